Context: an optimization exercise on an open-source flow, tuned for small area. The choices shown serve that exercise and are no tape-out recipe.
Function was checked by simulation only, so behaviour that the tests miss may differ from the original.
Order is by start time. A run may have started before the one above it ended, and the first run may already hold edits.
Some runs may be left out. An edit can pass the tests and still lose a function that they never use.
The flow treats the clock pin as an ideal source, which a real chip does not have.
Power figures rest on the tool's default switching activity, not on a simulated workload.

`run.sh`:
```
#!/bin/bash
# synth_recipe.tcl (not shown) runs the flow's synth.tcl, then flattens the netlist and writes it again
# the make line also repeats each setting of config.mk as NAME=value (left out here)
make -C /OpenROAD-flow-scripts/flow DESIGN_CONFIG=/design/flow/config.mk WORK_HOME=/design/flow/orfs CLKGATE_MAP_FILE= SYNTH_SCRIPT=/design/flow/synth_recipe.tcl finish
```
`config.mk`:
```
export PLATFORM = sky130hd
export DESIGN_NAME = vga_demo
export DESIGN_NICKNAME = vga_demo
export VERILOG_FILES = /design/flow/design.v
export SDC_FILE = /design/flow/constraint.sdc
export NUM_CORES = 4
export LEC_CHECK = 0
export CAP_MARGIN = 20
export CORE_MARGIN = 2
export CORE_UTILIZATION = 40
export PLACE_DENSITY = 0.6
export SLEW_MARGIN = 20
```
`constraint.sdc`:
```
create_clock -name core_clock -period 10.0 [get_ports {ClkPort}]
set_input_delay 2.0000 -clock core_clock [delete_from_list [all_inputs] [get_ports {ClkPort}]]
set_output_delay 2.0000 -clock core_clock [all_outputs]
set_load 0.01 [all_outputs]
```
`design.v`:
```
module hvsync_generator(clk, ce, reset,vga_h_sync, vga_v_sync, inDisplayArea, CounterX, CounterY);
input clk;
input ce;
input reset;
output vga_h_sync, vga_v_sync;
output inDisplayArea;
output [9:0] CounterX;
output [9:0] CounterY;
reg [9:0] CounterX;
reg [9:0] CounterY;
reg vga_HS, vga_VS;
reg inDisplayArea;
always @(posedge clk)
begin
   if(reset)
      CounterX <= 0;
   else if(!ce)
      CounterX <= CounterX;
   else if(CounterX==10'h320)
	   CounterX <= 0;
   else
	   CounterX <= CounterX +1;
end
always @(posedge clk)
begin
   if(reset)
      CounterY<=0; 
   else if(!ce)
      CounterY <= CounterY;
   else if(CounterY==10'h209)     
      CounterY<=0;
   else if(CounterX==10'h320)     
      CounterY <= CounterY + 1;
end
always @(posedge clk)
if(reset || ce)
begin
	vga_HS <= (CounterX>655 && CounterX<752); 	 
	vga_VS <= (CounterY==490 ||CounterY==491); 	 
end 
always @(posedge clk)
   if(reset)
      inDisplayArea<=0;
   else if(ce)
	   inDisplayArea <= (CounterX<640) && (CounterY<480);
assign vga_h_sync = ~vga_HS;
assign vga_v_sync = ~vga_VS;
endmodule
`timescale 1ns / 1ps
module ee354_spinvaders_sm(Clk, ce, reset, L, R, shoot, topY, midY, botY, position, projectileX, projectileY, returnX, returnY,
	alien1X, alien2X,alien3X,alien4X,alien5X,alien6X,alien7X,alien8X,alien9X,alien10X,alien11X,alien12X,alien13X,alien14X,alien15X, score  
		);
    input Clk, ce, reset;
	 input L, R;
	 input shoot;
	 output[9:0] topY, midY, botY;
	 output[3:0] score;
	 output reg[9:0] position;
	 output reg[9:0] alien1X, alien2X,alien3X,alien4X,alien5X;
	 output reg[9:0] alien6X, alien7X,alien8X,alien9X,alien10X;
	 output reg[9:0] alien11X, alien12X,alien13X,alien14X,alien15X;
	 reg[9:0] topY, midY, botY, base;
	 reg[3:0] score;
	 reg[3:0] direction;
	 wire gameOver;
	 output reg[9:0] returnX, returnY;
	 reg[3:0] alienSel;
	 output reg[9:0] projectileX, projectileY;
	assign gameOver = (score == 15) || (botY > 410) || ( returnY > 415 && returnY < 435 && returnX > position-10 && returnX < position+10);
    always @(posedge Clk)  
		if(reset || ce)
		begin
			if(reset || gameOver)
			begin
				position <= 300;
			end
			else if(R && ~L)
				position <= position+5;
			else if(L && ~R)
				position <= position-5;
		end
	always @(posedge Clk)  
	if(reset || ce)
	begin
		if(reset)
		begin
			alienSel <= 1;
			returnX <= 0;
			returnY <= 0;
		end
		else if( returnY >= 480 )
		begin
			case(alienSel)
			4'd0: alienSel <= alienSel + 6;
			4'd1: 
			if(alien1X == 950) alienSel <=alienSel + 6;
			else
			begin
				returnX <= alien1X;
				returnY <= topY;
			end
			4'd2: 
			if(alien2X == 950)alienSel <= alienSel + 6;
			else
			begin
				returnX <= alien2X;
				returnY <= topY;
			end
			4'd3: 
			if(alien3X == 950)alienSel <= alienSel + 6;
			else
			begin
				returnX <= alien3X;
				returnY <= topY;
			end
			4'd4: 
			if(alien4X == 950)alienSel <= alienSel + 6;
			else
			begin
				returnX <= alien4X;
				returnY <= topY;
			end
			4'd5: 
			if(alien5X == 950)alienSel <= alienSel + 6;
			else
			begin
				returnX <= alien5X;
				returnY <= topY;
			end
			4'd6: 
			if(alien6X == 950)alienSel <= alienSel + 6;
			else
			begin
				returnX <= alien6X;
				returnY <= midY;
			end
			4'd7: 
			if(alien7X == 950)alienSel <= alienSel + 6;
			else
			begin
				returnX <= alien7X;
				returnY <= midY;
			end
			4'd8: 
			if(alien8X == 950)alienSel <= alienSel + 6;
			else
			begin
				returnX <= alien8X;
				returnY <= midY;
			end
			4'd9: 
			if(alien9X == 950)alienSel <= alienSel + 6;
			else
			begin
				returnX <= alien9X;
				returnY <= midY;
			end
			4'd10: 
			if(alien10X == 950)alienSel <= alienSel + 6;
			else
			begin
				returnX <= alien10X;
				returnY <= midY;
			end
			4'd11: 
			if(alien11X == 950)alienSel <= alienSel + 6;
			else
			begin
				returnX <= alien11X;
				returnY <= botY;
			end
			4'd12: 
			if(alien12X == 950)alienSel <= alienSel + 6;
			else
			begin
				returnX <= alien12X;
				returnY <= botY;
			end
			4'd13: 
			if(alien13X == 950)alienSel <= alienSel + 6;
			else
			begin
				returnX <= alien13X;
				returnY <= botY;
			end
			4'd14: 
			if(alien14X == 950)alienSel <= alienSel + 6;
			else
			begin
				returnX <= alien14X;
				returnY <= botY;
			end
			4'd15: 
			if(alien15X == 950)alienSel <= alienSel + 6;
			else
			begin
				returnX <= alien15X;
				returnY <= botY;
			end
			endcase
		end
		else
		begin
			returnY <= returnY + 10;
		end
	end
	 always @ (posedge Clk)  
	 if(reset || ce)
	 begin
		if(direction)
		begin
			if(base > 25)
			begin
				direction <= 0;
				topY <= topY + 7;
				midY <= midY + 7;
				botY <= botY + 7;
			end
			else
			begin
				alien1X <= alien1X + 2; 		
				alien2X <= alien2X + 2;
				alien3X <= alien3X + 2;
				alien4X <= alien4X + 2;
				alien5X <= alien5X + 2;
				alien6X <= alien6X + 2;
				alien7X <= alien7X + 2;
				alien8X <= alien8X + 2;
				alien9X <= alien9X + 2;
				alien10X <= alien10X + 2;
				alien11X <= alien11X + 2;
				alien12X <= alien12X + 2;
				alien13X <= alien13X + 2;
				alien14X <= alien14X + 2;
				alien15X <= alien15X + 2;
				base <= base + 1;
			end
		end
		else
		begin
		if(base == 0)
		begin
				direction <=1;
				topY <= topY + 7;
				midY <= midY + 7;
				botY <= botY + 7;
		end
			else
			begin
				base <= base-1;
				alien1X <= alien1X - 2; 		
				alien2X <= alien2X - 2;
				alien3X <= alien3X - 2;
				alien4X <= alien4X - 2;
				alien5X <= alien5X - 2;
				alien6X <= alien6X - 2;
				alien7X <= alien7X - 2;
				alien8X <= alien8X - 2;
				alien9X <= alien9X - 2;
				alien10X <= alien10X - 2;
				alien11X <= alien11X - 2;
				alien12X <= alien12X - 2;
				alien13X <= alien13X - 2;
				alien14X <= alien14X - 2;
				alien15X <= alien15X - 2;
			end
		end
		if(reset || gameOver)
		begin
			direction <= 1;
			base <= 0;
			projectileX <= 10'd900;
			projectileY <= 0;
			alien1X <= 10'd75; 		
			alien2X <= 10'd175;
			alien3X <= 10'd275;
			alien4X <= 10'd375;
			alien5X <= 10'd475;
			alien6X <= 10'd150;
			alien7X <= 10'd250;
			alien8X <= 10'd350;
			alien9X <= 10'd450;
			alien10X <= 10'd550;
			alien11X <= 10'd75;
			alien12X <= 10'd175;
			alien13X <= 10'd275;
			alien14X <= 10'd375;
			alien15X <= 10'd475;
			topY <= 10'd50;
			midY <= 10'd100;
			botY <= 10'd150;
			score <= 0;
		end
		 else if(projectileX == 10'd900 )  
		 begin
			if(shoot)  
			begin
				projectileX <= position;
				projectileY <= 400;
			end
		 end
		 else if(projectileY == 0)  
		 begin
			projectileX <= 10'd900;  
			projectileY <= 10;
		 end
		 else if( projectileY <= topY +10 && projectileY >= topY-10)  
		 begin 
			if(projectileX <= alien1X+20 && projectileX >=alien1X-20)
			begin
				projectileX <= 10'd900;
				projectileY <=10;
				alien1X <= 10'd950;
				score <= score + 1;
			end
			else if(projectileX <= alien2X+20 && projectileX >=alien2X-20)
			begin
				projectileX <= 10'd900;
				projectileY <= 10;
				alien2X <= 10'd950;
				score <= score + 1;
			end
			else if(projectileX <= alien3X+20 && projectileX >=alien3X-20)
			begin
				projectileX <= 10'd900;
				projectileY <= 10;
				alien3X <= 10'd950;
				score <= score + 1;
			end
			else if(projectileX <= alien4X+20 && projectileX >=alien4X-20)
			begin
				projectileX <= 10'd900;
				projectileY <= 10;
				alien4X <= 10'd950;
				score <= score + 1;
			end
			else if(projectileX <= alien5X+20 && projectileX >=alien5X-20)
			begin
				projectileX <= 10'd900;
				projectileY <=0;
				alien5X <= 10'd950;
				score <= score + 1;
			end
			else
				projectileY <= projectileY - 10;
		 end
		 else if( projectileY <= midY +10 && projectileY >= midY-10)  
		 begin
			if(projectileX <= alien6X+20 && projectileX >=alien6X-20)
			begin
				projectileX <= 10'd900;
				projectileY <=0;
				alien6X <= 10'd950;
				score <= score + 1;
			end
			else if(projectileX <= alien7X+20 && projectileX >=alien7X-20) 
			begin
				projectileX <= 10'd900;
				projectileY <=0;
				alien7X <= 10'd950;
				score <= score + 1;
			end
			else if(projectileX <= alien8X+20 && projectileX >=alien8X-20)
			begin
				projectileX <= 10'd900;
				projectileY <=0;
				alien8X <= 10'd950;
				score <= score + 1;
			end
			else if(projectileX <= alien9X+20 && projectileX >=alien9X-20)
			begin
				projectileX <= 10'd900;
				projectileY <=0;
				alien9X <= 10'd950;
				score <= score + 1;
			end
			else if(projectileX <= alien10X+20 && projectileX >=alien10X-20)
			begin
				projectileX <= 10'd900;
				projectileY <=0;
				alien10X <= 10'd950;
				score <= score + 1;
			end
			else
				projectileY <= projectileY - 10;
		 end
		 else if( projectileY <= botY +10 && projectileY >= botY-10)  
		 begin
			if(projectileX <= alien11X+20 && projectileX >=alien11X-20)
			begin
				projectileX <= 10'd900;
				projectileY <=0;
				alien11X <= 10'd950;
				score <= score + 1;
			end
			else if(projectileX <= alien12X+20 && projectileX >=alien12X-20)
			begin
				projectileX <= 10'd900;
				projectileY <=0;
				alien12X <= 10'd950;
				score <= score + 1;
			end
			else if(projectileX <= alien13X+20 && projectileX >=alien13X-20)
			begin
				projectileX <= 10'd900;
				projectileY <=0;
				alien13X <= 10'd950;
				score <= score + 1;
			end
			else if(projectileX <= alien14X+20 && projectileX >=alien14X-20)
			begin
				projectileX <= 10'd900;
				projectileY <=0;
				alien14X <= 10'd950;
				score <= score + 1;
			end
			else if(projectileX <= alien15X+20 && projectileX >=alien15X-20)
			begin
				projectileX <= 10'd900;
				projectileY <=0;
				alien15X <= 10'd950;
				score <= score + 1;
			end
			else
				projectileY <= projectileY - 10;
		 end
		 else  
		 begin
			projectileY <= projectileY - 10; 
		 end
	 end
endmodule 
`timescale 1ns / 1ps
module vga_demo(ClkPort, vga_h_sync, vga_v_sync, vga_r, vga_g, vga_b, Sw0, Sw1, btnU, btnR, btnL,
	St_ce_bar, St_rp_bar, Mt_ce_bar, Mt_St_oe_bar, Mt_St_we_bar,
	An0, An1, An2, An3, Ca, Cb, Cc, Cd, Ce, Cf, Cg, Dp,
	LD0, LD1, LD2, LD3, LD4, LD5, LD6, LD7);
	input ClkPort, btnU, btnR, btnL, Sw0, Sw1;
	output St_ce_bar, St_rp_bar, Mt_ce_bar, Mt_St_oe_bar, Mt_St_we_bar;
	output vga_h_sync, vga_v_sync, vga_r, vga_g, vga_b;
	output An0, An1, An2, An3, Ca, Cb, Cc, Cd, Ce, Cf, Cg, Dp;
	output LD0, LD1, LD2, LD3, LD4, LD5, LD6, LD7;
	reg vga_r, vga_g, vga_b;
	wire	reset, start, board_clk, pixel_ce, game_ce;
	assign board_clk = ClkPort;
	assign reset = Sw0;
	assign start = Sw1;
	reg [12:0]	DIV_CLK;
	always @ (posedge board_clk)
	begin : CLOCK_DIVIDER
      if (reset)
			DIV_CLK <= 0;
      else
			DIV_CLK <= DIV_CLK + 1'b1;
	end	
	assign	pixel_ce = (DIV_CLK[1:0] == 2'b01);        
	assign	game_ce = (DIV_CLK[12:0] == 13'h0FFF);     
	assign 	{St_ce_bar, St_rp_bar, Mt_ce_bar, Mt_St_oe_bar, Mt_St_we_bar} = {5'b11111};
	wire inDisplayArea;
	wire [9:0] CounterX;
	wire [9:0] CounterY;
	wire[9:0] alien1X, alien2X,alien3X,alien4X,alien5X;
	wire[9:0] alien6X, alien7X,alien8X,alien9X,alien10X;
	wire[9:0] alien11X, alien12X,alien13X,alien14X,alien15X;
	wire[9:0] topY, midY, botY;
	wire[3:0] score;
	wire[9:0] projectileX, projectileY;
	hvsync_generator syncgen(.clk(board_clk), .ce(pixel_ce), .reset(reset),.vga_h_sync(vga_h_sync), .vga_v_sync(vga_v_sync), .inDisplayArea(inDisplayArea), .CounterX(CounterX), .CounterY(CounterY));
	wire [9:0] playerX;
	reg [9:0] playerY;
	wire[9:0] returnX, returnY;
	ee354_spinvaders_sm Invaders(.Clk(board_clk), .ce(game_ce), .reset(reset), .L(btnL), .R(btnR), .shoot(btnU), .topY(topY), .midY(midY), .botY(botY), .position(playerX), .projectileX(projectileX), .projectileY(projectileY), .returnX(returnX), .returnY(returnY),
	.alien1X(alien1X), .alien2X(alien2X), .alien3X(alien3X),.alien4X(alien4X), .alien5X(alien5X), 
	.alien6X(alien6X), .alien7X(alien7X), .alien8X(alien8X), .alien9X(alien9X), .alien10X(alien10X), 
	.alien11X(alien11X), .alien12X(alien12X), .alien13X(alien13X), .alien14X(alien14X),.alien15X(alien15X), .score(score));
	wire R = (CounterX>=(alien1X-20) && CounterX<=(alien1X+20) && CounterY<=(topY+10) && CounterY>=(topY-10)) || 
		(CounterX>=(alien2X-20) && CounterX<=(alien2X+20) && CounterY<=(topY+10) && CounterY>=(topY-10)) || 
		(CounterX>=(alien3X-20) && CounterX<=(alien3X+20) && CounterY<=(topY+10) && CounterY>=(topY-10)) || 
		(CounterX>=(alien4X-20) && CounterX<=(alien4X+20) && CounterY<=(topY+10) && CounterY>=(topY-10)) || 
		(CounterX>=(alien5X-20) && CounterX<=(alien5X+20) && CounterY<=(topY+10) && CounterY>=(topY-10)) || 
		(CounterX>=(alien6X-20) && CounterX<=(alien6X+20) && CounterY<=(midY+10) && CounterY>=(midY-10)) || 
		(CounterX>=(alien7X-20) && CounterX<=(alien7X+20) && CounterY<=(midY+10) && CounterY>=(midY-10)) || 
		(CounterX>=(alien8X-20) && CounterX<=(alien8X+20) && CounterY<=(midY+10) && CounterY>=(midY-10)) || 
		(CounterX>=(alien9X-20) && CounterX<=(alien9X+20) && CounterY<=(midY+10) && CounterY>=(midY-10)) || 
		(CounterX>=(alien10X-20) && CounterX<=(alien10X+20) && CounterY<=(midY+10) && CounterY>=(midY-10)) || 
		(CounterX>=(alien11X-20) && CounterX<=(alien11X+20) && CounterY<=(botY+10) && CounterY>=(botY-10)) || 
		(CounterX>=(alien12X-20) && CounterX<=(alien12X+20) && CounterY<=(botY+10) && CounterY>=(botY-10)) ||
		(CounterX>=(alien13X-20) && CounterX<=(alien13X+20) && CounterY<=(botY+10) && CounterY>=(botY-10)) || 
		(CounterX>=(alien14X-20) && CounterX<=(alien14X+20) && CounterY<=(botY+10) && CounterY>=(botY-10)) || 
		(CounterX>=(alien15X-20) && CounterX<=(alien15X+20) && CounterY<=(botY+10) && CounterY>=(botY-10)); 
	wire G = CounterX>=(playerX-20) && CounterX<=(playerX+20) && CounterY<=(425+10) && CounterY>=(425-10);
	wire B = (CounterX>=(projectileX-2) && CounterX<=(projectileX+2) && CounterY<=(projectileY+5) && CounterY>=(projectileY-5)) ||
				(CounterX>=(returnX-2) && CounterX<=(returnX+2) && CounterY<=(returnY+5) && CounterY>=(returnY-5));
	always @(posedge board_clk)
	if (reset || pixel_ce)
	begin
		vga_r <= R & inDisplayArea;
		vga_g <= G & inDisplayArea;
		vga_b <= B & inDisplayArea;
	end
	wire [3:0] p2_score = 4'b0000;
	wire [3:0] p1_score = 4'b0000;
	wire [1:0] state = 2'b00;
	wire LD0, LD1, LD2, LD3, LD4, LD5, LD6, LD7;
	assign LD0 = (p1_score == 4'b1010);
	assign LD1 = (p2_score == 4'b1010);
	assign LD2 = start;
	assign LD4 = reset;
	assign LD3 = (state == 2'b00);
	assign LD5 = (state == 2'b01);	
	assign LD6 = (state == 2'b10);
	assign LD7 = (state == 2'b11);
	reg 	[3:0]	SSD;
	wire 	[3:0]	SSD0, SSD1, SSD2, SSD3;
	wire 	[1:0] ssdscan_clk;
	assign SSD3 = 4'b1111;
	assign SSD2 = 4'b1111;
	assign SSD1 = 4'B1111;
	assign SSD0 = score[3:0];
	assign ssdscan_clk = DIV_CLK[10:9];	
	assign An0	= !(~(ssdscan_clk[1]) && ~(ssdscan_clk[0]));   
	assign An1	= !(~(ssdscan_clk[1]) &&  (ssdscan_clk[0]));   
	assign An2	= !( (ssdscan_clk[1]) && ~(ssdscan_clk[0]));   
	assign An3	= !( (ssdscan_clk[1]) &&  (ssdscan_clk[0]));   
	always @ (ssdscan_clk, SSD0, SSD1, SSD2, SSD3)
	begin : SSD_SCAN_OUT
		case (ssdscan_clk) 
			2'b00:
					SSD = SSD0;
			2'b01:
					SSD = SSD1;
			2'b10:
					SSD = SSD2;
			2'b11:
					SSD = SSD3;
		endcase 
	end	
	reg [6:0]  SSD_CATHODES;
	assign {Ca, Cb, Cc, Cd, Ce, Cf, Cg, Dp} = {SSD_CATHODES, 1'b1};
	always @ (SSD) 
	begin : HEX_TO_SSD
		case (SSD)		
			4'b1111: SSD_CATHODES = 7'b1111111 ;  
			4'b0000: SSD_CATHODES = 7'b0000001 ;  
			4'b0001: SSD_CATHODES = 7'b1001111 ;  
			4'b0010: SSD_CATHODES = 7'b0010010 ;  
			4'b0011: SSD_CATHODES = 7'b0000110 ;  
			4'b0100: SSD_CATHODES = 7'b1001100 ;  
			4'b0101: SSD_CATHODES = 7'b0100100 ;  
			4'b0110: SSD_CATHODES = 7'b0100000 ;  
			4'b0111: SSD_CATHODES = 7'b0001111 ;  
			4'b1000: SSD_CATHODES = 7'b0000000 ;  
			4'b1001: SSD_CATHODES = 7'b0000100 ;  
			4'b1010: SSD_CATHODES = 7'b0001000 ;  
			4'b1011: SSD_CATHODES = 7'b1100000 ;  
			4'b1100: SSD_CATHODES = 7'b0110001 ;  
			4'b1101: SSD_CATHODES = 7'b1000010 ;  
			4'b1110: SSD_CATHODES = 7'b0110000 ;  
			4'b1111: SSD_CATHODES = 7'b0111000 ;  
			default: SSD_CATHODES = 7'b1111111 ;  
		endcase
	end
endmodule
```
==> results of run 1 <==
==> final timing paths <==
kind | slack [ns] | cells past startpoint | end
min reg2reg | 0.46 | 1 | DIV_CLK[0]
max | 4.72 | 3 | LD4
max reg2reg | 4.84 | 13 | Invaders.projectileX[9]
min | 0.46 | 1 | DIV_CLK[0]
==> cells by family after synthesis <==
| logic type | after synthesis | share of synthesized area [%] |
|---|---|---|
| flops | 287 | 20.2 |
| mux | 27 | 0.856 |
| buf+inv | 392 | 3.97 |
| xor+xnor | 499 | 10.7 |
| compound gates | 1205 | 19.1 |
| simple gates | 1540 | 18.7 |
| other cells | 2 | 0.0183 |
| fa+ha+maj | 865 | 26.5 |
==> cells in the final DEF, fill, tap and decap left out, types with 27 or more instances in the layout <==
cell type	n
o21ai_0	292
xor2_1	258
a211oi_1	48
nor2b_1	78
nor3_1	125
a21oi_1	287
clkbuf_16	38
or3_1	33
a2111oi_0	32
nand2b_1	85
o211ai_1	65
a21o_1	105
o21a_1	71
nand2_1	366
and3_1	53
buf_4	67
o21bai_1	27
edfxtp_1	253
ha_1	862
a31oi_1	54
nor4_1	50
xnor2_1	241
nand4_1	110
nor2_1	362
inv_1	156
a221oi_1	31
nand3_1	154
==> metrics by stage <==
step,cell area [um2],hold WS (ns),setup WS [ns]
floorplan,41000,0.430,3.63
global placement,42400,0.444,4.45
detailed placement,42400,0.461,4.39
CTS,43600,0.475,4.71
global route,43600,0.502,4.57
finish,43600,0.465,4.72
==> report_power, final <==
group / internal [mW] / switching, mW
combinational: 1.06 / 1.59
sequential: 1.46 / 0.275
clock: 0.744 / 0.593
total: 3.26 / 2.46
==> metal layers <==
metal | up-vias | share of wire, % | track usage, %
li1 | 17700 | - | -
met1 | 17700 | 45 | 33.5
met2 | 1178 | 45 | 41.1
met3 | 232 | 6.5 | 3.26
met4 | 2 | 3.8 | 8.59
met5 | - | 0.0083 | 0
==> synth_stat cells, drive strengths merged (19+ instances only) <==
cell	count	area share [%]
ha	862	26
nand2	366	3.4
nor2	365	3.4
o21ai	299	3.7
a21oi	288	3.5
xor2	258	5.5
edfxtp	253	19
xnor2	241	5.2
inv	158	1.4
nand3	155	1.9
clkbuf	136	1.3
nor3	126	1.6
nand4	110	1.7
a21o	105	1.9
buf	96	1.3
nand2b	86	1.3
nor2b	79	1.2
o21a	71	1.3
o211ai	65	1.2
a31oi	54	0.83
and3	53	0.81
a211oi	50	0.94
nor4	50	0.76
a2111oi	34	0.74
dfxtp	34	1.7
or3	33	0.50
a221oi	31	0.66
or4	28	0.53
o21bai	27	0.50
and2	25	0.39
o2111ai	25	0.53
a211o	19	0.41
a22oi	19	0.35
==> worst reg2reg max path, cell delays in order (launching register included) <==
cell and delay, ns:
edfxtp_1 0.64, or3_1 0.50, or2_2 0.31, nor2b_1 0.14, xnor2_1 0.19, ha_1 0.30, and4_1 0.22, a221o_1 0.29
a31oi_1 0.34, o22ai_1 0.15, o41ai_1 0.91, and2_1 0.28, a32oi_4 0.12, o31a_1 0.46
==> layout make-up <==
| type | instances | area [um2] | share of cell area [%] |
|---|---|---|---|
| flip-flops and latches | 287 | 8290 | 19.0 |
| clock buffers | 45 | 997 | 2.29 |
| repair buffers | 89 | 736 | 1.69 |
| inverters | 160 | 606 | 1.39 |
| multi-input cells | 4149 | 31100 | 71.3 |
| well taps | 1368 | 1710 | 3.92 |
| clock inverters | 23 | 171 | 0.393 |
==> results_dict.tcl, run 1 <==
set metrics [dict create \
    status "timing/DRC/antenna clean" \
    io_buffers 21 \
    layout_min_cycle_time_ns 5.28 \
    grt_usage_pct 25.0 \
    clk_pin_slew_ns 0.06 \
    ys_seq_area_share_pct 20.2 \
    synth-edff-count 253 \
    syn_avg_cell_area_um2 8.50 \
    power.total_mw 5.73 \
    path_buf_inv 3 \
    hold_viol_final 0 \
    nNetsFinal 5594 \
    powerDensity_nw_per_um2 131 \
    ir_drop_v 0.000105 \
    setup_viol 0 \
    insertion_delay_ns 0.58 \
    regMostFlops "DIV_CLK" \
    arrival_ns 3.28 \
    crit_required_ns 8.00 \
    vias 36800 \
    cp_max_fo 17 \
    rsz0062_at_grt "no" \
    fin_util_pct 43.0 \
    clockBufferDepth 3 \
    routedWlPerCell_um 21.8 \
    slew_headroom_pct 20.9 \
    end_kind "output port" \
    route.antenna.remaining_nets 0 \
    rows 117 \
    crit_start "Sw0" \
    synthesis.area_um2 40900 \
    max_freq_mhz 189 \
    cts_resized 0 \
    yosysUniqueCellTypes 93 \
    place_hpwl_um 94700 \
    tritoncts "built" \
    antenna_found_initial 3 \
    post-place-cells 6052 \
    yosys_warnings 3 \
    grt_pass1_vias 35200 \
    die_h_um 324 \
    yosys_register_bits 287 \
    dieArea_um2 105000 \
    io_pins 36 \
    first_pass_iters 6 \
    async_reset_ff_share_pct 0 \
    worstHoldStart "DIV_CLK[0]" \
    cts_root_buf "clkbuf_16" \
    diodes 0 \
    timing.rr.start "Invaders.alien7X[5]" \
    drc 0 \
    wl_um 133000 \
    post-cts-setup-buffers 0 \
    fin_skew_ns 0.0293 \
    final_cells 6121 \
    period_share_pct 52.8 \
    largest_reg_flops 13 \
    numCtsBuffers 37 \
    core_um2 102000 \
    postCtsHoldBufs 0 \
    ys.flop_type "edfxtp_1" \
    via_per_inst 6.02 \
    die_w_um 324 \
    start_kind "input pin" \
    crit_chain "buf_2 > buf_4 > clkdlybuf4s50_1" \
    drv_slew 0 \
    cap_violations 0 \
    nFillCells 10200 \
    crit_path_top_delay_cell "clkdlybuf4s50_1" \
    area_growth_pct 6.61 \
    worstHoldPathType "flip-flop to flip-flop" \
    crit_family "buffers and inverters" \
    grt_pass1_wl_um 206000 \
    tns_ns 0 \
    power.leakage_nw 18.2 \
    grt_max_degree 68 \
    tightestPinTransition_ns 1.18 \
    globalplace.congestion 0.945 \
    syn-instance-count 4817 \
    grt-ovfl-total 0 \
    cp_slowest_stage_delay_ns 0.60 \
    critPathKind "input pin to output port" \
    cts-htree-levels 2 \
    initial_core_util_pct 40.3 \
    first_iter_violations 2989 \
    clock_sinks 287 \
    drive_gt1_share_pct 4.02 \
]
==> run 2: changes to the inputs <==
==> design.v (replaced) <==
module hvsync_generator(clk, ce, reset,vga_h_sync, vga_v_sync, inDisplayArea, CounterX, CounterY);
input clk;
input ce;
input reset;
output vga_h_sync, vga_v_sync;
output inDisplayArea;
output [9:0] CounterX;
output [9:0] CounterY;
reg [9:0] CounterX;
reg [9:0] CounterY;
reg vga_HS, vga_VS;
reg inDisplayArea;
always @(posedge clk)
begin
   if(reset)
      CounterX <= 0;
   else if(!ce)
      CounterX <= CounterX;
   else if(CounterX==10'h320)
	   CounterX <= 0;
   else
	   CounterX <= CounterX +1;
end
always @(posedge clk)
begin
   if(reset)
      CounterY<=0; 
   else if(!ce)
      CounterY <= CounterY;
   else if(CounterY==10'h209)     
      CounterY<=0;
   else if(CounterX==10'h320)     
      CounterY <= CounterY + 1;
end
always @(posedge clk)
if(reset || ce)
begin
	vga_HS <= (CounterX>655 && CounterX<752); 	 
	vga_VS <= (CounterY==490 ||CounterY==491); 	 
end 
always @(posedge clk)
   if(reset)
      inDisplayArea<=0;
   else if(ce)
	   inDisplayArea <= (CounterX<640) && (CounterY<480);
assign vga_h_sync = ~vga_HS;
assign vga_v_sync = ~vga_VS;
endmodule
`timescale 1ns / 1ps
module ee354_spinvaders_sm(Clk, ce, win, p, reset, L, R, shoot,
	position, projX, py, returnX, returnY, topY, base, alive, score);
	input Clk, ce, win, reset;
	input [3:0] p;
	input L, R, shoot;
	output reg [9:0] position;
	output reg [9:0] projX;
	output reg [7:0] py;           
	output reg [9:0] returnX;
	output reg [8:0] returnY;
	output reg [8:0] topY;         
	output reg [4:0] base;         
	output reg [14:0] alive;       
	output reg [3:0] score;
	reg dir;
	reg [2:0] selh;                
	reg [79:0] ring;
	reg found;
	reg [4:0] sel_bk;
	reg sel_dead;
	wire [4:0] head = ring[4:0];
	wire go = (score == 4'd15) || (topY > 9'd310) ||
		(returnY > 9'd415 && returnY < 9'd435 && position >= 10'd10 &&
		 {1'b0, returnX} + 11'd10 > {1'b0, position} && {1'b0, returnX} < {1'b0, position} + 11'd10);
	wire turn = dir ? (base > 5'd25) : (base == 5'd0);
	wire [4:0] base_next = turn ? base : (dir ? base + 5'd1 : base - 5'd1);
	wire [9:0] projY = {1'b0, py, 1'b0};
	wire [11:0] f = {2'b0, projY} + 12'd16 - {3'b0, topY};
	wire prow0 = (f >= 12'd6) && (f <= 12'd26);
	wire prow1 = (f >= 12'd56) && (f <= 12'd76);
	wire prow2 = (f >= 12'd106) && (f <= 12'd126);
	wire active = !go && (projX != 10'd900) && (py != 8'd0);
	wire [11:0] g = {2'b0, projX} + 12'd64 - {6'b0, base, 1'b0};
	wire [4:0] gA, gB;
	genvar m;
	generate for (m = 0; m < 5; m = m + 1) begin : cols
		assign gA[m] = (g >= 119 + 100*m) && (g <= 159 + 100*m);
		assign gB[m] = (g >= 194 + 100*m) && (g <= 234 + 100*m);
	end endgenerate
	wire [14:0] ahit = alive & {{5{prow2}} & gA, {5{prow1}} & gB, {5{prow0}} & gA};
	wire head_alive = (p == 4'd15) ? 1'b1 : alive[p];
	wire head_row = (p < 4'd5) ? prow0 : (p < 4'd10) ? prow1 : (p < 4'd15) ? prow2 : 1'b0;
	wire [11:0] s = g + {6'b0, head, 1'b0};
	wire cand = win && active && head_row && !head_alive && (s >= 12'd994) && (s <= 12'd1034);
	wire found_eff = found && (p != 4'd0);
	wire first = cand && !found_eff;
	always @(posedge Clk) begin
		found <= found_eff | cand;
		ring <= {(head_alive | first) ? base_next : head, ring[79:5]};
		if (p == {selh, 1'b0}) begin
			sel_bk <= head;
			sel_dead <= !head_alive;
		end
	end
	wire sel_is950 = sel_dead && (sel_bk == base);
	reg [9:0] sel_init;
	reg [1:0] sel_row;
	always @(*) begin
		case (selh)
			3'd0: begin sel_init = 10'd75;  sel_row = 2'd0; end
			3'd1: begin sel_init = 10'd275; sel_row = 2'd0; end
			3'd2: begin sel_init = 10'd475; sel_row = 2'd0; end
			3'd3: begin sel_init = 10'd250; sel_row = 2'd1; end
			3'd4: begin sel_init = 10'd450; sel_row = 2'd1; end
			3'd5: begin sel_init = 10'd75;  sel_row = 2'd2; end
			3'd6: begin sel_init = 10'd275; sel_row = 2'd2; end
			default: begin sel_init = 10'd475; sel_row = 2'd2; end
		endcase
	end
	wire [9:0] selX = {base, 1'b0} + (sel_dead ? 10'd950 - {4'b0, sel_bk, 1'b0} : sel_init);
	wire [8:0] selY = topY + ((sel_row == 2'd0) ? 9'd0 : (sel_row == 2'd1) ? 9'd50 : 9'd100);
	always @(posedge Clk)
	if (reset || ce) begin
		if (reset || go)
			position <= 10'd300;
		else if (R && !L)
			position <= position + 10'd5;
		else if (L && !R)
			position <= position - 10'd5;
		if (reset) begin
			selh <= 3'd0;
			returnX <= 10'd0;
			returnY <= 9'd0;
		end else if (returnY >= 9'd480) begin
			if (sel_is950)
				selh <= selh + 3'd3;
			else begin
				returnX <= selX;
				returnY <= selY;
			end
		end else
			returnY <= returnY + 9'd10;
		if (reset || go) begin
			dir <= 1'b1;
			base <= 5'd0;
			projX <= 10'd900;
			py <= 8'd0;
			alive <= 15'h7fff;
			topY <= 9'd50;
			score <= 4'd0;
		end else begin
			base <= base_next;
			if (turn) begin
				dir <= !dir;
				topY <= topY + 9'd7;
			end
			if (projX == 10'd900) begin
				if (shoot) begin
					projX <= position;
					py <= 8'd200;
				end
			end else if (py == 8'd0)
				projX <= 10'd900;
			else if ((|ahit) || found) begin
				projX <= 10'd900;
				score <= score + 4'd1;
				alive <= alive & ~ahit;
			end else
				py <= py - 8'd5;
		end
	end
endmodule
`timescale 1ns / 1ps
module vga_demo(ClkPort, vga_h_sync, vga_v_sync, vga_r, vga_g, vga_b, Sw0, Sw1, btnU, btnR, btnL,
	St_ce_bar, St_rp_bar, Mt_ce_bar, Mt_St_oe_bar, Mt_St_we_bar,
	An0, An1, An2, An3, Ca, Cb, Cc, Cd, Ce, Cf, Cg, Dp,
	LD0, LD1, LD2, LD3, LD4, LD5, LD6, LD7);
	input ClkPort, btnU, btnR, btnL, Sw0, Sw1;
	output St_ce_bar, St_rp_bar, Mt_ce_bar, Mt_St_oe_bar, Mt_St_we_bar;
	output vga_h_sync, vga_v_sync, vga_r, vga_g, vga_b;
	output An0, An1, An2, An3, Ca, Cb, Cc, Cd, Ce, Cf, Cg, Dp;
	output LD0, LD1, LD2, LD3, LD4, LD5, LD6, LD7;
	reg vga_r, vga_g, vga_b;
	wire board_clk = ClkPort;
	wire reset = Sw0;
	reg [12:0] DIV_CLK;
	always @(posedge board_clk)
		if (reset)
			DIV_CLK <= 13'd0;
		else
			DIV_CLK <= DIV_CLK + 1'b1;
	wire pixel_ce = (DIV_CLK[1:0] == 2'b01);
	wire game_ce = (DIV_CLK == 13'h0FFF);
	wire scan_win = (DIV_CLK[12:4] == 9'h0FF);    
	assign {St_ce_bar, St_rp_bar, Mt_ce_bar, Mt_St_oe_bar, Mt_St_we_bar} = 5'b11111;
	wire inDisplayArea;
	wire [9:0] CounterX, CounterY;
	hvsync_generator syncgen(.clk(board_clk), .ce(pixel_ce), .reset(reset), .vga_h_sync(vga_h_sync),
		.vga_v_sync(vga_v_sync), .inDisplayArea(inDisplayArea), .CounterX(CounterX), .CounterY(CounterY));
	wire [9:0] position, projX, returnX;
	wire [7:0] py;
	wire [8:0] returnY, topY;
	wire [4:0] base;
	wire [14:0] alive;
	wire [3:0] score;
	ee354_spinvaders_sm Invaders(.Clk(board_clk), .ce(game_ce), .win(scan_win), .p(DIV_CLK[3:0]), .reset(reset),
		.L(btnL), .R(btnR), .shoot(btnU), .position(position), .projX(projX), .py(py),
		.returnX(returnX), .returnY(returnY), .topY(topY), .base(base), .alive(alive), .score(score));
	wire [11:0] d = {2'b0, CounterX} + 12'd64 - {6'b0, base, 1'b0};
	wire [11:0] e = {2'b0, CounterY} + 12'd16 - {3'b0, topY};
	wire row0 = (e >= 12'd6) && (e <= 12'd26);
	wire row1 = (e >= 12'd56) && (e <= 12'd76);
	wire row2 = (e >= 12'd106) && (e <= 12'd126);
	wire [4:0] dA, dB;
	genvar m;
	generate for (m = 0; m < 5; m = m + 1) begin : cols
		assign dA[m] = (d >= 119 + 100*m) && (d <= 159 + 100*m);
		assign dB[m] = (d >= 194 + 100*m) && (d <= 234 + 100*m);
	end endgenerate
	wire R = (row0 && |(alive[4:0] & dA)) || (row1 && |(alive[9:5] & dB)) || (row2 && |(alive[14:10] & dA));
	wire [10:0] cx = {1'b0, CounterX};
	wire [10:0] cy = {1'b0, CounterY};
	wire G = (CounterY >= 10'd415) && (CounterY <= 10'd435) && (position >= 10'd20) &&
		(cx + 11'd20 >= {1'b0, position}) && (cx <= {1'b0, position} + 11'd20);
	wire [9:0] projY = {1'b0, py, 1'b0};
	wire B = ((projX >= 10'd2) && (cx + 11'd2 >= {1'b0, projX}) && (cx <= {1'b0, projX} + 11'd2) &&
		  (projY >= 10'd5) && (cy + 11'd5 >= {1'b0, projY}) && (cy <= {1'b0, projY} + 11'd5)) ||
		 ((returnX >= 10'd2) && (cx + 11'd2 >= {1'b0, returnX}) && (cx <= {1'b0, returnX} + 11'd2) &&
		  (returnY >= 9'd5) && (cy + 11'd5 >= {2'b0, returnY}) && (cy <= {2'b0, returnY} + 11'd5));
	always @(posedge board_clk)
	if (reset || pixel_ce) begin
		vga_r <= R & inDisplayArea;
		vga_g <= G & inDisplayArea;
		vga_b <= B & inDisplayArea;
	end
	assign {LD0, LD1, LD2, LD3, LD4, LD5, LD6, LD7} = {1'b0, 1'b0, Sw1, 1'b1, reset, 1'b0, 1'b0, 1'b0};
	wire [1:0] ssdscan_clk = DIV_CLK[10:9];
	assign An0 = !(ssdscan_clk == 2'b00);
	assign An1 = !(ssdscan_clk == 2'b01);
	assign An2 = !(ssdscan_clk == 2'b10);
	assign An3 = !(ssdscan_clk == 2'b11);
	reg [6:0] seg;
	always @(*)
		case (score)
			4'b0000: seg = 7'b0000001;
			4'b0001: seg = 7'b1001111;
			4'b0010: seg = 7'b0010010;
			4'b0011: seg = 7'b0000110;
			4'b0100: seg = 7'b1001100;
			4'b0101: seg = 7'b0100100;
			4'b0110: seg = 7'b0100000;
			4'b0111: seg = 7'b0001111;
			4'b1000: seg = 7'b0000000;
			4'b1001: seg = 7'b0000100;
			4'b1010: seg = 7'b0001000;
			4'b1011: seg = 7'b1100000;
			4'b1100: seg = 7'b0110001;
			4'b1101: seg = 7'b1000010;
			4'b1110: seg = 7'b0110000;
			default: seg = 7'b1111111;
		endcase
	assign {Ca, Cb, Cc, Cd, Ce, Cf, Cg, Dp} = {(ssdscan_clk == 2'b00) ? seg : 7'b1111111, 1'b1};
endmodule
==> run 2 against run 1 <==
  * First-iteration DRC count is 65% lower
  * Combinational power is 67% lower
  * Design area is 56% lower
  * Flip-flop and latch count is 70 lower
  * Worst setup slack worse by 0.44 ns
  * Critical path type is now flip-flop to flip-flop
  * Highest routed layer unchanged
==> results_dict.tcl, run 2 <==
set metrics [dict create \
    status "timing/DRC/antenna clean" \
    grt_max_degree 46 \
    tightestPinTransition_ns 1.05 \
    cts_root_buf "clkbuf_16" \
    cts_resized 0 \
    dieArea_um2 45200 \
    setup_viol 0 \
    ys.flop_type "dfxtp_1" \
    fin_skew_ns 0.0212 \
    crit_chain "inv_1 > ha_1 > ha_1 > a21o_1 > a221oi_1 > a21oi_1 > o211a_1 > o2111a_1 > o21bai_1 > a221oi_1 > a221o_1 > or3_1 > nand2_1 > a21oi_4 > o22ai_1 > inv_1 > ha_1 > o21ai_0 > o32ai_1" \
    area_growth_pct 9.09 \
    synthesis.area_um2 17400 \
    diodes 0 \
    initial_core_util_pct 40.5 \
    power.leakage_nw 7.80 \
    ir_drop_v 0.000203 \
    clockBufferDepth 3 \
    grt-ovfl-total 0 \
    routedWlPerCell_um 18.6 \
    worstHoldPathType "flip-flop to flip-flop" \
    fin_area_um2 19000 \
    via_per_inst 5.56 \
    end_kind "flip-flop" \
    layout_min_cycle_time_ns 5.72 \
    post-cts-setup-buffers 0 \
    async_reset_ff_share_pct 0 \
    powerDensity_nw_per_um2 157 \
    hold_viol_final 0 \
    largest_reg_flops 80 \
    drc 0 \
    insertion_delay_ns 0.55 \
    io_buffers 21 \
    p_clk_share_pct 31.7 \
    die_w_um 213 \
    syn-instance-count 1985 \
    first_iter_violations 1055 \
    ys_seq_area_share_pct 30.4 \
    slew_headroom_pct 29.4 \
    tritoncts "built" \
    crit_path_top_delay_cell "edfxtp_1" \
    synth_most_common_cell "ha_1" \
    drive_gt1_share_pct 4.65 \
    comb_power_share_pct 29.2 \
    yosys_register_bits 217 \
    power.total_mw 2.99 \
    cts-htree-levels 1 \
    start_kind "flip-flop" \
    p_int_mw 1.98 \
    final_common_cell "ha_1" \
    max_freq_mhz 175 \
    cap_violations 0 \
    p_seq_share_pct 39.1 \
    clk_pin_slew_ns 0.06 \
    p_switching_mw 1.01 \
    grt_usage_pct 21.4 \
    final_cells 2584 \
    rsz0062_at_grt "no" \
    reg2reg_setup_slack_ns 4.28 \
    regMostFlops "Invaders.ring" \
    dpl_cell_area_um2 18100 \
    rr_endpoint "seg[2]" \
    fin_util_pct 44.2 \
    r2r.worst_path.cells 19 \
    nNetsFinal 2239 \
    yosys_warnings 3 \
    synth_top_area_share_pct 17.5 \
    grt_pass1_vias 13800 \
    synth-edff-count 95 \
    timing.rr.start "Invaders.py[3]" \
    endpoint "seg[2]" \
    place_ws_ns 4.14 \
    synth_area_leader_cell "ha_1" \
    core_um2 43000 \
    rows 76 \
    first_pass_iters 5 \
    postCtsHoldBufs 0 \
    cp_max_fo 20 \
    crit_start "Invaders.py[3]" \
    worst_path_most_repeated_cell "ha_1" \
    period_share_pct 57.2 \
    arrival_ns 6.12 \
    route.antenna.remaining_nets 0 \
    globalplace.congestion 0.911 \
    antenna_found_initial 1 \
    cp_slowest_stage_delay_ns 0.58 \
    p_sw_share_pct 33.8 \
    whs_path_depth 0 \
    mostFrequentLayoutCells "ha_1 (243), nor2_1 (164), inv_1 (149)" \
    syn_avg_cell_area_um2 8.77 \
    reg_top3 "Invaders.ring x80, Invaders.alive x15, DIV_CLK x13" \
    io_pins 36 \
    drv_slew 0 \
    yosysUniqueCellTypes 90 \
    crit_required_ns 10.40 \
    clock_sinks 217 \
    die_h_um 213 \
    tns_ns 0 \
    yosys-top-cells-area "ha_1 (17%), edfxtp_1 (16%), dfxtp_1 (14%)" \
    hold_ws_ns 0.324 \
    setup_slack_ns 4.28 \
    synth_common_cells "ha_1 (243), nor2_1 (166), inv_1 (149)" \
    wl_um 48100 \
    numCtsBuffers 25 \
    critPathKind "flip-flop to flip-flop" \
    vias 14400 \
    grt_pass1_wl_um 76100 \
    place_hpwl_um 36900 \
    post-place-cells 2538 \
]
-- run 2: final cells by class --
class / count / area [um2]
fill: 4262 / 24000
clock inverter: 18 / 195
timing repair buffer: 35 / 310
sequential: 217 / 5300
inverter: 151 / 567
tap: 585 / 732
multi-input combinational: 1550 / 11200
clock buffer: 28 / 647
-- run 2: cell families (layout without fill, tap and decap cells) --
logic type | after synthesis | in the layout | synth area share, %
AOI/OAI and AO/OA | 433 | 433 | 16.1
other | 2 | 12 | 0.0431
muxes | 26 | 26 | 1.83
DFF | 217 | 217 | 30.4
adders and majority gates | 253 | 253 | 18.6
xor gates and xnor gates | 176 | 176 | 8.86
buffers and inverters | 228 | 232 | 5.41
and+or+nand+nor | 650 | 650 | 18.7
-- run 2: worst min-delay path by stage --
stage,from,end
5_1_grt,Invaders.ring[22],Invaders.ring[17]
4_1_cts,Invaders.ring[33],Invaders.ring[28]
3_5_place_dp,Invaders.ring[33],Invaders.ring[28]
3_3_place_gp,Invaders.ring[8],Invaders.ring[3]
6_report,Invaders.ring[5],Invaders.ring[0]
2_1_floorplan,Invaders.ring[5],Invaders.ring[0]
-- run 2: worst max-delay path: cells and delay by family (launching register included) --
kind | cells | cell delay, ns
AOI/OAI and AO/OA | 12 | 3.08
adders and majority gates | 3 | 0.97
buffers and inverters | 2 | 0.34
DFF | 1 | 0.58
and+or+nand+nor | 2 | 0.62
-- run 2: routing by layer --
metal  routed length (um)  vias up  part of all wire (%)  GRT usage [%]
met1                22000     6742                    46           29.2
met5                   12        -                 0.025              0
met3                 3110       82                   6.5           2.98
li1                     -     7069                     -              -
met2                21400      471                    44           34.2
met4                 1590        2                   3.3           8.01
-- run 2: power groups by stage --
stage               clock, mW  sequential, mW  combinational (mW)
global route             1.00            1.19               0.971
CTS                     0.966            1.17               0.861
floorplan                   0            1.14               0.674
detailed placement          0            1.19               0.853
finish                  0.945            1.17               0.872
global placement            0            1.19               0.849
==> run 3: changes to the inputs <==
--- a/design.v
+++ b/design.v
@@ -68,9 +68,9 @@
 	reg [4:0] sel_bk;
 	reg sel_dead;
 	wire [4:0] head = ring[4:0];
+	wire [10:0] rpd = {1'b0, returnX} + 11'd9 - {1'b0, position};
 	wire go = (score == 4'd15) || (topY > 9'd310) ||
-		(returnY > 9'd415 && returnY < 9'd435 && position >= 10'd10 &&
-		 {1'b0, returnX} + 11'd10 > {1'b0, position} && {1'b0, returnX} < {1'b0, position} + 11'd10);
+		(returnY > 9'd415 && returnY < 9'd435 && position >= 10'd10 && rpd <= 11'd18);
 	wire turn = dir ? (base > 5'd25) : (base == 5'd0);
 	wire [4:0] base_next = turn ? base : (dir ? base + 5'd1 : base - 5'd1);
 	wire [9:0] projY = {1'b0, py, 1'b0};
@@ -205,27 +205,26 @@
 	ee354_spinvaders_sm Invaders(.Clk(board_clk), .ce(game_ce), .win(scan_win), .p(DIV_CLK[3:0]), .reset(reset),
 		.L(btnL), .R(btnR), .shoot(btnU), .position(position), .projX(projX), .py(py),
 		.returnX(returnX), .returnY(returnY), .topY(topY), .base(base), .alive(alive), .score(score));
-	wire [11:0] d = {2'b0, CounterX} + 12'd64 - {6'b0, base, 1'b0};
 	wire [11:0] e = {2'b0, CounterY} + 12'd16 - {3'b0, topY};
 	wire row0 = (e >= 12'd6) && (e <= 12'd26);
 	wire row1 = (e >= 12'd56) && (e <= 12'd76);
 	wire row2 = (e >= 12'd106) && (e <= 12'd126);
-	wire [4:0] dA, dB;
+	wire [11:0] q = {2'b0, CounterX} - {6'b0, base, 1'b0} + (row1 ? 12'd126 : 12'd201);
+	wire [4:0] rowalive = ({5{row0}} & alive[4:0]) | ({5{row1}} & alive[9:5]) | ({5{row2}} & alive[14:10]);
+	wire [4:0] col;
 	genvar m;
 	generate for (m = 0; m < 5; m = m + 1) begin : cols
-		assign dA[m] = (d >= 119 + 100*m) && (d <= 159 + 100*m);
-		assign dB[m] = (d >= 194 + 100*m) && (d <= 234 + 100*m);
+		assign col[m] = (q >= 256 + 100*m) && (q <= 296 + 100*m);
 	end endgenerate
-	wire R = (row0 && |(alive[4:0] & dA)) || (row1 && |(alive[9:5] & dB)) || (row2 && |(alive[14:10] & dA));
-	wire [10:0] cx = {1'b0, CounterX};
-	wire [10:0] cy = {1'b0, CounterY};
-	wire G = (CounterY >= 10'd415) && (CounterY <= 10'd435) && (position >= 10'd20) &&
-		(cx + 11'd20 >= {1'b0, position}) && (cx <= {1'b0, position} + 11'd20);
-	wire [9:0] projY = {1'b0, py, 1'b0};
-	wire B = ((projX >= 10'd2) && (cx + 11'd2 >= {1'b0, projX}) && (cx <= {1'b0, projX} + 11'd2) &&
-		  (projY >= 10'd5) && (cy + 11'd5 >= {1'b0, projY}) && (cy <= {1'b0, projY} + 11'd5)) ||
-		 ((returnX >= 10'd2) && (cx + 11'd2 >= {1'b0, returnX}) && (cx <= {1'b0, returnX} + 11'd2) &&
-		  (returnY >= 9'd5) && (cy + 11'd5 >= {2'b0, returnY}) && (cy <= {2'b0, returnY} + 11'd5));
+	wire R = |(rowalive & col);
+	wire [10:0] gx = {1'b0, CounterX} + 11'd20 - {1'b0, position};
+	wire G = (CounterY >= 10'd415) && (CounterY <= 10'd435) && (position >= 10'd20) && (gx <= 11'd40);
+	wire [10:0] pxd = {1'b0, CounterX} + 11'd2 - {1'b0, projX};
+	wire [10:0] pyd = {1'b0, CounterY} + 11'd5 - {2'b0, py, 1'b0};
+	wire [10:0] rxd = {1'b0, CounterX} + 11'd2 - {1'b0, returnX};
+	wire [10:0] ryd = {1'b0, CounterY} + 11'd5 - {2'b0, returnY};
+	wire B = (|projX[9:1] && pxd <= 11'd4 && py >= 8'd3 && pyd <= 11'd10) ||
+		 (|returnX[9:1] && rxd <= 11'd4 && returnY >= 9'd5 && ryd <= 11'd10);
 	always @(posedge board_clk)
 	if (reset || pixel_ce) begin
 		vga_r <= R & inDisplayArea;
==> run 3 against run 2 <==
  * Global-route usage fell by 0.53 points
  * Maximum frequency fell by 6.1%
  * Clock skew fell by 0.0040 ns
  * Critical path type unchanged
  * Worst hold slack improved by 0.0019 ns
==> results_dict.tcl, run 3 <==
set metrics [dict create \
    drive_gt1_share_pct 5.81 \
    max_freq_mhz 164 \
    cp_max_fo 7 \
    wl_um 43400 \
    cts_root_buf "clkbuf_16" \
    postCtsHoldBufs 0 \
    ys_seq_area_share_pct 32.9 \
    worstHoldPathType "flip-flop to flip-flop" \
    area_growth_pct 9.05 \
    slew_headroom_pct 30.2 \
    insertion_delay_ns 0.55 \
    vias 13000 \
    clk_pin_slew_ns 0.06 \
    grt-ovfl-total 0 \
    regMostFlops "Invaders.ring" \
    critPathKind "flip-flop to flip-flop" \
    syn_avg_cell_area_um2 9.01 \
    clockBufferDepth 3 \
    grt_max_degree 38 \
    via_per_inst 5.58 \
    fin_skew_ns 0.0172 \
    ir_drop_v 0.000172 \
    tns_ns 0 \
    async_reset_ff_share_pct 0 \
    final_common_cell "ha_1" \
    power.leakage_nw 7.27 \
    io_pins 36 \
    initial_core_util_pct 40.5 \
    start_kind "flip-flop" \
    period_share_pct 60.8 \
    power.total_mw 2.87 \
    first_pass_iters 8 \
    globalplace.congestion 0.934 \
    grt_usage_pct 20.8 \
    largest_reg_flops 80 \
    synth_top_area_share_pct 17.7 \
    place_hpwl_um 33800 \
    crit_required_ns 10.36 \
    numCtsBuffers 24 \
    synth_common_cells "ha_1 (182), inv_1 (158), nor2_1 (151)" \
    yosys_register_bits 217 \
    diodes 0 \
    die_w_um 205 \
    tritoncts "built" \
    setup_viol 0 \
    yosys_warnings 3 \
    grt_pass1_vias 12500 \
    tightestPinTransition_ns 1.04 \
    synth_area_leader_cell "edfxtp_1" \
    reg_top3 "Invaders.ring x80, Invaders.alive x15, DIV_CLK x13" \
    die_h_um 205 \
    drc 0 \
    cap_violations 0 \
    layout_min_cycle_time_ns 6.08 \
    status "timing/DRC/antenna clean" \
    mostFrequentLayoutCells "ha_1 (182), inv_1 (159), nor2_1 (151)" \
    rows 73 \
    synthesis.area_um2 16100 \
    synth-edff-count 95 \
    hold_ws_ns 0.326 \
    grt_pass1_wl_um 68500 \
    clock_sinks 217 \
    drv_slew 0 \
    cts_resized 0 \
    antenna_found_initial 0 \
    post-cts-setup-buffers 0 \
    core_um2 39700 \
    powerDensity_nw_per_um2 164 \
    rsz0062_at_grt "no" \
    ys.flop_type "dfxtp_1" \
    first_iter_violations 1032 \
    route.antenna.remaining_nets 0 \
    yosys-top-cells-area "edfxtp_1 (18%), dfxtp_1 (15%), ha_1 (14%)" \
    nNetsFinal 1990 \
    arrival_ns 6.44 \
    io_buffers 21 \
    yosysUniqueCellTypes 102 \
    hold_viol_final 0 \
    nFillCells 3854 \
    cts-htree-levels 1 \
    dieArea_um2 41800 \
    syn-instance-count 1785 \
    end_kind "flip-flop" \
    routedWlPerCell_um 18.6 \
    synth_most_common_cell "ha_1" \
]
==> run 3: cell types whose count changed after synthesis, sizes merged, moves of 10 or more <==
| cell | delta |
|---|---|
| xnor2 | -40 |
| nor2b | -11 |
| nand2 | -13 |
| a21oi | -35 |
| nand2b | -12 |
| nand3 | -20 |
| inv | +10 |
| clkbuf | -15 |
| xor2 | +11 |
| nor2 | -14 |
| ha | -61 |
==> run 3: cell families after synthesis <==
kind of cell / after synthesis / synth area share (%)
AND/OR/NAND/NOR: 564 / 17.4
AO/OA/AOI/OAI: 399 / 17.3
buffers and inverters: 224 / 5.76
flip-flops: 217 / 32.9
adder cells (fa/ha/maj): 196 / 15.9
XOR/XNOR: 147 / 8.05
multiplexers: 36 / 2.54
other: 2 / 0.0467
==> run 3: report_power, final <==
group	switching, mW	internal [mW]	total, mW
combinational	0.498	0.332	0.830
sequential	0.0763	1.08	1.16
clock	0.378	0.503	0.881
==> run 3: layout make-up <==
type / instances / area [um2] / share of cell area (%)
Clock buffer: 31 / 668 / 3.81
Clock inverter: 13 / 115 / 0.656
Inverter: 161 / 604 / 3.45
Multi-Input combinational cell: 1354 / 9930 / 56.6
Sequential cell: 217 / 5300 / 30.2
Tap cell: 525 / 657 / 3.74
Timing Repair Buffer: 30 / 273 / 1.55
==> run 3: path summary, 6_finish.rpt <==
path,cells past startpoint,from,slack [ns],to
setup / recovery,22,Invaders.topY[2],3.92,vga_r
hold / removal,0,Invaders.ring[9],0.33,Invaders.ring[4]
setup reg to reg,22,Invaders.topY[2],3.92,vga_r
hold reg to reg,0,Invaders.ring[9],0.33,Invaders.ring[4]
==> run 3: metal layers <==
metal	track usage, %	vias up	share of wire [%]
met3	2.97	83	5.4
li1	-	6366	-
met5	0	-	0
met1	28.4	6206	46
met4	7.79	0	3.8
met2	33.4	343	44
==> run 3: critical path, stage by stage, from the launching register on <==
cell,delay (ns)
edfxtp_1,0.44
inv_1,0.26
ha_1,0.33
ha_1,0.30
a21o_1,0.16
a21oi_1,0.30
o21bai_1,0.11
a21oi_1,0.23
xnor2_1,0.23
mux2i_1,0.64
nor2b_1,0.41
ha_1,0.33
nor2b_1,0.14
nor3_1,0.26
nor2b_1,0.08
o21ai_0,0.21
nand2_1,0.10
xor2_1,0.42
mux2i_1,0.14
nor3_1,0.22
a21oi_1,0.08
a211o_1,0.30
a211oi_1,0.22
==> run 3: through the flow <==
step                area, um2  std cells  setup WS [ns]  utilization (%)
floorplan               16100       1795           4.85                -
global placement        16700       2287           4.27             42.1
detailed placement      16700       2287           4.09             42.1
CTS                     17500       2331           4.04             44.1
global route            17500       2331           3.47             44.2
finish                  17500       2331           3.92             44.2
==> run 4: changes to the inputs <==
--- a/config.mk
+++ b/config.mk
@@ -7,6 +7,9 @@
 export LEC_CHECK = 0
 export CAP_MARGIN = 20
 export CORE_MARGIN = 2
-export CORE_UTILIZATION = 40
-export PLACE_DENSITY = 0.6
+export CORE_UTILIZATION = 60
+export CTS_BUF_LIST = sky130_fd_sc_hd__clkbuf_8
+export CTS_CLUSTER_DIAMETER = 50
+export CTS_CLUSTER_SIZE = 12
+export PLACE_DENSITY = 0.75
 export SLEW_MARGIN = 20
==> run 4 against run 3 <==
  * Clock-buffer cell count shrank 1
  * Core utilization grew 21 points
  * Flip-flop and latch count is the same
  * Largest power group unchanged
  * First-iteration DRC count grew 6.5%
  * Worst setup slack gained 0.042 ns
  * Maximum frequency grew 0.69%
  * Synthesized cell count is the same
  * Cell count shrank 7.8%
  * Sequential share of layout area grew 0.76 points
  * Power shrank 6.7%
  * Still clean
  * Wire length shrank 5.0%
==> results_dict.tcl, run 4 <==
set metrics [dict create \
    status "timing/DRC/antenna clean" \
    route.antenna.remaining_nets 0 \
    vias 13200 \
    largest_reg_flops 80 \
    cp_slowest_stage_delay_ns 0.71 \
    crit_start "Invaders.topY[2]" \
    via_per_inst 6.13 \
    endpoint "vga_r" \
    die_w_um 168 \
    arrival_ns 6.45 \
    clock_sinks 217 \
    ys_seq_area_share_pct 32.9 \
    yosys-top-cells-area "edfxtp_1 (18%), dfxtp_1 (15%), ha_1 (14%)" \
    syn-instance-count 1785 \
    p_sw_share_pct 35.2 \
    ir_drop_v 0.000196 \
    drc 0 \
    p_int_mw 1.73 \
    start_kind "flip-flop" \
    post-cts-setup-buffers 0 \
    crit_required_ns 10.41 \
    clk_pin_slew_ns 0.08 \
    io_buffers 21 \
    r2r.worst_path.cells 22 \
    diodes 0 \
    reg_top3 "Invaders.ring x80, Invaders.alive x15, DIV_CLK x13" \
    nFillCells 2160 \
    grt-ovfl-total 0 \
    setup_slack_ns 3.96 \
    io_pins 36 \
    period_share_pct 60.4 \
    p_switching_uw 942 \
    max_freq_mhz 165 \
    clockBufferDepth 3 \
    powerDensity_nw_per_um2 156 \
    yosys_warnings 3 \
    die_h_um 168 \
    async_reset_ff_share_pct 0 \
    critPathKind "flip-flop to flip-flop" \
    area_growth_pct 6.37 \
    globalplace.congestion 0.991 \
    grt_max_degree 46 \
    nNetsFinal 1996 \
    p_clk_share_pct 25.6 \
    fin_skew_ns 0.0379 \
    postCtsHoldBufs 0 \
    final_common_cell "ha_1" \
    crit_family "compound AO/OA/AOI/OAI gates" \
    antenna_found_initial 1 \
    grt_usage_pct 29.2 \
    layout_min_cycle_time_ns 6.04 \
    timing.rr.start "Invaders.topY[2]" \
    worstHoldPathType "flip-flop to flip-flop" \
    setup_viol 0 \
    cp.depth 22 \
    wl_um 41200 \
    synthesis.area_um2 16100 \
    comb_power_share_pct 31.0 \
    whs_path_depth 0 \
    path_buf_inv 1 \
    place_hpwl_um 32200 \
    first_pass_iters 7 \
    cp_max_fo 7 \
    numCtsBuffers 28 \
    insertion_delay_ns 0.61 \
    grt_pass1_wl_um 66400 \
    ys.flop_type "dfxtp_1" \
    syn_avg_cell_area_um2 9.01 \
    rr_endpoint "vga_r" \
    synth_most_common_cell "ha_1" \
    grt_pass1_vias 12800 \
    cts-htree-levels 1 \
    synth_common_cells "ha_1 (182), inv_1 (158), nor2_1 (151)" \
    mostFrequentLayoutCells "ha_1 (182), inv_1 (165), nor2_1 (151)" \
    hold_viol_final 0 \
    synth_area_leader_cell "edfxtp_1" \
    synth-edff-count 95 \
    regMostFlops "Invaders.ring" \
    p_seq_share_pct 43.4 \
    end_kind "flip-flop" \
    drive_gt1_share_pct 6.17 \
    tightestPinTransition_ns 1.15 \
    yosys_register_bits 217 \
    core_um2 26200 \
    power.leakage_nw 7.22 \
    tns_ns 0 \
    crit_path_top_delay_cell "mux2i_1" \
    reg2reg_setup_slack_ns 3.96 \
    dieArea_um2 28100 \
    synth_top_area_share_pct 17.7 \
    routedWlPerCell_um 19.2 \
    cts_root_buf "clkbuf_8" \
    initial_core_util_pct 61.4 \
    crit_chain "inv_1 > ha_1 > ha_1 > a21o_1 > a21oi_1 > o21bai_1 > a21oi_1 > xnor2_1 > mux2i_1 > nor2b_1 > ha_1 > nor2b_1 > nor3_1 > nor2b_1 > o21ai_0 > nand2_1 > xor2_1 > mux2i_1 > nor3_1 > a21oi_1 > a211o_1 > a211oi_1" \
    first_iter_violations 1099 \
    rsz0062_at_grt "no" \
    place_ws_ns 4.07 \
    cts_resized 0 \
    drv_slew 0 \
    rows 59 \
    yosysUniqueCellTypes 102 \
    slew_headroom_pct 23.0 \
    cap_violations 0 \
    tritoncts "built" \
]
[run 4: worst register-to-register path, delay by kind of cell, from the launching register on]
kind / cells / cell delay, ns
compound gates: 8 / 1.60
xor+xnor: 2 / 0.64
fa+ha+maj: 3 / 0.94
buf+inv: 1 / 0.23
flops: 1 / 0.45
mux: 2 / 0.85
simple gates: 6 / 1.17
[run 4: worst min-delay path by stage]
| stage | end | startpoint | slack, ns |
|---|---|---|---|
| 3_3_place_gp | Invaders.ring[3] | Invaders.ring[8] | 0.31 |
| 6_report | Invaders.ring[70] | Invaders.ring[75] | 0.32 |
| 4_1_cts | Invaders.ring[70] | Invaders.ring[75] | 0.32 |
| 3_5_place_dp | Invaders.ring[50] | Invaders.ring[55] | 0.31 |
| 5_1_grt | Invaders.ring[70] | Invaders.ring[75] | 0.33 |
| 2_1_floorplan | Invaders.ring[0] | Invaders.ring[5] | 0.31 |
[run 4: final cells by class]
class	count	area (um2)	area share, %
clock inverter	20	165	0.965
sequential	217	5300	30.9
tap	335	419	2.45
clock buffer	30	413	2.41
multi-input combinational	1354	9930	58.0
inverter	161	604	3.53
timing repair buffer	32	288	1.68
[run 4: layer usage]
| layer | vias to the layer above | GRT usage, % | share of wire (%) |
|---|---|---|---|
| li1 | 6384 | - | - |
| met1 | 6253 | 39.6 | 45 |
| met2 | 447 | 48.5 | 46 |
| met3 | 94 | 3.33 | 5.7 |
| met4 | 0 | 10.9 | 3.5 |
| met5 | - | 0 | 0 |
[run 4: cells by family (layout without fill, tap and decap cells)]
logic type / count (synthesis) / count (layout) / synth area share [%]
other: 2 / 12 / 0.0467
multiplexers: 36 / 36 / 2.54
AND/OR/NAND/NOR: 564 / 564 / 17.4
AO/OA/AOI/OAI: 399 / 399 / 17.3
adder cells (fa/ha/maj): 196 / 196 / 15.9
flip-flops: 217 / 217 / 32.9
buffers and inverters: 224 / 243 / 5.76
XOR/XNOR: 147 / 147 / 8.05
[run 4: metrics by stage]
| stage | power [mW] | cells | hold slack [ns] | utilization (%) | area (um2) |
|---|---|---|---|---|---|
| finish | 2.68 | 2149 | 0.319 | 65.3 | 17100 |
| global route | 2.83 | 2149 | 0.329 | 65.3 | 17100 |
| CTS | 2.67 | 2149 | 0.321 | 65.2 | 17100 |
| detailed placement | 1.99 | 2099 | 0.312 | 63.0 | 16500 |
| global placement | 1.96 | 2099 | 0.310 | 63.0 | 16500 |
| floorplan | 1.77 | 1795 | 0.310 | - | 16100 |
[run 4: power by group through the flow]
stage | Clock [mW] | Sequential [mW] | Combinational, mW
2_1_floorplan | 0 | 1.14 | 0.633
3_3_place_gp | 0 | 1.18 | 0.787
3_5_place_dp | 0 | 1.18 | 0.809
4_1_cts | 0.695 | 1.16 | 0.815
5_1_grt | 0.729 | 1.18 | 0.922
6_report | 0.687 | 1.16 | 0.829
==> run 5: changes to the inputs <==
--- a/config.mk
+++ b/config.mk
@@ -8,8 +8,8 @@
 export CAP_MARGIN = 20
 export CORE_MARGIN = 2
 export CORE_UTILIZATION = 60
-export CTS_BUF_LIST = sky130_fd_sc_hd__clkbuf_8
-export CTS_CLUSTER_DIAMETER = 50
-export CTS_CLUSTER_SIZE = 12
+export CTS_BUF_LIST = sky130_fd_sc_hd__clkbuf_4
+export CTS_CLUSTER_DIAMETER = 30
+export CTS_CLUSTER_SIZE = 8
 export PLACE_DENSITY = 0.75
 export SLEW_MARGIN = 20
==> run 5 against run 4 <==
  * Still clean on timing, DRC and antenna
  * Global-route usage rose by 0.26 points
  * Critical path depth did not move
  * Non-clock buffer count did not move
  * Power rose by 3.7%
==> results_dict.tcl, run 5 <==
set metrics [dict create \
    setup_viol 0 \
    fin_skew_ns 0.0730 \
    largest_reg_flops 80 \
    p_int_mw 1.83 \
    arrival_ns 6.57 \
    post-cts-setup-buffers 0 \
    power.leakage_nw 7.26 \
    synth_common_cells "ha_1 (182), inv_1 (158), nor2_1 (151)" \
    cts-htree-levels 2 \
    vias 13300 \
    initial_core_util_pct 61.4 \
    regMostFlops "Invaders.ring" \
    hold_ws_ns 0.322 \
    insertion_delay_ns 0.70 \
    worstHoldPathType "flip-flop to flip-flop" \
    start_kind "flip-flop" \
    seqCellArea_um2 5300 \
    grt_pass1_wl_um 66800 \
    crit_chain "inv_1 > ha_1 > ha_1 > a21o_1 > a21oi_1 > o21bai_1 > a21oi_1 > xnor2_1 > mux2i_1 > nor2b_1 > ha_1 > nor2b_1 > nor3_1 > nor2b_1 > o21ai_0 > nand2_1 > xor2_1 > mux2i_1 > nor3_1 > a21oi_1 > a211o_1 > a211oi_1" \
    rsz0062_at_grt "no" \
    tightestPinTransition_ns 1.12 \
    route.antenna.remaining_nets 0 \
    drv_slew 0 \
    yosys_register_bits 217 \
    nFillCells 2159 \
    tns_ns 0 \
    numCtsBuffers 45 \
    p_switching_uw 942 \
    grt-ovfl-total 0 \
    globalplace.congestion 0.991 \
    synth_area_leader_cell "edfxtp_1" \
    io_pins 36 \
    drc 0 \
    postCtsHoldBufs 0 \
    routedWlPerCell_um 19.0 \
    die_h_um 168 \
    cp_max_fo 7 \
    crit_required_ns 10.46 \
    reg_top3 "Invaders.ring x80, Invaders.alive x15, DIV_CLK x13" \
    clock_sinks 217 \
    rows 59 \
    first_pass_iters 6 \
    cp_slowest_stage_delay_ns 0.71 \
    crit_path_top_delay_cell "mux2i_1" \
    synth_most_common_cell "ha_1" \
    drive_gt1_share_pct 7.77 \
    ys_seq_area_share_pct 32.9 \
    grt_usage_pct 29.5 \
    yosys-top-cells-area "edfxtp_1 (18%), dfxtp_1 (15%), ha_1 (14%)" \
    yosysUniqueCellTypes 102 \
    via_per_inst 6.11 \
    nNetsFinal 2013 \
    period_share_pct 61.1 \
    syn-instance-count 1785 \
    synth_top_area_share_pct 17.7 \
    final_common_cell "ha_1" \
    synth-edff-count 95 \
    grt_max_degree 46 \
    ys.flop_type "dfxtp_1" \
    multi_input_area_um2 9930 \
    grt_pass1_vias 12900 \
    p_seq_share_pct 41.8 \
    core_um2 26200 \
    die_w_um 168 \
    power.total_mw 2.78 \
    powerDensity_nw_per_um2 161 \
    end_kind "flip-flop" \
    clk_pin_slew_ns 0.10 \
    ir_drop_v 0.000171 \
    place_hpwl_um 32200 \
    slew_headroom_pct 25.0 \
    status "timing/DRC/antenna clean" \
    tritoncts "built" \
    async_reset_ff_share_pct 0 \
    cts_resized 0 \
    hold_viol_final 0 \
    max_freq_mhz 164 \
    cts_root_buf "clkbuf_4" \
    comb_power_share_pct 29.9 \
    clockBufferDepth 3 \
    critPathKind "flip-flop to flip-flop" \
    dieArea_um2 28100 \
    p_clk_share_pct 28.3 \
    area_growth_pct 7.10 \
    synthesis.area_um2 16100 \
    p_sw_share_pct 33.9 \
    yosys_warnings 3 \
    mostFrequentLayoutCells "ha_1 (182), inv_1 (158), nor2_1 (151)" \
    cap_violations 0 \
    antenna_found_initial 2 \
    first_iter_violations 1142 \
    layout_min_cycle_time_ns 6.11 \
    wl_um 41400 \
    syn_avg_cell_area_um2 9.01 \
    io_buffers 21 \
]
==> run 5: cell counts after synthesis <==
Identical to the previous run, type by type.
==> run 5: power by group through the flow <==
stage	logic [mW]	registers [mW]	clock network (mW)
after CTS	0.816	1.16	0.799
after detailed placement	0.809	1.18	0
after global routing	0.922	1.18	0.841
after floorplan	0.633	1.14	0
after global placement	0.787	1.18	0
final	0.830	1.16	0.785
==> run 5: area by class of cell <==
cell class	instances	area share [%]
antenna	2	0.0291
inverter	161	3.51
multi-input combinational	1354	57.6
clock buffer	53	2.31
timing repair buffer	32	1.67
clock inverter	23	1.70
tap	335	2.43
sequential	217	30.7
==> run 5: layer usage <==
metal / vias up / part of all wire, % / track usage (%)
met5: - / 0 / 0
met4: 0 / 3.7 / 10.9
met3: 112 / 5.2 / 3.88
met2: 455 / 46 / 49.0
met1: 6309 / 45 / 39.5
li1: 6435 / - / -
==> run 5: stage by stage <==
stage / area (um2) / utilization, % / setup slack (ns) / std cells
5_1_grt: 17200 / 65.7 / 3.43 / 2177
6_report: 17200 / 65.7 / 3.89 / 2177
2_1_floorplan: 16100 / - / 4.85 / 1795
3_3_place_gp: 16500 / 63.0 / 4.29 / 2099
4_1_cts: 17200 / 65.7 / 3.94 / 2175
3_5_place_dp: 16500 / 63.0 / 4.07 / 2099
==> run 5: worst paths after layout <==
path	startpoint	to	slack, ns	cells past startpoint
hold / removal	Invaders.ring[11]	Invaders.ring[6]	0.32	0
setup reg to reg	Invaders.topY[2]	vga_r	3.89	22
hold reg to reg	Invaders.ring[11]	Invaders.ring[6]	0.32	0
setup / recovery	Invaders.topY[2]	vga_r	3.89	22
==> run 5: kinds of logic (layout without fill, tap and decap cells) <==
group | Yosys count | count (layout) | synth area share (%)
other | 2 | 14 | 0.0467
XOR/XNOR | 147 | 147 | 8.05
buffers and inverters | 224 | 269 | 5.76
flip-flops | 217 | 217 | 32.9
adder cells (fa/ha/maj) | 196 | 196 | 15.9
AND/OR/NAND/NOR | 564 | 564 | 17.4
AO/OA/AOI/OAI | 399 | 399 | 17.3
multiplexers | 36 | 36 | 2.54
==> run 5: critical path: cells and delay by family, from the launching register on <==
kind / cells / cell delay (ns)
buffers and inverters: 1 / 0.23
multiplexers: 2 / 0.85
flip-flops: 1 / 0.45
adder cells (fa/ha/maj): 3 / 0.94
AO/OA/AOI/OAI: 8 / 1.61
AND/OR/NAND/NOR: 6 / 1.15
XOR/XNOR: 2 / 0.65
==> run 6: changes to the inputs <==
--- a/config.mk
+++ b/config.mk
@@ -8,8 +8,8 @@
 export CAP_MARGIN = 20
 export CORE_MARGIN = 2
 export CORE_UTILIZATION = 60
-export CTS_BUF_LIST = sky130_fd_sc_hd__clkbuf_4
-export CTS_CLUSTER_DIAMETER = 30
-export CTS_CLUSTER_SIZE = 8
+export CTS_BUF_LIST = sky130_fd_sc_hd__clkbuf_8
+export CTS_CLUSTER_DIAMETER = 60
+export CTS_CLUSTER_SIZE = 18
 export PLACE_DENSITY = 0.75
 export SLEW_MARGIN = 20
==> run 6 against run 5 <==
  * Die area unchanged
  * Combinational power about the same
  * Worst setup slack better by 0.082 ns
  * Maximum frequency up 1.4%
  * Clock skew down 0.043 ns
  * Wire length down 0.59%
  * Largest cell class unchanged
==> results_dict.tcl, run 6 <==
set metrics [dict create \
    status "timing/DRC/antenna clean" \
    initial_core_util_pct 61.4 \
    tns_ns 0 \
    regMostFlops "Invaders.ring" \
    rows 59 \
    globalplace.congestion 0.991 \
    worstHoldPathType "flip-flop to flip-flop" \
    clockBufferDepth 3 \
    hold_ws_ns 0.322 \
    setup_slack_ns 3.98 \
    rr_endpoint "vga_r" \
    yosys_warnings 3 \
    critPathKind "flip-flop to flip-flop" \
    setup_viol 0 \
    synth_common_cells "ha_1 (182), inv_1 (158), nor2_1 (151)" \
    cts_resized 0 \
    vias 13100 \
    crit_path_top_delay_cell "mux2i_1" \
    synth_top_area_share_pct 17.7 \
    tightestPinTransition_ns 1.12 \
    crit_chain "inv_1 > ha_1 > ha_1 > a21o_1 > a21oi_1 > o21bai_1 > a21oi_1 > xnor2_1 > mux2i_1 > nor2b_1 > ha_1 > nor2b_1 > nor3_1 > nor2b_1 > o21ai_0 > nand2_1 > xor2_1 > mux2i_1 > nor3_1 > a21oi_1 > a211o_1 > a211oi_1" \
    synth_most_common_cell "ha_1" \
    grt_pass1_wl_um 66300 \
    hold_viol_final 0 \
    grt-ovfl-total 0 \
    yosysUniqueCellTypes 102 \
    min_to "Invaders.ring[21]" \
    io_pins 36 \
    diodes 0 \
    ys_seq_area_share_pct 32.9 \
    synth-edff-count 95 \
    route.antenna.remaining_nets 0 \
    multi_input_area_um2 9930 \
    via_per_inst 6.15 \
    synth_area_leader_cell "edfxtp_1" \
    crit_required_ns 10.39 \
    cts_root_buf "clkbuf_8" \
    fin_skew_ns 0.0304 \
    mostFrequentLayoutCells "ha_1 (182), inv_1 (161), nor2_1 (151)" \
    rsz0062_at_grt "no" \
    cp_slowest_stage_delay_ns 0.71 \
    die_w_um 168 \
    syn-instance-count 1785 \
    nFillCells 2180 \
    grt_pass1_vias 12700 \
    first_pass_iters 5 \
    cts-htree-levels 1 \
    yosys-top-cells-area "edfxtp_1 (18%), dfxtp_1 (15%), ha_1 (14%)" \
    grt_max_degree 46 \
    routedWlPerCell_um 19.3 \
    arrival_ns 6.41 \
    place_ws_ns 4.07 \
    wl_um 41200 \
    die_h_um 168 \
    cap_violations 0 \
    antenna_found_initial 0 \
    whs_path_depth 0 \
    cp_max_fo 7 \
    drc 0 \
    dpl_cell_area_um2 16500 \
    drv_slew 0 \
    ys.flop_type "dfxtp_1" \
    clk_pin_slew_ns 0.11 \
    start_kind "flip-flop" \
    max_freq_mhz 166 \
    drive_gt1_share_pct 5.51 \
    grt_usage_pct 29.2 \
    io_buffers 21 \
    async_reset_ff_share_pct 0 \
    end_kind "flip-flop" \
    layout_min_cycle_time_ns 6.02 \
    yosys_register_bits 217 \
    worstHoldStart "Invaders.ring[26]" \
    place_hpwl_um 32200 \
    insertion_delay_ns 0.56 \
    powerDensity_nw_per_um2 151 \
    largest_reg_flops 80 \
    synthesis.area_um2 16100 \
    period_share_pct 60.2 \
    dieArea_um2 28100 \
    seqCellArea_um2 5300 \
    tritoncts "built" \
    final_common_cell "ha_1" \
    r2r.worst_path.cells 22 \
    numCtsBuffers 19 \
    syn_avg_cell_area_um2 9.01 \
    postCtsHoldBufs 0 \
    slew_headroom_pct 25.5 \
    core_um2 26200 \
    reg2reg_setup_slack_ns 3.98 \
    clock_sinks 217 \
    post-cts-setup-buffers 0 \
    ir_drop_v 0.000193 \
    area_growth_pct 5.47 \
    reg_top3 "Invaders.ring x80, Invaders.alive x15, DIV_CLK x13" \
    first_iter_violations 1142 \
    nNetsFinal 1987 \
    power.leakage_nw 7.12 \
    fin_util_pct 64.7 \
    timing.rr.start "Invaders.topY[2]" \
    fin_area_um2 17000 \
]
[run 6: kinds of logic after synthesis]
| family | after synthesis | share of synthesized area (%) |
|---|---|---|
| DFF | 217 | 32.9 |
| AOI/OAI and AO/OA | 399 | 17.3 |
| and+or+nand+nor | 564 | 17.4 |
| adders and majority gates | 196 | 15.9 |
| xor gates and xnor gates | 147 | 8.05 |
| muxes | 36 | 2.54 |
| buffers and inverters | 224 | 5.76 |
| other | 2 | 0.0467 |
[run 6: area by class of cell]
cell class	count	share of cell area [%]
timing repair buffer	32	1.70
tap	335	2.47
multi-input combinational	1354	58.5
clock buffer	20	1.62
inverter	161	3.56
sequential	217	31.2
clock inverter	13	0.929
[run 6: worst max path at each step]
stage	from	slack, ns	to	cells past startpoint
final	Invaders.topY[2]	3.98	vga_r	22
after global routing	Invaders.topY[2]	3.51	vga_r	29
after CTS	Invaders.topY[2]	4.05	vga_r	24
after detailed placement	Invaders.topY[2]	4.07	vga_r	24
after global placement	Invaders.topY[2]	4.29	vga_r	29
after floorplan	Invaders.topY[2]	4.85	vga_r	29
[run 6: metrics by stage]
step,total power [mW],std cells
after floorplan,1.77,1795
after global placement,1.96,2099
after detailed placement,1.99,2099
after CTS,2.56,2132
after global routing,2.72,2132
final,2.57,2132
[run 6: worst max-delay path: cells and delay by family, from the launching register on]
kind                       cells  cell delay [ns]
muxes                          2             0.85
buffers and inverters          1             0.22
xor gates and xnor gates       2             0.64
and+or+nand+nor                6             1.16
adders and majority gates      3             0.94
AOI/OAI and AO/OA              8             1.58
DFF                            1             0.46
[run 6: power by group]
group | switching [mW] | internal, mW | total (mW)
clock | 0.325 | 0.252 | 0.577
sequential | 0.0795 | 1.08 | 1.16
combinational | 0.498 | 0.333 | 0.832
total | 0.902 | 1.67 | 2.57
[run 6: metal layers]
| layer | vias up | track usage [%] | routed length, um | part of all wire [%] |
|---|---|---|---|---|
| met2 | 451 | 48.5 | 18900 | 46 |
| met5 | - | 0 | 0 | 0 |
| met1 | 6223 | 39.9 | 18600 | 45 |
| met3 | 88 | 2.93 | 2270 | 5.5 |
| met4 | 0 | 10.2 | 1440 | 3.5 |
| li1 | 6356 | - | - | - |
==> run 7: changes to the inputs <==
--- a/design.v
+++ b/design.v
@@ -255,7 +255,7 @@
 			4'b1100: seg = 7'b0110001;
 			4'b1101: seg = 7'b1000010;
 			4'b1110: seg = 7'b0110000;
-			default: seg = 7'b1111111;
+			default: seg = 7'b0111000;
 		endcase
-	assign {Ca, Cb, Cc, Cd, Ce, Cf, Cg, Dp} = {(ssdscan_clk == 2'b00) ? seg : 7'b1111111, 1'b1};
+	assign {Ca, Cb, Cc, Cd, Ce, Cf, Cg, Dp} = {seg | {7{(ssdscan_clk != 2'b00) || (score == 4'd15)}}, 1'b1};
 endmodule
--- a/config.mk
+++ b/config.mk
@@ -8,8 +8,8 @@
 export CAP_MARGIN = 20
 export CORE_MARGIN = 2
 export CORE_UTILIZATION = 60
-export CTS_BUF_LIST = sky130_fd_sc_hd__clkbuf_8
-export CTS_CLUSTER_DIAMETER = 60
-export CTS_CLUSTER_SIZE = 18
+export CTS_BUF_LIST = sky130_fd_sc_hd__clkbuf_16
+export CTS_CLUSTER_DIAMETER = 80
+export CTS_CLUSTER_SIZE = 30
 export PLACE_DENSITY = 0.75
 export SLEW_MARGIN = 20
==> run 7 against run 6 <==
  * Clock skew down 0.0089 ns
  * Combinational power down 2%
  * Sequential power is essentially flat
  * Global-route usage decreased by 1.2 points
  * Still clean on timing, DRC and antenna
  * Register-to-register slack worse by 0.17 ns
==> results_dict.tcl, run 7 <==
set metrics [dict create \
    fin_skew_ns 0.0215 \
    grt_pass1_vias 12300 \
    post-cts-setup-buffers 0 \
    power.leakage_nw 7.10 \
    endpoint "vga_r" \
    grt-ovfl-total 0 \
    grt_pass1_wl_um 63100 \
    tightestPinTransition_ns 1.07 \
    largest_reg_flops 80 \
    crit_required_ns 10.26 \
    numCtsBuffers 14 \
    grt_usage_pct 27.9 \
    start_kind "flip-flop" \
    power.total_mw 2.60 \
    layout_min_cycle_time_ns 6.20 \
    final_common_cell "ha_1" \
    initial_core_util_pct 61.2 \
    synth_top_area_share_pct 17.9 \
    max_freq_mhz 161 \
    cap_violations 0 \
    io_pins 36 \
    vias 13100 \
    mostFrequentLayoutCells "ha_1 (182), inv_1 (158), nor2_1 (146)" \
    synth-edff-count 95 \
    via_per_inst 6.14 \
    area_growth_pct 5.82 \
    clockBufferDepth 3 \
    arrival_ns 6.46 \
    powerDensity_nw_per_um2 154 \
    routedWlPerCell_um 18.7 \
    async_reset_ff_share_pct 0 \
    dieArea_um2 27900 \
    nNetsFinal 1994 \
    globalplace.congestion 0.990 \
    end_kind "flip-flop" \
    diodes 0 \
    critPathKind "flip-flop to flip-flop" \
    r2r.worst_path.cells 32 \
    yosysUniqueCellTypes 86 \
    cp_max_fo 7 \
    setup_viol 0 \
    io_buffers 21 \
    route.antenna.remaining_nets 0 \
    core_um2 26100 \
    clock_sinks 217 \
    yosys-top-cells-area "edfxtp_1 (18%), dfxtp_1 (15%), ha_1 (14%)" \
    synth_common_cells "ha_1 (182), inv_1 (156), nor2_1 (146)" \
    crit_start "Invaders.topY[2]" \
    synthesis.area_um2 16000 \
    tritoncts "built" \
    ys.flop_type "dfxtp_1" \
    drive_gt1_share_pct 4.39 \
    reg_top3 "Invaders.ring x80, Invaders.alive x15, DIV_CLK x13" \
    ys_seq_area_share_pct 33.2 \
    worstHoldPathType "flip-flop to flip-flop" \
    reg2reg_setup_slack_ns 3.80 \
    regMostFlops "Invaders.ring" \
    synth_most_common_cell "ha_1" \
    die_h_um 167 \
    crit_path_top_delay_cell "edfxtp_1" \
    die_w_um 167 \
    rsz0062_at_grt "no" \
    rows 59 \
    clk_pin_slew_ns 0.11 \
    slew_headroom_pct 28.2 \
    place_hpwl_um 30700 \
    antenna_found_initial 0 \
    yosys_warnings 3 \
    cts_resized 0 \
    cts_root_buf "clkbuf_16" \
    drv_slew 0 \
    postCtsHoldBufs 0 \
    insertion_delay_ns 0.51 \
    timing.rr.start "Invaders.topY[2]" \
    wl_um 39800 \
    hold_viol_final 0 \
    first_pass_iters 9 \
    yosys_register_bits 217 \
    grt_max_degree 45 \
    cts-htree-levels 1 \
    ir_drop_v 0.000198 \
    status "timing/DRC/antenna clean" \
    cp_slowest_stage_delay_ns 0.44 \
    syn-instance-count 1801 \
    rr_endpoint "vga_r" \
    drc 0 \
    tns_ns 0 \
    syn_avg_cell_area_um2 8.86 \
    synth_area_leader_cell "edfxtp_1" \
    first_iter_violations 1411 \
    period_share_pct 62.0 \
]
run 7: changes by cell type in the layout (fill, tap and decap cells not counted), moves of 7 or more:
cell       before  now
a21oi_1        96  120
clkbuf_8       20    0
a21o_1         31   46
clkbuf_16       0   15
mux2i_1        24    9
xor2_1         48   62
o21a_1         24   12
a31oi_1        10   21
o22ai_1         2   11
nand2_1       124  132
nor2b_1        35   28
nor3_1         52   59
or2_2           8   15
run 7: kinds of logic after synthesis:
family / after synthesis / synth area share [%]
mux: 22 / 1.79
buf+inv: 223 / 5.65
other cells: 2 / 0.0471
xor+xnor: 158 / 8.72
flops: 217 / 33.2
fa+ha+maj: 196 / 16.0
compound gates: 410 / 16.7
simple gates: 573 / 17.9
run 7: final cells by class:
type | count | area [um2]
clock buffer | 15 | 375
clock inverter | 9 | 134
fill | 2202 | 9170
inverter | 158 | 593
multi-input combinational | 1371 | 9800
sequential | 217 | 5300
tap | 335 | 419
timing repair buffer | 30 | 273
run 7: through the flow:
stage	hold slack [ns]	setup WS [ns]	std cells	area (um2)	utilization, %
floorplan	0.310	4.62	1811	16000	-
global placement	0.312	4.12	2111	16400	62.9
detailed placement	0.312	3.91	2111	16400	62.9
CTS	0.331	3.83	2135	16900	64.8
global route	0.333	3.12	2135	16900	64.8
finish	0.329	3.80	2135	16900	64.8
run 7: worst min-delay path by stage:
stage,start,endpoint,slack [ns],cells after the start
after CTS,Invaders.ring[74],Invaders.ring[69],0.33,0
after global routing,Invaders.ring[74],Invaders.ring[69],0.33,0
after floorplan,Invaders.ring[5],Invaders.ring[0],0.31,0
final,Invaders.ring[5],Invaders.ring[0],0.33,0
after global placement,Invaders.ring[44],Invaders.ring[39],0.31,0
after detailed placement,Invaders.ring[30],Invaders.ring[25],0.31,0
run 7: critical path, delay by kind of cell, from the launching register on:
family / cells / cell delay [ns]
compound gates: 10 / 2.08
xor+xnor: 1 / 0.07
fa+ha+maj: 4 / 1.03
buf+inv: 4 / 0.47
flops: 1 / 0.44
simple gates: 13 / 1.84
run 7: power by group:
part           leakage, nW  internal [mW]  switching (mW)
registers             1.88           1.06          0.0701
logic                 4.97          0.328           0.487
clock network        0.251          0.300           0.351
run 7: per-layer routing:
metal / GRT usage, % / vias up / wire (um)
li1: - / 6376 / -
met3: 4.04 / 96 / 2980
met4: 10.9 / 0 / 1670
met1: 38.5 / 6116 / 17600
met2: 44.6 / 515 / 17600
met5: 0 / - / 0
==> run 8: changes to the inputs <==
--- a/config.mk
+++ b/config.mk
@@ -8,8 +8,8 @@
 export CAP_MARGIN = 20
 export CORE_MARGIN = 2
 export CORE_UTILIZATION = 60
-export CTS_BUF_LIST = sky130_fd_sc_hd__clkbuf_16
-export CTS_CLUSTER_DIAMETER = 80
-export CTS_CLUSTER_SIZE = 30
+export CTS_BUF_LIST = sky130_fd_sc_hd__clkbuf_8
+export CTS_CLUSTER_DIAMETER = 50
+export CTS_CLUSTER_SIZE = 15
 export PLACE_DENSITY = 0.75
 export SLEW_MARGIN = 20
==> run 8 against run 7 <==
  * Flip-flop and latch count did not move
  * Sequential power barely moved
  * Via count rose by 0.73%
  * Core utilization rose by 0.053 points
  * Design area barely moved
  * First-iteration DRC count fell by 5.7%
  * Clock skew rose by 0.0058 ns
  * Critical endpoint unchanged
  * Largest cell class unchanged
==> results_dict.tcl, run 8 <==
set metrics [dict create \
    yosysUniqueCellTypes 86 \
    post-cts-setup-buffers 0 \
    mostFrequentLayoutCells "ha_1 (182), inv_1 (162), nor2_1 (146)" \
    first_iter_violations 1330 \
    ir_drop_v 0.000175 \
    synth-edff-count 95 \
    critPathKind "flip-flop to flip-flop" \
    nNetsFinal 2005 \
    diodes 0 \
    synthXorXnorAreaFrac_pct 8.72 \
    routedWlPerCell_um 18.4 \
    regMostFlops "Invaders.ring" \
    route.antenna.remaining_nets 0 \
    initial_core_util_pct 61.2 \
    synthAdderAreaFrac_pct 16.0 \
    drv_slew 0 \
    hold_viol_final 0 \
    core_um2 26100 \
    layout_min_cycle_time_ns 6.16 \
    die_w_um 167 \
    insertion_delay_ns 0.57 \
    period_share_pct 61.6 \
    wl_um 39700 \
    syn-instance-count 1801 \
    synth_common_cells "ha_1 (182), inv_1 (156), nor2_1 (146)" \
    cap_violations 0 \
    hold_ws_ns 0.320 \
    arrival_ns 6.47 \
    postCtsHoldBufs 0 \
    worstHoldPathType "flip-flop to flip-flop" \
    power.total_mw 2.58 \
    yosys_warnings 3 \
    vias 13200 \
    cts_resized 0 \
    tns_ns 0 \
    ys.flop_type "dfxtp_1" \
    yosys-top-cells-area "edfxtp_1 (18%), dfxtp_1 (15%), ha_1 (14%)" \
    max_freq_mhz 162 \
    synth.mux.area_fraction_pct 1.79 \
    cts-htree-levels 1 \
    tritoncts "built" \
    reg_top3 "Invaders.ring x80, Invaders.alive x15, DIV_CLK x13" \
    tightestPinTransition_ns 1.07 \
    rows 59 \
    synth_top_area_share_pct 17.9 \
    post-place-cells 2111 \
    numCtsBuffers 25 \
    final_cells 2157 \
    grt-ovfl-total 0 \
    clk_pin_slew_ns 0.09 \
    drive_gt1_share_pct 5.21 \
    start_kind "flip-flop" \
    end_kind "flip-flop" \
    synth-simple-area-share_pct 17.9 \
    globalplace.congestion 0.990 \
    grt_pass1_wl_um 63300 \
    ys_seq_area_share_pct 33.2 \
    antenna_found_initial 0 \
    synthesis.area_um2 16000 \
    nFillCells 2212 \
    first_pass_iters 7 \
    synth_compound_area_share_pct 16.7 \
    grt_usage_pct 27.8 \
    synth_top_family_by_area "simple AND/OR/NAND/NOR gates" \
    place_hpwl_um 30700 \
    cp_max_fo 7 \
    clockBufferDepth 3 \
    power.leakage_nw 7.13 \
    crit_path_top_delay_cell "edfxtp_1" \
    async_reset_ff_share_pct 0 \
    powerDensity_nw_per_um2 153 \
    io_buffers 21 \
    yosys_register_bits 217 \
    via_per_inst 6.12 \
    grt_pass1_vias 12400 \
    fin_util_pct 64.9 \
    status "timing/DRC/antenna clean" \
    synth_most_common_cell "ha_1" \
    drc 0 \
    rsz0062_at_grt "no" \
    synth_area_leader_cell "edfxtp_1" \
    area_growth_pct 5.91 \
    largest_reg_flops 80 \
    fin_skew_ns 0.0273 \
    grt_max_degree 45 \
    syn_avg_cell_area_um2 8.86 \
    crit_required_ns 10.31 \
    cp_slowest_stage_delay_ns 0.43 \
    cts_root_buf "clkbuf_8" \
    setup_viol 0 \
    io_pins 36 \
    final_common_cell "ha_1" \
    die_h_um 167 \
    clock_sinks 217 \
    slew_headroom_pct 28.5 \
    dieArea_um2 27900 \
]
[run 8: per-stage QoR]
stage	setup slack, ns	area, um2
final	3.84	16900
after global routing	3.18	16900
after CTS	3.87	16900
after detailed placement	3.91	16400
after global placement	4.12	16400
after floorplan	4.62	16000
[run 8: path summary, 6_finish.rpt]
kind	startpoint	end	slack (ns)	cells after the start
setup / recovery	Invaders.topY[2]	vga_r	3.84	32
hold / removal	Invaders.ring[50]	Invaders.ring[45]	0.32	0
setup reg to reg	Invaders.topY[2]	vga_r	3.84	32
hold reg to reg	Invaders.ring[50]	Invaders.ring[45]	0.32	0
[run 8: cell families after synthesis]
| kind of cell | after synthesis |
|---|---|
| AND/OR/NAND/NOR | 573 |
| AO/OA/AOI/OAI | 410 |
| buffers and inverters | 223 |
| flip-flops | 217 |
| adder cells (fa/ha/maj) | 196 |
| XOR/XNOR | 158 |
| multiplexers | 22 |
| other | 2 |
[run 8: area by class of cell]
class / instances / area [um2] / area share (%)
inverters: 158 / 593 / 3.51
multi-input cells: 1371 / 9800 / 58.0
flip-flops and latches: 217 / 5300 / 31.3
well taps: 335 / 419 / 2.48
clock inverters: 21 / 179 / 1.06
clock buffers: 25 / 344 / 2.04
repair buffers: 30 / 273 / 1.61
[run 8: power by group]
| group | switching (mW) | internal (mW) | leakage, nW |
|---|---|---|---|
| logic | 0.487 | 0.328 | 4.97 |
| registers | 0.0701 | 1.06 | 1.88 |
| clock network | 0.355 | 0.279 | 0.281 |
| total | 0.913 | 1.67 | 7.13 |
[run 8: critical path: cells and delay by family (launching register included)]
| family | cells | cell delay, ns |
|---|---|---|
| flops | 1 | 0.43 |
| fa+ha+maj | 4 | 1.03 |
| simple gates | 13 | 1.85 |
| buf+inv | 4 | 0.47 |
| xor+xnor | 1 | 0.07 |
| compound gates | 10 | 2.06 |
[run 8: routing by layer]
metal  wire length, um  up-vias  GRT usage (%)
li1                  -     6403              -
met1             17700     6153           38.7
met5                 0        -              0
met4              1400        0           9.26
met3              2950      101           3.57
met2             17700      542           45.1
==> run 9: changes to the inputs <==
==> flow/run.sh (new file) <==
#!/bin/bash
# Layout flow: the standard flow, with one extra step after synthesis that
# re-maps the combinational logic of the standard synthesis netlist for area
# (ABC: deepsyn, choices, area mapping).  Flip-flops are left untouched.
# Each tool writes its full output to a log file of its own in this folder.
set -uo pipefail
W=$PWD
F=$W/flow
R=$W/orfs/results/${FLOW_PLATFORM}/vga_demo/base
LIB=$FLOW_HOME/platforms/${FLOW_PLATFORM}/lib/sky130_fd_sc_hd__tt_025C_1v80.lib
YOSYS=$FLOW_HOME/../tools/install/yosys/bin/yosys
[ -x "$YOSYS" ] || YOSYS=$(command -v yosys)

bash standard.sh synth > $W/std_synth.log 2>&1 || exit 1

cp $R/1_2_yosys.v $W/std_1_2_yosys.v
KEEP=$(grep -oE 'sky130_fd_sc_hd__(df|edf|sdf|dl|conb)[a-z0-9_]*' $W/std_1_2_yosys.v | sort -u | tr '\n' ' ')
sed -e "s#{LIB}#$LIB#g" -e "s#{IN}#$W/std_1_2_yosys.v#" -e "s#{OUT}#$W/resyn.v#g" \
    -e "s#{ABC}#$F/resyn.abc#" -e "s#{KEEP}#$KEEP#" -e "s#{DONTUSE}#$(cat $F/dont_use.txt)#" \
    $F/resyn.ys > $W/resyn.ys
timeout 1200 $YOSYS -c /dev/null -s $W/resyn.ys > $W/resyn.log 2>&1
ok=$?
# use the re-mapped netlist only if it holds the same flip-flops and only library cells
if [ $ok -eq 0 ] && [ -s $W/resyn.v ]; then
  ff() { grep -oE '^\s*sky130_fd_sc_hd__(df|edf|sdf|dl)[a-z0-9_]* \S+' $1 | sed 's/^\s*//' | sort; }
  if [ "$(ff $W/std_1_2_yosys.v)" == "$(ff $W/resyn.v)" ] && ! grep -qE '^\s*\\?\$' $W/resyn.v; then
    cp $W/resyn.v $R/1_2_yosys.v
    rm -f $R/1_synth.odb $R/1_synth.sdc
    echo "re-mapped netlist in use" >> $W/resyn.log
  else
    echo "re-mapped netlist refused; standard netlist kept" >> $W/resyn.log
  fi
fi

bash standard.sh > $W/std_finish.log 2>&1
==> flow/dont_use.txt (new file) <==
-dont_use sky130_fd_sc_hd__lpflow_bleeder_1 -dont_use sky130_fd_sc_hd__lpflow_clkbufkapwr_1 -dont_use sky130_fd_sc_hd__lpflow_clkbufkapwr_16 -dont_use sky130_fd_sc_hd__lpflow_clkbufkapwr_2 -dont_use sky130_fd_sc_hd__lpflow_clkbufkapwr_4 -dont_use sky130_fd_sc_hd__lpflow_clkbufkapwr_8 -dont_use sky130_fd_sc_hd__lpflow_clkinvkapwr_1 -dont_use sky130_fd_sc_hd__lpflow_clkinvkapwr_16 -dont_use sky130_fd_sc_hd__lpflow_clkinvkapwr_2 -dont_use sky130_fd_sc_hd__lpflow_clkinvkapwr_4 -dont_use sky130_fd_sc_hd__lpflow_clkinvkapwr_8 -dont_use sky130_fd_sc_hd__lpflow_decapkapwr_12 -dont_use sky130_fd_sc_hd__lpflow_decapkapwr_3 -dont_use sky130_fd_sc_hd__lpflow_decapkapwr_4 -dont_use sky130_fd_sc_hd__lpflow_decapkapwr_6 -dont_use sky130_fd_sc_hd__lpflow_decapkapwr_8 -dont_use sky130_fd_sc_hd__lpflow_inputiso0n_1 -dont_use sky130_fd_sc_hd__lpflow_inputiso0p_1 -dont_use sky130_fd_sc_hd__lpflow_inputiso1n_1 -dont_use sky130_fd_sc_hd__lpflow_inputiso1p_1 -dont_use sky130_fd_sc_hd__lpflow_inputisolatch_1 -dont_use sky130_fd_sc_hd__lpflow_isobufsrc_1 -dont_use sky130_fd_sc_hd__lpflow_isobufsrc_16 -dont_use sky130_fd_sc_hd__lpflow_isobufsrc_2 -dont_use sky130_fd_sc_hd__lpflow_isobufsrc_4 -dont_use sky130_fd_sc_hd__lpflow_isobufsrc_8 -dont_use sky130_fd_sc_hd__lpflow_isobufsrckapwr_16 -dont_use sky130_fd_sc_hd__lpflow_lsbuf_lh_hl_isowell_tap_1 -dont_use sky130_fd_sc_hd__lpflow_lsbuf_lh_hl_isowell_tap_2 -dont_use sky130_fd_sc_hd__lpflow_lsbuf_lh_hl_isowell_tap_4 -dont_use sky130_fd_sc_hd__lpflow_lsbuf_lh_isowell_4 -dont_use sky130_fd_sc_hd__lpflow_lsbuf_lh_isowell_tap_1 -dont_use sky130_fd_sc_hd__lpflow_lsbuf_lh_isowell_tap_2 -dont_use sky130_fd_sc_hd__lpflow_lsbuf_lh_isowell_tap_4 -dont_use sky130_fd_sc_hd__probe_p_8 -dont_use sky130_fd_sc_hd__probec_p_8 
==> flow/resyn.abc (new file) <==
strash
&get -n
&deepsyn -T 60
&put
dch -f
amap -F 40 -A 40
topo
==> flow/resyn.ys (new file) <==
# Re-map the combinational logic of the standard synthesis for area.
# The flip-flops and tie cells are kept as they are (same instances, names and cell types).
read_liberty -overwrite -ignore_miss_func -setattr liberty_cell {LIB}
read_verilog {IN}
hierarchy -top vga_demo
setattr -mod -set keep_hierarchy 1 {KEEP}
flatten
rename -hide w:_*.*
opt_clean
select vga_demo
opt -purge
abc -liberty {LIB} {DONTUSE} -script {ABC}
opt_clean -purge
hilomap -singleton -hicell sky130_fd_sc_hd__conb_1 HI -locell sky130_fd_sc_hd__conb_1 LO
setundef -zero
splitnets
opt_clean -purge
insbuf -buf sky130_fd_sc_hd__buf_4 A X
tee -o {OUT}.stat stat -liberty {LIB}
write_verilog -noattr -noexpr -nohex -nodec -selected {OUT}
==> standard.sh (new file) <==
#!/bin/bash
# synth_recipe.tcl (not shown) runs the flow's synth.tcl, then flattens the netlist and writes it again
# the make line also repeats each setting of config.mk as NAME=value (left out here)
make -C /OpenROAD-flow-scripts/flow DESIGN_CONFIG=/design/flow/config.mk WORK_HOME=/design/flow/orfs CLKGATE_MAP_FILE= SYNTH_SCRIPT=/design/flow/synth_recipe.tcl "${@:-finish}"
removed: run.sh
==> run 9 against run 8 <==
  * Core utilization is the same
  * Clock power is essentially flat
  * Register-to-register slack is essentially flat
  * Power is the same
  * Via count is the same
  * Sequential power is essentially flat
  * Wire length is the same
  * Highest routed layer unchanged
==> results_dict.tcl, run 9 <==
set metrics [dict create \
    area_growth_pct 5.91 \
    place_hpwl_um 30700 \
    end_kind "flip-flop" \
    postCtsHoldBufs 0 \
    cap_violations 0 \
    whs_path_depth 0 \
    async_reset_ff_share_pct 0 \
    grt_usage_pct 27.8 \
    drive_gt1_share_pct 5.21 \
    cp_slowest_stage_delay_ns 0.43 \
    arrival_ns 6.47 \
    tns_ns 0 \
    drv_slew 0 \
    crit_path_top_delay_cell "edfxtp_1" \
    dieArea_um2 27900 \
    ir_drop_v 0.000175 \
    post-cts-setup-buffers 0 \
    ys.flop_type "dfxtp_1" \
    largest_reg_flops 80 \
    mostFrequentLayoutCells "ha_1 (182), inv_1 (162), nor2_1 (146)" \
    initial_core_util_pct 61.2 \
    yosys_warnings 3 \
    critPathKind "flip-flop to flip-flop" \
    synth-edff-count 95 \
    insertion_delay_ns 0.57 \
    syn-instance-count 1801 \
    dpl_cell_area_um2 16400 \
    cp.depth 32 \
    crit_family "compound AO/OA/AOI/OAI gates" \
    synthesis.area_um2 16000 \
    yosysUniqueCellTypes 86 \
    fin_skew_ns 0.0273 \
    synth_top_area_share_pct 17.9 \
    grt_pass1_vias 12400 \
    clockBufferDepth 3 \
    tritoncts "built" \
    rsz0062_at_grt "no" \
    synth_common_cells "ha_1 (182), inv_1 (156), nor2_1 (146)" \
    worstHoldPathType "flip-flop to flip-flop" \
    rows 59 \
    route.antenna.remaining_nets 0 \
    syn_avg_cell_area_um2 8.86 \
    regMostFlops "Invaders.ring" \
    drc 0 \
    max_freq_mhz 162 \
    power.leakage_nw 7.13 \
    first_pass_iters 7 \
    powerDensity_nw_per_um2 153 \
    first_iter_violations 1330 \
    status "timing/DRC/antenna clean" \
    synth_area_leader_cell "edfxtp_1" \
    clock_sinks 217 \
    routedWlPerCell_um 18.4 \
    cts_resized 0 \
    cts-htree-levels 1 \
    yosys_register_bits 217 \
    start_kind "flip-flop" \
    ys_seq_area_share_pct 33.2 \
    final_common_cell "ha_1" \
    fin_area_um2 16900 \
    clk_pin_slew_ns 0.09 \
    layout_min_cycle_time_ns 6.16 \
    cts_root_buf "clkbuf_8" \
    path_buf_inv 4 \
    hold_viol_final 0 \
    setup_viol 0 \
    core_um2 26100 \
    diodes 0 \
    r2r.worst_path.cells 32 \
    die_w_um 167 \
    grt_pass1_wl_um 63300 \
    globalplace.congestion 0.990 \
    yosys-top-cells-area "edfxtp_1 (18%), dfxtp_1 (15%), ha_1 (14%)" \
    tightestPinTransition_ns 1.07 \
    wl_um 39700 \
    slew_headroom_pct 28.5 \
    grt_max_degree 45 \
    io_buffers 21 \
    reg_top3 "Invaders.ring x80, Invaders.alive x15, DIV_CLK x13" \
    synth_most_common_cell "ha_1" \
    io_pins 36 \
    die_h_um 167 \
    via_per_inst 6.12 \
    cp_max_fo 7 \
    numCtsBuffers 25 \
    vias 13200 \
    nNetsFinal 2005 \
    crit_required_ns 10.31 \
    grt-ovfl-total 0 \
    reg2reg_setup_slack_ns 3.84 \
    antenna_found_initial 0 \
    period_share_pct 61.6 \
]
## run 9: cell counts after synthesis
No cell type changed its count.
## run 9: logic make-up after synthesis
| kind of cell | share of synthesized area, % |
|---|---|
| mux | 1.79 |
| simple gates | 17.9 |
| xor+xnor | 8.72 |
| other cells | 0.0471 |
| compound gates | 16.7 |
| buf+inv | 5.65 |
| fa+ha+maj | 16.0 |
| flops | 33.2 |
## run 9: power by group
group	switching [mW]	internal [mW]	total, mW
clock	0.355	0.279	0.635
combinational	0.487	0.328	0.815
sequential	0.0701	1.06	1.13
## run 9: layer usage
metal | global-route usage (%) | part of all wire, % | vias to the layer above
met3 | 3.57 | 7.4 | 101
met4 | 9.26 | 3.5 | 0
met5 | 0 | 0 | -
met1 | 38.7 | 45 | 6153
li1 | - | - | 6403
met2 | 45.1 | 44 | 542
## run 9: cell type report
cell class                      instances  area, um2
Multi-Input combinational cell       1371       9800
Fill cell                            2212       9160
Sequential cell                       217       5300
Inverter                              158        593
Tap cell                              335        419
Clock buffer                           25        344
Timing Repair Buffer                   30        273
Clock inverter                         21        179
## run 9: stage by stage
stage	cells	hold WS, ns	utilization [%]	setup slack, ns	power (mW)
after global placement	2111	0.312	62.9	4.12	1.93
after floorplan	1811	0.310	-	4.62	1.75
after detailed placement	2111	0.312	62.9	3.91	1.95
final	2157	0.320	64.9	3.84	2.58
after global routing	2157	0.321	64.9	3.18	2.73
after CTS	2157	0.321	64.9	3.87	2.58
## run 9: path summary, 6_finish.rpt
path / start / end
worst max-delay path: Invaders.topY[2] / vga_r
worst min-delay path: Invaders.ring[50] / Invaders.ring[45]
worst max register to register: Invaders.topY[2] / vga_r
worst min register to register: Invaders.ring[50] / Invaders.ring[45]
==> run 10: changes to the inputs <==
--- a/flow/run.sh
+++ b/flow/run.sh
@@ -18,7 +18,7 @@
 sed -e "s#{LIB}#$LIB#g" -e "s#{IN}#$W/std_1_2_yosys.v#" -e "s#{OUT}#$W/resyn.v#g" \
     -e "s#{ABC}#$F/resyn.abc#" -e "s#{KEEP}#$KEEP#" -e "s#{DONTUSE}#$(cat $F/dont_use.txt)#" \
     $F/resyn.ys > $W/resyn.ys
-timeout 1200 $YOSYS -c /dev/null -s $W/resyn.ys > $W/resyn.log 2>&1
+timeout 1200 $YOSYS -s $W/resyn.ys > $W/resyn.log 2>&1
 ok=$?
 # use the re-mapped netlist only if it holds the same flip-flops and only library cells
 if [ $ok -eq 0 ] && [ -s $W/resyn.v ]; then
==> run 10 against run 9 <==
  * Synthesized cell count is 12% lower
  * Design area fell by 21%
  * Clock skew up 0.0040 ns
  * Via count shrank 8.3%
  * Worst setup slack worse by 0.32 ns
  * Clock power increased by 5.8%
  * Critical endpoint is now seg[6]
  * Largest cell class unchanged
  * Largest power group unchanged
==> results_dict.tcl, run 10 <==
set metrics [dict create \
    final_common_cell "nor2_1" \
    power.leakage_nw 4.46 \
    drc 0 \
    syn_avg_cell_area_um2 7.71 \
    via_per_inst 6.28 \
    start_kind "flip-flop" \
    yosys_warnings 3 \
    io_buffers 21 \
    numCtsBuffers 28 \
    route.antenna.remaining_nets 0 \
    grt_max_degree 36 \
    reg_top3 "Invaders.ring x80, Invaders.alive x15, DIV_CLK x13" \
    cts_resized 0 \
    max_freq_mhz 154 \
    arrival_ns 6.95 \
    mostFrequentLayoutCells "nor2_1 (293), clkinv_1 (224), o21ai_0 (171)" \
    largest_reg_flops 80 \
    dieArea_um2 21400 \
    ir_drop_v 0.000205 \
    core_um2 20000 \
    setup_viol 0 \
    antenna_found_initial 1 \
    worstHoldPathType "flip-flop to flip-flop" \
    insertion_delay_ns 0.60 \
    wl_um 36300 \
    worstHoldStart "Invaders.ring[36]" \
    cp_max_fo 9 \
    slew_headroom_pct 26.8 \
    powerDensity_nw_per_um2 177 \
    layout_min_cycle_time_ns 6.48 \
    initial_core_util_pct 60.6 \
    status "timing/DRC/antenna clean" \
    globalplace.congestion 1.00 \
    drive_gt1_share_pct 3.62 \
    crit_start "Invaders.topY[1]" \
    area_growth_pct 9.57 \
    cp_slowest_stage_delay_ns 0.57 \
    regMostFlops "Invaders.ring" \
    drv_slew 0 \
    grt-ovfl-total 0 \
    crit_required_ns 10.47 \
    cts-htree-levels 1 \
    first_pass_iters 8 \
    hold_viol_final 0 \
    place_hpwl_um 27700 \
    end_kind "flip-flop" \
    rows 52 \
    cap_violations 0 \
    tns_ns 0 \
    fin_util_pct 66.5 \
    timing.rr.start "Invaders.topY[1]" \
    clock_sinks 217 \
    diodes 0 \
    first_iter_violations 1144 \
    nNetsFinal 1644 \
    fin_skew_ns 0.0312 \
    grt_pass1_wl_um 57400 \
    syn-instance-count 1576 \
    io_pins 36 \
    postCtsHoldBufs 0 \
    die_h_um 146 \
    period_share_pct 64.8 \
    clk_pin_slew_ns 0.09 \
    tritoncts "built" \
    die_w_um 146 \
    crit_path_top_delay_cell "a2111oi_0" \
    clockBufferDepth 3 \
    nFillCells 1773 \
    grt_usage_pct 33.6 \
    grt_pass1_vias 11000 \
    synthesis.area_um2 12200 \
    tightestPinTransition_ns 1.09 \
    post-cts-setup-buffers 0 \
    critPathKind "flip-flop to flip-flop" \
    vias 12100 \
    routedWlPerCell_um 18.8 \
    cts_root_buf "clkbuf_8" \
    rsz0062_at_grt "no" \
    worst_path_most_repeated_cell "nor2_1" \
]
==> run 10: final cells by class <==
| type | instances | area (um2) | share of cell area [%] |
|---|---|---|---|
| Multi-Input combinational cell | 1133 | 5970 | 44.8 |
| Sequential cell | 217 | 5300 | 39.8 |
| Inverter | 224 | 841 | 6.31 |
| Clock buffer | 28 | 385 | 2.89 |
| Tap cell | 270 | 338 | 2.54 |
| Timing Repair Buffer | 34 | 308 | 2.31 |
| Clock inverter | 23 | 181 | 1.36 |
==> run 10: stage by stage <==
stage	total power [mW]	cell area (um2)	hold slack [ns]	setup WS, ns	instances
floorplan	1.52	12200	0.310	4.00	1586
global placement	1.67	12700	0.310	3.95	1878
detailed placement	1.68	12700	0.312	3.71	1878
CTS	2.35	13300	0.324	3.68	1929
global route	2.47	13300	0.325	2.91	1929
finish	2.35	13300	0.322	3.52	1929
==> run 10: power by group <==
group,switching [mW],leakage (nW),internal [mW]
Combinational,0.355,2.25,0.183
Sequential,0.0761,1.89,1.07
Clock,0.386,0.308,0.285
Total,0.817,4.46,1.54
==> run 10: layer usage <==
metal	share of wire [%]	track usage [%]
met4	3.8	13.0
met1	42	46.0
met3	10	7.66
met5	0	0
met2	44	52.4
==> run 10: critical path: cells and delay by family, from the launching register on <==
| kind | cells | cell delay (ns) |
|---|---|---|
| simple gates | 7 | 0.89 |
| flops | 1 | 0.53 |
| buf+inv | 4 | 0.84 |
| compound gates | 18 | 4.10 |
==> run 10: path summary, 6_finish.rpt <==
check / to / slack, ns / depth (start not counted)
max: seg[6] / 3.52 / 29
min: Invaders.ring[31] / 0.32 / 0
max reg2reg: seg[6] / 3.52 / 29
min reg2reg: Invaders.ring[31] / 0.32 / 0
==> run 11: changes to the inputs <==
--- a/design.v
+++ b/design.v
@@ -48,7 +48,7 @@
 endmodule
 `timescale 1ns / 1ps
 module ee354_spinvaders_sm(Clk, ce, win, p, reset, L, R, shoot,
-	position, projX, py, returnX, returnY, topY, base, alive, score);
+	position, projX, py, returnX, returnY, topY, base, alive, score, prow, ahit);
 	input Clk, ce, win, reset;
 	input [3:0] p;
 	input L, R, shoot;
@@ -61,6 +61,8 @@
 	output reg [4:0] base;         
 	output reg [14:0] alive;       
 	output reg [3:0] score;
+	output [2:0] prow;             
+	input [14:0] ahit;             
 	reg dir;
 	reg [2:0] selh;                
 	reg [79:0] ring;
@@ -79,17 +81,11 @@
 	wire prow1 = (f >= 12'd56) && (f <= 12'd76);
 	wire prow2 = (f >= 12'd106) && (f <= 12'd126);
 	wire active = !go && (projX != 10'd900) && (py != 8'd0);
-	wire [11:0] g = {2'b0, projX} + 12'd64 - {6'b0, base, 1'b0};
-	wire [4:0] gA, gB;
-	genvar m;
-	generate for (m = 0; m < 5; m = m + 1) begin : cols
-		assign gA[m] = (g >= 119 + 100*m) && (g <= 159 + 100*m);
-		assign gB[m] = (g >= 194 + 100*m) && (g <= 234 + 100*m);
-	end endgenerate
-	wire [14:0] ahit = alive & {{5{prow2}} & gA, {5{prow1}} & gB, {5{prow0}} & gA};
+	assign prow = {prow2, prow1, prow0};
 	wire head_alive = (p == 4'd15) ? 1'b1 : alive[p];
 	wire head_row = (p < 4'd5) ? prow0 : (p < 4'd10) ? prow1 : (p < 4'd15) ? prow2 : 1'b0;
-	wire [11:0] s = g + {6'b0, head, 1'b0};
+	wire [5:0] t = {1'b0, head} - {1'b0, base};
+	wire [11:0] s = {2'b0, projX} + {{5{t[5]}}, t, 1'b0} + 12'd64;
 	wire cand = win && active && head_row && !head_alive && (s >= 12'd994) && (s <= 12'd1034);
 	wire found_eff = found && (p != 4'd0);
 	wire first = cand && !found_eff;
@@ -204,27 +200,37 @@
 	wire [3:0] score;
 	ee354_spinvaders_sm Invaders(.Clk(board_clk), .ce(game_ce), .win(scan_win), .p(DIV_CLK[3:0]), .reset(reset),
 		.L(btnL), .R(btnR), .shoot(btnU), .position(position), .projX(projX), .py(py),
-		.returnX(returnX), .returnY(returnY), .topY(topY), .base(base), .alive(alive), .score(score));
+		.returnX(returnX), .returnY(returnY), .topY(topY), .base(base), .alive(alive), .score(score),
+		.prow(prow), .ahit(colhit));
 	wire [11:0] e = {2'b0, CounterY} + 12'd16 - {3'b0, topY};
 	wire row0 = (e >= 12'd6) && (e <= 12'd26);
 	wire row1 = (e >= 12'd56) && (e <= 12'd76);
 	wire row2 = (e >= 12'd106) && (e <= 12'd126);
-	wire [11:0] q = {2'b0, CounterX} - {6'b0, base, 1'b0} + (row1 ? 12'd126 : 12'd201);
-	wire [4:0] rowalive = ({5{row0}} & alive[4:0]) | ({5{row1}} & alive[9:5]) | ({5{row2}} & alive[14:10]);
+	wire hitchk = game_ce && !reset;
+	wire [2:0] prow;
+	wire [2:0] rsel = hitchk ? prow : {row2, row1, row0};
+	wire [9:0] xin = hitchk ? projX : CounterX;
+	wire [11:0] q = {2'b0, xin} - {6'b0, base, 1'b0} + (rsel[1] ? 12'd126 : 12'd201);
 	wire [4:0] col;
 	genvar m;
 	generate for (m = 0; m < 5; m = m + 1) begin : cols
 		assign col[m] = (q >= 256 + 100*m) && (q <= 296 + 100*m);
 	end endgenerate
-	wire R = |(rowalive & col);
-	wire [10:0] gx = {1'b0, CounterX} + 11'd20 - {1'b0, position};
-	wire G = (CounterY >= 10'd415) && (CounterY <= 10'd435) && (position >= 10'd20) && (gx <= 11'd40);
-	wire [10:0] pxd = {1'b0, CounterX} + 11'd2 - {1'b0, projX};
-	wire [10:0] pyd = {1'b0, CounterY} + 11'd5 - {2'b0, py, 1'b0};
-	wire [10:0] rxd = {1'b0, CounterX} + 11'd2 - {1'b0, returnX};
-	wire [10:0] ryd = {1'b0, CounterY} + 11'd5 - {2'b0, returnY};
-	wire B = (|projX[9:1] && pxd <= 11'd4 && py >= 8'd3 && pyd <= 11'd10) ||
-		 (|returnX[9:1] && rxd <= 11'd4 && returnY >= 9'd5 && ryd <= 11'd10);
+	wire [14:0] colhit = alive & {{5{rsel[2]}} & col, {5{rsel[1]}} & col, {5{rsel[0]}} & col};
+	wire R = |colhit;
+	wire [10:0] gx = {1'b0, CounterX} - {1'b0, position};
+	wire G = (CounterY >= 10'd415) && (CounterY <= 10'd435) && (position >= 10'd20) &&
+		((gx[10:5] == 6'b000000 && gx[4:0] <= 5'd20) || (gx[10:5] == 6'b111111 && gx[4:0] >= 5'd12));
+	wire [10:0] pxd = {1'b0, CounterX} - {1'b0, projX};
+	wire [10:0] pyd = {1'b0, CounterY} - {2'b0, py, 1'b0};
+	wire [10:0] rxd = {1'b0, CounterX} - {1'b0, returnX};
+	wire [10:0] ryd = {1'b0, CounterY} - {2'b0, returnY};
+	wire pxin = (pxd[10:2] == 9'h000 && pxd[1:0] != 2'b11) || (pxd[10:1] == 10'h3ff);
+	wire rxin = (rxd[10:2] == 9'h000 && rxd[1:0] != 2'b11) || (rxd[10:1] == 10'h3ff);
+	wire pyin = (pyd[10:3] == 8'h00 && pyd[2:0] <= 3'd5) || (pyd[10:3] == 8'hff && pyd[2:0] >= 3'd3);
+	wire ryin = (ryd[10:3] == 8'h00 && ryd[2:0] <= 3'd5) || (ryd[10:3] == 8'hff && ryd[2:0] >= 3'd3);
+	wire B = (|projX[9:1] && pxin && py >= 8'd3 && pyin) ||
+		 (|returnX[9:1] && rxin && returnY >= 9'd5 && ryin);
 	always @(posedge board_clk)
 	if (reset || pixel_ce) begin
 		vga_r <= R & inDisplayArea;
==> run 11 against run 10 <==
  * Synthesized area is 3.3% lower
  * Worst hold slack better by 0.0061 ns
  * Die area fell by 3.2%
  * Global-route usage decreased by 1.7 points
  * Sequential share of layout area grew 1.1 points
  * Still clean
  * Cell count is 5.1% lower
  * Clock skew down 0.0044 ns
  * Critical path type unchanged
  * Largest power group unchanged
  * Combinational power down 6.5%
  * Critical path depth grew 15
  * Via count decreased by 5.9%
  * Worst setup slack got worse by 2.4 ns
  * Clock-buffer cell count down 2
==> results_dict.tcl, run 11 <==
set metrics [dict create \
    syn-instance-count 1484 \
    io_buffers 21 \
    io_pins 36 \
    crit_path_top_delay_cell "edfxtp_1" \
    grt_pass1_vias 10200 \
    grt_usage_pct 31.9 \
    drive_gt1_share_pct 3.77 \
    slew_headroom_pct 24.1 \
    largest_reg_flops 80 \
    timing.rr.start "Invaders.topY[1]" \
    clock_sinks 217 \
    tightestPinTransition_ns 1.13 \
    reg2reg_setup_slack_ns 1.16 \
    tritoncts "built" \
    regMostFlops "Invaders.ring" \
    mostFrequentLayoutCells "nor2_1 (260), clkinv_1 (187), a21oi_1 (145)" \
    vias 11400 \
    reg_top3 "Invaders.ring x80, Invaders.alive x15, DIV_CLK x13" \
    drv_slew 0 \
    yosys_warnings 3 \
    grt_max_degree 32 \
    layout_min_cycle_time_ns 8.84 \
    fin_skew_ns 0.0269 \
    end_kind "flip-flop" \
    place_hpwl_um 24700 \
    antenna_found_initial 0 \
    start_kind "flip-flop" \
    powerDensity_nw_per_um2 180 \
    hold_viol_final 0 \
    min_to "Invaders.ring[23]" \
    p_sw_share_pct 33.0 \
    p_switching_uw 772 \
    via_per_inst 6.23 \
    final_common_cell "nor2_1" \
    rr_endpoint "seg[3]" \
    multi_input_area_um2 5710 \
    cp_max_fo 19 \
    dpl_cell_area_um2 12300 \
    rows 51 \
    fin_area_um2 13000 \
    grt-ovfl-total 0 \
    route.antenna.remaining_nets 0 \
    worst_path_most_repeated_cell "nor2_1" \
    clockBufferDepth 3 \
    die_w_um 144 \
    numCtsBuffers 26 \
    synthesis.area_um2 11800 \
    setup_viol 0 \
    nFillCells 1671 \
    arrival_ns 9.27 \
    power.leakage_nw 4.43 \
    status "timing/DRC/antenna clean" \
    initial_core_util_pct 60.8 \
    cap_violations 0 \
    nNetsFinal 1550 \
    globalplace.congestion 0.985 \
    insertion_delay_ns 0.59 \
    p_seq_share_pct 48.3 \
    die_h_um 144 \
    period_share_pct 88.4 \
    p_int_mw 1.56 \
    tns_ns 0 \
    worstHoldStart "Invaders.ring[28]" \
    syn_avg_cell_area_um2 7.92 \
    power.total_mw 2.34 \
    grt_pass1_wl_um 52000 \
    critPathKind "flip-flop to flip-flop" \
    whs_path_depth 0 \
    worstHoldPathType "flip-flop to flip-flop" \
    routedWlPerCell_um 17.9 \
    max_freq_mhz 113 \
    rsz0062_at_grt "no" \
    wl_um 32700 \
    cp_slowest_stage_delay_ns 0.48 \
    dieArea_um2 20700 \
    ir_drop_v 0.000185 \
    p_clk_share_pct 30.2 \
    cts_root_buf "clkbuf_8" \
    drc 0 \
    seqCellArea_um2 5300 \
    first_pass_iters 6 \
    comb_power_share_pct 21.5 \
    core_um2 19300 \
    clk_pin_slew_ns 0.09 \
    r2r.worst_path.cells 44 \
    crit_required_ns 10.44 \
    area_growth_pct 10.3 \
    first_iter_violations 1093 \
    cts-htree-levels 1 \
]
## run 11: changes by cell type in the layout (fill, tap and decap cells not counted), sizes merged, moves of 9 or more
cell | before | now
clkinv | 232 | 195
nor2 | 294 | 260
o21ai | 171 | 137
o22ai | 92 | 110
a21o | 9 | 20
a21oi | 135 | 145
nand2 | 113 | 104
## run 11: worst max-delay path: cells and delay by family, from the launching register on
family	cells	cell delay, ns
AND/OR/NAND/NOR	17	2.92
buffers and inverters	7	1.21
AO/OA/AOI/OAI	20	4.06
flip-flops	1	0.48
## run 11: stage by stage
| stage | hold slack [ns] | utilization (%) | instances | setup WS, ns |
|---|---|---|---|---|
| finish | 0.328 | 67.0 | 1830 | 1.16 |
| global route | 0.336 | 67.0 | 1829 | 0.0926 |
| CTS | 0.327 | 67.0 | 1829 | 1.20 |
| detailed placement | 0.312 | 63.8 | 1781 | 0.960 |
| global placement | 0.310 | 63.8 | 1781 | 1.36 |
| floorplan | 0.310 | - | 1494 | 1.72 |
## run 11: layer usage
metal / vias to the layer above / global-route usage, % / part of all wire, %
met5: - / 0 / 0
met4: 0 / 12.1 / 3.6
met3: 89 / 5.46 / 9.1
met2: 518 / 49.9 / 44
met1: 5189 / 44.5 / 43
li1: 5603 / - / -
## run 11: what timing repair did
| action | 4_1_cts | 5_1_grt |
|---|---|---|
| hold buffers | 0 | 0 |
| endpoints found under the setup margin | 0 | 3 |
| setup buffers | 0 | 0 |
| gates resized for setup | 0 | 2 |
## run 11: how the worst max path moves through the flow
stage,start,endpoint,slack (ns),cells past startpoint
2_1_floorplan,Sw0,seg[3],1.72,36
3_3_place_gp,Sw0,seg[3],1.36,38
3_5_place_dp,Sw0,seg[3],0.96,38
4_1_cts,syncgen.CounterY[1],seg[3],1.20,46
5_1_grt,Invaders.topY[1],seg[3],0.09,44
6_report,Invaders.topY[1],seg[3],1.16,44
## run 11: layout make-up
| type | count | share of cell area [%] |
|---|---|---|
| Timing Repair Buffer | 34 | 2.37 |
| Clock buffer | 26 | 2.76 |
| Multi-Input combinational cell | 1078 | 44.1 |
| Tap cell | 265 | 2.56 |
| Inverter | 187 | 5.42 |
| Clock inverter | 22 | 1.96 |
| Sequential cell | 217 | 40.9 |
| Antenna cell | 1 | 0.0193 |
## run 11: power by group through the flow
stage	clock (mW)	sequential, mW	combinational, mW
2_1_floorplan	0	1.12	0.370
3_3_place_gp	0	1.14	0.476
3_5_place_dp	0	1.15	0.487
4_1_cts	0.715	1.13	0.490
5_1_grt	0.747	1.14	0.560
6_report	0.705	1.13	0.502
==> run 12: changes to the inputs <==
--- a/flow/run.sh
+++ b/flow/run.sh
@@ -2,6 +2,8 @@
 # Layout flow: the standard flow, with one extra step after synthesis that
 # re-maps the combinational logic of the standard synthesis netlist for area
 # (ABC: deepsyn, choices, area mapping).  Flip-flops are left untouched.
+# After global placement the port buffers are made the smallest buffer, and after
+# clock tree synthesis its dummy loads are removed.
 # Each tool writes its full output to a log file of its own in this folder.
 set -uo pipefail
 W=$PWD
@@ -32,4 +34,9 @@
   fi
 fi
 
+OPENROAD=$(command -v openroad || echo $FLOW_HOME/../tools/install/OpenROAD/bin/openroad)
+bash standard.sh $R/3_3_place_gp.odb > $W/std_place_gp.log 2>&1 || exit 1
+EDIT_DB=$R/3_3_place_gp.odb $OPENROAD -no_init -exit $F/edit_ports.tcl > $W/edit_ports.log 2>&1
+bash standard.sh $R/4_1_cts.odb > $W/std_cts.log 2>&1 || exit 1
+EDIT_DB=$R/4_1_cts.odb $OPENROAD -no_init -exit $F/edit_cts.tcl > $W/edit_cts.log 2>&1
 bash standard.sh > $W/std_finish.log 2>&1
==> flow/edit_cts.tcl (new file) <==
# Remove the dummy loads that clock tree synthesis adds to balance its leaf nets.
read_db $::env(EDIT_DB)
set block [ord::get_db_block]
set n 0
foreach inst [$block getInsts] {
  if {[string match clkload* [$inst getName]]} {
    odb::dbInst_destroy $inst
    incr n
  }
}
puts "dummy clock loads removed: $n"
write_db $::env(EDIT_DB)
==> flow/edit_ports.tcl (new file) <==
# Port buffers: the smallest buffer of the library (every port keeps its buffer).
read_db $::env(EDIT_DB)
set block [ord::get_db_block]
set master [[ord::get_db] findMaster sky130_fd_sc_hd__buf_1]
set n 0
foreach inst [$block getInsts] {
  if {[regexp {^(input|output)[0-9]+$} [$inst getName]] &&
      [[$inst getMaster] getName] eq "sky130_fd_sc_hd__clkdlybuf4s50_1"} {
    $inst swapMaster $master
    incr n
  }
}
puts "port buffers resized: $n"
write_db $::env(EDIT_DB)
--- a/config.mk
+++ b/config.mk
@@ -11,5 +11,6 @@
 export CTS_BUF_LIST = sky130_fd_sc_hd__clkbuf_8
 export CTS_CLUSTER_DIAMETER = 50
 export CTS_CLUSTER_SIZE = 15
+export GPL_TIMING_DRIVEN = 0
 export PLACE_DENSITY = 0.75
 export SLEW_MARGIN = 20
==> run 12 against run 11 <==
  * Cell count fell by 0.87%
  * First-iteration DRC count shrank 1.8%
  * Power shrank 9.2%
  * Still clean
==> results_dict.tcl, run 12 <==
set metrics [dict create \
    io_buffers 22 \
    p_seq_share_pct 53.2 \
    reg_top3 "Invaders.ring x80, Invaders.alive x15, DIV_CLK x13" \
    clk_pin_slew_ns 0.09 \
    clock_sinks 217 \
    cp_max_fo 19 \
    via_per_inst 6.18 \
    p_switching_uw 677 \
    rr_endpoint "seg[3]" \
    syn-instance-count 1484 \
    cap_violations 0 \
    route.antenna.remaining_nets 0 \
    nNetsFinal 1555 \
    tightestPinTransition_ns 1.06 \
    syn_avg_cell_area_um2 7.92 \
    synthesis.area_um2 11800 \
    vias 11200 \
    met2_usage_pct 50.4 \
    power.leakage_nw 4.26 \
    first_iter_violations 1073 \
    worst_path_most_repeated_cell "nor2_1" \
    dpl_cell_area_um2 12300 \
    largest_reg_flops 80 \
    hold_ws_ns 0.298 \
    crit_path_top_delay_cell "edfxtp_1" \
    met1_usage_pct 42.9 \
    place_hpwl_um 23800 \
    comb_power_share_pct 23.5 \
    r2r.worst_path.cells 46 \
    grt_max_degree 33 \
    drive_gt1_share_pct 3.68 \
    slew_headroom_pct 29.6 \
    post-place-cells 1785 \
    hold_viol_final 0 \
    core_um2 19300 \
    status "timing/DRC/antenna clean" \
    critPathKind "flip-flop to flip-flop" \
    path_buf_inv 5 \
    yosys_warnings 3 \
    ir_drop_v 0.000187 \
    end_kind "flip-flop" \
    first_pass_iters 6 \
    numCtsBuffers 24 \
    final_cells 1814 \
    p_int_mw 1.45 \
    grt_usage_pct 30.8 \
    tritoncts "built" \
    period_share_pct 89.8 \
    rsz0062_at_grt "no" \
    setup_viol 0 \
    worstHoldPathType "flip-flop to flip-flop" \
    reg2reg_setup_slack_ns 1.02 \
    globalplace.congestion 0.952 \
    rows 51 \
    cts_root_buf "clkbuf_8" \
    cp.depth 46 \
    die_h_um 144 \
    antenna_found_initial 1 \
    cp_slowest_stage_delay_ns 0.49 \
    powerDensity_nw_per_um2 167 \
    timing.rr.start "Invaders.topY[1]" \
    crit_start "Invaders.topY[1]" \
    layout_min_cycle_time_ns 8.98 \
    regMostFlops "Invaders.ring" \
    arrival_ns 9.40 \
    nFillCells 1720 \
    area_growth_pct 7.80 \
    dieArea_um2 20700 \
    initial_core_util_pct 60.8 \
    gr-usage-met3_pct 4.17 \
    crit_family "compound AO/OA/AOI/OAI gates" \
    clockBufferDepth 3 \
    fin_area_um2 12700 \
    insertion_delay_ns 0.57 \
    p_sw_share_pct 31.9 \
    fin_skew_ns 0.0812 \
    drv_slew 0 \
    routedWlPerCell_um 17.4 \
    start_kind "flip-flop" \
    crit_required_ns 10.42 \
    mostFrequentLayoutCells "nor2_1 (257), clkinv_1 (185), a21oi_1 (144)" \
    wl_um 31600 \
    max_freq_mhz 111 \
    final_common_cell "nor2_1" \
    cts-htree-levels 1 \
    tns_ns 0 \
    p_clk_share_pct 23.3 \
    grt-busiest-layer "met2" \
    grt_pass1_wl_um 50400 \
    die_w_um 144 \
    io_pins 36 \
    grt-ovfl-total 0 \
    grt_pass1_vias 10100 \
    postCtsHoldBufs 0 \
    drc 0 \
    endpoint "seg[3]" \
]
-- run 12: cell count changes in the layout (fill, tap and decap cells not counted), sizes merged, moves of 2 or more --
cell           delta
inv              -11
clkinv           -10
buf              +27
bufinv            -2
clkinvlp          +2
clkdlybuf4s50    -21
clkbuf            -2
-- run 12: cell type report --
| cell class | instances | area [um2] | share of cell area, % |
|---|---|---|---|
| antenna | 2 | 5.00 | 0.0395 |
| buffer | 12 | 90.1 | 0.711 |
| sequential | 217 | 5300 | 41.8 |
| multi-input combinational | 1078 | 5760 | 45.5 |
| inverter | 187 | 709 | 5.60 |
| clock buffer | 24 | 330 | 2.61 |
| tap | 265 | 332 | 2.62 |
| timing repair buffer | 28 | 139 | 1.10 |
| timing repair inverter | 1 | 5.00 | 0.0395 |
-- run 12: metrics by stage --
| step | power (mW) | util (%) | worst slack (ns) |
|---|---|---|---|
| 2_1_floorplan | 1.49 | - | 1.72 |
| 3_3_place_gp | 1.62 | 63.8 | -2.04 |
| 3_5_place_dp | 1.63 | 63.4 | -0.925 |
| 4_1_cts | 2.26 | 66.2 | 0.125 |
| 5_1_grt | 2.24 | 65.5 | 0.0258 |
| 6_report | 2.12 | 65.5 | 1.02 |
-- run 12: routing by layer --
| layer | wire length [um] | share of wire, % | up-vias |
|---|---|---|---|
| li1 | - | - | 5595 |
| met4 | 830 | 2.6 | 0 |
| met5 | 0 | 0 | - |
| met1 | 14100 | 45 | 5098 |
| met3 | 2490 | 7.9 | 56 |
| met2 | 14100 | 45 | 465 |
-- run 12: power groups by stage --
| stage | Combinational [mW] | Sequential, mW | Clock, mW |
|---|---|---|---|
| floorplan | 0.370 | 1.12 | 0 |
| global placement | 0.475 | 1.14 | 0 |
| detailed placement | 0.479 | 1.15 | 0 |
| CTS | 0.481 | 1.13 | 0.652 |
| global route | 0.556 | 1.14 | 0.539 |
| finish | 0.498 | 1.13 | 0.494 |
-- run 12: how the worst min path moves through the flow --
stage                            startpoint                end  slack, ns  cells past startpoint
final                     Invaders.ring[61]  Invaders.ring[56]       0.30                      0
after global routing      Invaders.ring[61]  Invaders.ring[56]       0.30                      0
after CTS                 Invaders.ring[65]  Invaders.ring[60]       0.33                      0
after detailed placement  Invaders.ring[25]  Invaders.ring[20]       0.31                      0
after global placement    Invaders.ring[27]  Invaders.ring[22]       0.31                      0
after floorplan            Invaders.ring[5]   Invaders.ring[0]       0.31                      0
-- run 12: repair_timing --
item / CTS / global route
gates resized for setup: 1 / 10
pin swaps: 0 / 0
cloned: 0 / 1
buffers inserted: 0 / 2
setup endpoints to repair: 3 / 7
==> run 13: changes to the inputs <==
--- a/config.mk
+++ b/config.mk
@@ -11,6 +11,5 @@
 export CTS_BUF_LIST = sky130_fd_sc_hd__clkbuf_8
 export CTS_CLUSTER_DIAMETER = 50
 export CTS_CLUSTER_SIZE = 15
-export GPL_TIMING_DRIVEN = 0
 export PLACE_DENSITY = 0.75
 export SLEW_MARGIN = 20
==> run 13 against run 12 <==
  * Still clean
  * Combinational power shrank 1%
  * Design area shrank 0.76%
  * Worst setup slack gained 0.10 ns
  * Register-to-register slack gained 0.10 ns
  * Synthesized area is the same
  * Clock skew shrank 0.016 ns
==> results_dict.tcl, run 13 <==
set metrics [dict create \
    final_common_cell "nor2_1" \
    cts_resized 0 \
    numCtsBuffers 26 \
    status "timing/DRC/antenna clean" \
    drive_gt1_share_pct 2.59 \
    tritoncts "built" \
    antenna_found_initial 0 \
    tns_ns 0 \
    routedWlPerCell_um 18.1 \
    initial_core_util_pct 60.8 \
    yosys_warnings 3 \
    grt_usage_pct 31.7 \
    syn-instance-count 1484 \
    largest_reg_flops 80 \
    p_sw_share_pct 31.8 \
    p_clk_share_pct 24.3 \
    hold_viol_final 0 \
    insertion_delay_ns 0.58 \
    r2r.worst_path.cells 46 \
    setup_slack_ns 1.12 \
    drv_slew 0 \
    reg2reg_setup_slack_ns 1.12 \
    clock_sinks 217 \
    end_kind "flip-flop" \
    cap_violations 0 \
    tightestPinTransition_ns 1.05 \
    first_pass_iters 6 \
    worst_path_most_repeated_cell "nor2_1" \
    crit_start "syncgen.CounterY[1]" \
    regMostFlops "Invaders.ring" \
    ir_drop_v 0.000176 \
    grt-ovfl-total 0 \
    worstHoldStart "Invaders.ring[30]" \
    max_freq_mhz 113 \
    wl_um 32700 \
    crit_path_top_delay_cell "dfxtp_1" \
    drc 0 \
    cts_root_buf "clkbuf_8" \
    via_per_inst 6.26 \
    worstHoldPathType "flip-flop to flip-flop" \
    grt_max_degree 32 \
    core_um2 19300 \
    timing.rr.start "syncgen.CounterY[1]" \
    critPathKind "flip-flop to flip-flop" \
    place_hpwl_um 24800 \
    die_h_um 144 \
    powerDensity_nw_per_um2 170 \
    grt_pass1_vias 10000 \
    io_buffers 21 \
    area_growth_pct 6.98 \
    p_int_mw 1.46 \
    slew_headroom_pct 29.6 \
    rows 51 \
    dieArea_um2 20700 \
    post-cts-setup-buffers 0 \
    power.leakage_nw 4.23 \
    p_switching_uw 682 \
    io_pins 36 \
    diodes 0 \
    cp_max_fo 19 \
    reg_top3 "Invaders.ring x80, Invaders.alive x15, DIV_CLK x13" \
    setup_viol 0 \
    min_to "Invaders.ring[25]" \
    syn_avg_cell_area_um2 7.92 \
    power.total_mw 2.14 \
    clk_pin_slew_ns 0.09 \
    cts-htree-levels 1 \
    arrival_ns 9.30 \
    rr_endpoint "seg[3]" \
    die_w_um 144 \
    clockBufferDepth 3 \
    globalplace.congestion 0.985 \
    mostFrequentLayoutCells "nor2_1 (260), clkinv_1 (187), a21oi_1 (145)" \
    postCtsHoldBufs 0 \
    crit_required_ns 10.42 \
    whs_path_depth 0 \
    comb_power_share_pct 22.9 \
    rsz0062_at_grt "no" \
    layout_min_cycle_time_ns 8.88 \
    first_iter_violations 1057 \
    fin_area_um2 12600 \
    place_ws_ns 1.27 \
    dpl_cell_area_um2 12200 \
    start_kind "flip-flop" \
    vias 11300 \
    route.antenna.remaining_nets 0 \
    nNetsFinal 1550 \
    period_share_pct 88.8 \
    fin_skew_ns 0.0652 \
    p_seq_share_pct 52.7 \
    cp_slowest_stage_delay_ns 0.62 \
    synthesis.area_um2 11800 \
    grt_pass1_wl_um 51300 \
]
run 13: power groups by stage:
stage	clock network, mW	logic [mW]	registers (mW)
after global placement	0	0.476	1.14
final	0.521	0.491	1.13
after global routing	0.558	0.549	1.15
after CTS	0.698	0.479	1.13
after detailed placement	0	0.477	1.15
after floorplan	0	0.370	1.12
run 13: final cells by class:
class,count,area (um2)
clock buffers,26,358
fillers,1699,6760
inverters,187,702
multi-input cells,1078,5710
flip-flops and latches,217,5300
well taps,265,332
repair buffers,34,176
run 13: stage by stage:
stage | cells | hold WS (ns) | util (%)
after floorplan | 1494 | 0.310 | -
after global placement | 1781 | 0.310 | 63.8
after detailed placement | 1781 | 0.312 | 63.1
after CTS | 1829 | 0.328 | 66.2
after global routing | 1807 | 0.313 | 65.0
final | 1807 | 0.314 | 65.0
run 13: worst max-delay path by stage:
stage / to / slack [ns] / cells past startpoint
3_5_place_dp: seg[3] / 1.27 / 46
4_1_cts: seg[3] / 1.29 / 46
3_3_place_gp: seg[3] / 1.36 / 38
2_1_floorplan: seg[3] / 1.72 / 36
6_report: seg[3] / 1.12 / 46
5_1_grt: seg[3] / 0.06 / 48
run 13: worst max-delay path, delay by kind of cell, from the launching register on:
family | cells | cell delay (ns)
buf+inv | 6 | 1.06
compound gates | 20 | 3.88
simple gates | 20 | 3.17
flops | 1 | 0.62
run 13: layer usage:
metal	vias up	share of wire [%]	global-route usage [%]
met5	-	0	0
met4	0	3.8	11.9
met3	92	9.1	6.76
met2	472	44	49.6
met1	5174	43	43.4
li1	5566	-	-
==> run 14: changes to the inputs <==
--- a/config.mk
+++ b/config.mk
@@ -9,7 +9,7 @@
 export CORE_MARGIN = 2
 export CORE_UTILIZATION = 60
 export CTS_BUF_LIST = sky130_fd_sc_hd__clkbuf_8
-export CTS_CLUSTER_DIAMETER = 50
-export CTS_CLUSTER_SIZE = 15
+export CTS_CLUSTER_DIAMETER = 80
+export CTS_CLUSTER_SIZE = 16
 export PLACE_DENSITY = 0.75
 export SLEW_MARGIN = 20
==> run 14 against run 13 <==
  * Global-route usage fell by 0.19 points
  * Critical endpoint unchanged
  * Non-clock buffer count unchanged
  * Largest power group unchanged
  * Sequential share of layout area up 0.38 points
  * Via count down 0.13%
  * Cell count shrank 0.44%
  * Core utilization is 0.56 points lower
  * Worst setup slack gained 0.079 ns
  * Still clean
  * Maximum frequency up 0.89%
  * Flip-flop and latch count did not move
  * Register-to-register slack better by 0.08 ns
  * Combinational power about the same
  * Synthesized cell count is the same
==> results_dict.tcl, run 14 <==
set metrics [dict create \
    diodes 0 \
    first_iter_violations 1028 \
    p_clk_share_pct 21.2 \
    largest_reg_flops 80 \
    layout_min_cycle_time_ns 8.80 \
    worst_path_most_repeated_cell "nor2_1" \
    tns_ns 0 \
    clock_sinks 217 \
    crit_path_top_delay_cell "edfxtp_1" \
    area_growth_pct 6.06 \
    core_um2 19300 \
    route.antenna.remaining_nets 0 \
    cts_root_buf "clkbuf_8" \
    start_kind "flip-flop" \
    syn_avg_cell_area_um2 7.92 \
    period_share_pct 88.0 \
    fin_skew_ns 0.0952 \
    vias 11300 \
    wl_um 32600 \
    powerDensity_nw_per_um2 165 \
    clk_pin_slew_ns 0.10 \
    grt_max_degree 32 \
    die_h_um 144 \
    whs_path_depth 0 \
    yosys_warnings 3 \
    place_hpwl_um 24800 \
    min_to "Invaders.ring[42]" \
    rsz0062_at_grt "no" \
    dpl_cell_area_um2 12200 \
    nFillCells 1724 \
    fin_area_um2 12500 \
    multi_input_area_um2 5710 \
    fin_util_pct 64.5 \
    globalplace.congestion 0.985 \
    regMostFlops "Invaders.ring" \
    timing.rr.start "Invaders.topY[1]" \
    synthesis.area_um2 11800 \
    seqCellArea_um2 5300 \
    final_common_cell "nor2_1" \
    mostFrequentLayoutCells "nor2_1 (260), clkinv_1 (187), a21oi_1 (145)" \
    reg2reg_setup_slack_ns 1.20 \
    routedWlPerCell_um 18.1 \
    dieArea_um2 20700 \
    first_pass_iters 8 \
    p_sw_share_pct 32.3 \
    tightestPinTransition_ns 1.04 \
    r2r.worst_path.cells 46 \
    final_cells 1799 \
    drv_slew 0 \
    setup_slack_ns 1.20 \
    clockBufferDepth 3 \
    io_pins 36 \
    grt_usage_pct 31.5 \
    antenna_found_initial 0 \
    setup_viol 0 \
    slew_headroom_pct 30.7 \
    ir_drop_v 0.000169 \
    cap_violations 0 \
    grt_pass1_wl_um 51100 \
    status "timing/DRC/antenna clean" \
    drc 0 \
    place_ws_ns 1.27 \
    crit_required_ns 10.35 \
    rows 51 \
    nNetsFinal 1542 \
    critPathKind "flip-flop to flip-flop" \
    worstHoldStart "Invaders.ring[47]" \
    insertion_delay_ns 0.56 \
    arrival_ns 9.15 \
    tritoncts "built" \
    postCtsHoldBufs 0 \
    grt-ovfl-total 0 \
    numCtsBuffers 18 \
    end_kind "flip-flop" \
    p_switching_uw 665 \
    syn-instance-count 1484 \
    io_buffers 21 \
    via_per_inst 6.28 \
    post-place-cells 1781 \
    reg_top3 "Invaders.ring x80, Invaders.alive x15, DIV_CLK x13" \
    cts-htree-levels 1 \
    die_w_um 144 \
    comb_power_share_pct 23.9 \
    worstHoldPathType "flip-flop to flip-flop" \
    cp_slowest_stage_delay_ns 0.48 \
    hold_viol_final 0 \
    p_int_mw 1.39 \
    p_seq_share_pct 54.9 \
    drive_gt1_share_pct 2.15 \
    rr_endpoint "seg[3]" \
    grt_pass1_vias 9976 \
    power.leakage_nw 4.18 \
    cp_max_fo 19 \
    initial_core_util_pct 60.8 \
    max_freq_mhz 114 \
]
## run 14: critical path, delay by kind of cell (launching register included)
kind                   cells  cell delay, ns
AO/OA/AOI/OAI             20            3.94
AND/OR/NAND/NOR           20            3.21
buffers and inverters      6            1.00
flip-flops                 1            0.48
## run 14: power groups by stage
stage | clock network, mW | registers, mW | logic [mW]
6_report | 0.437 | 1.13 | 0.491
2_1_floorplan | 0 | 1.12 | 0.370
3_3_place_gp | 0 | 1.14 | 0.476
4_1_cts | 0.491 | 1.13 | 0.479
3_5_place_dp | 0 | 1.15 | 0.477
5_1_grt | 0.475 | 1.14 | 0.548
## run 14: layout make-up
| type | count | area share (%) |
|---|---|---|
| Timing Repair Buffer | 34 | 1.42 |
| Inverter | 187 | 5.63 |
| Multi-Input combinational cell | 1078 | 45.8 |
| Tap cell | 265 | 2.66 |
| Clock buffer | 18 | 1.99 |
| Sequential cell | 217 | 42.5 |
## run 14: worst max path at each step
stage                                    from  endpoint  slack (ns)  cells past startpoint
after floorplan                           Sw0    seg[3]        1.72                     36
after global routing         Invaders.topY[1]    seg[3]        0.15                     48
final                        Invaders.topY[1]    seg[3]        1.20                     46
after detailed placement  syncgen.CounterY[1]    seg[3]        1.27                     46
after CTS                 syncgen.CounterY[1]    seg[3]        1.19                     46
after global placement                    Sw0    seg[3]        1.36                     38
## run 14: timing repair
action | 4_1_cts | 5_1_grt
endpoints found under the setup margin | 0 | 3
buffers inserted | 0 | 0
hold endpoints to repair | 0 | 0
resized for setup | 0 | 1
## run 14: per-stage QoR
| step | power (mW) | hold slack, ns |
|---|---|---|
| 3_5_place_dp | 1.62 | 0.312 |
| 5_1_grt | 2.17 | 0.316 |
| 6_report | 2.06 | 0.299 |
| 3_3_place_gp | 1.62 | 0.310 |
| 4_1_cts | 2.10 | 0.312 |
| 2_1_floorplan | 1.49 | 0.310 |
## run 14: layer usage
metal / up-vias / track usage [%] / wire (um)
met5: - / 0 / 0
met4: 0 / 11.8 / 1150
met3: 85 / 5.63 / 2830
met2: 513 / 49.6 / 14300
met1: 5145 / 43.6 / 14300
li1: 5546 / - / -
==> run 15: changes to the inputs <==
--- a/config.mk
+++ b/config.mk
@@ -9,7 +9,7 @@
 export CORE_MARGIN = 2
 export CORE_UTILIZATION = 60
 export CTS_BUF_LIST = sky130_fd_sc_hd__clkbuf_8
-export CTS_CLUSTER_DIAMETER = 80
-export CTS_CLUSTER_SIZE = 16
+export CTS_CLUSTER_DIAMETER = 70
+export CTS_CLUSTER_SIZE = 19
 export PLACE_DENSITY = 0.75
 export SLEW_MARGIN = 20
==> run 15 against run 14 <==
  * Flip-flop and latch count is the same
  * Sequential power about the same
  * Clock-buffer cell count unchanged
  * Worst setup slack worse by 0.11 ns
  * Global-route usage is 0.069 points lower
  * Critical path depth stayed put
  * Maximum frequency fell by 1.2%
  * Register-to-register slack lost 0.11 ns
  * Clock skew is 0.046 ns lower
  * Die area unchanged
  * Largest cell class unchanged
==> results_dict.tcl, run 15 <==
set metrics [dict create \
    status "timing/DRC/antenna clean" \
    initial_core_util_pct 60.8 \
    max_freq_mhz 112 \
    io_pins 36 \
    end_kind "flip-flop" \
    period_share_pct 89.1 \
    layout_min_cycle_time_ns 8.91 \
    tightestPinTransition_ns 1.02 \
    fin_util_pct 64.5 \
    arrival_ns 9.31 \
    postCtsHoldBufs 0 \
    place_ws_ns 1.27 \
    mostFrequentLayoutCells "nor2_1 (260), clkinv_1 (187), a21oi_1 (145)" \
    diodes 0 \
    clock_sinks 217 \
    hold_ws_ns 0.294 \
    cp_max_fo 19 \
    drc 0 \
    numCtsBuffers 18 \
    fin_area_um2 12500 \
    area_growth_pct 6.05 \
    cap_violations 0 \
    wl_um 32600 \
    worst_path_most_repeated_cell "nor2_1" \
    first_pass_iters 7 \
    largest_reg_flops 80 \
    ir_drop_v 0.000174 \
    final_common_cell "nor2_1" \
    antenna_found_initial 0 \
    tns_ns 0 \
    clockBufferDepth 3 \
    power.leakage_nw 4.18 \
    post-cts-setup-buffers 0 \
    first_iter_violations 1003 \
    rsz0062_at_grt "no" \
    slew_headroom_pct 31.7 \
    io_buffers 21 \
    globalplace.congestion 0.985 \
    syn-instance-count 1484 \
    cts_root_buf "clkbuf_8" \
    grt_usage_pct 31.5 \
    crit_path_top_delay_cell "dfxtp_1" \
    setup_slack_ns 1.09 \
    rows 51 \
    grt-ovfl-total 0 \
    powerDensity_nw_per_um2 165 \
    multi_input_area_um2 5710 \
    nFillCells 1716 \
    cts_resized 0 \
    place_hpwl_um 24800 \
    cts-htree-levels 1 \
    grt_pass1_wl_um 51000 \
    fin_skew_ns 0.0492 \
    insertion_delay_ns 0.53 \
    worstHoldPathType "flip-flop to flip-flop" \
    drive_gt1_share_pct 2.09 \
    nNetsFinal 1542 \
    die_w_um 144 \
    syn_avg_cell_area_um2 7.92 \
    core_um2 19300 \
    clk_pin_slew_ns 0.11 \
    tritoncts "built" \
    grt_max_degree 32 \
    die_h_um 144 \
    reg2reg_setup_slack_ns 1.09 \
    crit_required_ns 10.40 \
    reg_top3 "Invaders.ring x80, Invaders.alive x15, DIV_CLK x13" \
    regMostFlops "Invaders.ring" \
    setup_viol 0 \
    synthesis.area_um2 11800 \
    hold_viol_final 0 \
    start_kind "flip-flop" \
    drv_slew 0 \
    dpl_cell_area_um2 12200 \
    critPathKind "flip-flop to flip-flop" \
    dieArea_um2 20700 \
    yosys_warnings 3 \
    via_per_inst 6.26 \
    seqCellArea_um2 5300 \
    cp_slowest_stage_delay_ns 0.64 \
    grt_pass1_vias 9961 \
    vias 11300 \
    route.antenna.remaining_nets 0 \
    routedWlPerCell_um 18.1 \
]
[run 15: power breakdown]
part           internal (mW)  switching, mW  total [mW]
Combinational          0.169          0.321       0.491
Clock                  0.162          0.273       0.436
Sequential              1.06         0.0688        1.13
[run 15: final timing paths]
path,start,to,depth (start not counted)
min,Invaders.ring[30],Invaders.ring[25],0
min reg2reg,Invaders.ring[30],Invaders.ring[25],0
max,syncgen.CounterY[1],seg[3],46
max reg2reg,syncgen.CounterY[1],seg[3],46
[run 15: routing by layer]
metal | vias to the layer above | routed length [um] | global-route usage [%]
met5 | - | 0 | 0
met4 | 0 | 1250 | 11.1
met3 | 90 | 2940 | 6.43
met2 | 488 | 14200 | 49.7
met1 | 5139 | 14200 | 43.1
li1 | 5545 | - | -
[run 15: critical path: cells and delay by family, from the launching register on]
kind	cells	cell delay, ns
AOI/OAI and AO/OA	20	3.93
buffers and inverters	6	1.06
DFF	1	0.64
and+or+nand+nor	20	3.15
[run 15: through the flow]
stage               cells  power [mW]
floorplan            1494        1.49
global placement     1781        1.62
detailed placement   1781        1.62
CTS                  1813        2.17
global route         1799        2.16
finish               1799        2.06
[run 15: cell type report]
type / instances / share of cell area [%]
multi-input combinational: 1078 / 45.8
sequential: 217 / 42.5
inverter: 187 / 5.63
tap: 265 / 2.66
clock buffer: 18 / 1.99
timing repair buffer: 34 / 1.42
==> run 16: changes to the inputs <==
--- a/flow/run.sh
+++ b/flow/run.sh
@@ -17,21 +17,32 @@
 
 cp $R/1_2_yosys.v $W/std_1_2_yosys.v
 KEEP=$(grep -oE 'sky130_fd_sc_hd__(df|edf|sdf|dl|conb)[a-z0-9_]*' $W/std_1_2_yosys.v | sort -u | tr '\n' ' ')
-sed -e "s#{LIB}#$LIB#g" -e "s#{IN}#$W/std_1_2_yosys.v#" -e "s#{OUT}#$W/resyn.v#g" \
-    -e "s#{ABC}#$F/resyn.abc#" -e "s#{KEEP}#$KEEP#" -e "s#{DONTUSE}#$(cat $F/dont_use.txt)#" \
-    $F/resyn.ys > $W/resyn.ys
-timeout 1200 $YOSYS -s $W/resyn.ys > $W/resyn.log 2>&1
-ok=$?
-# use the re-mapped netlist only if it holds the same flip-flops and only library cells
-if [ $ok -eq 0 ] && [ -s $W/resyn.v ]; then
-  ff() { grep -oE '^\s*sky130_fd_sc_hd__(df|edf|sdf|dl)[a-z0-9_]* \S+' $1 | sed 's/^\s*//' | sort; }
-  if [ "$(ff $W/std_1_2_yosys.v)" == "$(ff $W/resyn.v)" ] && ! grep -qE '^\s*\\?\$' $W/resyn.v; then
-    cp $W/resyn.v $R/1_2_yosys.v
-    rm -f $R/1_synth.odb $R/1_synth.sdc
-    echo "re-mapped netlist in use" >> $W/resyn.log
-  else
-    echo "re-mapped netlist refused; standard netlist kept" >> $W/resyn.log
-  fi
+ff() { grep -oE '^\s*sky130_fd_sc_hd__(df|edf|sdf|dl)[a-z0-9_]* \S+' $1 | sed 's/^\s*//' | sort; }
+# three ABC runs with different seeds, in parallel; the smallest valid netlist is used
+for S in 1 2 3; do
+  sed -e "s/{SEED}/$S/" $F/resyn.abc > $W/resyn_$S.abc
+  sed -e "s#{LIB}#$LIB#g" -e "s#{IN}#$W/std_1_2_yosys.v#" -e "s#{OUT}#$W/resyn_$S.v#g" \
+      -e "s#{ABC}#$W/resyn_$S.abc#" -e "s#{KEEP}#$KEEP#" -e "s#{DONTUSE}#$(cat $F/dont_use.txt)#" \
+      $F/resyn.ys > $W/resyn_$S.ys
+  timeout 1200 $YOSYS -s $W/resyn_$S.ys > $W/resyn_$S.log 2>&1 &
+done
+wait
+best=""; bestarea=""
+for S in 1 2 3; do
+  v=$W/resyn_$S.v
+  [ -s $v ] && [ -s $v.stat ] || continue
+  [ "$(ff $W/std_1_2_yosys.v)" == "$(ff $v)" ] || continue
+  grep -qE '^\s*\\?\$' $v && continue
+  a=$(grep "Chip area" $v.stat | awk '{print $NF}')
+  echo "seed $S: area $a" >> $W/resyn.log
+  if [ -z "$best" ] || awk "BEGIN{exit !($a < $bestarea)}"; then best=$v; bestarea=$a; fi
+done
+if [ -n "$best" ]; then
+  cp $best $R/1_2_yosys.v
+  rm -f $R/1_synth.odb $R/1_synth.sdc
+  echo "re-mapped netlist in use: $best" >> $W/resyn.log
+else
+  echo "no re-mapped netlist passed the checks; standard netlist kept" >> $W/resyn.log
 fi
 
 OPENROAD=$(command -v openroad || echo $FLOW_HOME/../tools/install/OpenROAD/bin/openroad)
==> flow/resyn.abc (replaced) <==
strash
&get -n
&deepsyn -T 60 -S {SEED}
&put
dch -f
amap -F 40 -A 40
topo
--- a/config.mk
+++ b/config.mk
@@ -9,7 +9,7 @@
 export CORE_MARGIN = 2
 export CORE_UTILIZATION = 60
 export CTS_BUF_LIST = sky130_fd_sc_hd__clkbuf_8
-export CTS_CLUSTER_DIAMETER = 70
-export CTS_CLUSTER_SIZE = 19
+export CTS_CLUSTER_DIAMETER = 80
+export CTS_CLUSTER_SIZE = 16
 export PLACE_DENSITY = 0.75
 export SLEW_MARGIN = 20
==> run 16 against run 15 <==
  * Sequential share of layout area hardly changed
  * Wire length increased by 2.4%
  * Via count increased by 1.1%
  * Non-clock buffer count shrank 2
  * Cell count up 0.22%
  * Die area about the same
  * Clock skew down 0.033 ns
  * First-iteration DRC count increased by 25%
  * Power is 1.5% lower
  * Combinational power fell by 4.5%
  * Flip-flop and latch count did not move
  * Critical path type unchanged
  * Critical endpoint is now seg[0]
  * Largest power group unchanged
==> results_dict.tcl, run 16 <==
set metrics [dict create \
    status "timing/DRC/antenna clean" \
    p_clk_share_pct 21.0 \
    area_growth_pct 5.83 \
    worstHoldStart "Invaders.ring[31]" \
    io_buffers 21 \
    fin_skew_ns 0.0166 \
    routedWlPerCell_um 18.5 \
    timing.rr.start "syncgen.CounterY[1]" \
    crit_family "compound AO/OA/AOI/OAI gates" \
    tritoncts "built" \
    ir_drop_v 0.000212 \
    postCtsHoldBufs 0 \
    arrival_ns 9.39 \
    post-place-cells 1786 \
    post-cts-setup-buffers 0 \
    grt_usage_pct 32.1 \
    synthesis.area_um2 11800 \
    nNetsFinal 1546 \
    rr_endpoint "seg[0]" \
    clockBufferDepth 3 \
    initial_core_util_pct 60.8 \
    insertion_delay_ns 0.51 \
    crit_required_ns 10.46 \
    max_freq_mhz 112 \
    p_int_mw 1.37 \
    dieArea_um2 20700 \
    cp_max_fo 17 \
    first_iter_violations 1252 \
    crit_path_top_delay_cell "dfxtp_1" \
    place_hpwl_um 25100 \
    yosys_warnings 3 \
    reg2reg_setup_slack_ns 1.07 \
    cap_violations 0 \
    rows 51 \
    p_switching_uw 651 \
    setup_viol 0 \
    clk_pin_slew_ns 0.11 \
    route.antenna.remaining_nets 0 \
    grt_max_degree 32 \
    cp_slowest_stage_delay_ns 0.59 \
    p_sw_share_pct 32.2 \
    globalplace.congestion 0.960 \
    r2r.worst_path.cells 46 \
    comb_power_share_pct 23.2 \
    p_seq_share_pct 55.8 \
    core_um2 19300 \
    die_w_um 144 \
    cts_root_buf "clkbuf_8" \
    grt_pass1_vias 10000 \
    grt_pass1_wl_um 51700 \
    min_to "Invaders.ring[26]" \
    cts-htree-levels 1 \
    tns_ns 0 \
    mostFrequentLayoutCells "nor2_1 (276), clkinv_1 (187), a21oi_1 (156)" \
    whs_path_depth 0 \
    drive_gt1_share_pct 2.02 \
    power.leakage_nw 4.14 \
    io_pins 36 \
    vias 11400 \
    critPathKind "flip-flop to flip-flop" \
    numCtsBuffers 17 \
    syn_avg_cell_area_um2 7.89 \
    die_h_um 144 \
    final_cells 1803 \
    cts_resized 0 \
    clock_sinks 217 \
    drv_slew 0 \
    diodes 0 \
    rsz0062_at_grt "no" \
    via_per_inst 6.32 \
    slew_headroom_pct 33.0 \
    hold_ws_ns 0.320 \
    largest_reg_flops 80 \
    layout_min_cycle_time_ns 8.93 \
    final_common_cell "nor2_1" \
    regMostFlops "Invaders.ring" \
    end_kind "flip-flop" \
    grt-ovfl-total 0 \
    first_pass_iters 5 \
    path_buf_inv 6 \
    syn-instance-count 1491 \
    worstHoldPathType "flip-flop to flip-flop" \
    hold_viol_final 0 \
    antenna_found_initial 1 \
    period_share_pct 89.3 \
    tightestPinTransition_ns 1.01 \
    reg_top3 "Invaders.ring x80, Invaders.alive x15, DIV_CLK x13" \
    start_kind "flip-flop" \
    worst_path_most_repeated_cell "nor2_1" \
    powerDensity_nw_per_um2 163 \
    wl_um 33400 \
    drc 0 \
]
==> run 16: how the worst max path moves through the flow <==
| stage | start | end | depth (start not counted) |
|---|---|---|---|
| after floorplan | Sw0 | seg[0] | 35 |
| after detailed placement | Sw0 | seg[0] | 42 |
| final | syncgen.CounterY[1] | seg[0] | 46 |
| after global routing | Invaders.topY[1] | seg[0] | 50 |
| after global placement | Sw0 | seg[0] | 42 |
| after CTS | syncgen.CounterY[1] | seg[0] | 48 |
==> run 16: per-layer routing <==
| metal | global-route usage, % | wire, um |
|---|---|---|
| met1 | 43.2 | 14100 |
| met4 | 12.9 | 1520 |
| met5 | 0 | 18 |
| met2 | 52.1 | 14800 |
| met3 | 5.00 | 2910 |
==> run 16: power by group through the flow <==
stage               clock [mW]  sequential [mW]  combinational, mW
floorplan                    0             1.12              0.352
global placement             0             1.15              0.453
global route             0.463             1.14              0.522
finish                   0.425             1.13              0.469
CTS                      0.479             1.13              0.455
detailed placement           0             1.15              0.452
==> run 16: layout make-up <==
type	instances	area [um2]
fill	1764	6890
multi-input combinational	1084	5720
sequential	217	5300
inverter	188	709
tap	265	332
clock buffer	17	234
timing repair buffer	32	161
==> run 16: stage by stage <==
step | worst slack [ns] | power (mW) | area, um2 | util, %
6_report | 1.07 | 2.02 | 12400 | 64.4
5_1_grt | 0.0760 | 2.13 | 12400 | 64.4
3_3_place_gp | 0.976 | 1.60 | 12300 | 63.8
2_1_floorplan | 1.24 | 1.47 | 11800 | -
3_5_place_dp | 1.01 | 1.60 | 12200 | 63.1
4_1_cts | 1.24 | 2.07 | 12500 | 64.8
==> run 17: changes to the inputs <==
--- a/config.mk
+++ b/config.mk
@@ -7,9 +7,9 @@
 export LEC_CHECK = 0
 export CAP_MARGIN = 20
 export CORE_MARGIN = 2
-export CORE_UTILIZATION = 60
+export CORE_UTILIZATION = 70
 export CTS_BUF_LIST = sky130_fd_sc_hd__clkbuf_8
 export CTS_CLUSTER_DIAMETER = 80
 export CTS_CLUSTER_SIZE = 16
-export PLACE_DENSITY = 0.75
+export PLACE_DENSITY = 0.85
 export SLEW_MARGIN = 20
==> run 17 against run 16 <==
  * Register-to-register slack better by 0.06 ns
  * Die area down 14%
  * Non-clock buffer count down 2
  * Critical endpoint unchanged
  * Worst hold slack worse by 0.0027 ns
  * First-iteration DRC count up 43%
==> results_dict.tcl, run 17 <==
set metrics [dict create \
    status "timing/DRC/antenna clean" \
    end_kind "flip-flop" \
    yosys_warnings 3 \
    antenna_found_initial 0 \
    tns_ns 0 \
    slew_headroom_pct 36.5 \
    synthesis.area_um2 11800 \
    whs_path_depth 0 \
    grt_usage_pct 38.8 \
    grt_max_degree 33 \
    cts_resized 0 \
    grt-ovfl-total 0 \
    clk_pin_slew_ns 0.10 \
    vias 12000 \
    rows 47 \
    die_h_um 134 \
    layout_min_cycle_time_ns 8.95 \
    clockBufferDepth 3 \
    tightestPinTransition_ns 0.949 \
    nFillCells 1275 \
    mostFrequentLayoutCells "nor2_1 (276), clkinv_1 (188), a21oi_1 (157)" \
    initial_core_util_pct 71.2 \
    route.antenna.remaining_nets 0 \
    core_um2 16500 \
    rr_endpoint "seg[0]" \
    cp_slowest_stage_delay_ns 0.46 \
    place_ws_ns 0.753 \
    via_per_inst 6.85 \
    cts_root_buf "clkbuf_8" \
    powerDensity_nw_per_um2 165 \
    endpoint "seg[0]" \
    first_iter_violations 1796 \
    max_freq_mhz 112 \
    numCtsBuffers 17 \
    grt_pass1_wl_um 55100 \
    dieArea_um2 17900 \
    area_growth_pct 5.22 \
    regMostFlops "Invaders.ring" \
    timing.rr.start "syncgen.CounterY[1]" \
    cts-htree-levels 1 \
    final_common_cell "nor2_1" \
    wl_um 35200 \
    globalplace.congestion 1.01 \
    grt_pass1_vias 10900 \
    dpl_cell_area_um2 12100 \
    io_buffers 21 \
    drc 0 \
    fin_area_um2 12400 \
    critPathKind "input pin to flip-flop" \
    power.leakage_nw 4.14 \
    io_pins 36 \
    ir_drop_v 0.000214 \
    cp_max_fo 17 \
    fin_skew_ns 0.0460 \
    insertion_delay_ns 0.54 \
    crit_family "simple AND/OR/NAND/NOR gates" \
    routedWlPerCell_um 20.0 \
    syn-instance-count 1491 \
    first_pass_iters 9 \
    worstHoldPathType "flip-flop to flip-flop" \
    nNetsFinal 1544 \
    reg_top3 "Invaders.ring x80, Invaders.alive x15, DIV_CLK x13" \
    crit_required_ns 10.47 \
    hold_viol_final 0 \
    crit_start "Sw0" \
    reg2reg_setup_slack_ns 1.13 \
    cp.depth 41 \
    worst_path_most_repeated_cell "nor2_1" \
    largest_reg_flops 80 \
    clock_sinks 217 \
    syn_avg_cell_area_um2 7.89 \
    drv_slew 0 \
    crit_path_top_delay_cell "a2111oi_0" \
    cap_violations 0 \
    place_hpwl_um 25800 \
    arrival_ns 9.42 \
    drive_gt1_share_pct 1.82 \
    setup_viol 0 \
    post-cts-setup-buffers 0 \
    path_buf_inv 8 \
    rsz0062_at_grt "no" \
    diodes 0 \
    setup_slack_ns 1.05 \
    tritoncts "built" \
    start_kind "input pin" \
    postCtsHoldBufs 0 \
    period_share_pct 89.5 \
    r2r.worst_path.cells 48 \
    die_w_um 134 \
]
run 17: worst min path at each step:
| stage | startpoint | endpoint | slack, ns |
|---|---|---|---|
| final | Invaders.ring[27] | Invaders.ring[22] | 0.32 |
| after global placement | Invaders.ring[19] | Invaders.ring[14] | 0.31 |
| after global routing | Invaders.ring[51] | Invaders.ring[46] | 0.33 |
| after detailed placement | Invaders.ring[11] | Invaders.ring[6] | 0.31 |
| after floorplan | Invaders.ring[5] | Invaders.ring[0] | 0.31 |
| after CTS | Invaders.ring[27] | Invaders.ring[22] | 0.33 |
run 17: worst reg2reg max path: cells and delay by family (launching register included):
family	cells	cell delay, ns
compound gates	20	3.99
buf+inv	7	1.18
flops	1	0.52
simple gates	21	3.14
run 17: cell type report:
class	count	area [um2]	area share (%)
clock buffer	17	234	1.89
inverter	188	706	5.70
multi-input combinational	1084	5720	46.2
sequential	217	5300	42.8
tap	220	275	2.22
timing repair buffer	30	146	1.18
run 17: where the power goes:
part	switching (mW)	total [mW]	internal, mW
registers	0.0778	1.14	1.06
clock network	0.280	0.434	0.154
logic	0.317	0.476	0.158
total	0.675	2.05	1.37
run 17: per-stage QoR:
| stage | hold slack (ns) | total power [mW] | instances | util (%) |
|---|---|---|---|---|
| 2_1_floorplan | 0.310 | 1.47 | 1501 | - |
| 3_3_place_gp | 0.311 | 1.59 | 1739 | 74.2 |
| 3_5_place_dp | 0.312 | 1.61 | 1739 | 73.4 |
| 4_1_cts | 0.329 | 2.05 | 1769 | 75.2 |
| 5_1_grt | 0.327 | 2.12 | 1756 | 74.9 |
| 6_report | 0.318 | 2.05 | 1756 | 74.9 |
run 17: metal layers:
| layer | wire [um] | track usage [%] | vias up |
|---|---|---|---|
| li1 | - | - | 5551 |
| met1 | 12900 | 48.6 | 5367 |
| met2 | 15800 | 62.5 | 912 |
| met3 | 4240 | 8.18 | 206 |
| met4 | 2310 | 22.5 | 0 |
| met5 | 0 | 0 | - |
==> run 18: changes to the inputs <==
--- a/flow/run.sh
+++ b/flow/run.sh
@@ -18,8 +18,8 @@
 cp $R/1_2_yosys.v $W/std_1_2_yosys.v
 KEEP=$(grep -oE 'sky130_fd_sc_hd__(df|edf|sdf|dl|conb)[a-z0-9_]*' $W/std_1_2_yosys.v | sort -u | tr '\n' ' ')
 ff() { grep -oE '^\s*sky130_fd_sc_hd__(df|edf|sdf|dl)[a-z0-9_]* \S+' $1 | sed 's/^\s*//' | sort; }
-# three ABC runs with different seeds, in parallel; the smallest valid netlist is used
-for S in 1 2 3; do
+# four ABC runs with different seeds, in parallel; the smallest valid netlist is used
+for S in 0 1 2 3; do
   sed -e "s/{SEED}/$S/" $F/resyn.abc > $W/resyn_$S.abc
   sed -e "s#{LIB}#$LIB#g" -e "s#{IN}#$W/std_1_2_yosys.v#" -e "s#{OUT}#$W/resyn_$S.v#g" \
       -e "s#{ABC}#$W/resyn_$S.abc#" -e "s#{KEEP}#$KEEP#" -e "s#{DONTUSE}#$(cat $F/dont_use.txt)#" \
@@ -28,7 +28,7 @@
 done
 wait
 best=""; bestarea=""
-for S in 1 2 3; do
+for S in 0 1 2 3; do
   v=$W/resyn_$S.v
   [ -s $v ] && [ -s $v.stat ] || continue
   [ "$(ff $W/std_1_2_yosys.v)" == "$(ff $v)" ] || continue
--- a/config.mk
+++ b/config.mk
@@ -7,9 +7,9 @@
 export LEC_CHECK = 0
 export CAP_MARGIN = 20
 export CORE_MARGIN = 2
-export CORE_UTILIZATION = 70
+export CORE_UTILIZATION = 60
 export CTS_BUF_LIST = sky130_fd_sc_hd__clkbuf_8
 export CTS_CLUSTER_DIAMETER = 80
 export CTS_CLUSTER_SIZE = 16
-export PLACE_DENSITY = 0.85
+export PLACE_DENSITY = 0.75
 export SLEW_MARGIN = 20
==> run 18 against run 17 <==
  * Critical path depth rose by 5
  * First-iteration DRC count fell by 43%
  * Design area rose by 0.70%
  * Power rose by 0.44%
  * Clock power barely moved
==> results_dict.tcl, run 18 <==
set metrics [dict create \
    status "timing/DRC/antenna clean" \
    max_freq_mhz 114 \
    crit_required_ns 10.35 \
    first_iter_violations 1028 \
    initial_core_util_pct 60.8 \
    antenna_found_initial 0 \
    dieArea_um2 20700 \
    die_w_um 144 \
    cap_violations 0 \
    syn-instance-count 1484 \
    period_share_pct 88.0 \
    cts-htree-levels 1 \
    route.antenna.remaining_nets 0 \
    cp_slowest_stage_delay_ns 0.48 \
    arrival_ns 9.15 \
    clock_sinks 217 \
    reg2reg_setup_slack_ns 1.20 \
    reg_top3 "Invaders.ring x80, Invaders.alive x15, DIV_CLK x13" \
    nNetsFinal 1542 \
    grt_usage_pct 31.5 \
    syn_avg_cell_area_um2 7.92 \
    largest_reg_flops 80 \
    core_um2 19300 \
    numCtsBuffers 18 \
    die_h_um 144 \
    ir_drop_v 0.000169 \
    diodes 0 \
    rows 51 \
    end_kind "flip-flop" \
    setup_viol 0 \
    cts_root_buf "clkbuf_8" \
    powerDensity_nw_per_um2 165 \
    nFillCells 1724 \
    synthesis.area_um2 11800 \
    hold_viol_final 0 \
    power.leakage_nw 4.18 \
    tns_ns 0 \
    place_hpwl_um 24800 \
    layout_min_cycle_time_ns 8.80 \
    setup_slack_ns 1.20 \
    postCtsHoldBufs 0 \
    regMostFlops "Invaders.ring" \
    clk_pin_slew_ns 0.10 \
    drc 0 \
    worstHoldPathType "flip-flop to flip-flop" \
    drive_gt1_share_pct 2.15 \
    io_buffers 21 \
    final_common_cell "nor2_1" \
    grt_pass1_vias 9976 \
    wl_um 32600 \
    mostFrequentLayoutCells "nor2_1 (260), clkinv_1 (187), a21oi_1 (145)" \
    place_ws_ns 1.27 \
    globalplace.congestion 0.985 \
    power.total_mw 2.06 \
    io_pins 36 \
    r2r.worst_path.cells 46 \
    via_per_inst 6.28 \
    cp_max_fo 19 \
    crit_path_top_delay_cell "edfxtp_1" \
    tightestPinTransition_ns 1.04 \
    clockBufferDepth 3 \
    grt_pass1_wl_um 51100 \
    routedWlPerCell_um 18.1 \
    fin_skew_ns 0.0952 \
    whs_path_depth 0 \
    grt_max_degree 32 \
    post-cts-setup-buffers 0 \
    drv_slew 0 \
    vias 11300 \
    cts_resized 0 \
    worst_path_most_repeated_cell "nor2_1" \
    tritoncts "built" \
    yosys_warnings 3 \
    area_growth_pct 6.06 \
    rsz0062_at_grt "no" \
    insertion_delay_ns 0.56 \
    grt-ovfl-total 0 \
    slew_headroom_pct 30.7 \
    first_pass_iters 8 \
    critPathKind "flip-flop to flip-flop" \
    start_kind "flip-flop" \
]
[run 18: worst max-delay path, delay by kind of cell (launching register included)]
family	cells	cell delay, ns
buf+inv	6	1.00
compound gates	20	3.94
simple gates	20	3.21
flops	1	0.48
[run 18: final timing paths]
check                    start           endpoint
max           Invaders.topY[1]             seg[3]
min          Invaders.ring[47]  Invaders.ring[42]
max reg2reg   Invaders.topY[1]             seg[3]
min reg2reg  Invaders.ring[47]  Invaders.ring[42]
[run 18: metal layers]
layer / GRT usage (%) / share of wire (%)
met1: 43.6 / 44
met2: 49.6 / 44
met3: 5.63 / 8.7
met4: 11.8 / 3.5
met5: 0 / 0
[run 18: power breakdown]
| group | total [mW] | internal (mW) | switching [mW] | leakage [nW] |
|---|---|---|---|---|
| clock network | 0.437 | 0.162 | 0.275 | 0.129 |
| registers | 1.13 | 1.06 | 0.0685 | 1.88 |
| logic | 0.491 | 0.169 | 0.322 | 2.16 |
| total | 2.06 | 1.39 | 0.665 | 4.18 |
[run 18: final cells by class]
class	instances	area [um2]	area share, %
Sequential cell	217	5300	42.5
Timing Repair Buffer	34	176	1.42
Inverter	187	702	5.63
Tap cell	265	332	2.66
Multi-Input combinational cell	1078	5710	45.8
Clock buffer	18	248	1.99
[run 18: metrics by stage]
step | instance area [um2] | std cells | util, % | hold slack, ns
floorplan | 11800 | 1494 | - | 0.310
global placement | 12300 | 1781 | 63.8 | 0.310
detailed placement | 12200 | 1781 | 63.1 | 0.312
CTS | 12500 | 1813 | 64.8 | 0.312
global route | 12500 | 1799 | 64.5 | 0.316
finish | 12500 | 1799 | 64.5 | 0.299
==> run 19: changes to the inputs <==
--- a/config.mk
+++ b/config.mk
@@ -8,7 +8,7 @@
 export CAP_MARGIN = 20
 export CORE_MARGIN = 2
 export CORE_UTILIZATION = 60
-export CTS_BUF_LIST = sky130_fd_sc_hd__clkbuf_8
+export CTS_BUF_LIST = sky130_fd_sc_hd__clkbuf_4 sky130_fd_sc_hd__clkbuf_8
 export CTS_CLUSTER_DIAMETER = 80
 export CTS_CLUSTER_SIZE = 16
 export PLACE_DENSITY = 0.75
==> run 19 against run 18 <==
  * Worst hold slack improved by 0.0053 ns
  * Core utilization barely moved
  * Register-to-register slack worse by 0.15 ns
==> results_dict.tcl, run 19 <==
set metrics [dict create \
    die_h_um 144 \
    antenna_found_initial 0 \
    setup_viol 0 \
    vias 11200 \
    gr-usage-met3_pct 5.63 \
    cts_root_buf "clkbuf_8" \
    regMostFlops "Invaders.ring" \
    grt_max_degree 32 \
    reg2reg_setup_slack_ns 1.05 \
    place_hpwl_um 24800 \
    met1_usage_pct 43.6 \
    hold_viol_final 0 \
    syn-instance-count 1484 \
    yosys_warnings 3 \
    drive_gt1_share_pct 2.09 \
    initial_core_util_pct 60.8 \
    grt_pass1_wl_um 51100 \
    drc 0 \
    worst_path_most_repeated_cell "nor2_1" \
    worstHoldPathType "flip-flop to flip-flop" \
    power.total_mw 2.06 \
    critPathKind "flip-flop to flip-flop" \
    status "timing/DRC/antenna clean" \
    clockBufferDepth 3 \
    grt-ovfl-total 0 \
    nNetsFinal 1542 \
    r2r.worst_path.cells 46 \
    timing.rr.start "syncgen.CounterY[1]" \
    globalplace.congestion 0.985 \
    p_seq_share_pct 54.9 \
    max_freq_mhz 112 \
    rsz0062_at_grt "no" \
    ir_drop_v 0.000169 \
    nFillCells 1723 \
    first_pass_iters 7 \
    power.leakage_nw 4.18 \
    crit_start "syncgen.CounterY[1]" \
    crit_path_top_delay_cell "dfxtp_1" \
    start_kind "flip-flop" \
    tns_ns 0 \
    endpoint "seg[3]" \
    core_um2 19300 \
    routedWlPerCell_um 18.1 \
    area_growth_pct 6.05 \
    fin_skew_ns 0.0899 \
    p_clk_share_pct 21.2 \
    via_per_inst 6.25 \
    wl_um 32600 \
    mostFrequentLayoutCells "nor2_1 (260), clkinv_1 (187), a21oi_1 (145)" \
    cp_slowest_stage_delay_ns 0.64 \
    p_int_mw 1.39 \
    p_sw_share_pct 32.3 \
    layout_min_cycle_time_ns 8.95 \
    final_common_cell "nor2_1" \
    die_w_um 144 \
    postCtsHoldBufs 0 \
    synthesis.area_um2 11800 \
    largest_reg_flops 80 \
    numCtsBuffers 18 \
    syn_avg_cell_area_um2 7.92 \
    grt_usage_pct 31.5 \
    tritoncts "built" \
    powerDensity_nw_per_um2 165 \
    crit_required_ns 10.35 \
    p_switching_uw 664 \
    tightestPinTransition_ns 1.05 \
    route.antenna.remaining_nets 0 \
    insertion_delay_ns 0.56 \
    grt_pass1_vias 9961 \
    cts-htree-levels 1 \
    first_iter_violations 1068 \
    slew_headroom_pct 29.6 \
    io_buffers 21 \
    drv_slew 0 \
    period_share_pct 89.5 \
    cp_max_fo 19 \
    met2_usage_pct 49.6 \
    end_kind "flip-flop" \
    comb_power_share_pct 23.9 \
    reg_top3 "Invaders.ring x80, Invaders.alive x15, DIV_CLK x13" \
    diodes 0 \
    arrival_ns 9.31 \
    cap_violations 0 \
    post-cts-setup-buffers 0 \
    fin_util_pct 64.5 \
    rr_endpoint "seg[3]" \
    io_pins 36 \
    dieArea_um2 20700 \
    rows 51 \
    clk_pin_slew_ns 0.10 \
    grt-busiest-layer "met2" \
    cts_resized 0 \
    clock_sinks 217 \
]
run 19: cell type report:
cell class,count,area (um2),area share [%]
well taps,265,332,2.66
clock buffers,18,248,1.99
flip-flops and latches,217,5300,42.5
inverters,187,702,5.63
repair buffers,34,176,1.42
multi-input cells,1078,5710,45.8
run 19: power by group through the flow:
stage | Combinational (mW) | Sequential (mW) | Clock (mW)
6_report | 0.491 | 1.13 | 0.437
5_1_grt | 0.548 | 1.14 | 0.475
4_1_cts | 0.480 | 1.13 | 0.528
3_5_place_dp | 0.477 | 1.15 | 0
3_3_place_gp | 0.476 | 1.14 | 0
2_1_floorplan | 0.370 | 1.12 | 0
run 19: worst min-delay path by stage:
stage	slack, ns	start	cells past startpoint	end
final	0.30	Invaders.ring[47]	0	Invaders.ring[42]
after global routing	0.32	Invaders.ring[14]	0	Invaders.ring[9]
after CTS	0.31	Invaders.ring[14]	0	Invaders.ring[9]
after detailed placement	0.31	Invaders.ring[69]	0	Invaders.ring[64]
after global placement	0.31	Invaders.ring[52]	0	Invaders.ring[47]
after floorplan	0.31	Invaders.ring[5]	0	Invaders.ring[0]
run 19: layer usage:
metal	up-vias	part of all wire, %
li1	5547	-
met1	5145	44
met2	456	44
met3	88	8.1
met4	0	3.7
met5	-	0
run 19: per-stage QoR:
| step | worst slack [ns] | cells | instance area (um2) | hold slack (ns) |
|---|---|---|---|---|
| 6_report | 1.05 | 1799 | 12500 | 0.304 |
| 4_1_cts | 1.21 | 1813 | 12600 | 0.312 |
| 2_1_floorplan | 1.72 | 1494 | 11800 | 0.310 |
| 3_5_place_dp | 1.27 | 1781 | 12200 | 0.312 |
| 5_1_grt | 0.00117 | 1799 | 12500 | 0.316 |
| 3_3_place_gp | 1.36 | 1781 | 12300 | 0.310 |
run 19: critical path, delay by kind of cell (launching register included):
family / cells / cell delay (ns)
AOI/OAI and AO/OA: 20 / 3.92
buffers and inverters: 6 / 1.05
DFF: 1 / 0.64
and+or+nand+nor: 20 / 3.20
==> run 20: changes to the inputs <==
--- a/flow/edit_ports.tcl
+++ b/flow/edit_ports.tcl
@@ -1,4 +1,6 @@
 # Port buffers: the smallest buffer of the library (every port keeps its buffer).
+# Buffers that timing-driven global placement added inside the design are taken
+# out again; the repair step that follows re-buffers any net that needs it.
 read_db $::env(EDIT_DB)
 set block [ord::get_db_block]
 set master [[ord::get_db] findMaster sky130_fd_sc_hd__buf_1]
@@ -11,4 +13,22 @@
   }
 }
 puts "port buffers resized: $n"
+set n 0
+foreach inst [$block getInsts] {
+  if {![regexp {^place[0-9]+$} [$inst getName]]} continue
+  if {![string match sky130_fd_sc_hd__buf_* [[$inst getMaster] getName]]} continue
+  set a [[$inst findITerm A] getNet]
+  set x [[$inst findITerm X] getNet]
+  if {$a eq "NULL" || $x eq "NULL" || [llength [$x getBTerms]] > 0} continue
+  foreach it [$x getITerms] {
+    if {[[$it getInst] getName] ne [$inst getName]} {
+      $it disconnect
+      $it connect $a
+    }
+  }
+  odb::dbInst_destroy $inst
+  odb::dbNet_destroy $x
+  incr n
+}
+puts "placement buffers removed: $n"
 write_db $::env(EDIT_DB)
--- a/config.mk
+++ b/config.mk
@@ -8,7 +8,7 @@
 export CAP_MARGIN = 20
 export CORE_MARGIN = 2
 export CORE_UTILIZATION = 60
-export CTS_BUF_LIST = sky130_fd_sc_hd__clkbuf_4 sky130_fd_sc_hd__clkbuf_8
+export CTS_BUF_LIST = sky130_fd_sc_hd__clkbuf_8
 export CTS_CLUSTER_DIAMETER = 80
 export CTS_CLUSTER_SIZE = 16
 export PLACE_DENSITY = 0.75
==> run 20 against run 19 <==
  * Highest routed layer unchanged
  * Sequential share of layout area about the same
  * Non-clock buffer count decreased by 7
  * Combinational power about the same
  * Maximum frequency about the same
  * Still clean
  * Cell count decreased by 0.33%
==> results_dict.tcl, run 20 <==
set metrics [dict create \
    status "timing/DRC/antenna clean" \
    setup_viol 0 \
    post-place-cells 1772 \
    insertion_delay_ns 0.53 \
    slew_headroom_pct 28.1 \
    hold_ws_ns 0.316 \
    p_int_mw 1.39 \
    cap_violations 0 \
    arrival_ns 9.42 \
    drv_slew 0 \
    syn_avg_cell_area_um2 7.92 \
    numCtsBuffers 18 \
    mostFrequentLayoutCells "nor2_1 (259), clkinv_1 (186), a21oi_1 (143)" \
    grt_pass1_wl_um 51000 \
    setup_slack_ns 1.05 \
    drive_gt1_share_pct 2.36 \
    clockBufferDepth 3 \
    dieArea_um2 20700 \
    yosys_warnings 3 \
    nNetsFinal 1536 \
    cp_max_fo 19 \
    vias 11100 \
    worstHoldStart "Invaders.ring[14]" \
    final_cells 1793 \
    synthesis.area_um2 11800 \
    io_buffers 21 \
    rows 51 \
    crit_path_top_delay_cell "edfxtp_1" \
    place_ws_ns -0.237 \
    critPathKind "flip-flop to flip-flop" \
    fin_skew_ns 0.0347 \
    final_common_cell "nor2_1" \
    period_share_pct 89.5 \
    wl_um 32400 \
    cts_root_buf "clkbuf_8" \
    power.leakage_nw 4.15 \
    start_kind "flip-flop" \
    io_pins 36 \
    p_clk_share_pct 21.3 \
    via_per_inst 6.20 \
    tritoncts "built" \
    rsz0062_at_grt "no" \
    grt-ovfl-total 0 \
    die_w_um 144 \
    antenna_found_initial 0 \
    max_freq_mhz 112 \
    hold_viol_final 0 \
    layout_min_cycle_time_ns 8.95 \
    clk_pin_slew_ns 0.11 \
    reg_top3 "Invaders.ring x80, Invaders.alive x15, DIV_CLK x13" \
    first_iter_violations 936 \
    largest_reg_flops 80 \
    place_hpwl_um 24600 \
    p_sw_share_pct 32.4 \
    powerDensity_nw_per_um2 165 \
    grt_usage_pct 31.4 \
    initial_core_util_pct 60.8 \
    timing.rr.start "Invaders.topY[1]" \
    globalplace.congestion 0.985 \
    worst_path_most_repeated_cell "nor2_1" \
    end_kind "flip-flop" \
    first_pass_iters 6 \
    area_growth_pct 6.12 \
    crit_required_ns 10.47 \
    grt_pass1_vias 9947 \
    syn-instance-count 1484 \
    p_seq_share_pct 54.9 \
    cp_slowest_stage_delay_ns 0.49 \
    comb_power_share_pct 23.8 \
    core_um2 19300 \
    worstHoldPathType "flip-flop to flip-flop" \
    drc 0 \
    tightestPinTransition_ns 1.07 \
    p_switching_uw 666 \
    routedWlPerCell_um 18.1 \
    clock_sinks 217 \
    postCtsHoldBufs 0 \
    ir_drop_v 0.000174 \
    regMostFlops "Invaders.ring" \
    cts-htree-levels 1 \
    diodes 0 \
    route.antenna.remaining_nets 0 \
    grt_max_degree 34 \
    crit_start "Invaders.topY[1]" \
    tns_ns 0 \
    die_h_um 144 \
]
==> run 20: what timing repair did <==
item                       in CTS  in global routing
setup endpoints to repair       0                  7
gates resized for setup         0                  7
setup buffers                   0                  1
==> run 20: final timing paths <==
path | to | slack (ns) | cells after the start
setup / recovery | seg[5] | 1.05 | 45
setup reg to reg | seg[5] | 1.05 | 45
hold reg to reg | Invaders.ring[9] | 0.32 | 0
hold / removal | Invaders.ring[9] | 0.32 | 0
==> run 20: power by group through the flow <==
stage / clock network, mW / registers (mW) / logic, mW
2_1_floorplan: 0 / 1.12 / 0.370
3_3_place_gp: 0 / 1.14 / 0.476
3_5_place_dp: 0 / 1.15 / 0.474
4_1_cts: 0.489 / 1.13 / 0.476
5_1_grt: 0.473 / 1.14 / 0.548
6_report: 0.438 / 1.13 / 0.490
==> run 20: area by class of cell <==
class,instances,area (um2)
inverters,187,706
clock buffers,18,248
repair buffers,27,133
fillers,1711,6860
multi-input cells,1078,5750
flip-flops and latches,217,5300
repair inverters,1,5.00
well taps,265,332
==> run 20: worst max-delay path: cells and delay by family, from the launching register on <==
family / cells / cell delay, ns
buf+inv: 5 / 0.88
simple gates: 20 / 3.42
flops: 1 / 0.49
compound gates: 20 / 4.12
==> run 20: routing by layer <==
layer	part of all wire, %	vias to the layer above	global-route usage, %
met2	44	453	49.6
met4	3.6	0	11.0
li1	-	5548	-
met3	8.6	71	5.63
met1	44	5043	43.5
met5	0	-	0
==> run 20: per-stage QoR <==
step | util, % | power, mW | instance area (um2)
floorplan | - | 1.49 | 11800
global placement | 63.8 | 1.62 | 12300
detailed placement | 63.0 | 1.62 | 12200
CTS | 64.6 | 2.10 | 12500
global route | 64.5 | 2.17 | 12500
finish | 64.5 | 2.06 | 12500

[afterwards: timing with drivers on the ports]
The flow's constraints put no driver on any port. The routed layouts listed below were extracted and timed again, unchanged, in two steps.
Step 1: set_driving_cell puts a clkbuf_16 on ClkPort and a buf_2 on each other input, an assumption about the parent block.
Step 2, shift: input delay + t, output delay - t, t = (earliest + latest rising clock arrival at the registers) / 2. This alone moves slack from input paths to output paths.
Slacks: ideal / step 1 / step 2; pairs: ideal / step 1.
run	t, ns	setup slack, ns	worst hold slack (ns)	latest minus earliest clock arrival (ns)
run 1	0.636	4.721 / 4.690 / 4.394	0.465 / 0.465 / 0.465	0.029 / 0.030
run 2	0.594	4.284 / 4.284 / 4.284	0.324 / 0.324 / 0.324	0.022 / 0.022
run 3	0.589	3.915 / 3.915 / 3.915	0.326 / 0.326 / 0.326	0.017 / 0.017
run 4	0.640	3.957 / 3.957 / 3.957	0.319 / 0.319 / 0.319	0.038 / 0.038
run 5	0.704	3.894 / 3.894 / 3.894	0.322 / 0.322 / 0.322	0.073 / 0.073
run 6	0.591	3.976 / 3.976 / 3.976	0.322 / 0.322 / 0.322	0.030 / 0.031
run 7	0.546	3.803 / 3.803 / 3.803	0.329 / 0.329 / 0.329	0.024 / 0.024
run 8	0.601	3.845 / 3.845 / 3.845	0.320 / 0.320 / 0.320	0.028 / 0.027
run 9	0.601	3.845 / 3.845 / 3.845	0.320 / 0.320 / 0.320	0.028 / 0.027
run 10	0.631	3.524 / 3.524 / 3.524	0.322 / 0.322 / 0.322	0.031 / 0.031
run 11	0.621	1.164 / 1.164 / 0.753	0.328 / 0.328 / 0.328	0.027 / 0.027
run 12	0.574	1.021 / 1.021 / 0.471	0.298 / 0.298 / 0.298	0.081 / 0.081
run 13	0.589	1.122 / 1.122 / 1.122	0.314 / 0.314 / 0.314	0.067 / 0.068
run 14	0.557	1.201 / 1.201 / 1.045	0.299 / 0.299 / 0.299	0.095 / 0.095
run 15	0.551	1.093 / 1.093 / 1.093	0.294 / 0.294 / 0.294	0.050 / 0.050
run 16	0.546	1.074 / 1.074 / 0.885	0.320 / 0.320 / 0.320	0.022 / 0.021
run 17	0.556	1.051 / 1.067 / 0.511	0.318 / 0.318 / 0.318	0.046 / 0.046
run 18	0.557	1.201 / 1.201 / 1.045	0.299 / 0.299 / 0.299	0.095 / 0.095
run 19	0.559	1.046 / 1.046 / 1.046	0.304 / 0.304 / 0.304	0.091 / 0.090
run 20	0.557	1.054 / 1.054 / 0.907	0.316 / 0.316 / 0.316	0.035 / 0.035
After both steps every run listed still meets setup and hold. For run 12, which loses most, drivers alone change the setup slack by 0.000 ns; drivers and shift together by -0.550 ns.
